This design comes from an exercise in tuning for small area on the open sky130 flow, not from production work.
RTL that was checked went through simulation tests only; none was proved equivalent to the original.
The runs stand in the order in which they began. Some may have run side by side, so a run need not build on the results above it, and the first need not be the original design.
The series may have gaps, and a smaller design here may also do less where the tests do not look.
The RTL of runs 1 to 3 and 16 was laid out without a check of its function.
In runs 8 to 19 the design's own scripts or RTL, not TritonCTS, make the clock network.
No driver is modelled on the clock port, so clock power and skew are understated where the tree is cut down; a real chip needs a root buffer or a tree.
Power figures rest on the tool's default switching activity, not on a simulated workload.

==> design/flow/design.v <==
module m_prescale(input clock, input reset, input en, input [32:0] length, output prescaled_clock);
	reg [32:0] count;
	assign prescaled_clock = (count == 32'b0) ? 1'b1 : 1'b0;
	always @(posedge clock)
	begin
		if(reset) count <= 0;
		else if(en) begin
			if(count >= length) count <= 0;
			else count <= count + 1;
		end
	end
endmodule
module m_chattering_filter(input clk, input reset, input sample, input signal_in, output signal_out);
	reg signal_reg;
	assign signal_out = signal_reg;
	always @(posedge clk) begin
		if(reset) signal_reg <= 1'b0;
		else if(sample) signal_reg <= signal_in;
	end
endmodule
module m_counter( clk, reset, increment_clock, res, law, q, countup );
    input   clk, reset, increment_clock, res;
		input [5:0] law;
    output  [5:0] q;
    reg     [5:0] q;
		output countup;
		reg countup;
		reg last_clock;
		always @( posedge clk )
    begin
        if( reset ) begin
            q <= 6'h0;
            countup <= 1'b0;
            last_clock <= 1'b1;
        end
        else begin
            last_clock <= increment_clock;
            if( res == 1'b1 )
                q <= 6'h0;
            else if (increment_clock == 1'b1 && last_clock == 1'b0) begin
                q <= q + 6'h1;
                if(q + 6'h1 >= law) begin
                    q <= 6'h0;
                    countup <= 1'b1;
                end
                else begin
                    countup <= 1'b0;
                end
            end
        end
    end
endmodule
module m_seven_segment(input [3:0] idat, input should_show_point, output [7:0] odat);
    function [7:0] LedDec;
      input [3:0] num;
      input _should_show_point;
      begin
        if (num == 4'h0) LedDec = {~_should_show_point, 7'b1000000};   
        else if (num == 4'h1) LedDec = {~_should_show_point, 7'b1111001};   
        else if (num == 4'h2) LedDec = {~_should_show_point, 7'b0100100};   
        else if (num == 4'h3) LedDec = {~_should_show_point, 7'b0110000};   
        else if (num == 4'h4) LedDec = {~_should_show_point, 7'b0011001};   
        else if (num == 4'h5) LedDec = {~_should_show_point, 7'b0010010};   
        else if (num == 4'h6) LedDec = {~_should_show_point, 7'b0000010};   
        else if (num == 4'h7) LedDec = {~_should_show_point, 7'b1111000};   
        else if (num == 4'h8) LedDec = {~_should_show_point, 7'b0000000};   
        else if (num == 4'h9) LedDec = {~_should_show_point, 7'b0011000};   
        else if (num == 4'ha) LedDec = {~_should_show_point, 7'b0001000};   
        else if (num == 4'hb) LedDec = {~_should_show_point, 7'b0000011};   
        else if (num == 4'hc) LedDec = {~_should_show_point, 7'b0100111};   
        else if (num == 4'hd) LedDec = {~_should_show_point, 7'b0100001};   
        else if (num == 4'he) LedDec = {~_should_show_point, 7'b0000110};   
        else if (num == 4'hf) LedDec = {~_should_show_point, 7'b0001110};   
        else LedDec = 8'b11111111;   
      end
    endfunction
    assign odat = LedDec(idat, should_show_point);
endmodule
module TopModule(
	input 		          		CLK1,
	input 		          		RST,
	output		     [7:0]		HEX0,
	output		     [7:0]		HEX1,
	output		     [7:0]		HEX2,
	output		     [7:0]		HEX3,
	output		     [7:0]		HEX4,
	output		     [7:0]		HEX5,
	input 		     [1:0]		BTN,
	output		     [9:0]		LED,
	input 		     [9:0]		SW
	);
	wire clock_chattering;
	m_prescale p_chat(CLK1, RST, 1'b1, 32'd31, clock_chattering);
	reg last_chattering;
	always @(posedge CLK1) begin
		if(RST) last_chattering <= 1'b1;
		else last_chattering <= clock_chattering;
	end
	wire sample = clock_chattering & ~last_chattering;
	wire increment_button;
	m_chattering_filter f_inc(CLK1, RST, sample, ~BTN[0], increment_button);
	wire reset_button;
	m_chattering_filter f_res(CLK1, RST, sample, ~BTN[1], reset_button);
	wire is_second_editing;
	m_chattering_filter f_sec(CLK1, RST, sample, SW[0], is_second_editing);
	wire is_minute_editing;
	m_chattering_filter f_min(CLK1, RST, sample, SW[1], is_minute_editing);
	wire is_hour_editing;
	m_chattering_filter f_hour(CLK1, RST, sample, SW[2], is_hour_editing);
	wire is_editing = is_second_editing || is_minute_editing || is_hour_editing;
	wire clock_1hz;
	m_prescale p_1hz(CLK1, RST, ~is_editing, 32'd32767, clock_1hz);
	wire [5:0] hour;
	wire [6:0] minute;
	wire [6:0] second;
	wire second_countup, minute_countup, hour_countup;
	m_counter c_sec(CLK1, RST, clock_1hz || (is_second_editing && increment_button), is_second_editing && reset_button, 6'd60, second, second_countup);
	m_counter c_min(CLK1, RST, second_countup || (is_minute_editing && increment_button), is_minute_editing && reset_button, 6'd60, minute, minute_countup);
	m_counter c_hour(CLK1, RST, minute_countup || (is_hour_editing && increment_button), is_hour_editing && reset_button, 6'd24, hour, hour_countup);
	assign LED={is_editing, 4'b0, reset_button, increment_button, is_hour_editing, is_minute_editing, is_second_editing};
	m_seven_segment s0(second % 10, 1'b1, HEX0);
	m_seven_segment s1(second / 10, 1'b0, HEX1);
	m_seven_segment s2(minute % 10, 1'b1, HEX2);
	m_seven_segment s3(minute / 10, 1'b0, HEX3);
	m_seven_segment s4(hour % 10, 1'b1, HEX4);
	m_seven_segment s5(hour / 10, 1'b0, HEX5);
endmodule
==> design/flow/run.sh <==
#!/bin/bash
# synth_recipe.tcl (not shown) runs the flow's synth.tcl, then flattens the netlist and writes it again
# the make line also repeats each setting of config.mk as NAME=value (left out here)
make -C /OpenROAD-flow-scripts/flow DESIGN_CONFIG=/design/flow/config.mk WORK_HOME=/design/flow/orfs CLKGATE_MAP_FILE= SYNTH_SCRIPT=/design/flow/synth_recipe.tcl finish
==> design/flow/config.mk <==
export PLATFORM = sky130hd
export DESIGN_NAME = TopModule
export DESIGN_NICKNAME = TopModule
export VERILOG_FILES = /design/flow/design.v
export SDC_FILE = /design/flow/constraint.sdc
export NUM_CORES = 4
export LEC_CHECK = 0
export CAP_MARGIN = 20
export CORE_MARGIN = 2
export CORE_UTILIZATION = 40
export SLEW_MARGIN = 20
==> design/flow/constraint.sdc <==
create_clock -name core_clock -period 20.0 [get_ports {CLK1}]
set_input_delay 4.0000 -clock core_clock [delete_from_list [all_inputs] [get_ports {CLK1}]]
set_output_delay 4.0000 -clock core_clock [all_outputs]
set_load 0.01 [all_outputs]
==> out/qor.yml, run 1 <==
cells_and_area:
  layout.nets: 832
  area_growth_pct: 14.4
  drive_gt1_share_pct: 5.47
  reg_top3: "p_1hz.count: 33 flops, p_chat.count: 33 flops"
  antenna-diode-count: 0
synth:
  share_of_synthesized_area_occupied_by_flip_flops_and_latches_pct: 31.8
  synth.largest_area_cell: "sky130_fd_sc_hd__dfxtp_1"
  synth.most_common_cell: "sky130_fd_sc_hd__nor2_1"
  yosys.area_share.adder_pct: 4.14
  mappedNetlistArea_mm2: 0.00598
  yosys_register_bits: 95
  synth.area.top_cells: "sky130_fd_sc_hd__dfxtp_1 32%, sky130_fd_sc_hd__nor2_1 6.0%, sky130_fd_sc_hd__a21oi_1 4.8%, sky130_fd_sc_hd__ha_1 4.0%, sky130_fd_sc_hd__nand2_1 3.9%"
  synth_edf_count: 0
  ys_warn_count: 13
  main_combinational_cell_family_by_area_after_synthesis: "simple AND/OR/NAND/NOR gates"
  synth_cells: 762
  synth_xor_area_share_pct: 5.81
  yosys.area.top_type_share_pct: 31.8
  synth.avg_cell_area_um2: 7.85
  synth_compound_gate_area_share_pct: 22.5
  post_synth_num_cell_types: 81
  ys.flop_type: "sky130_fd_sc_hd__dfxtp_1"
  proportion_of_synthesized_flip_flops_having_asynchronous_set_or_reset_pct: 0
  synthMuxAreaShare_pct: 2.38
  ys_top_cells_by_count: "96 x sky130_fd_sc_hd__nor2_1, 95 x sky130_fd_sc_hd__dfxtp_1, 62 x sky130_fd_sc_hd__nand2_1"
  synth_simple_gate_area_share_pct: 26.3
critical_path:
  worst-endpoint-arrival_ns: 4.61
  setup.worst_path.end_class: "output pin"
  worstSetupEndpoint: "HEX0[1]"
  worst_path_largest_cell_delay_ns: 0.78
  highest_delay_cell_along_the_critical_path: "sky130_fd_sc_hd__a311oi_1"
  worstRegToRegCells: 7
  worstReg2RegEnd: "c_sec.q[4]"
  worst_r2r_startpoint: "c_sec.q[1]"
  worstPathMaxFanout: 22
  r2r_setup_slack_ns: 17.59
  crit_path_cell_trace: "or2_2 -> ha_1 -> nor2b_4 -> a211oi_1 -> a311oi_1 -> ha_1 -> xor2_2 -> nand2b_1 -> a32o_1 -> or3_1 -> clkdlybuf4s50_1"
  worst_setup_path_start_kind: "register"
  crit_required_ns: 16.00
  worst-setup-path-type: "register to output pin"
  setup.worst_path.start: "c_sec.q[3]"
  critical-path-top-cell-by-count: "sky130_fd_sc_hd__ha_1"
power:
  power.total_w: 0.000380
  pwr-share-comb_pct: 4.0
  power.share.switching_pct: 24.1
  power.clock.fraction_pct: 44.5
  switching_power_summed_over_all_nets_w: 0.0000916
  power.internal_w: 0.000288
  power.ir.vdd_worst_mv: 0.0578
  cellLeakagePower_nw: 2.54
  power-per-cell-area_mw_per_mm2: 55.5
  seqPwrFrac_pct: 51.6
clock_network:
  worst_setup_hold_path_clk_slew_ns: 0.07
  insertion_delay_ns: 0.34
  numCtsBuffers: 9
  cts_setup_buffers: 0
  cts.sink_count: 95
  htree_num_levels: 3
  post_cts_resize_count: 0
  cts_hold_fix_bufs: 0
  cts_tree: "done"
  clock_tree.buffer_depth: 2
  cts_root_buf: "sky130_fd_sc_hd__clkbuf_16"
routing:
  drt_first_pass_iters: 4
  post_drt_via_cell_ratio: 5.44
  detail_route.wirelength_um: 12900
  first_iter_violations: 342
  route.detailed.drc: 0
  met2_length_um: 6090
  met3_wirelength_um: 386
  route.top_layer_used: "met4"
  detail-route-antenna-nets: 0
  routed_wl_per_cell_um: 13.0
  detailroute.via_count: 5376
  wirelength_met1_um: 6180
sta:
  final_max_slew_viol_count: 0
  setup_violations: 0
  clock-skew-final_ns: 0.00810
  tns_ns: 0
  max_freq_mhz: 116
  post-route-period-util_pct: 43.1
  final_hold_viol_count: 0
  finalCriticalPeriod_ns: 8.61
  grt_setup_unrepaired: "no"
  worst_margin_slew_ns: 0.985
  max-slew-margin-rel_pct: 33.9
place:
  numPortBuffers: 54
  detailed_place_hpwl_um: 9330
  gpl.final_weighted_congestion: 0.862
global_routing:
  number_of_antenna_violations_at_the_first_check_in_global_routing: 0
  gr-total-overflow: 0
  gr-usage-all-layers_pct: 15.9
  vias_in_the_first_global_route: 4981
  grt_pass1_wl_um: 21900
  grt_start_max_net_pins: 34
min_path:
  worst_hold_startpoint: "c_min.countup"
  holdCritPathClass: "register to register"
die:
  die_x_um: 126
  io_pins: 72
  core-area_mm2: 0.0146
  die-height_um: 126
  num_rows: 44
  start_util_pct: 41.0
  full_die_area_mm2: 0.0160
outcome:
  status: "timing/DRC/antenna clean"
flow_run:
  cap_violations: 0
[layout by cell type (no fill, tap or decap), drive strengths merged, types with 16 or more instances in the layout]
cell type	count
a21oi	58
clkdlybuf4s50	54
conb	38
dfxtp	95
ha	19
inv	21
nand2	63
nand2b	19
nand3	24
nor2	96
nor3	22
nor4	16
o21ai	40
xnor2	21
xor2	17
[critical path, delay by kind of cell, from the launching register on]
family | cells | cell delay, ns
fa+ha+maj | 2 | 0.76
flops | 1 | 0.77
buf+inv | 1 | 0.48
xor+xnor | 1 | 0.14
compound gates | 3 | 1.17
simple gates | 4 | 0.94
[layout make-up]
class,count,area [um2]
Tap cell,184,230
Clock buffer,9,225
Inverter,16,60.1
Fill cell,1418,7750
Sequential cell,95,1900
Timing Repair Buffer,55,548
Multi-Input combinational cell,622,3800
Clock inverter,7,73.8
[cells by family after synthesis]
kind of cell               count (synthesis)
xor gates and xnor gates                  38
other                                      2
AOI/OAI and AO/OA                        199
DFF                                       95
adders and majority gates                 20
and+or+nand+nor                          313
muxes                                     14
buffers and inverters                     81
[routing by layer]
layer  track usage [%]  vias to the layer above
li1                  -                     2745
met1              21.0                     2518
met2              27.1                      101
met3              1.56                       12
met4              5.56                        0
met5                 0                        -
[worst min-delay path by stage]
stage / endpoint / slack (ns) / depth (start not counted)
floorplan: c_hour.last_clock / 0.43 / 2
global route: c_min.countup / 0.48 / 2
global placement: c_hour.last_clock / 0.45 / 2
detailed placement: c_hour.last_clock / 0.45 / 2
CTS: c_min.countup / 0.47 / 2
finish: c_min.countup / 0.47 / 2
[power groups by stage]
stage / Combinational (W) / Sequential, W / Clock (W)
finish: 0.0000151 / 0.000196 / 0.000169
floorplan: 0.0000129 / 0.000199 / 0
global placement: 0.0000147 / 0.000200 / 0
detailed placement: 0.0000150 / 0.000200 / 0
CTS: 0.0000151 / 0.000196 / 0.000174
global route: 0.0000170 / 0.000196 / 0.000182
[metrics by stage]
| stage | utilization [%] | hold WS, ns | instances | cell area, um2 | setup WS (ns) |
|---|---|---|---|---|---|
| 2_1_floorplan | - | 0.428 | 798 | 6120 | 12.99 |
| 3_3_place_gp | 44.9 | 0.447 | 972 | 6540 | 11.89 |
| 3_5_place_dp | 44.9 | 0.453 | 972 | 6540 | 11.81 |
| 4_1_cts | 46.9 | 0.470 | 988 | 6840 | 11.41 |
| 5_1_grt | 46.9 | 0.484 | 988 | 6840 | 11.16 |
| 6_report | 46.9 | 0.467 | 988 | 6840 | 11.39 |
==> run 2: changes to the inputs <==
==> design/flow/design.v (replaced) <==
module m_prescale(input clock, input reset, output sample, output ca0, output ca31);
	reg [4:0] ca;
	reg la;
	assign ca0 = (ca == 5'd0);
	assign sample = ca0 & ~la;
	assign ca31 = &ca;
	always @(posedge clock) begin
		if(reset) ca <= 5'd0;
		else ca <= ca + 5'd1;
		la <= reset;
	end
endmodule
module m_chattering_filter(input clk, input reset, input sample, input signal_in, output signal_out);
	reg signal_reg;
	assign signal_out = signal_reg;
	always @(posedge clk) begin
		if(reset) signal_reg <= 1'b0;
		else if(sample) signal_reg <= signal_in;
	end
endmodule
module m_counter #(parameter HOURS = 0) (clk, reset, increment_clock, res, ones, tens, countup);
	input clk, reset, increment_clock, res;
	output reg [3:0] ones;
	output reg [2:0] tens;
	output reg countup;
	reg last_clock;
	wire ones9 = ones[3] & ones[0];
	wire [2:0] tens_inc = HOURS ? {1'b0, tens[0], ~tens[0]} : tens + 3'd1;
	wire wrap = HOURS ? (tens[1] & ones[1] & ones[0]) : (tens[2] & tens[0] & ones9);
	always @(posedge clk) begin
		if(reset) begin
			ones <= 4'd0;
			tens <= 3'd0;
			countup <= 1'b0;
			last_clock <= 1'b1;
		end
		else begin
			last_clock <= increment_clock;
			if(res) begin
				ones <= 4'd0;
				tens <= 3'd0;
			end
			else if(increment_clock & ~last_clock) begin
				if(wrap) begin
					ones <= 4'd0;
					tens <= 3'd0;
					countup <= 1'b1;
				end
				else begin
					countup <= 1'b0;
					if(ones9) begin
						ones <= 4'd0;
						tens <= tens_inc;
					end
					else ones <= ones + 4'd1;
				end
			end
		end
	end
endmodule
module m_seven_segment(input [3:0] idat, output [6:0] odat);
	reg [6:0] r;
	always @(*) begin
		case(idat)
			4'h0: r = 7'b1000000;
			4'h1: r = 7'b1111001;
			4'h2: r = 7'b0100100;
			4'h3: r = 7'b0110000;
			4'h4: r = 7'b0011001;
			4'h5: r = 7'b0010010;
			4'h6: r = 7'b0000010;
			4'h7: r = 7'b1111000;
			4'h8: r = 7'b0000000;
			default: r = 7'b0011000;
		endcase
	end
	assign odat = r;
endmodule
module TopModule(
	input CLK1,
	input RST,
	output [7:0] HEX0,
	output [7:0] HEX1,
	output [7:0] HEX2,
	output [7:0] HEX3,
	output [7:0] HEX4,
	output [7:0] HEX5,
	input [1:0] BTN,
	output [9:0] LED,
	input [9:0] SW
	);
	wire sample, ca0, ca31;
	m_prescale p_chat(CLK1, RST, sample, ca0, ca31);
	wire increment_button, reset_button;
	wire is_second_editing, is_minute_editing, is_hour_editing;
	m_chattering_filter f_inc(CLK1, RST, sample, ~BTN[0], increment_button);
	m_chattering_filter f_res(CLK1, RST, sample, ~BTN[1], reset_button);
	m_chattering_filter f_sec(CLK1, RST, sample, SW[0], is_second_editing);
	m_chattering_filter f_min(CLK1, RST, sample, SW[1], is_minute_editing);
	m_chattering_filter f_hour(CLK1, RST, sample, SW[2], is_hour_editing);
	wire is_editing = is_second_editing | is_minute_editing | is_hour_editing;
	reg [9:0] cb;
	always @(posedge CLK1) begin
		if(RST) cb <= 10'd0;
		else if(ca31 & ~is_editing) cb <= cb + 10'd1;
	end
	wire clock_1hz = ca0 & (cb == 10'd0);
	wire [3:0] s1, m1, h1;
	wire [2:0] s10, m10, h10;
	wire second_countup, minute_countup, hour_countup;
	m_counter #(0) c_sec(CLK1, RST, clock_1hz | (is_second_editing & increment_button), is_second_editing & reset_button, s1, s10, second_countup);
	m_counter #(0) c_min(CLK1, RST, second_countup | (is_minute_editing & increment_button), is_minute_editing & reset_button, m1, m10, minute_countup);
	m_counter #(1) c_hour(CLK1, RST, minute_countup | (is_hour_editing & increment_button), is_hour_editing & reset_button, h1, h10, hour_countup);
	assign LED = {is_editing, 4'b0, reset_button, increment_button, is_hour_editing, is_minute_editing, is_second_editing};
	m_seven_segment s0(s1, HEX0[6:0]);
	m_seven_segment s1d({1'b0, s10}, HEX1[6:0]);
	m_seven_segment s2(m1, HEX2[6:0]);
	m_seven_segment s3({1'b0, m10}, HEX3[6:0]);
	m_seven_segment s4(h1, HEX4[6:0]);
	m_seven_segment s5({1'b0, h10}, HEX5[6:0]);
	assign HEX0[7] = 1'b0;
	assign HEX1[7] = 1'b1;
	assign HEX2[7] = 1'b0;
	assign HEX3[7] = 1'b1;
	assign HEX4[7] = 1'b0;
	assign HEX5[7] = 1'b1;
endmodule
==> out/qor.yml, run 2 <==
die:
  start_util_pct: 41.0  # about the same
  die-height_um: 104  # -18%
  full_die_area_mm2: 0.0107  # -33%
  io_pins: 72  # unchanged
  core-area_mm2: 0.00968  # -34%
  die_x_um: 104  # -18%
  num_rows: 36  # -18%
power:
  cellLeakagePower_nw: 1.95  # -23%
  power-per-cell-area_mw_per_mm2: 72.6  # +31%
  power.total_w: 0.000347  # -8.7%
  power.ir.vdd_worst_mv: 0.0336  # -42%
critical_path:
  worst_r2r_startpoint: "p_chat.ca[0]"
  r2r_setup_slack_ns: 17.15  # -0.44 ns
  worstRegToRegCells: 11  # +4
  setup.worst_path.end_class: "register"
  worstReg2RegEnd: "s0.odat[3]"
  crit_required_ns: 20.23  # +4.23 ns
  worst-endpoint-arrival_ns: 6.33  # +1.72 ns
  worstPathMaxFanout: 32  # +45%
  worst_setup_path_start_kind: "primary input"
  worst-setup-path-type: "primary input to register"
synth:
  synth.most_common_cell: "sky130_fd_sc_hd__dfxtp_1"
  ys_top_cells_by_count: "86 x sky130_fd_sc_hd__dfxtp_1, 45 x sky130_fd_sc_hd__nor2_1, 33 x sky130_fd_sc_hd__ha_1"
  synth_cells: 407  # -47%
  post_synth_num_cell_types: 53  # -35%
  ys_warn_count: 6  # -7
  synth.avg_cell_area_um2: 9.75  # +24%
  synth.area.top_cells: "sky130_fd_sc_hd__dfxtp_1 43%, sky130_fd_sc_hd__ha_1 10%, sky130_fd_sc_hd__nor2_1 4.3%, sky130_fd_sc_hd__mux2i_1 3.5%, sky130_fd_sc_hd__a21oi_1 3.4%"
  proportion_of_synthesized_flip_flops_having_asynchronous_set_or_reset_pct: 0  # unchanged
  share_of_synthesized_area_occupied_by_flip_flops_and_latches_pct: 43.4  # +12 points
  yosys_register_bits: 86  # -9.5%
  ys.flop_type: "sky130_fd_sc_hd__dfxtp_1"
  synth_edf_count: 0  # unchanged
  yosys.area.top_type_share_pct: 43.4  # +12 points
  mappedNetlistArea_mm2: 0.00397  # -34%
  synth.largest_area_cell: "sky130_fd_sc_hd__dfxtp_1"
sta:
  clock-skew-final_ns: 0.00727  # -0.000824 ns
  setup_violations: 0  # unchanged
  worst_margin_slew_ns: 0.626  # -0.359 ns
  finalCriticalPeriod_ns: 6.10  # -2.51 ns
  post-route-period-util_pct: 30.5  # -13 points
  final_hold_viol_count: 0  # unchanged
  hold_ws_ns: 0.462  # -0.00495 ns
  max-slew-margin-rel_pct: 58.2  # +24 points
  tns_ns: 0  # unchanged
  grt_setup_unrepaired: "no"
  max_freq_mhz: 164  # +41%
  final_max_slew_viol_count: 0  # unchanged
global_routing:
  gr-total-overflow: 0  # unchanged
  gr-usage-all-layers_pct: 13.1  # -2.8 points
  number_of_antenna_violations_at_the_first_check_in_global_routing: 0  # unchanged
  vias_in_the_first_global_route: 2732  # -45%
  grt_start_max_net_pins: 33  # -2.9%
  grt_pass1_wl_um: 11800  # -46%
routing:
  drt_first_pass_iters: 4  # unchanged
  first_iter_violations: 74  # -78%
  route.detailed.drc: 0  # unchanged
  post_drt_via_cell_ratio: 4.68  # -14%
  detail_route.wirelength_um: 6940  # -46%
  routed_wl_per_cell_um: 11.7  # -10%
  detail-route-antenna-nets: 0  # unchanged
  detailroute.via_count: 2782  # -48%
clock_network:
  htree_num_levels: 3  # unchanged
  cts_tree: "done"
  insertion_delay_ns: 0.35  # about the same
  cts_setup_buffers: 0  # unchanged
  clock_tree.buffer_depth: 2  # unchanged
  cts.sink_count: 86  # -9.5%
  worst_setup_hold_path_clk_slew_ns: 0.08  # about the same
  post_cts_resize_count: 0  # unchanged
  cts_root_buf: "sky130_fd_sc_hd__clkbuf_8"
  numCtsBuffers: 9  # unchanged
  cts_hold_fix_bufs: 0  # unchanged
flow_run:
  cap_violations: 0  # unchanged
place:
  gpl.final_weighted_congestion: 0.824  # -4.4%
  detailed_place_hpwl_um: 4940  # -47%
  numPortBuffers: 53  # -1.9%
cells_and_area:
  largest_register: "cb"
  antenna-diode-count: 0  # unchanged
  final.fill_count: 901  # -36%
  layout.nets: 503  # -40%
  area_growth_pct: 20.5
  commonest_non_fill_non_tap_cells_in_the_layout: "86 x sky130_fd_sc_hd__dfxtp_1, 53 x sky130_fd_sc_hd__clkdlybuf4s50_1, 45 x sky130_fd_sc_hd__nor2_1"
  leading_cell_type_in_the_layout_fill_and_taps_excluded: "sky130_fd_sc_hd__dfxtp_1"
  drive_gt1_share_pct: 8.46  # +3.0 points
  max_reg_flops: 10
min_path:
  worst_hold_startpoint: "p_chat.ca[0]"
  holdCritPathClass: "register to register"
  hold-path-cell-count: 1  # -1
  hold_end: "p_chat.ca[0]"
outcome:
  status: "timing/DRC/antenna clean"
[run 2: worst max-delay path by stage]
stage	start	to	slack (ns)	cells after the start
floorplan	RST	s0.odat[4]	14.46	8
global placement	RST	s2.odat[3]	13.55	10
detailed placement	RST	s2.odat[3]	13.53	10
CTS	RST	s2.odat[3]	13.90	10
global route	RST	s2.odat[4]	13.67	10
finish	RST	s2.odat[3]	13.90	10
[run 2: cells by family (layout without fill, tap and decap cells)]
kind of cell | count (synthesis) | count (layout) | synth area share (%)
AO/OA/AOI/OAI | 65 | 65 | 11.3
XOR/XNOR | 19 | 19 | 4.19
adder cells (fa/ha/maj) | 33 | 33 | 10.4
buffers and inverters | 52 | 97 | 6.62
flip-flops | 86 | 86 | 43.4
multiplexers | 21 | 21 | 5.70
other | 2 | 11 | 0.189
AND/OR/NAND/NOR | 129 | 129 | 18.2
[run 2: cell type report]
| type | count | area [um2] | share of cell area, % |
|---|---|---|---|
| Tap cell | 133 | 166 | 3.48 |
| Inverter | 27 | 101 | 2.12 |
| Multi-Input combinational cell | 278 | 2020 | 42.2 |
| Timing Repair Buffer | 54 | 538 | 11.2 |
| Clock inverter | 7 | 113 | 2.35 |
| Sequential cell | 86 | 1720 | 36.0 |
| Clock buffer | 9 | 124 | 2.59 |
[run 2: power by group]
group | leakage, nW | total [W] | internal [W] | switching, W
combinational | 1.14 | 0.0000242 | 0.0000116 | 0.0000127
sequential | 0.696 | 0.000179 | 0.000175 | 0.00000406
clock | 0.119 | 0.000144 | 0.0000823 | 0.0000617
total | 1.95 | 0.000347 | 0.000269 | 0.0000784
[run 2: worst max-delay path, cell delays in order]
cell and delay (ns):
sky130_fd_sc_hd__clkdlybuf4s50_1 0.39, sky130_fd_sc_hd__buf_4 0.23, sky130_fd_sc_hd__a21oi_1 0.36, sky130_fd_sc_hd__nand2b_1 0.23, sky130_fd_sc_hd__a21oi_1 0.35, sky130_fd_sc_hd__inv_1 0.15
sky130_fd_sc_hd__ha_1 0.29, sky130_fd_sc_hd__nand2_1 0.05, sky130_fd_sc_hd__o21ai_0 0.16, sky130_fd_sc_hd__a21oi_1 0.09
[run 2: stage by stage]
step / instance area [um2] / instances / util (%) / setup slack, ns
after detailed placement: 4550 / 578 / 47.0 / 13.53
final: 4780 / 594 / 49.4 / 13.90
after global routing: 4780 / 594 / 49.4 / 13.67
after CTS: 4780 / 594 / 49.4 / 13.90
after global placement: 4550 / 578 / 47.0 / 13.55
after floorplan: 4000 / 416 / - / 14.46
[run 2: layer usage]
layer / vias to the layer above / part of all wire (%) / routed length, um / GRT usage (%)
met4: 0 / 0.99 / 69 / 5.79
met2: 52 / 46 / 3220 / 22.0
li1: 1453 / - / - / -
met1: 1269 / 49 / 3390 / 16.0
met3: 8 / 3.7 / 257 / 2.89
met5: - / 0 / 0 / 0
==> run 3: changes to the inputs <==
--- a/design/flow/design.v
+++ b/design/flow/design.v
@@ -59,22 +59,16 @@
 	end
 endmodule
 module m_seven_segment(input [3:0] idat, output [6:0] odat);
-	reg [6:0] r;
-	always @(*) begin
-		case(idat)
-			4'h0: r = 7'b1000000;
-			4'h1: r = 7'b1111001;
-			4'h2: r = 7'b0100100;
-			4'h3: r = 7'b0110000;
-			4'h4: r = 7'b0011001;
-			4'h5: r = 7'b0010010;
-			4'h6: r = 7'b0000010;
-			4'h7: r = 7'b1111000;
-			4'h8: r = 7'b0000000;
-			default: r = 7'b0011000;
-		endcase
-	end
-	assign odat = r;
+	assign odat =
+		(idat == 4'h0) ? 7'b1000000 :
+		(idat == 4'h1) ? 7'b1111001 :
+		(idat == 4'h2) ? 7'b0100100 :
+		(idat == 4'h3) ? 7'b0110000 :
+		(idat == 4'h4) ? 7'b0011001 :
+		(idat == 4'h5) ? 7'b0010010 :
+		(idat == 4'h6) ? 7'b0000010 :
+		(idat == 4'h7) ? 7'b1111000 :
+		(idat == 4'h8) ? 7'b0000000 : 7'b0011000;
 endmodule
 module TopModule(
 	input CLK1,
@@ -104,7 +98,7 @@
 		if(RST) cb <= 10'd0;
 		else if(ca31 & ~is_editing) cb <= cb + 10'd1;
 	end
-	wire clock_1hz = ca0 & (cb == 10'd0);
+	wire clock_1hz = ca0 & ~is_editing & (cb == 10'd0);
 	wire [3:0] s1, m1, h1;
 	wire [2:0] s10, m10, h10;
 	wire second_countup, minute_countup, hour_countup;
==> design/flow/flow/run.sh (new file) <==
#!/bin/bash
# Own layout flow: the standard synthesis unchanged, then the standard ORFS
# steps with area-oriented settings (smallest port buffers, no large cells
# after synthesis, a small clock tree without dummy loads, power recovery).
set -euo pipefail
bash standard.sh synth > synth.log 2>&1

# the platform's don't-use cells and every cell above the smallest drive
DONT_USE=$(tr '\n' ' ' < flow/dont_use.txt)

bash standard.sh \
  "DONT_USE_CELLS=$DONT_USE" \
  "BUFFER_PORTS_ARGS=-buffer_cell sky130_fd_sc_hd__buf_1" \
  "CTS_ARGS=$(cat flow/cts_args.txt)" \
  "RECOVER_POWER=100" \
  finish > finish.log 2>&1
==> design/flow/flow/cts_args.txt (new file) <==
-sink_clustering_enable -sink_clustering_size 30 -sink_clustering_max_diameter 200 -buf_list {sky130_fd_sc_hd__clkbuf_4 sky130_fd_sc_hd__clkbuf_8} -dont_use_dummy_load -repair_clock_nets
==> design/flow/flow/dont_use.txt (new file) <==
sky130_fd_sc_hd__a2111o_2
sky130_fd_sc_hd__a2111o_4
sky130_fd_sc_hd__a2111oi_2
sky130_fd_sc_hd__a2111oi_4
sky130_fd_sc_hd__a211o_2
sky130_fd_sc_hd__a211o_4
sky130_fd_sc_hd__a211oi_2
sky130_fd_sc_hd__a211oi_4
sky130_fd_sc_hd__a21bo_2
sky130_fd_sc_hd__a21bo_4
sky130_fd_sc_hd__a21boi_2
sky130_fd_sc_hd__a21boi_4
sky130_fd_sc_hd__a21o_2
sky130_fd_sc_hd__a21o_4
sky130_fd_sc_hd__a21oi_2
sky130_fd_sc_hd__a21oi_4
sky130_fd_sc_hd__a221o_2
sky130_fd_sc_hd__a221o_4
sky130_fd_sc_hd__a221oi_2
sky130_fd_sc_hd__a221oi_4
sky130_fd_sc_hd__a22o_2
sky130_fd_sc_hd__a22o_4
sky130_fd_sc_hd__a22oi_2
sky130_fd_sc_hd__a22oi_4
sky130_fd_sc_hd__a2bb2o_2
sky130_fd_sc_hd__a2bb2o_4
sky130_fd_sc_hd__a2bb2oi_2
sky130_fd_sc_hd__a2bb2oi_4
sky130_fd_sc_hd__a311o_2
sky130_fd_sc_hd__a311o_4
sky130_fd_sc_hd__a311oi_2
sky130_fd_sc_hd__a311oi_4
sky130_fd_sc_hd__a31o_2
sky130_fd_sc_hd__a31o_4
sky130_fd_sc_hd__a31oi_2
sky130_fd_sc_hd__a31oi_4
sky130_fd_sc_hd__a32o_2
sky130_fd_sc_hd__a32o_4
sky130_fd_sc_hd__a32oi_2
sky130_fd_sc_hd__a32oi_4
sky130_fd_sc_hd__a41o_2
sky130_fd_sc_hd__a41o_4
sky130_fd_sc_hd__a41oi_2
sky130_fd_sc_hd__a41oi_4
sky130_fd_sc_hd__and2_2
sky130_fd_sc_hd__and2_4
sky130_fd_sc_hd__and2b_2
sky130_fd_sc_hd__and2b_4
sky130_fd_sc_hd__and3_2
sky130_fd_sc_hd__and3_4
sky130_fd_sc_hd__and3b_2
sky130_fd_sc_hd__and3b_4
sky130_fd_sc_hd__and4_2
sky130_fd_sc_hd__and4_4
sky130_fd_sc_hd__and4b_2
sky130_fd_sc_hd__and4b_4
sky130_fd_sc_hd__and4bb_2
sky130_fd_sc_hd__and4bb_4
sky130_fd_sc_hd__buf_12
sky130_fd_sc_hd__buf_16
sky130_fd_sc_hd__buf_2
sky130_fd_sc_hd__buf_4
sky130_fd_sc_hd__buf_6
sky130_fd_sc_hd__buf_8
sky130_fd_sc_hd__bufbuf_16
sky130_fd_sc_hd__bufbuf_8
sky130_fd_sc_hd__bufinv_16
sky130_fd_sc_hd__bufinv_8
sky130_fd_sc_hd__clkdlybuf4s15_1
sky130_fd_sc_hd__clkdlybuf4s15_2
sky130_fd_sc_hd__clkdlybuf4s18_1
sky130_fd_sc_hd__clkdlybuf4s18_2
sky130_fd_sc_hd__clkdlybuf4s25_1
sky130_fd_sc_hd__clkdlybuf4s25_2
sky130_fd_sc_hd__clkdlybuf4s50_1
sky130_fd_sc_hd__clkdlybuf4s50_2
sky130_fd_sc_hd__clkinv_16
sky130_fd_sc_hd__clkinv_2
sky130_fd_sc_hd__clkinv_4
sky130_fd_sc_hd__clkinv_8
sky130_fd_sc_hd__clkinvlp_2
sky130_fd_sc_hd__clkinvlp_4
sky130_fd_sc_hd__decap_12
sky130_fd_sc_hd__decap_3
sky130_fd_sc_hd__decap_4
sky130_fd_sc_hd__decap_6
sky130_fd_sc_hd__decap_8
sky130_fd_sc_hd__dfbbn_2
sky130_fd_sc_hd__dfrbp_2
sky130_fd_sc_hd__dfrtp_2
sky130_fd_sc_hd__dfrtp_4
sky130_fd_sc_hd__dfsbp_2
sky130_fd_sc_hd__dfstp_2
sky130_fd_sc_hd__dfstp_4
sky130_fd_sc_hd__dfxbp_2
sky130_fd_sc_hd__dfxtp_2
sky130_fd_sc_hd__dfxtp_4
sky130_fd_sc_hd__diode_2
sky130_fd_sc_hd__dlclkp_2
sky130_fd_sc_hd__dlclkp_4
sky130_fd_sc_hd__dlrbn_2
sky130_fd_sc_hd__dlrbp_2
sky130_fd_sc_hd__dlrtn_2
sky130_fd_sc_hd__dlrtn_4
sky130_fd_sc_hd__dlrtp_2
sky130_fd_sc_hd__dlrtp_4
sky130_fd_sc_hd__dlxbn_2
sky130_fd_sc_hd__dlxtn_2
sky130_fd_sc_hd__dlxtn_4
sky130_fd_sc_hd__dlygate4sd1_1
sky130_fd_sc_hd__dlygate4sd2_1
sky130_fd_sc_hd__dlygate4sd3_1
sky130_fd_sc_hd__dlymetal6s2s_1
sky130_fd_sc_hd__dlymetal6s4s_1
sky130_fd_sc_hd__dlymetal6s6s_1
sky130_fd_sc_hd__ebufn_2
sky130_fd_sc_hd__ebufn_4
sky130_fd_sc_hd__ebufn_8
sky130_fd_sc_hd__einvn_2
sky130_fd_sc_hd__einvn_4
sky130_fd_sc_hd__einvn_8
sky130_fd_sc_hd__einvp_2
sky130_fd_sc_hd__einvp_4
sky130_fd_sc_hd__einvp_8
sky130_fd_sc_hd__fa_2
sky130_fd_sc_hd__fa_4
sky130_fd_sc_hd__ha_2
sky130_fd_sc_hd__ha_4
sky130_fd_sc_hd__inv_12
sky130_fd_sc_hd__inv_16
sky130_fd_sc_hd__inv_2
sky130_fd_sc_hd__inv_4
sky130_fd_sc_hd__inv_6
sky130_fd_sc_hd__inv_8
sky130_fd_sc_hd__lpflow_bleeder_1
sky130_fd_sc_hd__lpflow_clkbufkapwr_1
sky130_fd_sc_hd__lpflow_clkbufkapwr_16
sky130_fd_sc_hd__lpflow_clkbufkapwr_2
sky130_fd_sc_hd__lpflow_clkbufkapwr_4
sky130_fd_sc_hd__lpflow_clkbufkapwr_8
sky130_fd_sc_hd__lpflow_clkinvkapwr_1
sky130_fd_sc_hd__lpflow_clkinvkapwr_16
sky130_fd_sc_hd__lpflow_clkinvkapwr_2
sky130_fd_sc_hd__lpflow_clkinvkapwr_4
sky130_fd_sc_hd__lpflow_clkinvkapwr_8
sky130_fd_sc_hd__lpflow_decapkapwr_12
sky130_fd_sc_hd__lpflow_decapkapwr_3
sky130_fd_sc_hd__lpflow_decapkapwr_4
sky130_fd_sc_hd__lpflow_decapkapwr_6
sky130_fd_sc_hd__lpflow_decapkapwr_8
sky130_fd_sc_hd__lpflow_inputiso0n_1
sky130_fd_sc_hd__lpflow_inputiso0p_1
sky130_fd_sc_hd__lpflow_inputiso1n_1
sky130_fd_sc_hd__lpflow_inputiso1p_1
sky130_fd_sc_hd__lpflow_inputisolatch_1
sky130_fd_sc_hd__lpflow_isobufsrc_1
sky130_fd_sc_hd__lpflow_isobufsrc_16
sky130_fd_sc_hd__lpflow_isobufsrc_2
sky130_fd_sc_hd__lpflow_isobufsrc_4
sky130_fd_sc_hd__lpflow_isobufsrc_8
sky130_fd_sc_hd__lpflow_isobufsrckapwr_16
sky130_fd_sc_hd__lpflow_lsbuf_lh_hl_isowell_tap_1
sky130_fd_sc_hd__lpflow_lsbuf_lh_hl_isowell_tap_2
sky130_fd_sc_hd__lpflow_lsbuf_lh_hl_isowell_tap_4
sky130_fd_sc_hd__lpflow_lsbuf_lh_isowell_4
sky130_fd_sc_hd__lpflow_lsbuf_lh_isowell_tap_1
sky130_fd_sc_hd__lpflow_lsbuf_lh_isowell_tap_2
sky130_fd_sc_hd__lpflow_lsbuf_lh_isowell_tap_4
sky130_fd_sc_hd__maj3_2
sky130_fd_sc_hd__maj3_4
sky130_fd_sc_hd__mux2_2
sky130_fd_sc_hd__mux2_4
sky130_fd_sc_hd__mux2_8
sky130_fd_sc_hd__mux2i_2
sky130_fd_sc_hd__mux2i_4
sky130_fd_sc_hd__mux4_2
sky130_fd_sc_hd__mux4_4
sky130_fd_sc_hd__nand2_2
sky130_fd_sc_hd__nand2_4
sky130_fd_sc_hd__nand2_8
sky130_fd_sc_hd__nand2b_2
sky130_fd_sc_hd__nand2b_4
sky130_fd_sc_hd__nand3_2
sky130_fd_sc_hd__nand3_4
sky130_fd_sc_hd__nand3b_2
sky130_fd_sc_hd__nand3b_4
sky130_fd_sc_hd__nand4_2
sky130_fd_sc_hd__nand4_4
sky130_fd_sc_hd__nand4b_2
sky130_fd_sc_hd__nand4b_4
sky130_fd_sc_hd__nand4bb_2
sky130_fd_sc_hd__nand4bb_4
sky130_fd_sc_hd__nor2_2
sky130_fd_sc_hd__nor2_4
sky130_fd_sc_hd__nor2_8
sky130_fd_sc_hd__nor2b_2
sky130_fd_sc_hd__nor2b_4
sky130_fd_sc_hd__nor3_2
sky130_fd_sc_hd__nor3_4
sky130_fd_sc_hd__nor3b_2
sky130_fd_sc_hd__nor3b_4
sky130_fd_sc_hd__nor4_2
sky130_fd_sc_hd__nor4_4
sky130_fd_sc_hd__nor4b_2
sky130_fd_sc_hd__nor4b_4
sky130_fd_sc_hd__nor4bb_2
sky130_fd_sc_hd__nor4bb_4
sky130_fd_sc_hd__o2111a_2
sky130_fd_sc_hd__o2111a_4
sky130_fd_sc_hd__o2111ai_2
sky130_fd_sc_hd__o2111ai_4
sky130_fd_sc_hd__o211a_2
sky130_fd_sc_hd__o211a_4
sky130_fd_sc_hd__o211ai_2
sky130_fd_sc_hd__o211ai_4
sky130_fd_sc_hd__o21a_2
sky130_fd_sc_hd__o21a_4
sky130_fd_sc_hd__o21ai_2
sky130_fd_sc_hd__o21ai_4
sky130_fd_sc_hd__o21ba_2
sky130_fd_sc_hd__o21ba_4
sky130_fd_sc_hd__o21bai_2
sky130_fd_sc_hd__o21bai_4
sky130_fd_sc_hd__o221a_2
sky130_fd_sc_hd__o221a_4
sky130_fd_sc_hd__o221ai_2
sky130_fd_sc_hd__o221ai_4
sky130_fd_sc_hd__o22a_2
sky130_fd_sc_hd__o22a_4
sky130_fd_sc_hd__o22ai_2
sky130_fd_sc_hd__o22ai_4
sky130_fd_sc_hd__o2bb2a_2
sky130_fd_sc_hd__o2bb2a_4
sky130_fd_sc_hd__o2bb2ai_2
sky130_fd_sc_hd__o2bb2ai_4
sky130_fd_sc_hd__o311a_2
sky130_fd_sc_hd__o311a_4
sky130_fd_sc_hd__o311ai_2
sky130_fd_sc_hd__o311ai_4
sky130_fd_sc_hd__o31a_2
sky130_fd_sc_hd__o31a_4
sky130_fd_sc_hd__o31ai_2
sky130_fd_sc_hd__o31ai_4
sky130_fd_sc_hd__o32a_2
sky130_fd_sc_hd__o32a_4
sky130_fd_sc_hd__o32ai_2
sky130_fd_sc_hd__o32ai_4
sky130_fd_sc_hd__o41a_2
sky130_fd_sc_hd__o41a_4
sky130_fd_sc_hd__o41ai_2
sky130_fd_sc_hd__o41ai_4
sky130_fd_sc_hd__or2_2
sky130_fd_sc_hd__or2_4
sky130_fd_sc_hd__or2b_2
sky130_fd_sc_hd__or2b_4
sky130_fd_sc_hd__or3_2
sky130_fd_sc_hd__or3_4
sky130_fd_sc_hd__or3b_2
sky130_fd_sc_hd__or3b_4
sky130_fd_sc_hd__or4_2
sky130_fd_sc_hd__or4_4
sky130_fd_sc_hd__or4b_2
sky130_fd_sc_hd__or4b_4
sky130_fd_sc_hd__or4bb_2
sky130_fd_sc_hd__or4bb_4
sky130_fd_sc_hd__probe_p_8
sky130_fd_sc_hd__probec_p_8
sky130_fd_sc_hd__sdfbbn_2
sky130_fd_sc_hd__sdfrbp_2
sky130_fd_sc_hd__sdfrtp_2
sky130_fd_sc_hd__sdfrtp_4
sky130_fd_sc_hd__sdfsbp_2
sky130_fd_sc_hd__sdfstp_2
sky130_fd_sc_hd__sdfstp_4
sky130_fd_sc_hd__sdfxbp_2
sky130_fd_sc_hd__sdfxtp_2
sky130_fd_sc_hd__sdfxtp_4
sky130_fd_sc_hd__sdlclkp_2
sky130_fd_sc_hd__sdlclkp_4
sky130_fd_sc_hd__sedfxbp_2
sky130_fd_sc_hd__sedfxtp_2
sky130_fd_sc_hd__sedfxtp_4
sky130_fd_sc_hd__xnor2_2
sky130_fd_sc_hd__xnor2_4
sky130_fd_sc_hd__xnor3_2
sky130_fd_sc_hd__xnor3_4
sky130_fd_sc_hd__xor2_2
sky130_fd_sc_hd__xor2_4
sky130_fd_sc_hd__xor3_2
sky130_fd_sc_hd__xor3_4
==> design/flow/standard.sh (new file) <==
#!/bin/bash
# synth_recipe.tcl (not shown) runs the flow's synth.tcl, then flattens the netlist and writes it again
# the make line also repeats each setting of config.mk as NAME=value (left out here)
make -C /OpenROAD-flow-scripts/flow DESIGN_CONFIG=/design/flow/config.mk WORK_HOME=/design/flow/orfs CLKGATE_MAP_FILE= SYNTH_SCRIPT=/design/flow/synth_recipe.tcl "${@:-finish}"
removed: design/flow/run.sh
==> out/qor.yml, run 3 <==
outcome:
  status: "timing/DRC/antenna clean"
critical_path:
  worstRegToRegCells: 7  # -4
  worst_setup_path_start_kind: "register"
  r2r_setup_slack_ns: 17.94  # +0.79 ns
  worst-setup-path-type: "register to output pin"
  setup.worst_path.end_class: "output pin"
  crit_required_ns: 16.00  # -4.23 ns
  worstReg2RegEnd: "c_sec.countup"
  worst_r2r_startpoint: "p_chat.ca[0]"
  worst-endpoint-arrival_ns: 1.88  # -4.45 ns
  worstPathMaxFanout: 10  # -69%
routing:
  route.detailed.drc: 0  # unchanged
  drt_first_pass_iters: 4  # unchanged
  post_drt_via_cell_ratio: 5.02  # +7.2%
  detail_route.wirelength_um: 5800  # -16%
  first_iter_violations: 93  # +26%
  routed_wl_per_cell_um: 11.1  # -5.3%
  detailroute.via_count: 2635  # -5.3%
  detail-route-antenna-nets: 0  # unchanged
clock_network:
  cts_setup_buffers: 0  # unchanged
  cts.sink_count: 46  # -47%
  worst_setup_hold_path_clk_slew_ns: 0.08  # about the same
  numCtsBuffers: 5  # -4
  post_cts_resize_count: 0  # unchanged
  htree_num_levels: 2  # -1
  insertion_delay_ns: 0.29  # -0.06 ns
  cts_tree: "done"
  cts_root_buf: "sky130_fd_sc_hd__clkbuf_8"
  clock_tree.buffer_depth: 2  # unchanged
  cts_hold_fix_bufs: 0  # unchanged
synth:
  proportion_of_synthesized_flip_flops_having_asynchronous_set_or_reset_pct: 0  # unchanged
  yosys.area_share.adder_pct: 11.8  # +1.4 points
  main_combinational_cell_family_by_area_after_synthesis: "simple AND/OR/NAND/NOR gates"
  synth_simple_gate_area_share_pct: 26.7  # +8.5 points
  post_synth_num_cell_types: 44  # -17%
  ys.flop_type: "sky130_fd_sc_hd__dfxtp_1"
  mappedNetlistArea_mm2: 0.00307  # -23%
  yosys.area.top_type_share_pct: 30.0  # -13 points
  ys_warn_count: 5  # -1
  synthMuxAreaShare_pct: 2.97  # -2.7 points
  ys_top_cells_by_count: "55 x sky130_fd_sc_hd__nor2_1, 46 x sky130_fd_sc_hd__dfxtp_1, 30 x sky130_fd_sc_hd__a21oi_1"
  yosys_register_bits: 46  # -47%
  synth.most_common_cell: "sky130_fd_sc_hd__nor2_1"
  share_of_synthesized_area_occupied_by_flip_flops_and_latches_pct: 30.0  # -13 points
  synth.largest_area_cell: "sky130_fd_sc_hd__dfxtp_1"
  synth.area.top_cells: "sky130_fd_sc_hd__dfxtp_1 30%, sky130_fd_sc_hd__ha_1 12%, sky130_fd_sc_hd__nor2_1 6.7%, sky130_fd_sc_hd__a21oi_1 4.9%, sky130_fd_sc_hd__buf_4 4.4%"
  synth_xor_area_share_pct: 3.70  # -0.49 points
  synth.avg_cell_area_um2: 7.78  # -20%
  synth_edf_count: 0  # unchanged
  synth_compound_gate_area_share_pct: 15.2  # +3.9 points
  synth_cells: 395  # -2.9%
cells_and_area:
  leading_cell_type_in_the_layout_fill_and_taps_excluded: "sky130_fd_sc_hd__nor2_1"
  multi_input_area_mm2: 0.00190  # -5.9%
  largest_register: "cb"
  area_growth_pct: 7.16
  antenna-diode-count: 0  # unchanged
  commonest_non_fill_non_tap_cells_in_the_layout: "55 x sky130_fd_sc_hd__nor2_1, 54 x sky130_fd_sc_hd__buf_1, 46 x sky130_fd_sc_hd__dfxtp_1"
  final.fill_count: 755  # -16%
  finish.cell_count_without_fillers: 525  # -12%
  layout.area.seq_um2: 921  # -47%
  drive_gt1_share_pct: 2.58  # -5.9 points
  max_reg_flops: 10  # unchanged
  reg_top3: "cb: 10 flops, p_chat.ca: 5 flops"
  final_area_mm2: 0.00329  # -31%
  layout.nets: 471  # -6.4%
sta:
  clock-skew-final_ns: 0.0123  # +0.00507 ns
  max-slew-margin-rel_pct: 45.7  # -12 points
  worst_margin_slew_ns: 0.808  # +0.182 ns
  post-route-period-util_pct: 29.4  # -1.1 points
  tns_ns: 0  # unchanged
  hold_ws_ns: 0.470  # +0.00823 ns
  grt_setup_unrepaired: "no"
  final_hold_viol_count: 0  # unchanged
  final_max_slew_viol_count: 0  # unchanged
  finalCriticalPeriod_ns: 5.88  # -0.216 ns
  max_freq_mhz: 170  # +3.7%
  setup_violations: 0  # unchanged
flow_run:
  cap_violations: 0  # unchanged
die:
  core-area_mm2: 0.00733  # -24%
  full_die_area_mm2: 0.00840  # -22%
  die-height_um: 91.7  # -12%
  io_pins: 72  # unchanged
  num_rows: 31  # -14%
  die_x_um: 91.7  # -12%
  start_util_pct: 41.9  # +0.94 points
power:
  switching_power_summed_over_all_nets_w: 0.0000438  # -44%
  power.internal_w: 0.000125  # -53%
  power.clock.fraction_pct: 29.3  # -12 points
  power-per-cell-area_mw_per_mm2: 51.3  # -29%
  power.total_w: 0.000169  # -51%
  cellLeakagePower_nw: 1.23  # -37%
  seqPwrFrac_pct: 57.6  # +6.1 points
  power.share.switching_pct: 25.9  # +3.3 points
  power.ir.vdd_worst_mv: 0.0330  # -2.0%
  pwr-share-comb_pct: 13.0  # +6.0 points
min_path:
  hold_end: "p_chat.ca[0]"
  hold-path-cell-count: 1  # unchanged
  holdCritPathClass: "register to register"
  worst_hold_startpoint: "p_chat.ca[0]"
global_routing:
  grt_pass1_wl_um: 10100  # -14%
  gr-total-overflow: 0  # unchanged
  globalRoute.busiestLayer: "met2"
  gr-usage-met3_pct: 2.22  # -0.68 points
  grt_start_max_net_pins: 18  # -45%
  vias_in_the_first_global_route: 2339  # -14%
  met2_usage_pct: 24.1  # +2.1 points
  gr-usage-all-layers_pct: 14.0  # +0.96 points
  number_of_antenna_violations_at_the_first_check_in_global_routing: 0  # unchanged
  global_route_track_usage_on_met1_pct: 18.7  # +2.7 points
place:
  dpl.cell_count: 520  # -10%
  detailed_place_hpwl_um: 4390  # -11%
  placed_area_mm2: 0.00323  # -29%
  gpl.final_weighted_congestion: 0.756  # -8.2%
  numPortBuffers: 53  # unchanged
[run 3: changes by cell type after synthesis, sizes merged, moves of 6 or more]
cell	before	now
dfxtp	86	46
o21ai	7	21
a211oi	12	5
mux2	7	1
nor2	46	56
mux2i	14	8
inv	27	21
clkbuf	6	15
nor3	6	14
nor4	1	9
[run 3: layout make-up]
cell class                      instances  share of cell area [%]
Sequential cell                        46                    28.0
Clock buffer                            5                    2.09
Multi-Input combinational cell        300                    57.7
Tap cell                               99                    3.76
Timing Repair Buffer                   54                    6.15
Inverter                               21                    2.39
[run 3: cell families after synthesis]
logic type | count (synthesis)
AOI/OAI and AO/OA | 78
adders and majority gates | 29
DFF | 46
xor gates and xnor gates | 13
other | 2
muxes | 9
and+or+nand+nor | 160
buffers and inverters | 58
[run 3: per-layer routing]
metal / vias up / wire length, um
met1: 1213 / 2880
met2: 35 / 2710
met5: - / 0
met4: 0 / 34
li1: 1383 / -
met3: 4 / 171
[run 3: power by group through the flow]
stage,combinational (W),clock [W],sequential (W)
final,0.0000220,0.0000496,0.0000974
after global routing,0.0000251,0.0000553,0.0000980
after CTS,0.0000223,0.0000521,0.0000974
after detailed placement,0.0000222,0,0.0000996
after global placement,0.0000218,0,0.0000994
after floorplan,0.0000204,0,0.0000985
[run 3: how the worst max path moves through the flow]
stage	startpoint	endpoint	slack, ns	cells after the start
2_1_floorplan	c_sec.ones[0]	HEX0[6]	14.56	7
3_3_place_gp	c_sec.ones[0]	HEX0[6]	14.44	7
3_5_place_dp	c_sec.ones[0]	HEX0[6]	14.43	7
4_1_cts	c_sec.ones[0]	HEX0[6]	14.10	7
5_1_grt	c_sec.ones[0]	HEX0[6]	13.86	7
6_report	c_sec.ones[0]	HEX0[6]	14.12	7
[run 3: worst max-delay path, stage by stage, from the launching register on]
cell	delay, ns
sky130_fd_sc_hd__dfxtp_1	0.43
sky130_fd_sc_hd__inv_1	0.15
sky130_fd_sc_hd__ha_1	0.33
sky130_fd_sc_hd__nor2_1	0.17
sky130_fd_sc_hd__nand3_1	0.09
sky130_fd_sc_hd__o22a_1	0.19
sky130_fd_sc_hd__nor2_1	0.08
sky130_fd_sc_hd__buf_1	0.15
[run 3: through the flow]
stage	utilization [%]	setup WS (ns)
2_1_floorplan	-	14.56
3_3_place_gp	44.0	14.44
3_5_place_dp	44.0	14.43
4_1_cts	44.9	14.10
5_1_grt	44.9	13.86
6_report	44.9	14.12
==> run 4: changes to the inputs <==
==> design/flow/design.v (replaced) <==
module m_prescale(input clock, input reset, output [4:0] count);
	reg [4:0] ca;
	assign count = ca;
	always @(posedge clock) begin
		if(reset) ca <= 5'd0;
		else ca <= {ca[4] ^ (&ca[3:0]), ca[3] ^ (&ca[2:0]), ca[2] ^ (&ca[1:0]), ca[1] ^ ca[0], ~ca[0]};
	end
endmodule
module m_chattering_filter(input clk, input reset, input sample, input signal_in, output signal_out);
	reg signal_reg;
	assign signal_out = signal_reg;
	always @(posedge clk) begin
		if(reset) signal_reg <= 1'b0;
		else if(sample) signal_reg <= signal_in;
	end
endmodule
module m_counter #(parameter HOURS = 0) (clk, reset, increment_clock, res, ones, tens, last_clock, countup);
	input clk, reset, increment_clock, res;
	output reg [3:0] ones;
	output reg [2:0] tens;
	output reg last_clock;
	output reg countup;
	wire ones9 = ones[3] & ones[0];
	wire [3:0] ones_inc = {ones[3] ^ (&ones[2:0]), ones[2] ^ (&ones[1:0]), ones[1] ^ ones[0], ~ones[0]};
	wire tens_max = HOURS ? tens[1] : (~tens[0] & tens[1] & ~tens[2]);
	wire wrap = HOURS ? (tens[1] & ones[1] & ones[0]) : (tens_max & ones9);
	wire [2:0] tens_inc = HOURS ? {1'b0, tens[0], ~tens[0]} :
		{~tens[1] | (tens[2] & tens[0]), ~(tens[2] & tens[0]), ~tens[0] & (tens[2] ~^ tens[1])};
	wire step = increment_clock & ~last_clock;
	always @(posedge clk) begin
		if(reset) begin
			ones <= 4'd0;
			tens <= 3'd0;
			countup <= 1'b0;
			last_clock <= 1'b1;
		end
		else begin
			last_clock <= increment_clock;
			if(res) begin
				ones <= 4'd0;
				tens <= 3'd0;
			end
			else if(step) begin
				countup <= wrap;
				if(wrap) begin
					ones <= 4'd0;
					tens <= 3'd0;
				end
				else if(ones9) begin
					ones <= 4'd0;
					tens <= tens_inc;
				end
				else ones <= ones_inc;
			end
		end
	end
endmodule
module m_seven_segment(input [3:0] idat, output [6:0] odat);
	assign odat =
		(idat == 4'h0) ? 7'b1000000 :
		(idat == 4'h1) ? 7'b1111001 :
		(idat == 4'h2) ? 7'b0100100 :
		(idat == 4'h3) ? 7'b0110000 :
		(idat == 4'h4) ? 7'b0011001 :
		(idat == 4'h5) ? 7'b0010010 :
		(idat == 4'h6) ? 7'b0000010 :
		(idat == 4'h7) ? 7'b1111000 :
		(idat == 4'h8) ? 7'b0000000 : 7'b0011000;
endmodule
module m_seven_segment_tens(input [2:0] t, output [6:0] odat);
	wire a = t[0], e = t[1], f = t[2];
	assign odat = {(e ~^ f) & (a | ~e), f, e, a, ~e & f, ~a & e & ~f, a};
endmodule
module TopModule(
	input CLK1,
	input RST,
	output [7:0] HEX0,
	output [7:0] HEX1,
	output [7:0] HEX2,
	output [7:0] HEX3,
	output [7:0] HEX4,
	output [7:0] HEX5,
	input [1:0] BTN,
	output [9:0] LED,
	input [9:0] SW
	);
	wire [4:0] ca;
	m_prescale p_chat(CLK1, RST, ca);
	wire ca0 = ~|ca;
	wire increment_button, reset_button;
	wire is_second_editing, is_minute_editing, is_hour_editing;
	wire sample;
	m_chattering_filter f_inc(CLK1, RST, sample, ~BTN[0], increment_button);
	m_chattering_filter f_res(CLK1, RST, sample, ~BTN[1], reset_button);
	m_chattering_filter f_sec(CLK1, RST, sample, SW[0], is_second_editing);
	m_chattering_filter f_min(CLK1, RST, sample, SW[1], is_minute_editing);
	m_chattering_filter f_hour(CLK1, RST, sample, SW[2], is_hour_editing);
	wire is_editing = is_second_editing | is_minute_editing | is_hour_editing;
	reg [9:0] cb;
	wire cb_en = (&ca) & ~is_editing;
	always @(posedge CLK1) begin
		if(RST) cb <= 10'd0;
		else if(cb_en) cb <= {cb[9] ^ (&cb[8:0]), cb[8] ^ (&cb[7:0]), cb[7] ^ (&cb[6:0]), cb[6] ^ (&cb[5:0]),
			cb[5] ^ (&cb[4:0]), cb[4] ^ (&cb[3:0]), cb[3] ^ (&cb[2:0]), cb[2] ^ (&cb[1:0]), cb[1] ^ cb[0], ~cb[0]};
	end
	wire clock_1hz = ca0 & ~is_editing & ~|cb;
	wire [3:0] s1, m1, h1;
	wire [2:0] s10, m10, h10;
	wire second_last, minute_last, hour_last;
	wire second_countup, minute_countup, hour_countup;
	m_counter #(0) c_sec(CLK1, RST, clock_1hz | (is_second_editing & increment_button), is_second_editing & reset_button, s1, s10, second_last, second_countup);
	m_counter #(0) c_min(CLK1, RST, second_countup | (is_minute_editing & increment_button), is_minute_editing & reset_button, m1, m10, minute_last, minute_countup);
	m_counter #(1) c_hour(CLK1, RST, minute_countup | (is_hour_editing & increment_button), is_hour_editing & reset_button, h1, h10, hour_last, hour_countup);
	assign sample = ca0 & ~(clock_1hz & second_last);
	assign LED = {is_editing, 4'b0, reset_button, increment_button, is_hour_editing, is_minute_editing, is_second_editing};
	m_seven_segment d0(s1, HEX0[6:0]);
	m_seven_segment_tens d1(s10, HEX1[6:0]);
	m_seven_segment d2(m1, HEX2[6:0]);
	m_seven_segment_tens d3(m10, HEX3[6:0]);
	m_seven_segment d4(h1, HEX4[6:0]);
	assign HEX5[6:0] = {~h10[1], h10[1] | h10[0], h10[0], h10[0], h10[1], 1'b0, h10[0]};
	assign HEX0[7] = 1'b0;
	assign HEX1[7] = 1'b1;
	assign HEX2[7] = 1'b0;
	assign HEX3[7] = 1'b1;
	assign HEX4[7] = 1'b0;
	assign HEX5[7] = 1'b1;
endmodule
--- a/design/flow/flow/run.sh
+++ b/design/flow/flow/run.sh
@@ -13,4 +13,5 @@
   "BUFFER_PORTS_ARGS=-buffer_cell sky130_fd_sc_hd__buf_1" \
   "CTS_ARGS=$(cat flow/cts_args.txt)" \
   "RECOVER_POWER=100" \
+  "POST_FLOORPLAN_TCL=$PWD/flow/downsize.tcl" \
   finish > finish.log 2>&1
==> design/flow/flow/downsize.tcl (new file) <==
# Replace every combinational cell by the smallest-area cell of the same
# function (same name stem, other drive strength) that is not don't-use.
set db [ord::get_db]
set dont_use [split $::env(DONT_USE_CELLS)]
set masters {}
foreach lib [$db getLibs] {
  foreach m [$lib getMasters] { dict set masters [$m getName] $m }
}
set n 0
foreach inst [[ord::get_db_block] getInsts] {
  set m [$inst getMaster]
  if {[$m getType] ne "CORE"} continue
  set name [$m getName]
  if {![regexp {^(sky130_fd_sc_hd__[a-z0-9]+)_([0-9]+)$} $name -> stem drive]} continue
  if {[string match "*__df*" $stem] || [string match "*__conb" $stem]} continue
  set best $name
  set best_area [expr {[$m getWidth] * [$m getHeight]}]
  dict for {cand cm} $masters {
    if {![regexp "^${stem}_\[0-9\]+\$" $cand]} continue
    if {$cand in $dont_use} continue
    set a [expr {[$cm getWidth] * [$cm getHeight]}]
    if {$a < $best_area} { set best $cand; set best_area $a }
  }
  if {$best ne $name} {
    replace_cell [$inst getName] $best
    incr n
  }
}
puts "downsize: replaced $n cells"
==> out/qor.yml, run 4 <==
outcome:
  status: "timing/DRC/antenna clean"
synth:
  ys_warn_count: 5  # unchanged
  share_of_synthesized_area_occupied_by_flip_flops_and_latches_pct: 30.9  # +0.93 points
  synth.area.top_cells: "sky130_fd_sc_hd__dfxtp_1 31%, sky130_fd_sc_hd__ha_1 11%, sky130_fd_sc_hd__buf_4 6.2%, sky130_fd_sc_hd__nor2_1 5.0%, sky130_fd_sc_hd__a21oi_1 4.8%"
  yosys.area.top_type_share_pct: 30.9  # +0.93 points
  yosys_register_bits: 45  # -2.2%
  post_synth_num_cell_types: 50  # +14%
  synth.most_common_cell: "sky130_fd_sc_hd__dfxtp_1"
  synth_cells: 360  # -8.9%
  ys_top_cells_by_count: "45 x sky130_fd_sc_hd__dfxtp_1, 39 x sky130_fd_sc_hd__nor2_1, 28 x sky130_fd_sc_hd__a21oi_1"
  synth.largest_area_cell: "sky130_fd_sc_hd__dfxtp_1"
  ys.flop_type: "sky130_fd_sc_hd__dfxtp_1"
  mappedNetlistArea_mm2: 0.00292  # -5.1%
  synth_edf_count: 0  # unchanged
  proportion_of_synthesized_flip_flops_having_asynchronous_set_or_reset_pct: 0  # unchanged
  synth.avg_cell_area_um2: 8.10  # +4.1%
clock_network:
  numCtsBuffers: 5  # unchanged
  cts_hold_fix_bufs: 0  # unchanged
  htree_num_levels: 2  # unchanged
  cts_setup_buffers: 0  # unchanged
  worst_setup_hold_path_clk_slew_ns: 0.07  # about the same
  clock_tree.buffer_depth: 2  # unchanged
  cts_root_buf: "sky130_fd_sc_hd__clkbuf_8"
  cts.sink_count: 45  # -2.2%
  post_cts_resize_count: 0  # unchanged
  cts_tree: "done"
  insertion_delay_ns: 0.29  # about the same
critical_path:
  crit_required_ns: 16.00  # about the same
  crit_path_cell_trace: "inv_1 -> ha_1 -> nor2_1 -> nand3b_1 -> a211oi_1 -> buf_1"
  worst-setup-path-type: "register to output pin"
  setup.worst_path.start: "c_hour.ones[0]"
  worst_setup_path_start_kind: "register"
  r2r_setup_slack_ns: 17.81  # -0.13 ns
  highest_delay_cell_along_the_critical_path: "sky130_fd_sc_hd__dfxtp_1"
  setup.worst_path.end_class: "output pin"
  worst_path_largest_cell_delay_ns: 0.44  # about the same
  worstSetupEndpoint: "HEX4[6]"
  worst_r2r_startpoint: "p_chat.ca[0]"
  worstRegToRegCells: 5  # -2
  worst-endpoint-arrival_ns: 1.88  # about the same
  worstPathMaxFanout: 6  # -4
  worstReg2RegEnd: "f_inc.signal_reg"
routing:
  detail-route-antenna-nets: 0  # unchanged
  first_iter_violations: 68  # -27%
  route.detailed.drc: 0  # unchanged
  detailroute.via_count: 2392  # -9.2%
  detail_route.wirelength_um: 5380  # -7.3%
  drt_first_pass_iters: 4  # unchanged
  post_drt_via_cell_ratio: 4.90  # -2.3%
  routed_wl_per_cell_um: 11.0  # -0.28%
sta:
  final_max_slew_viol_count: 0  # unchanged
  finalCriticalPeriod_ns: 5.88  # +0.000300 ns
  clock-skew-final_ns: 0.00802  # -0.00432 ns
  tns_ns: 0  # unchanged
  grt_setup_unrepaired: "no"
  post-route-period-util_pct: 29.4  # about the same
  worst_margin_slew_ns: 0.931  # +0.123 ns
  max-slew-margin-rel_pct: 37.9  # -7.8 points
  final_hold_viol_count: 0  # unchanged
  setup_violations: 0  # unchanged
  max_freq_mhz: 170  # about the same
cells_and_area:
  drive_gt1_share_pct: 2.83  # +0.25 points
  commonest_non_fill_non_tap_cells_in_the_layout: "55 x sky130_fd_sc_hd__buf_1, 45 x sky130_fd_sc_hd__dfxtp_1, 39 x sky130_fd_sc_hd__nor2_1"
  finish.utilization_pct: 43.1  # -1.8 points
  leading_cell_type_in_the_layout_fill_and_taps_excluded: "sky130_fd_sc_hd__buf_1"
  area_growth_pct: 5.49
  layout.nets: 431  # -8.5%
  largest_register: "cb"
  antenna-diode-count: 0  # unchanged
  max_reg_flops: 10  # unchanged
  reg_top3: "cb: 10 flops, p_chat.ca: 5 flops"
place:
  numPortBuffers: 53  # unchanged
  gpl.final_weighted_congestion: 0.776  # +2.6%
  detailed_place_hpwl_um: 4080  # -7.0%
die:
  die_x_um: 89.4  # -2.5%
  full_die_area_mm2: 0.00799  # -4.9%
  num_rows: 31  # unchanged
  start_util_pct: 40.9  # -1.1 points
  io_pins: 72  # unchanged
  die-height_um: 89.4  # -2.5%
  core-area_mm2: 0.00714  # -2.6%
power:
  switching_power_summed_over_all_nets_w: 0.0000498  # +14%
  power-per-cell-area_mw_per_mm2: 57.2  # +11%
  power.internal_w: 0.000126  # +0.72%
  cellLeakagePower_nw: 1.15  # -5.9%
  power.ir.vdd_worst_mv: 0.0378  # +15%
  pwr-share-comb_pct: 15.9  # +2.9 points
  power.share.switching_pct: 28.3  # +2.4 points
  seqPwrFrac_pct: 56.0  # -1.6 points
  power.clock.fraction_pct: 28.0  # -1.3 points
global_routing:
  grt_start_max_net_pins: 19  # +1
  gr-total-overflow: 0  # unchanged
  gr-usage-all-layers_pct: 13.5  # -0.50 points
  number_of_antenna_violations_at_the_first_check_in_global_routing: 0  # unchanged
  grt_pass1_wl_um: 8740  # -13%
  vias_in_the_first_global_route: 2051  # -12%
flow_run:
  cap_violations: 0  # unchanged
min_path:
  holdCritPathClass: "register to register"
[run 4: power by group through the flow]
stage / registers (W) / clock network (W) / logic [W]
finish: 0.0000986 / 0.0000493 / 0.0000280
global route: 0.0000993 / 0.0000556 / 0.0000320
CTS: 0.0000987 / 0.0000521 / 0.0000284
detailed placement: 0.000101 / 0 / 0.0000282
global placement: 0.000101 / 0 / 0.0000278
floorplan: 0.0000980 / 0 / 0.0000283
[run 4: final cells by class]
cell class                 count  area (um2)
sequential                    45         901
multi-input combinational    262        1690
tap                           99         124
timing repair buffer          55         206
fill                         761        4060
inverter                      22        82.6
clock buffer                   5        68.8
[run 4: worst min-delay path by stage]
| stage | from | endpoint | slack, ns | cells past startpoint |
|---|---|---|---|---|
| after floorplan | p_chat.ca[0] | p_chat.ca[0] | 0.40 | 1 |
| after global placement | p_chat.ca[0] | p_chat.ca[0] | 0.42 | 1 |
| after detailed placement | p_chat.ca[0] | p_chat.ca[0] | 0.42 | 1 |
| after CTS | p_chat.ca[0] | p_chat.ca[0] | 0.44 | 1 |
| after global routing | p_chat.ca[0] | p_chat.ca[0] | 0.48 | 1 |
| final | p_chat.ca[0] | p_chat.ca[0] | 0.43 | 1 |
[run 4: metal layers]
| layer | wire (um) | global-route usage [%] | vias to the layer above |
|---|---|---|---|
| met3 | 204 | 2.68 | 5 |
| met5 | 0 | 0 | - |
| met2 | 2490 | 23.3 | 40 |
| li1 | - | - | 1258 |
| met1 | 2650 | 17.4 | 1089 |
| met4 | 37 | 3.26 | 0 |
[run 4: critical path: cells and delay by family (launching register included)]
family	cells	cell delay, ns
AND/OR/NAND/NOR	2	0.36
adder cells (fa/ha/maj)	1	0.24
buffers and inverters	2	0.31
AO/OA/AOI/OAI	1	0.25
flip-flops	1	0.44
[run 4: cell families (layout without fill, tap and decap cells)]
family          after synthesis  in the layout  share of synthesized area (%)
compound gates               67             67                           15.1
fa+ha+maj                    26             26                           11.2
xor+xnor                      9              9                           2.70
flops                        45             45                           30.9
other cells                   2             11                          0.257
simple gates                133            133                           23.1
buf+inv                      62             82                           11.1
mux                          16             16                           5.66
[run 4: per-stage QoR]
stage | hold slack [ns] | std cells | total power (W) | area (um2) | setup WS [ns]
after detailed placement | 0.421 | 483 | 0.000129 | 3010 | 13.99
after global routing | 0.477 | 488 | 0.000187 | 3080 | 13.94
after global placement | 0.417 | 483 | 0.000128 | 3010 | 14.00
after floorplan | 0.402 | 369 | 0.000126 | 2950 | 14.58
after CTS | 0.439 | 488 | 0.000179 | 3080 | 14.09
final | 0.432 | 488 | 0.000176 | 3080 | 14.12
==> run 5: changes to the inputs <==
==> design/flow/flow/run.sh (replaced) <==
#!/bin/bash
# Own layout flow: the standard synthesis script, with no half/full adder
# cells and no cell above the smallest drive, then the standard ORFS steps with
# area-oriented settings (smallest port buffers, cells downsized after
# floorplan, a small clock tree without dummy loads).
set -euo pipefail

# the platform's don't-use cells and every cell above the smallest drive
DONT_USE=$(tr '\n' ' ' < flow/dont_use.txt)

bash standard.sh \
  "DONT_USE_CELLS=$DONT_USE sky130_fd_sc_hd__ha_1 sky130_fd_sc_hd__fa_1" \
  "MIN_BUF_CELL_AND_PORTS=sky130_fd_sc_hd__buf_1 A X" \
  synth > synth.log 2>&1

bash standard.sh \
  "DONT_USE_CELLS=$DONT_USE" \
  "REMOVE_ABC_BUFFERS=1" \
  "BUFFER_PORTS_ARGS=-buffer_cell sky130_fd_sc_hd__buf_1" \
  "CTS_ARGS=$(cat flow/cts_args.txt)" \
  "RECOVER_POWER=100" \
  "POST_FLOORPLAN_TCL=$PWD/flow/downsize.tcl" \
  finish > finish.log 2>&1
==> out/qor.yml, run 5 <==
outcome:
  status: "timing/DRC/antenna clean"
global_routing:
  global_route_track_usage_on_met1_pct: 20.5  # +3.2 points
  globalRoute.busiestLayer: "met2"
  number_of_antenna_violations_at_the_first_check_in_global_routing: 0  # unchanged
  gr-usage-all-layers_pct: 15.0  # +1.5 points
  grt_start_max_net_pins: 24  # +5
  gr-usage-met3_pct: 2.82  # +0.14 points
  vias_in_the_first_global_route: 2014  # -1.8%
  met2_usage_pct: 24.2  # +0.92 points
  gr-total-overflow: 0  # unchanged
  grt_pass1_wl_um: 9090  # +4.0%
synth:
  yosys_register_bits: 45  # unchanged
  ys_warn_count: 5  # unchanged
  mappedNetlistArea_mm2: 0.00263  # -9.8%
  yosys.area.top_type_share_pct: 34.2  # +3.3 points
  synth.largest_area_cell: "sky130_fd_sc_hd__dfxtp_1"
  ys_top_cells_by_count: "45 x sky130_fd_sc_hd__dfxtp_1, 30 x sky130_fd_sc_hd__nor2_1, 26 x sky130_fd_sc_hd__a21oi_1"
  synth.most_common_cell: "sky130_fd_sc_hd__dfxtp_1"
  synth_edf_count: 0  # unchanged
  synth.avg_cell_area_um2: 7.63  # -5.9%
  proportion_of_synthesized_flip_flops_having_asynchronous_set_or_reset_pct: 0  # unchanged
  synth.area.top_cells: "sky130_fd_sc_hd__dfxtp_1 34%, sky130_fd_sc_hd__a21oi_1 4.9%, sky130_fd_sc_hd__nor2_1 4.3%, sky130_fd_sc_hd__mux2i_1 4.2%, sky130_fd_sc_hd__xnor2_1 3.7%"
  ys.flop_type: "sky130_fd_sc_hd__dfxtp_1"
  post_synth_num_cell_types: 46  # -8.0%
  share_of_synthesized_area_occupied_by_flip_flops_and_latches_pct: 34.2  # +3.3 points
  synth_cells: 345  # -4.2%
die:
  die-height_um: 85.1  # -4.8%
  full_die_area_mm2: 0.00724  # -9.4%
  io_pins: 72  # unchanged
  start_util_pct: 41.4  # +0.57 points
  num_rows: 29  # -6.5%
  die_x_um: 85.1  # -4.8%
  core-area_mm2: 0.00635  # -11%
sta:
  max-slew-margin-rel_pct: 38.3  # +0.33 points
  post-route-period-util_pct: 28.4  # -0.98 points
  grt_setup_unrepaired: "no"
  final_hold_viol_count: 0  # unchanged
  clock-skew-final_ns: 0.00797  # -0.0000523 ns
  final_max_slew_viol_count: 0  # unchanged
  finalCriticalPeriod_ns: 5.69  # -0.196 ns
  final.setup.worst_slack_ns: 14.31  # +0.196 ns
  worst_margin_slew_ns: 0.926  # -0.00498 ns
  tns_ns: 0  # unchanged
  setup_violations: 0  # unchanged
  max_freq_mhz: 176  # +3.4%
clock_network:
  cts_tree: "done"
  numCtsBuffers: 5  # unchanged
  clock_tree.buffer_depth: 2  # unchanged
  cts_hold_fix_bufs: 0  # unchanged
  post_cts_resize_count: 0  # unchanged
  htree_num_levels: 2  # unchanged
  worst_setup_hold_path_clk_slew_ns: 0.08  # about the same
  cts_root_buf: "sky130_fd_sc_hd__clkbuf_8"
  cts.sink_count: 45  # unchanged
  cts_setup_buffers: 0  # unchanged
  insertion_delay_ns: 0.29  # about the same
flow_run:
  cap_violations: 0  # unchanged
cells_and_area:
  area_growth_pct: 8.42
  leading_cell_type_in_the_layout_fill_and_taps_excluded: "sky130_fd_sc_hd__buf_1"
  layout.nets: 382  # -11%
  commonest_non_fill_non_tap_cells_in_the_layout: "53 x sky130_fd_sc_hd__buf_1, 45 x sky130_fd_sc_hd__dfxtp_1, 30 x sky130_fd_sc_hd__nor2_1"
  antenna-diode-count: 0  # unchanged
  drive_gt1_share_pct: 1.37  # -1.5 points
  largest_register: "cb"
  max_reg_flops: 10  # unchanged
  reg_top3: "cb: 10 flops, p_chat.ca: 5 flops"
  final_area_mm2: 0.00285  # -7.3%
critical_path:
  setup.worst_path.end_class: "register"
  path_delay_family: "buffers and inverters"
  worst_path_largest_cell_delay_ns: 0.76  # +0.32 ns
  count_of_buffer_and_inverter_cells_on_the_critical_path: 2  # unchanged
  crit_required_ns: 20.19  # +4.19 ns
  r2r_setup_slack_ns: 17.59  # -0.22 ns
  worst-setup-path-type: "primary input to register"
  worstPathMaxFanout: 23  # +17
  worst_setup_path_start_kind: "primary input"
  worst-endpoint-arrival_ns: 5.88  # +4.00 ns
  crit_path_cell_trace: "buf_1 -> clkbuf_1 -> a21oi_1 -> a32o_1"
  highest_delay_cell_along_the_critical_path: "sky130_fd_sc_hd__clkbuf_1"
min_path:
  holdCritPathClass: "register to register"
place:
  numPortBuffers: 53  # unchanged
  detailed_place_hpwl_um: 3760  # -7.8%
  gpl.final_weighted_congestion: 0.744  # -4.2%
  pre_cts_slack_ns: 13.94  # -0.0491 ns
  placed_area_mm2: 0.00278  # -7.4%
routing:
  detail_route.wirelength_um: 5310  # -1.2%
  first_iter_violations: 93  # +37%
  detail-route-antenna-nets: 0  # unchanged
  drt_first_pass_iters: 4  # unchanged
  post_drt_via_cell_ratio: 5.31  # +8.4%
  detailroute.via_count: 2353  # -1.6%
  route.detailed.drc: 0  # unchanged
  routed_wl_per_cell_um: 12.0  # +8.8%
power:
  power-per-cell-area_mw_per_mm2: 63.6  # +11%
  power.ir.vdd_worst_mv: 0.0315  # -17%
  cellLeakagePower_nw: 1.03  # -11%
==> run 5: changes by cell type in the layout (fill, tap and decap cells not counted), sizes merged, moves of 5 or more <==
cell and change:
inv -15, nor2b +6, ha -26, xnor2 +7, nor2 -9, nor4 -5
==> run 5: routing by layer <==
layer / wire length, um / share of wire (%)
met2: 2430 / 46
met1: 2630 / 49
met5: 0 / 0
met4: 46 / 0.87
met3: 209 / 3.9
==> run 5: worst register-to-register path: cells and delay by family (launching register included) <==
family / cells / cell delay, ns
multiplexers: 1 / 0.39
flip-flops: 1 / 0.37
AO/OA/AOI/OAI: 1 / 0.67
AND/OR/NAND/NOR: 2 / 0.87
==> run 5: layout make-up <==
class / instances / area (um2)
timing repair buffer: 54 / 203
tap: 77 / 96.3
inverter: 7 / 26.3
sequential: 45 / 901
clock buffer: 5 / 68.8
fill: 643 / 3500
multi-input combinational: 255 / 1560
==> run 5: worst paths after layout <==
path / start / endpoint / cells after the start
worst max-delay path: RST / c_sec.tens[0] / 4
worst min-delay path: c_sec.countup / c_sec.countup / 2
worst max register to register: p_chat.ca[0] / f_res.signal_reg / 4
worst min register to register: c_sec.countup / c_sec.countup / 2
==> run 5: where the power goes <==
part / internal [W] / switching (W) / total (W)
Combinational: 0.0000125 / 0.0000168 / 0.0000293
Clock: 0.0000226 / 0.0000278 / 0.0000503
Sequential: 0.0000930 / 0.00000871 / 0.000102
Total: 0.000128 / 0.0000533 / 0.000181
==> run 5: cells by family (layout without fill, tap and decap cells) <==
family                 count (synthesis)  in the layout  share of synthesized area [%]
XOR/XNOR                              16             16                           5.33
multiplexers                          15             15                           5.90
AO/OA/AOI/OAI                         67             67                           16.0
buffers and inverters                 54             66                           7.85
flip-flops                            45             45                           34.2
other                                  2             11                          0.285
AND/OR/NAND/NOR                      146            146                           30.4
==> run 5: stage by stage <==
step	util, %	total power (W)	std cells	hold slack (ns)
6_report	44.9	0.000181	443	0.489
5_1_grt	44.9	0.000192	443	0.523
4_1_cts	44.9	0.000184	443	0.496
3_5_place_dp	43.8	0.000133	438	0.484
3_3_place_gp	43.8	0.000133	438	0.468
2_1_floorplan	-	0.000122	307	0.448
==> run 6: changes to the inputs <==
--- a/design/flow/flow/run.sh
+++ b/design/flow/flow/run.sh
@@ -8,7 +8,10 @@
 # the platform's don't-use cells and every cell above the smallest drive
 DONT_USE=$(tr '\n' ' ' < flow/dont_use.txt)
 
-bash standard.sh \
+# The standard flow's synthesis script, with ABC mapping for area (flow/abc_override.tcl)
+cat flow/abc_override.tcl synth_recipe.tcl > area_synth.tcl
+AREA_ABC_SCRIPT=$PWD/flow/area.script bash standard.sh \
+  "SYNTH_SCRIPT=$PWD/area_synth.tcl" \
   "DONT_USE_CELLS=$DONT_USE sky130_fd_sc_hd__ha_1 sky130_fd_sc_hd__fa_1" \
   "MIN_BUF_CELL_AND_PORTS=sky130_fd_sc_hd__buf_1 A X" \
   synth > synth.log 2>&1
==> design/flow/flow/abc_override.tcl (new file) <==
# Map with an area-oriented ABC script instead of the flow's speed script.
proc abc {args} {
  set i [lsearch -exact $args -script]
  if {$i >= 0} { lset args [expr {$i + 1}] $::env(AREA_ABC_SCRIPT) }
  yosys abc {*}$args
}
==> design/flow/flow/area.script (new file) <==
strash
&get -n
&deepsyn -T 20
&dch -f
&nf -R 1000
&put
topo
==> design/flow/flow/cts_args.txt (replaced) <==
-sink_clustering_enable -sink_clustering_size 60 -sink_clustering_max_diameter 500 -buf_list {sky130_fd_sc_hd__clkbuf_16} -dont_use_dummy_load -repair_clock_nets
==> out/qor.yml, run 6 <==
cells_and_area:
  commonest_non_fill_non_tap_cells_in_the_layout: "54 x sky130_fd_sc_hd__buf_1, 45 x sky130_fd_sc_hd__dfxtp_1, 38 x sky130_fd_sc_hd__nor2_1"
  layout.nets: 334  # -13%
  leading_cell_type_in_the_layout_fill_and_taps_excluded: "sky130_fd_sc_hd__buf_1"
  area_growth_pct: 17.5
  final.fill_count: 539  # -16%
  reg_top3: "cb: 10 flops, p_chat.ca: 5 flops"
  drive_gt1_share_pct: 1.57  # +0.21 points
  max_reg_flops: 10  # unchanged
  largest_register: "cb"
  antenna-diode-count: 0  # unchanged
critical_path:
  setup.worst_path.end_class: "output pin"
  count_of_buffer_and_inverter_cells_on_the_critical_path: 1  # -1
  path_delay_family: "simple AND/OR/NAND/NOR gates"
  worst-setup-path-type: "register to output pin"
  worst_path_largest_cell_delay_ns: 0.41  # -0.35 ns
  worst-endpoint-arrival_ns: 1.75  # -4.13 ns
  crit_path_cell_trace: "nand2b_1 -> o21ai_0 -> nand2b_1 -> nand2_1 -> nor2_1 -> nor2_1 -> nor3b_1 -> buf_1"
  worstPathMaxFanout: 6  # -74%
  highest_delay_cell_along_the_critical_path: "sky130_fd_sc_hd__dfxtp_1"
  worst_setup_path_start_kind: "register"
  crit_required_ns: 16.00  # -4.19 ns
die:
  die_x_um: 75.5  # -11%
  start_util_pct: 40.9  # -0.58 points
  core-area_mm2: 0.00501  # -21%
  num_rows: 26  # -10%
  io_pins: 72  # unchanged
  die-height_um: 75.5  # -11%
  full_die_area_mm2: 0.00571  # -21%
global_routing:
  global_route_track_usage_on_met1_pct: 18.4  # -2.1 points
  gr-usage-all-layers_pct: 14.3  # -0.69 points
  gr-total-overflow: 0  # unchanged
  vias_in_the_first_global_route: 1485  # -26%
  grt_pass1_wl_um: 6390  # -30%
  gr-usage-met3_pct: 4.37  # +1.5 points
  met2_usage_pct: 23.1  # -1.1 points
  number_of_antenna_violations_at_the_first_check_in_global_routing: 0  # unchanged
  globalRoute.busiestLayer: "met2"
  grt_start_max_net_pins: 18  # -25%
sta:
  grt_setup_unrepaired: "no"
  clock-skew-final_ns: 0.0133  # +0.00535 ns
  final.setup.worst_slack_ns: 14.25  # -0.0576 ns
  max_freq_mhz: 174  # -1.0%
  tns_ns: 0  # unchanged
  setup_violations: 0  # unchanged
  post-route-period-util_pct: 28.7  # +0.29 points
  worst_margin_slew_ns: 0.689  # -0.237 ns
  final_max_slew_viol_count: 0  # unchanged
  finalCriticalPeriod_ns: 5.75  # +0.0576 ns
  max-slew-margin-rel_pct: 54.1  # +16 points
  final_hold_viol_count: 0  # unchanged
clock_network:
  cts.sink_count: 45  # unchanged
  cts_hold_fix_bufs: 0  # unchanged
  numCtsBuffers: 5  # unchanged
  cts_tree: "done"
  worst_setup_hold_path_clk_slew_ns: 0.06  # -0.02 ns
  cts_setup_buffers: 0  # unchanged
  clock_tree.buffer_depth: 2  # unchanged
  htree_num_levels: 2  # unchanged
  insertion_delay_ns: 0.28  # about the same
  cts_root_buf: "sky130_fd_sc_hd__clkbuf_16"
  post_cts_resize_count: 0  # unchanged
flow_run:
  cap_violations: 0  # unchanged
synth:
  synth.most_common_cell: "sky130_fd_sc_hd__dfxtp_1"
  ys.flop_type: "sky130_fd_sc_hd__dfxtp_1"
  ys_top_cells_by_count: "45 x sky130_fd_sc_hd__dfxtp_1, 38 x sky130_fd_sc_hd__nor2_1, 36 x sky130_fd_sc_hd__a21oi_1"
  post_synth_num_cell_types: 26  # -43%
  proportion_of_synthesized_flip_flops_having_asynchronous_set_or_reset_pct: 0  # unchanged
  synth.avg_cell_area_um2: 7.47  # -2.0%
  synth_edf_count: 0  # unchanged
  synth_cells: 274  # -21%
  synth.largest_area_cell: "sky130_fd_sc_hd__dfxtp_1"
  yosys_register_bits: 45  # unchanged
  yosys.area.top_type_share_pct: 44.0  # +9.8 points
  synth.area.top_cells: "sky130_fd_sc_hd__dfxtp_1 44%, sky130_fd_sc_hd__a21oi_1 8.8%, sky130_fd_sc_hd__nor2_1 7.0%, sky130_fd_sc_hd__nor3_1 5.1%, sky130_fd_sc_hd__buf_1 4.4%"
  mappedNetlistArea_mm2: 0.00205  # -22%
  ys_warn_count: 5  # unchanged
  share_of_synthesized_area_occupied_by_flip_flops_and_latches_pct: 44.0  # +9.8 points
routing:
  routed_wl_per_cell_um: 10.4  # -13%
  first_iter_violations: 49  # -47%
  route.detailed.drc: 0  # unchanged
  detail-route-antenna-nets: 0  # unchanged
  drt_first_pass_iters: 4  # unchanged
  detailroute.via_count: 1858  # -21%
  detail_route.wirelength_um: 4050  # -24%
  post_drt_via_cell_ratio: 4.79  # -9.8%
place:
  detailed_place_hpwl_um: 3070  # -18%
  gpl.final_weighted_congestion: 0.768  # +3.3%
  pre_cts_slack_ns: 14.46  # +0.516 ns
  numPortBuffers: 53  # unchanged
power:
  power.ir.vdd_worst_mv: 0.0523  # +66%
  cellLeakagePower_nw: 0.948  # -7.6%
  power-per-cell-area_mw_per_mm2: 80.6  # +27%
outcome:
  status: "timing/DRC/antenna clean"
min_path:
  holdCritPathClass: "register to register"
run 6: worst paths after layout:
path	slack, ns	to	start	cells past startpoint
worst min register to register	0.48	p_chat.ca[0]	p_chat.ca[0]	1
worst min-delay path	0.48	p_chat.ca[0]	p_chat.ca[0]	1
worst max register to register	17.54	cb[9]	f_hour.signal_reg	8
worst max-delay path	14.25	HEX2[6]	c_min.ones[3]	8
run 6: power by group:
group	switching (W)	internal [W]
sequential	0.00000478	0.0000937
clock	0.0000281	0.0000440
combinational	0.0000152	0.00000823
total	0.0000481	0.000146
run 6: layer usage:
| metal | part of all wire (%) | up-vias | routed length (um) |
|---|---|---|---|
| met4 | 0.89 | 0 | 36 |
| met2 | 44 | 37 | 1790 |
| met1 | 49 | 813 | 2000 |
| met5 | 0 | - | 0 |
| met3 | 5.5 | 5 | 221 |
| li1 | - | 1003 | - |
run 6: stage by stage:
step / util, % / power [W] / cells / cell area [um2] / hold slack [ns]
finish: 48.0 / 0.000194 / 388 / 2410 / 0.476
global route: 48.0 / 0.000205 / 388 / 2410 / 0.517
CTS: 48.0 / 0.000197 / 388 / 2410 / 0.483
detailed placement: 45.5 / 0.000124 / 383 / 2280 / 0.468
global placement: 45.5 / 0.000124 / 383 / 2280 / 0.452
floorplan: - / 0.000115 / 259 / 1990 / 0.433
run 6: cell type report:
class,instances,area (um2),share of cell area (%)
Multi-Input combinational cell,205,1060,43.9
Sequential cell,45,901,37.4
Inverter,9,33.8,1.40
Timing Repair Buffer,54,203,8.42
Clock buffer,5,125,5.20
Tap cell,70,87.6,3.64
run 6: logic make-up after synthesis:
group	after synthesis	synth area share [%]
simple gates	128	30.6
compound gates	66	19.0
flops	45	44.0
buf+inv	33	6.05
other cells	2	0.367
run 6: worst reg2reg max path, cell delays in order (launching register included):
cell	delay, ns
sky130_fd_sc_hd__dfxtp_1	0.36
sky130_fd_sc_hd__nor3_1	0.43
sky130_fd_sc_hd__and3_1	0.30
sky130_fd_sc_hd__and3_1	0.25
sky130_fd_sc_hd__and3_1	0.22
sky130_fd_sc_hd__and2_0	0.24
sky130_fd_sc_hd__and3_1	0.27
sky130_fd_sc_hd__and3_1	0.18
sky130_fd_sc_hd__nor3_1	0.05
==> run 7: changes to the inputs <==
==> design/flow/flow/area.script (replaced) <==
strash
&get -n
&deepsyn -T 20
&put
dch -f
amap
topo
==> out/qor.yml, run 7 <==
die:
  full_die_area_mm2: 0.00567  # -0.69%
  num_rows: 25  # -3.8%
  io_pins: 72  # unchanged
  die-height_um: 75.3  # -0.34%
  start_util_pct: 42.2  # +1.3 points
  die_x_um: 75.3  # -0.34%
  core-area_mm2: 0.00482  # -3.8%
critical_path:
  path_delay_family: "simple AND/OR/NAND/NOR gates"
  count_of_buffer_and_inverter_cells_on_the_critical_path: 3  # +2
  worst_path_largest_cell_delay_ns: 0.37  # -0.04 ns
  crit_required_ns: 16.00  # about the same
  worst_setup_path_start_kind: "register"
  worstRegToRegCells: 13  # +5
  worst_r2r_startpoint: "cb[7]"
  highest_delay_cell_along_the_critical_path: "sky130_fd_sc_hd__dfxtp_1"
  r2r_setup_slack_ns: 17.47  # -0.07 ns
  worstReg2RegEnd: "c_sec.tens[2]"
  worst-endpoint-arrival_ns: 1.88  # +0.13 ns
  setup.worst_path.end_class: "output pin"
  crit_path_cell_trace: "clkinv_1 -> a22oi_1 -> or2_0 -> o311ai_0 -> clkinv_1 -> nor2_1 -> nor3_1 -> buf_1"
  worst-setup-path-type: "register to output pin"
  critical-path-top-cell-by-count: "sky130_fd_sc_hd__clkinv_1"
  worstPathMaxFanout: 4  # -2
clock_network:
  cts.sink_count: 45  # unchanged
  cts_setup_buffers: 0  # unchanged
  numCtsBuffers: 5  # unchanged
  post_cts_resize_count: 0  # unchanged
  worst_setup_hold_path_clk_slew_ns: 0.06  # about the same
  insertion_delay_ns: 0.28  # about the same
  cts_tree: "done"
  clock_tree.buffer_depth: 2  # unchanged
  cts_root_buf: "sky130_fd_sc_hd__clkbuf_16"
  htree_num_levels: 2  # unchanged
  cts_hold_fix_bufs: 0  # unchanged
routing:
  drt_first_pass_iters: 4  # unchanged
  detail_route.wirelength_um: 4050  # about the same
  post_drt_via_cell_ratio: 4.74  # -0.95%
  routed_wl_per_cell_um: 10.1  # -3.3%
  route.detailed.drc: 0  # unchanged
  first_iter_violations: 47  # -4.1%
  detailroute.via_count: 1902  # +2.4%
  detail-route-antenna-nets: 0  # unchanged
power:
  power.total_w: 0.000190  # -2.1%
  pwr-share-comb_pct: 11.2  # -0.9 points
  power.share.switching_pct: 24.3  # -0.48 points
  cellLeakagePower_nw: 0.879  # -7.3%
  switching_power_summed_over_all_nets_w: 0.0000462  # -4.0%
  power.ir.vdd_worst_mv: 0.0429  # -18%
  power.clock.fraction_pct: 38.5  # +1.4 points
  seqPwrFrac_pct: 50.3  # -0.5 points
  power-per-cell-area_mw_per_mm2: 79.6  # -1.3%
  power.internal_w: 0.000144  # -1.4%
synth:
  yosys_register_bits: 45  # unchanged
  synth.most_common_cell: "sky130_fd_sc_hd__nor2_1"
  share_of_synthesized_area_occupied_by_flip_flops_and_latches_pct: 44.3  # +0.33 points
  yosys.area.top_type_share_pct: 44.3  # +0.33 points
  ys.flop_type: "sky130_fd_sc_hd__dfxtp_1"
  synth.area.top_cells: "sky130_fd_sc_hd__dfxtp_1 44%, sky130_fd_sc_hd__nor2_1 11%, sky130_fd_sc_hd__clkinv_1 7.6%, sky130_fd_sc_hd__nor3_1 4.4%, sky130_fd_sc_hd__buf_1 4.4%"
  mappedNetlistArea_mm2: 0.00203  # -0.73%
  proportion_of_synthesized_flip_flops_having_asynchronous_set_or_reset_pct: 0  # unchanged
  post_synth_num_cell_types: 28  # +7.7%
  ys_warn_count: 5  # unchanged
  synth_cells: 290  # +5.8%
  ys_top_cells_by_count: "58 x sky130_fd_sc_hd__nor2_1, 45 x sky130_fd_sc_hd__dfxtp_1, 41 x sky130_fd_sc_hd__clkinv_1"
  synth_edf_count: 0  # unchanged
  synth.avg_cell_area_um2: 7.01  # -6.2%
  synth.largest_area_cell: "sky130_fd_sc_hd__dfxtp_1"
sta:
  post-route-period-util_pct: 29.4  # +0.68 points
  worst_margin_slew_ns: 0.833  # +0.144 ns
  max_freq_mhz: 170  # -2.3%
  grt_setup_unrepaired: "no"
  tns_ns: 0  # unchanged
  final_max_slew_viol_count: 0  # unchanged
  final_hold_viol_count: 0  # unchanged
  max-slew-margin-rel_pct: 44.5  # -9.6 points
  setup_violations: 0  # unchanged
  final.setup.worst_slack_ns: 14.12  # -0.135 ns
  clock-skew-final_ns: 0.0104  # -0.00296 ns
  finalCriticalPeriod_ns: 5.88  # +0.135 ns
min_path:
  holdCritPathClass: "register to register"
  worst_hold_startpoint: "p_chat.ca[0]"
  hold_end: "p_chat.ca[0]"
  hold-path-cell-count: 1  # unchanged
place:
  placed_area_mm2: 0.00226  # -0.82%
  pre_cts_slack_ns: 14.41  # -0.0448 ns
  numPortBuffers: 53  # unchanged
  detailed_place_hpwl_um: 3090  # +0.86%
  gpl.final_weighted_congestion: 0.801  # +4.2%
global_routing:
  gr-usage-all-layers_pct: 15.2  # +0.84 points
  number_of_antenna_violations_at_the_first_check_in_global_routing: 0  # unchanged
  grt_pass1_wl_um: 6530  # +2.3%
  vias_in_the_first_global_route: 1549  # +4.3%
  gr-total-overflow: 0  # unchanged
  grt_start_max_net_pins: 18  # unchanged
cells_and_area:
  commonest_non_fill_non_tap_cells_in_the_layout: "58 x sky130_fd_sc_hd__nor2_1, 54 x sky130_fd_sc_hd__buf_1, 45 x sky130_fd_sc_hd__dfxtp_1"
  area_growth_pct: 17.5  # about the same
  leading_cell_type_in_the_layout_fill_and_taps_excluded: "sky130_fd_sc_hd__nor2_1"
  layout.nets: 350  # +4.8%
  final.fill_count: 530  # -1.7%
  largest_register: "cb"
  final_area_mm2: 0.00239  # -0.78%
  reg_top3: "cb: 10 flops, p_chat.ca: 5 flops"
  antenna-diode-count: 0  # unchanged
  drive_gt1_share_pct: 1.50  # -0.075 points
  max_reg_flops: 10  # unchanged
outcome:
  status: "timing/DRC/antenna clean"
flow_run:
  cap_violations: 0  # unchanged
run 7: metal layers:
| layer | vias to the layer above | track usage, % | wire length, um | share of wire (%) |
|---|---|---|---|---|
| met5 | - | 0 | 0 | 0 |
| met4 | 0 | 5.26 | 22 | 0.54 |
| met3 | 2 | 4.95 | 223 | 5.5 |
| met2 | 48 | 23.7 | 1780 | 44 |
| met1 | 823 | 19.8 | 2020 | 50 |
| li1 | 1029 | - | - | - |
run 7: kinds of logic (layout without fill, tap and decap cells):
kind of cell | count (synthesis) | in the layout | share of synthesized area, %
buffers and inverters | 65 | 100 | 12.0
and+or+nand+nor | 122 | 122 | 26.8
DFF | 45 | 45 | 44.3
AOI/OAI and AO/OA | 56 | 56 | 16.4
other | 2 | 11 | 0.370
run 7: worst max-delay path by stage:
stage / from / endpoint / slack [ns] / cells past startpoint
floorplan: c_min.ones[3] / HEX2[6] / 14.39 / 7
global placement: c_min.ones[3] / HEX2[6] / 14.43 / 8
detailed placement: c_min.ones[3] / HEX2[6] / 14.41 / 8
CTS: c_min.ones[3] / HEX2[6] / 14.10 / 8
global route: c_min.ones[3] / HEX2[6] / 13.90 / 8
finish: c_min.ones[3] / HEX2[6] / 14.12 / 8
run 7: through the flow:
step	hold slack [ns]	utilization, %	std cells
final	0.444	49.6	401
after detailed placement	0.433	47.0	396
after global placement	0.425	47.0	396
after global routing	0.462	49.6	401
after CTS	0.444	49.6	401
after floorplan	0.404	-	275
run 7: power groups by stage:
stage          registers (W)  clock network (W)  logic [W]
2_1_floorplan      0.0000983                  0  0.0000127
3_5_place_dp       0.0000974                  0  0.0000214
5_1_grt            0.0000960          0.0000792  0.0000244
4_1_cts            0.0000955          0.0000757  0.0000216
6_report           0.0000955          0.0000732  0.0000213
3_3_place_gp       0.0000973                  0  0.0000212
run 7: layout make-up:
type | instances | area (um2) | share of cell area (%)
Timing Repair Buffer | 54 | 203 | 8.49
Sequential cell | 45 | 901 | 37.7
Inverter | 41 | 154 | 6.45
Tap cell | 67 | 83.8 | 3.51
Multi-Input combinational cell | 189 | 921 | 38.6
Clock buffer | 5 | 125 | 5.24
==> run 8: changes to the inputs <==
--- a/design/flow/flow/run.sh
+++ b/design/flow/flow/run.sh
@@ -19,8 +19,10 @@
 bash standard.sh \
   "DONT_USE_CELLS=$DONT_USE" \
   "REMOVE_ABC_BUFFERS=1" \
+  "SKIP_REPAIR_TIE_FANOUT=1" \
   "BUFFER_PORTS_ARGS=-buffer_cell sky130_fd_sc_hd__buf_1" \
   "CTS_ARGS=$(cat flow/cts_args.txt)" \
   "RECOVER_POWER=100" \
+  "POST_CTS_TCL=$PWD/flow/clock_split.tcl" "CLOCK_SPLIT_COUNT=2" "CLOCK_SPLIT_CELL=sky130_fd_sc_hd__clkbuf_16" \
   "POST_FLOORPLAN_TCL=$PWD/flow/downsize.tcl" \
   finish > finish.log 2>&1
==> design/flow/flow/clock_split.tcl (new file) <==
# After CTS: rebuild the clock tree as CLOCK_SPLIT_COUNT buffers of type
# CLOCK_SPLIT_CELL, each driven by the clock port and driving the flip-flops of
# one vertical strip of the core (sinks sorted by x), placed at the middle of
# its sinks. The buffers CTS made are removed.
set block [ord::get_db_block]
set db [ord::get_db]
set clk [$block findNet CLK1]
set k $::env(CLOCK_SPLIT_COUNT)
set master [$db findMaster $::env(CLOCK_SPLIT_CELL)]

# collect the flip-flop clock pins below the port through the CTS buffers
set sinks {}
set bufs {}
set todo [list $clk]
while {[llength $todo]} {
  set n [lindex $todo 0]
  set todo [lrange $todo 1 end]
  foreach it [$n getITerms] {
    set inst [$it getInst]
    if {[string match "*clkbuf*" [[$inst getMaster] getName]] && [$it getIoType] eq "INPUT"} {
      lappend bufs $inst
      lappend todo [[$inst findITerm X] getNet]
    } elseif {[$it getIoType] eq "INPUT"} {
      lappend sinks $it
    }
  }
}
foreach b $bufs {
  set n [[$b findITerm X] getNet]
  foreach it [$n getITerms] { $it disconnect }
  foreach it [$b getITerms] { if {[$it getNet] ne "NULL"} { $it disconnect } }
  odb::dbInst_destroy $b
  if {$n ne $clk} { odb::dbNet_destroy $n }
}
foreach it $sinks { if {[$it getNet] ne "NULL"} { $it disconnect } }

# strips by x
set keyed {}
foreach it $sinks { lappend keyed [list [lindex [[$it getInst] getLocation] 0] $it] }
set keyed [lsort -integer -index 0 $keyed]
set n [llength $keyed]
for {set g 0} {$g < $k} {incr g} {
  set lo [expr {$g * $n / $k}]
  set hi [expr {($g + 1) * $n / $k}]
  set buf [odb::dbInst_create $block $master "clkbuf_split_$g"]
  set net [odb::dbNet_create $block "clknet_split_$g"]
  $net setSigType CLOCK
  [$buf findITerm A] connect $clk
  [$buf findITerm X] connect $net
  set sx 0; set sy 0
  for {set i $lo} {$i < $hi} {incr i} {
    set it [lindex [lindex $keyed $i] 1]
    $it connect $net
    set loc [[$it getInst] getLocation]
    incr sx [lindex $loc 0]; incr sy [lindex $loc 1]
  }
  set m [expr {$hi - $lo}]
  $buf setLocation [expr {$sx / $m}] [expr {$sy / $m}]
  $buf setPlacementStatus PLACED
  puts "clock_split: $::env(CLOCK_SPLIT_CELL) clkbuf_split_$g drives $m sinks"
}
detailed_placement
estimate_parasitics -placement
==> out/qor.yml, run 8 <==
synth:
  synthMuxAreaShare_pct: 0  # unchanged
  share_of_synthesized_area_occupied_by_flip_flops_and_latches_pct: 44.3  # unchanged
  main_combinational_cell_family_by_area_after_synthesis: "simple AND/OR/NAND/NOR gates"
  synth_compound_gate_area_share_pct: 16.4  # unchanged
  yosys.area.top_type_share_pct: 44.3  # unchanged
  ys_top_cells_by_count: "58 x sky130_fd_sc_hd__nor2_1, 45 x sky130_fd_sc_hd__dfxtp_1, 41 x sky130_fd_sc_hd__clkinv_1"
  synth_cells: 290  # unchanged
  synth.largest_area_cell: "sky130_fd_sc_hd__dfxtp_1"
  synth.area.top_cells: "sky130_fd_sc_hd__dfxtp_1 44%, sky130_fd_sc_hd__nor2_1 11%, sky130_fd_sc_hd__clkinv_1 7.6%, sky130_fd_sc_hd__nor3_1 4.4%, sky130_fd_sc_hd__buf_1 4.4%"
  proportion_of_synthesized_flip_flops_having_asynchronous_set_or_reset_pct: 0  # unchanged
  ys_warn_count: 5  # unchanged
  synth.most_common_cell: "sky130_fd_sc_hd__nor2_1"
  ys.flop_type: "sky130_fd_sc_hd__dfxtp_1"
  synth_xor_area_share_pct: 0  # unchanged
  synth_simple_gate_area_share_pct: 26.8  # unchanged
  synth_edf_count: 0  # unchanged
  mappedNetlistArea_mm2: 0.00203  # unchanged
  yosys.area_share.adder_pct: 0  # unchanged
  yosys_register_bits: 45  # unchanged
  post_synth_num_cell_types: 28  # unchanged
  synth.avg_cell_area_um2: 7.01  # unchanged
power:
  switching_power_summed_over_all_nets_w: 0.0000386  # -16%
  cellLeakagePower_nw: 0.811  # -7.7%
  pwr-share-comb_pct: 13.5  # +2.3 points
  seqPwrFrac_pct: 60.9  # +11 points
  power.ir.vdd_worst_mv: 0.0645  # +50%
  power.total_w: 0.000156  # -18%
  power.share.switching_pct: 24.7  # +0.38 points
  power-per-cell-area_mw_per_mm2: 68.7  # -14%
  power.internal_w: 0.000118  # -18%
  power.clock.fraction_pct: 25.6  # -13 points
sta:
  max_freq_mhz: 168  # -1.0%
  grt_setup_unrepaired: "no"
  worst_margin_slew_ns: 0.843  # +0.0104 ns
  final_max_slew_viol_count: 0  # unchanged
  finalCriticalPeriod_ns: 5.94  # +0.0609 ns
  clock-skew-final_ns: 0.00572  # -0.00464 ns
  final.setup.worst_slack_ns: 14.06  # -0.0609 ns
  post-route-period-util_pct: 29.7  # +0.30 points
  max-slew-margin-rel_pct: 43.8  # -0.69 points
  tns_ns: 0  # unchanged
  setup_violations: 0  # unchanged
  final_hold_viol_count: 0  # unchanged
critical_path:
  worst-endpoint-arrival_ns: 6.03  # +4.15 ns
  worst-setup-path-type: "primary input to register"
  setup.worst_path.end_class: "register"
  worstPathMaxFanout: 18  # +14
  worst_setup_path_start_kind: "primary input"
  crit_required_ns: 20.08  # +4.08 ns
routing:
  post_drt_via_cell_ratio: 4.79  # +0.96%
  detailroute.via_count: 1858  # -2.3%
  route.detailed.drc: 0  # unchanged
  routed_wl_per_cell_um: 9.93  # -1.6%
  detail-route-antenna-nets: 0  # unchanged
  drt_first_pass_iters: 4  # unchanged
  detail_route.wirelength_um: 3850  # -4.8%
  first_iter_violations: 29  # -38%
cells_and_area:
  drive_gt1_share_pct: 0.623  # -0.87 points
  commonest_non_fill_non_tap_cells_in_the_layout: "58 x sky130_fd_sc_hd__nor2_1, 52 x sky130_fd_sc_hd__buf_1, 45 x sky130_fd_sc_hd__dfxtp_1"
  max_reg_flops: 10  # unchanged
  multi_input_area_um2: 887  # -3.7%
  final_area_mm2: 0.00227  # -4.7%
  antenna-diode-count: 0  # unchanged
  layout.area.seq_um2: 901  # unchanged
  finish.utilization_pct: 47.2  # -2.3 points
  final.fill_count: 539  # +1.7%
  area_growth_pct: 11.9
  reg_top3: "cb: 10 flops, p_chat.ca: 5 flops"
  layout.nets: 337  # -3.7%
  leading_cell_type_in_the_layout_fill_and_taps_excluded: "sky130_fd_sc_hd__nor2_1"
  largest_register: "cb"
clock_network:
  cts.sink_count: 45  # unchanged
  worst_setup_hold_path_clk_slew_ns: 0.09  # +0.03 ns
  insertion_delay_ns: 0.15  # -0.13 ns
global_routing:
  gr-usage-met3_pct: 3.08  # -1.9 points
  number_of_antenna_violations_at_the_first_check_in_global_routing: 0  # unchanged
  gr-usage-all-layers_pct: 13.2  # -2.0 points
  vias_in_the_first_global_route: 1464  # -5.5%
  grt_start_max_net_pins: 24  # +6
  met2_usage_pct: 22.4  # -1.3 points
  grt_pass1_wl_um: 5960  # -8.8%
  gr-total-overflow: 0  # unchanged
  global_route_track_usage_on_met1_pct: 17.2  # -2.6 points
  globalRoute.busiestLayer: "met2"
place:
  detailed_place_hpwl_um: 3100  # about the same
  placed_area_mm2: 0.00222  # -1.7%
  numPortBuffers: 53  # unchanged
  gpl.final_weighted_congestion: 0.768  # -4.1%
  pre_cts_slack_ns: 13.90  # -0.509 ns
min_path:
  holdCritPathClass: "register to register"
die:
  start_util_pct: 42.2  # unchanged
  die-height_um: 75.3  # unchanged
  core-area_mm2: 0.00482  # unchanged
  io_pins: 72  # unchanged
  full_die_area_mm2: 0.00567  # unchanged
  die_x_um: 75.3  # unchanged
  num_rows: 25  # unchanged
outcome:
  status: "timing/DRC/antenna clean"
flow_run:
  cap_violations: 0  # unchanged
==> run 8: cell counts after synthesis <==
Identical to the previous run, type by type.
==> run 8: path summary, 6_finish.rpt <==
path / end / slack [ns] / cells after the start / start
max reg2reg: c_sec.tens[2] / 17.41 / 13 / cb[7]
max: c_hour.tens[1] / 14.06 / 8 / RST
min reg2reg: p_chat.ca[0] / 0.43 / 1 / p_chat.ca[0]
min: p_chat.ca[0] / 0.43 / 1 / p_chat.ca[0]
==> run 8: metal layers <==
layer | part of all wire, % | vias up
met5 | 0 | -
met4 | 0.60 | 0
met3 | 4.4 | 2
met2 | 45 | 29
met1 | 50 | 821
li1 | - | 1006
==> run 8: worst max-delay path: stages <==
cell and delay (ns):
sky130_fd_sc_hd__clkbuf_1 0.62, sky130_fd_sc_hd__clkinv_1 0.42, sky130_fd_sc_hd__o21ai_0 0.30, sky130_fd_sc_hd__o21bai_1 0.19, sky130_fd_sc_hd__nor2_1 0.07, sky130_fd_sc_hd__nor2_1 0.20
sky130_fd_sc_hd__nand2b_1 0.11, sky130_fd_sc_hd__o22ai_1 0.12
==> run 8: through the flow <==
| step | hold slack [ns] | std cells |
|---|---|---|
| 3_3_place_gp | 0.421 | 386 |
| 6_report | 0.435 | 388 |
| 2_1_floorplan | 0.404 | 266 |
| 5_1_grt | 0.463 | 388 |
| 3_5_place_dp | 0.427 | 386 |
==> run 8: cells by family after synthesis <==
logic type             after synthesis
AND/OR/NAND/NOR                    122
other                                2
flip-flops                          45
AO/OA/AOI/OAI                       56
buffers and inverters               65
==> run 8: power groups by stage <==
stage	Combinational (W)	Clock [W]	Sequential, W
after global routing	0.0000238	0.0000447	0.0000958
after detailed placement	0.0000213	0	0.0000974
final	0.0000211	0.0000401	0.0000952
after floorplan	0.0000127	0	0.0000983
after global placement	0.0000212	0	0.0000972
==> run 8: final cells by class <==
| cell class | count | share of cell area [%] |
|---|---|---|
| plain buffers | 2 | 2.20 |
| inverters | 41 | 6.77 |
| multi-input cells | 180 | 39.0 |
| flip-flops and latches | 45 | 39.6 |
| well taps | 67 | 3.69 |
| repair buffers | 53 | 8.75 |
==> run 9: changes to the inputs <==
--- a/design/flow/flow/run.sh
+++ b/design/flow/flow/run.sh
@@ -23,6 +23,6 @@
   "BUFFER_PORTS_ARGS=-buffer_cell sky130_fd_sc_hd__buf_1" \
   "CTS_ARGS=$(cat flow/cts_args.txt)" \
   "RECOVER_POWER=100" \
-  "POST_CTS_TCL=$PWD/flow/clock_split.tcl" "CLOCK_SPLIT_COUNT=2" "CLOCK_SPLIT_CELL=sky130_fd_sc_hd__clkbuf_16" \
+  "POST_CTS_TCL=$PWD/flow/clock_split.tcl" "CLOCK_SPLIT_COUNT=3" "CLOCK_SPLIT_CELL=sky130_fd_sc_hd__clkbuf_8" \
   "POST_FLOORPLAN_TCL=$PWD/flow/downsize.tcl" \
   finish > finish.log 2>&1
==> out/qor.yml, run 9 <==
outcome:
  status: "timing/DRC/antenna clean"
cells_and_area:
  reg_top3: "cb: 10 flops, p_chat.ca: 5 flops"
  drive_gt1_share_pct: 0.932  # +0.31 points
  leading_cell_type_in_the_layout_fill_and_taps_excluded: "sky130_fd_sc_hd__nor2_1"
  commonest_non_fill_non_tap_cells_in_the_layout: "58 x sky130_fd_sc_hd__nor2_1, 52 x sky130_fd_sc_hd__buf_1, 45 x sky130_fd_sc_hd__dfxtp_1"
  area_growth_pct: 11.5
  largest_register: "cb"
  final_area_mm2: 0.00227  # -0.39%
  layout.nets: 338  # +0.30%
  max_reg_flops: 10  # unchanged
  antenna-diode-count: 0  # unchanged
synth:
  mappedNetlistArea_mm2: 0.00203  # unchanged
  synth.most_common_cell: "sky130_fd_sc_hd__nor2_1"
  ys_warn_count: 5  # unchanged
  share_of_synthesized_area_occupied_by_flip_flops_and_latches_pct: 44.3  # unchanged
  synth_edf_count: 0  # unchanged
  synth_cells: 290  # unchanged
  synth.avg_cell_area_um2: 7.01  # unchanged
  synth.largest_area_cell: "sky130_fd_sc_hd__dfxtp_1"
  ys_top_cells_by_count: "58 x sky130_fd_sc_hd__nor2_1, 45 x sky130_fd_sc_hd__dfxtp_1, 41 x sky130_fd_sc_hd__clkinv_1"
  ys.flop_type: "sky130_fd_sc_hd__dfxtp_1"
  post_synth_num_cell_types: 28  # unchanged
  yosys.area.top_type_share_pct: 44.3  # unchanged
  yosys_register_bits: 45  # unchanged
  synth.area.top_cells: "sky130_fd_sc_hd__dfxtp_1 44%, sky130_fd_sc_hd__nor2_1 11%, sky130_fd_sc_hd__clkinv_1 7.6%, sky130_fd_sc_hd__nor3_1 4.4%, sky130_fd_sc_hd__buf_1 4.4%"
  proportion_of_synthesized_flip_flops_having_asynchronous_set_or_reset_pct: 0  # unchanged
sta:
  post-route-period-util_pct: 29.6  # -0.16 points
  finalCriticalPeriod_ns: 5.91  # -0.0323 ns
  final_max_slew_viol_count: 0  # unchanged
  setup_violations: 0  # unchanged
  tns_ns: 0  # unchanged
  max-slew-margin-rel_pct: 46.1  # +2.3 points
  worst_margin_slew_ns: 0.808  # -0.0349 ns
  max_freq_mhz: 169  # +0.55%
  grt_setup_unrepaired: "no"
  clock-skew-final_ns: 0.00451  # -0.00121 ns
  final_hold_viol_count: 0  # unchanged
  final.setup.worst_slack_ns: 14.09  # +0.0323 ns
routing:
  routed_wl_per_cell_um: 9.99  # +0.68%
  route.detailed.drc: 0  # unchanged
  detailroute.via_count: 1861  # +0.16%
  post_drt_via_cell_ratio: 4.78  # about the same
  detail-route-antenna-nets: 0  # unchanged
  detail_route.wirelength_um: 3890  # +0.93%
  first_iter_violations: 41  # +41%
  drt_first_pass_iters: 4  # unchanged
place:
  gpl.final_weighted_congestion: 0.768  # unchanged
  detailed_place_hpwl_um: 3100  # unchanged
  placed_area_mm2: 0.00222  # unchanged
  pre_cts_slack_ns: 13.90  # unchanged
  numPortBuffers: 53  # unchanged
power:
  power.total_w: 0.000153  # -2.4%
  cellLeakagePower_nw: 0.808  # -0.38%
  power.ir.vdd_worst_mv: 0.0714  # +11%
  power-per-cell-area_mw_per_mm2: 67.3  # -2.0%
critical_path:
  crit_path_cell_trace: "clkbuf_1 -> clkinv_1 -> o21ai_0 -> o21bai_1 -> nor2_1 -> nor2_1 -> nand2b_1 -> o22ai_1"
  crit_required_ns: 20.09  # about the same
  worst-endpoint-arrival_ns: 6.00  # -0.03 ns
  setup.worst_path.end_class: "register"
  r2r_setup_slack_ns: 17.41  # about the same
  worst_r2r_startpoint: "cb[7]"
  worstPathMaxFanout: 18  # unchanged
  worst-setup-path-type: "primary input to register"
  path_delay_family: "buffers and inverters"
  highest_delay_cell_along_the_critical_path: "sky130_fd_sc_hd__clkbuf_1"
  critical-path-top-cell-by-count: "sky130_fd_sc_hd__nor2_1"
  timing.critical_path.depth: 8  # unchanged
  setup.worst_path.start: "RST"
  worst_setup_path_start_kind: "primary input"
  worstSetupEndpoint: "c_hour.tens[1]"
  count_of_buffer_and_inverter_cells_on_the_critical_path: 2  # unchanged
  worstRegToRegCells: 13  # unchanged
  worstReg2RegEnd: "c_sec.tens[2]"
  worst_path_largest_cell_delay_ns: 0.59  # -0.03 ns
die:
  die-height_um: 75.3  # unchanged
  die_x_um: 75.3  # unchanged
  core-area_mm2: 0.00482  # unchanged
  start_util_pct: 42.2  # unchanged
  full_die_area_mm2: 0.00567  # unchanged
  num_rows: 25  # unchanged
  io_pins: 72  # unchanged
global_routing:
  number_of_antenna_violations_at_the_first_check_in_global_routing: 0  # unchanged
  gr-total-overflow: 0  # unchanged
  gr-usage-all-layers_pct: 13.4  # +0.19 points
  grt_pass1_wl_um: 5990  # +0.47%
  grt_start_max_net_pins: 19  # -21%
  vias_in_the_first_global_route: 1462  # -0.14%
min_path:
  holdCritPathClass: "register to register"
clock_network:
  insertion_delay_ns: 0.15  # about the same
  worst_setup_hold_path_clk_slew_ns: 0.09  # about the same
  cts.sink_count: 45  # unchanged
flow_run:
  cap_violations: 0  # unchanged
run 9: cell counts after synthesis:
Identical to the previous run, type by type.
run 9: cell type report:
class | instances | area, um2
multi-input cells | 180 | 887
repair buffers | 53 | 199
fillers | 532 | 2550
inverters | 41 | 154
well taps | 67 | 83.8
plain buffers | 3 | 41.3
flip-flops and latches | 45 | 901
run 9: worst min-delay path by stage:
stage                            start            to  slack, ns  cells past startpoint
after global placement    p_chat.ca[0]  p_chat.ca[0]       0.42                      1
after detailed placement  p_chat.ca[0]  p_chat.ca[0]       0.43                      1
final                     p_chat.ca[0]  p_chat.ca[0]       0.44                      1
after floorplan           p_chat.ca[0]  p_chat.ca[0]       0.40                      1
after global routing      p_chat.ca[0]  p_chat.ca[0]       0.46                      1
run 9: routing by layer:
| metal | up-vias | global-route usage [%] | part of all wire [%] | wire length (um) |
|---|---|---|---|---|
| met5 | - | 0 | 0 | 0 |
| met4 | 0 | 2.53 | 0.36 | 14 |
| met3 | 2 | 3.48 | 4.0 | 156 |
| met2 | 27 | 23.0 | 46 | 1790 |
| met1 | 824 | 17.0 | 50 | 1930 |
| li1 | 1008 | - | - | - |
run 9: logic make-up after synthesis:
family | Yosys count | share of synthesized area (%)
AND/OR/NAND/NOR | 122 | 26.8
buffers and inverters | 65 | 12.0
AO/OA/AOI/OAI | 56 | 16.4
flip-flops | 45 | 44.3
other | 2 | 0.370
run 9: through the flow:
| step | hold slack [ns] | utilization (%) | cells |
|---|---|---|---|
| detailed placement | 0.427 | 46.2 | 386 |
| global placement | 0.421 | 46.2 | 386 |
| global route | 0.464 | 47.0 | 389 |
| finish | 0.436 | 47.0 | 389 |
| floorplan | 0.404 | - | 266 |
run 9: power breakdown:
group	leakage [nW]	total [W]	internal (W)	switching [W]
logic	0.421	0.0000211	0.00000662	0.0000145
clock network	0.0216	0.0000363	0.0000139	0.0000224
registers	0.366	0.0000953	0.0000929	0.00000238
run 9: worst reg2reg max path, delay by kind of cell, from the launching register on:
kind,cells,cell delay [ns]
and+or+nand+nor,9,1.64
AOI/OAI and AO/OA,2,0.25
buffers and inverters,2,0.30
DFF,1,0.33
==> run 10: changes to the inputs <==
--- a/design/flow/flow/run.sh
+++ b/design/flow/flow/run.sh
@@ -23,6 +23,6 @@
   "BUFFER_PORTS_ARGS=-buffer_cell sky130_fd_sc_hd__buf_1" \
   "CTS_ARGS=$(cat flow/cts_args.txt)" \
   "RECOVER_POWER=100" \
-  "POST_CTS_TCL=$PWD/flow/clock_split.tcl" "CLOCK_SPLIT_COUNT=3" "CLOCK_SPLIT_CELL=sky130_fd_sc_hd__clkbuf_8" \
+  "POST_CTS_TCL=$PWD/flow/clock_split.tcl" "CLOCK_SPLIT_COUNT=3" "CLOCK_SPLIT_CELL=sky130_fd_sc_hd__buf_6" \
   "POST_FLOORPLAN_TCL=$PWD/flow/downsize.tcl" \
   finish > finish.log 2>&1
==> out/qor.yml, run 10 <==
critical_path:
  r2r_setup_slack_ns: 17.41  # about the same
  worst-setup-path-type: "primary input to register"
  worst-endpoint-arrival_ns: 5.99  # about the same
  worst_setup_path_start_kind: "primary input"
  crit_required_ns: 20.06  # -0.03 ns
  worstRegToRegCells: 13  # unchanged
  worst_r2r_startpoint: "cb[7]"
  setup.worst_path.end_class: "register"
  setup.worst_path.start: "RST"
  worstReg2RegEnd: "c_sec.tens[2]"
  worstPathMaxFanout: 18  # unchanged
routing:
  detail-route-antenna-nets: 0  # unchanged
  route.detailed.drc: 0  # unchanged
  detailroute.via_count: 1858  # -0.16%
  drt_first_pass_iters: 4  # unchanged
  detail_route.wirelength_um: 3890  # +0.10%
  routed_wl_per_cell_um: 10.0  # +0.10%
  post_drt_via_cell_ratio: 4.78  # -0.16%
  first_iter_violations: 40  # -2.4%
global_routing:
  vias_in_the_first_global_route: 1462  # unchanged
  grt_start_max_net_pins: 19  # unchanged
  globalRoute.busiestLayer: "met2"
  grt_pass1_wl_um: 5990  # unchanged
  global_route_track_usage_on_met1_pct: 17.0  # unchanged
  gr-usage-met3_pct: 3.48  # unchanged
  gr-total-overflow: 0  # unchanged
  met2_usage_pct: 23.0  # unchanged
  number_of_antenna_violations_at_the_first_check_in_global_routing: 0  # unchanged
  gr-usage-all-layers_pct: 13.4  # unchanged
sta:
  final_max_slew_viol_count: 0  # unchanged
  max-slew-margin-rel_pct: 46.5  # +0.42 points
  max_freq_mhz: 169  # -0.27%
  worst_margin_slew_ns: 0.802  # -0.00625 ns
  setup_violations: 0  # unchanged
  finalCriticalPeriod_ns: 5.93  # +0.0162 ns
  clock-skew-final_ns: 0.00402  # -0.000483 ns
  grt_setup_unrepaired: "no"
  tns_ns: 0  # unchanged
  post-route-period-util_pct: 29.6  # +0.081 points
  final_hold_viol_count: 0  # unchanged
  hold_ws_ns: 0.437  # +0.00105 ns
die:
  full_die_area_mm2: 0.00567  # unchanged
  die-height_um: 75.3  # unchanged
  core-area_mm2: 0.00482  # unchanged
  die_x_um: 75.3  # unchanged
  num_rows: 25  # unchanged
  start_util_pct: 42.2  # unchanged
  io_pins: 72  # unchanged
synth:
  synth.largest_area_cell: "sky130_fd_sc_hd__dfxtp_1"
  ys_warn_count: 5  # unchanged
  ys_top_cells_by_count: "58 x sky130_fd_sc_hd__nor2_1, 45 x sky130_fd_sc_hd__dfxtp_1, 41 x sky130_fd_sc_hd__clkinv_1"
  synth.area.top_cells: "sky130_fd_sc_hd__dfxtp_1 44%, sky130_fd_sc_hd__nor2_1 11%, sky130_fd_sc_hd__clkinv_1 7.6%, sky130_fd_sc_hd__nor3_1 4.4%, sky130_fd_sc_hd__buf_1 4.4%"
  yosys_register_bits: 45  # unchanged
  mappedNetlistArea_mm2: 0.00203  # unchanged
  share_of_synthesized_area_occupied_by_flip_flops_and_latches_pct: 44.3  # unchanged
  post_synth_num_cell_types: 28  # unchanged
  synth.most_common_cell: "sky130_fd_sc_hd__nor2_1"
  yosys.area.top_type_share_pct: 44.3  # unchanged
  synth_edf_count: 0  # unchanged
  proportion_of_synthesized_flip_flops_having_asynchronous_set_or_reset_pct: 0  # unchanged
  synth.avg_cell_area_um2: 7.01  # unchanged
  synth_cells: 290  # unchanged
  ys.flop_type: "sky130_fd_sc_hd__dfxtp_1"
clock_network:
  worst_setup_hold_path_clk_slew_ns: 0.10  # about the same
  cts.sink_count: 45  # unchanged
  insertion_delay_ns: 0.13  # -0.02 ns
cells_and_area:
  reg_top3: "cb: 10 flops, p_chat.ca: 5 flops"
  layout.area.seq_um2: 901  # unchanged
  antenna-diode-count: 0  # unchanged
  multi_input_area_um2: 887  # unchanged
  largest_register: "cb"
  max_reg_flops: 10  # unchanged
  leading_cell_type_in_the_layout_fill_and_taps_excluded: "sky130_fd_sc_hd__nor2_1"
  drive_gt1_share_pct: 0.932  # unchanged
  layout.nets: 338  # unchanged
  area_growth_pct: 11.1
  commonest_non_fill_non_tap_cells_in_the_layout: "58 x sky130_fd_sc_hd__nor2_1, 52 x sky130_fd_sc_hd__buf_1, 45 x sky130_fd_sc_hd__dfxtp_1"
  final.fill_count: 533  # +0.19%
power:
  power.ir.vdd_worst_mv: 0.0696  # -2.5%
  power-per-cell-area_mw_per_mm2: 66.8  # -0.86%
  cellLeakagePower_nw: 0.805  # -0.42%
min_path:
  hold-path-cell-count: 1  # unchanged
  hold_end: "p_chat.ca[0]"
  holdCritPathClass: "register to register"
  worst_hold_startpoint: "p_chat.ca[0]"
outcome:
  status: "timing/DRC/antenna clean"
place:
  detailed_place_hpwl_um: 3100  # unchanged
  numPortBuffers: 53  # unchanged
  gpl.final_weighted_congestion: 0.768  # unchanged
flow_run:
  cap_violations: 0  # unchanged
-- run 10: cell types whose count changed in the layout (fill, tap and decap cells not counted) --
cell,delta
sky130_fd_sc_hd__buf_6,+3
sky130_fd_sc_hd__clkbuf_8,-3
-- run 10: cell type report --
type                    instances  area share, %
inverters                      41           6.81
well taps                      67           3.71
multi-input cells             180           39.3
plain buffers                   3           1.50
repair buffers                 53           8.81
flip-flops and latches         45           39.9
-- run 10: metal layers --
metal	up-vias	routed length (um)	share of wire, %
met5	-	0	0
met4	0	23	0.59
met3	2	176	4.5
met2	26	1780	46
met1	822	1910	49
li1	1008	-	-
-- run 10: logic make-up (layout without fill, tap and decap cells) --
logic type | Yosys count | count (layout) | synth area share (%)
DFF | 45 | 45 | 44.3
and+or+nand+nor | 122 | 122 | 26.8
buffers and inverters | 65 | 97 | 12.0
other | 2 | 2 | 0.370
AOI/OAI and AO/OA | 56 | 56 | 16.4
-- run 10: where the power goes --
group          internal (W)  switching (W)   total, W
logic            0.00000662      0.0000144  0.0000210
clock network     0.0000121      0.0000224  0.0000345
registers         0.0000929     0.00000238  0.0000953
total              0.000112      0.0000392   0.000151
-- run 10: metrics by stage --
| stage | utilization [%] | cell area, um2 | instances | setup slack [ns] | total power (W) |
|---|---|---|---|---|---|
| 5_1_grt | 46.9 | 2260 | 389 | 13.70 | 0.000158 |
| 2_1_floorplan | - | 1940 | 266 | 14.39 | 0.000111 |
| 3_3_place_gp | 46.2 | 2220 | 386 | 13.91 | 0.000118 |
| 6_report | 46.9 | 2260 | 389 | 14.07 | 0.000151 |
| 3_5_place_dp | 46.2 | 2220 | 386 | 13.90 | 0.000119 |
-- run 10: worst max path at each step --
stage,to,slack (ns),cells past startpoint
after floorplan,HEX2[6],14.39,7
after global placement,c_hour.tens[1],13.91,8
after detailed placement,c_hour.tens[1],13.90,8
after global routing,c_hour.tens[0],13.70,8
final,c_hour.tens[1],14.07,8
-- run 10: critical path, cell delays in order --
cell	delay, ns
sky130_fd_sc_hd__clkbuf_1	0.59
sky130_fd_sc_hd__clkinv_1	0.41
sky130_fd_sc_hd__o21ai_0	0.29
sky130_fd_sc_hd__o21bai_1	0.19
sky130_fd_sc_hd__nor2_1	0.07
sky130_fd_sc_hd__nor2_1	0.20
sky130_fd_sc_hd__nand2b_1	0.11
sky130_fd_sc_hd__o22ai_1	0.12
==> run 11: changes to the inputs <==
--- a/design/flow/flow/run.sh
+++ b/design/flow/flow/run.sh
@@ -23,6 +23,6 @@
   "BUFFER_PORTS_ARGS=-buffer_cell sky130_fd_sc_hd__buf_1" \
   "CTS_ARGS=$(cat flow/cts_args.txt)" \
   "RECOVER_POWER=100" \
-  "POST_CTS_TCL=$PWD/flow/clock_split.tcl" "CLOCK_SPLIT_COUNT=3" "CLOCK_SPLIT_CELL=sky130_fd_sc_hd__buf_6" \
+  "POST_CTS_TCL=$PWD/flow/clock_split.tcl" "CLOCK_SPLIT_COUNT=4" "CLOCK_SPLIT_CELL=sky130_fd_sc_hd__buf_4" \
   "POST_FLOORPLAN_TCL=$PWD/flow/downsize.tcl" \
   finish > finish.log 2>&1
==> out/qor.yml, run 11 <==
synth:
  synth.area.top_cells: "sky130_fd_sc_hd__dfxtp_1 44%, sky130_fd_sc_hd__nor2_1 11%, sky130_fd_sc_hd__clkinv_1 7.6%, sky130_fd_sc_hd__nor3_1 4.4%, sky130_fd_sc_hd__buf_1 4.4%"
  synth_simple_gate_area_share_pct: 26.8  # unchanged
  mappedNetlistArea_mm2: 0.00203  # unchanged
  yosys.area_share.adder_pct: 0  # unchanged
  synth_cells: 290  # unchanged
  share_of_synthesized_area_occupied_by_flip_flops_and_latches_pct: 44.3  # unchanged
  post_synth_num_cell_types: 28  # unchanged
  synth.avg_cell_area_um2: 7.01  # unchanged
  yosys.area.top_type_share_pct: 44.3  # unchanged
  synthMuxAreaShare_pct: 0  # unchanged
  ys_warn_count: 5  # unchanged
  synth_edf_count: 0  # unchanged
  main_combinational_cell_family_by_area_after_synthesis: "simple AND/OR/NAND/NOR gates"
  synth.most_common_cell: "sky130_fd_sc_hd__nor2_1"
  ys.flop_type: "sky130_fd_sc_hd__dfxtp_1"
  synth_xor_area_share_pct: 0  # unchanged
  synth.largest_area_cell: "sky130_fd_sc_hd__dfxtp_1"
  ys_top_cells_by_count: "58 x sky130_fd_sc_hd__nor2_1, 45 x sky130_fd_sc_hd__dfxtp_1, 41 x sky130_fd_sc_hd__clkinv_1"
  yosys_register_bits: 45  # unchanged
  proportion_of_synthesized_flip_flops_having_asynchronous_set_or_reset_pct: 0  # unchanged
  synth_compound_gate_area_share_pct: 16.4  # unchanged
routing:
  post_drt_via_cell_ratio: 4.82  # +0.87%
  first_iter_violations: 29  # -28%
  detailroute.via_count: 1879  # +1.1%
  routed_wl_per_cell_um: 10.0  # about the same
  route.detailed.drc: 0  # unchanged
  drt_first_pass_iters: 4  # unchanged
  detail_route.wirelength_um: 3900  # +0.23%
  detail-route-antenna-nets: 0  # unchanged
critical_path:
  worstReg2RegEnd: "c_sec.tens[2]"
  worstPathMaxFanout: 18  # unchanged
  critical-path-top-cell-by-count: "sky130_fd_sc_hd__nor2_1"
  count_of_buffer_and_inverter_cells_on_the_critical_path: 2  # unchanged
  r2r_setup_slack_ns: 17.38  # -0.03 ns
  crit_required_ns: 20.07  # about the same
  worst-setup-path-type: "primary input to register"
  setup.worst_path.end_class: "register"
  crit_path_cell_trace: "clkbuf_1 -> clkinv_1 -> o21ai_0 -> o21bai_1 -> nor2_1 -> nor2_1 -> nand2b_1 -> o22ai_1"
  worst_r2r_startpoint: "cb[7]"
  worstRegToRegCells: 13  # unchanged
  path_delay_family: "buffers and inverters"
  worst-endpoint-arrival_ns: 6.03  # +0.04 ns
  worst_setup_path_start_kind: "primary input"
  worst_path_largest_cell_delay_ns: 0.62  # +0.03 ns
  highest_delay_cell_along_the_critical_path: "sky130_fd_sc_hd__clkbuf_1"
cells_and_area:
  area_growth_pct: 11.0
  final.fill_count: 530  # -0.56%
  drive_gt1_share_pct: 1.24  # +0.31 points
  finish.utilization_pct: 46.8  # -0.078 points
  multi_input_area_um2: 887  # unchanged
  layout.nets: 339  # +0.30%
  reg_top3: "cb: 10 flops, p_chat.ca: 5 flops"
  antenna-diode-count: 0  # unchanged
  commonest_non_fill_non_tap_cells_in_the_layout: "58 x sky130_fd_sc_hd__nor2_1, 52 x sky130_fd_sc_hd__buf_1, 45 x sky130_fd_sc_hd__dfxtp_1"
  largest_register: "cb"
  leading_cell_type_in_the_layout_fill_and_taps_excluded: "sky130_fd_sc_hd__nor2_1"
  max_reg_flops: 10  # unchanged
  final_area_mm2: 0.00225  # -0.17%
  layout.area.seq_um2: 901  # unchanged
global_routing:
  grt_pass1_wl_um: 5990  # unchanged
  grt_start_max_net_pins: 19  # unchanged
  number_of_antenna_violations_at_the_first_check_in_global_routing: 0  # unchanged
  vias_in_the_first_global_route: 1475  # +0.89%
  gr-total-overflow: 0  # unchanged
  gr-usage-all-layers_pct: 13.4  # unchanged
sta:
  setup_violations: 0  # unchanged
  grt_setup_unrepaired: "no"
  max_freq_mhz: 168  # -0.60%
  worst_margin_slew_ns: 0.849  # +0.0467 ns
  max-slew-margin-rel_pct: 43.4  # -3.1 points
  final_max_slew_viol_count: 0  # unchanged
  final_hold_viol_count: 0  # unchanged
  post-route-period-util_pct: 29.8  # +0.18 points
  clock-skew-final_ns: 0.0118  # +0.00773 ns
  finalCriticalPeriod_ns: 5.96  # +0.0358 ns
  tns_ns: 0  # unchanged
power:
  cellLeakagePower_nw: 0.806  # +0.13%
  switching_power_summed_over_all_nets_w: 0.0000398  # +1.6%
  seqPwrFrac_pct: 63.6  # +0.4 points
  power.internal_w: 0.000110  # -1.4%
  power.ir.vdd_worst_mv: 0.0768  # +10%
  power.clock.fraction_pct: 22.4  # -0.5 points
  pwr-share-comb_pct: 14.1  # about the same
  power.share.switching_pct: 26.5  # +0.57 points
  power-per-cell-area_mw_per_mm2: 66.5  # -0.45%
die:
  die-height_um: 75.3  # unchanged
  core-area_mm2: 0.00482  # unchanged
  full_die_area_mm2: 0.00567  # unchanged
  num_rows: 25  # unchanged
  start_util_pct: 42.2  # unchanged
  io_pins: 72  # unchanged
  die_x_um: 75.3  # unchanged
place:
  gpl.final_weighted_congestion: 0.768  # unchanged
  placed_area_mm2: 0.00222  # unchanged
  numPortBuffers: 53  # unchanged
  detailed_place_hpwl_um: 3100  # unchanged
clock_network:
  insertion_delay_ns: 0.15  # +0.02 ns
  worst_setup_hold_path_clk_slew_ns: 0.10  # about the same
  cts.sink_count: 45  # unchanged
min_path:
  worst_hold_startpoint: "p_chat.ca[0]"
  hold-path-cell-count: 1  # unchanged
  hold_end: "p_chat.ca[0]"
  holdCritPathClass: "register to register"
outcome:
  status: "timing/DRC/antenna clean"
flow_run:
  cap_violations: 0  # unchanged
==> run 11: changes by cell type in the layout (fill, tap and decap cells not counted), sizes merged <==
| cell | previous run | this run |
|---|---|---|
| buf | 55 | 56 |
==> run 11: power by group through the flow <==
stage | sequential [W] | clock, W | combinational (W)
after global routing | 0.0000958 | 0.0000379 | 0.0000238
after global placement | 0.0000972 | 0 | 0.0000212
after floorplan | 0.0000983 | 0 | 0.0000127
final | 0.0000953 | 0.0000335 | 0.0000211
after detailed placement | 0.0000974 | 0 | 0.0000213
==> run 11: per-stage QoR <==
stage	hold slack, ns	std cells	worst slack [ns]	power [W]
after floorplan	0.404	266	14.39	0.000111
after global placement	0.421	386	13.91	0.000118
after detailed placement	0.427	386	13.90	0.000119
after global routing	0.467	390	13.71	0.000158
final	0.437	390	14.04	0.000150
==> run 11: worst max path at each step <==
stage                  startpoint        endpoint  slack [ns]  cells after the start
floorplan           c_min.ones[3]         HEX2[6]       14.39                      7
global placement              RST  c_hour.tens[1]       13.91                      8
detailed placement            RST  c_hour.tens[1]       13.90                      8
global route                  RST  c_hour.tens[0]       13.71                      8
finish                        RST  c_hour.tens[1]       14.04                      8
==> run 11: per-layer routing <==
metal | vias to the layer above | global-route usage [%] | routed length [um]
met5 | - | 0 | 0
met4 | 0 | 2.53 | 20
met3 | 2 | 3.48 | 176
met2 | 27 | 23.1 | 1800
met1 | 841 | 16.9 | 1900
li1 | 1009 | - | -
==> run 11: final cells by class <==
| type | count | share of cell area [%] |
|---|---|---|
| Sequential cell | 45 | 40.0 |
| Multi-Input combinational cell | 180 | 39.3 |
| Timing Repair Buffer | 53 | 8.82 |
| Buffer | 4 | 1.33 |
| Inverter | 41 | 6.83 |
| Tap cell | 67 | 3.72 |
==> run 11: logic make-up after synthesis <==
family	count (synthesis)
compound gates	56
other cells	2
buf+inv	65
simple gates	122
flops	45
==> run 12: changes to the inputs <==
--- a/design/flow/design.v
+++ b/design/flow/design.v
@@ -14,22 +14,31 @@
 		else if(sample) signal_reg <= signal_in;
 	end
 endmodule
-module m_counter #(parameter HOURS = 0) (clk, reset, increment_clock, res, ones, tens, last_clock, countup);
+module m_counter #(parameter HOURS = 0) (clk, reset, increment_clock, res, seg, tens, last_clock, countup);
 	input clk, reset, increment_clock, res;
-	output reg [3:0] ones;
+	output [6:0] seg;
 	output reg [2:0] tens;
 	output reg last_clock;
 	output reg countup;
-	wire ones9 = ones[3] & ones[0];
-	wire [3:0] ones_inc = {ones[3] ^ (&ones[2:0]), ones[2] ^ (&ones[1:0]), ones[1] ^ ones[0], ~ones[0]};
+	reg [3:0] ones;
+	localparam [3:0] ZERO = HOURS ? 4'd13 : 4'd15;
+	wire [3:0] ones_inc;
+	wire ones9, ones3;
+	generate
+		if (HOURS) begin : g24
+			m_ones24 d(ones, ones_inc, ones9, ones3, seg);
+		end else begin : g60
+			m_ones60 d(ones, ones_inc, ones9, ones3, seg);
+		end
+	endgenerate
 	wire tens_max = HOURS ? tens[1] : (~tens[0] & tens[1] & ~tens[2]);
-	wire wrap = HOURS ? (tens[1] & ones[1] & ones[0]) : (tens_max & ones9);
+	wire wrap = HOURS ? (tens[1] & ones3) : (tens_max & ones9);
 	wire [2:0] tens_inc = HOURS ? {1'b0, tens[0], ~tens[0]} :
 		{~tens[1] | (tens[2] & tens[0]), ~(tens[2] & tens[0]), ~tens[0] & (tens[2] ~^ tens[1])};
 	wire step = increment_clock & ~last_clock;
 	always @(posedge clk) begin
 		if(reset) begin
-			ones <= 4'd0;
+			ones <= ZERO;
 			tens <= 3'd0;
 			countup <= 1'b0;
 			last_clock <= 1'b1;
@@ -37,17 +46,17 @@
 		else begin
 			last_clock <= increment_clock;
 			if(res) begin
-				ones <= 4'd0;
+				ones <= ZERO;
 				tens <= 3'd0;
 			end
 			else if(step) begin
 				countup <= wrap;
 				if(wrap) begin
-					ones <= 4'd0;
+					ones <= ZERO;
 					tens <= 3'd0;
 				end
 				else if(ones9) begin
-					ones <= 4'd0;
+					ones <= ZERO;
 					tens <= tens_inc;
 				end
 				else ones <= ones_inc;
@@ -55,17 +64,35 @@
 		end
 	end
 endmodule
-module m_seven_segment(input [3:0] idat, output [6:0] odat);
-	assign odat =
-		(idat == 4'h0) ? 7'b1000000 :
-		(idat == 4'h1) ? 7'b1111001 :
-		(idat == 4'h2) ? 7'b0100100 :
-		(idat == 4'h3) ? 7'b0110000 :
-		(idat == 4'h4) ? 7'b0011001 :
-		(idat == 4'h5) ? 7'b0010010 :
-		(idat == 4'h6) ? 7'b0000010 :
-		(idat == 4'h7) ? 7'b1111000 :
-		(idat == 4'h8) ? 7'b0000000 : 7'b0011000;
+module m_ones60(input [3:0] q, output [3:0] next, output is9, output is3, output [6:0] seg);
+	assign next[0] = (~q[1] & q[3]) | (~q[2] & q[3]);
+	assign next[1] = (~q[1] & ~q[2]) | (~q[0] & q[1] & q[2] & q[3]);
+	assign next[2] = (~q[0]);
+	assign next[3] = (~q[1] & ~q[3]) | (~q[0] & ~q[1]);
+	assign is9 = (q[0] & q[2] & ~q[3]);
+	assign is3 = 1'b0;
+	assign seg[0] = (~q[0] & ~q[1] & ~q[3]);
+	assign seg[1] = (~q[1] & q[3]);
+	assign seg[2] = (~q[0] & q[1] & q[2] & q[3]);
+	assign seg[3] = (~q[1] & ~q[3]);
+	assign seg[4] = (~q[3]) | (~q[0] & ~q[1]);
+	assign seg[5] = (~q[1] & ~q[2]) | (~q[0] & q[1] & q[2]);
+	assign seg[6] = (~q[1] & ~q[2]) | (q[0] & q[1]);
+endmodule
+module m_ones24(input [3:0] q, output [3:0] next, output is9, output is3, output [6:0] seg);
+	assign next[0] = (q[1]) | (~q[0]);
+	assign next[1] = (~q[2]) | (~q[1] & ~q[3]) | (~q[0] & ~q[3]);
+	assign next[2] = (~q[2]) | (q[0] & ~q[3]);
+	assign next[3] = (q[0] & q[3]) | (~q[0] & ~q[3]);
+	assign is9 = (~q[2] & ~q[3]);
+	assign is3 = (~q[1] & q[2] & ~q[3]);
+	assign seg[0] = (~q[0] & ~q[1]) | (~q[0] & ~q[3]);
+	assign seg[1] = (q[0] & q[1] & q[3]);
+	assign seg[2] = (q[0] & q[1] & ~q[3]);
+	assign seg[3] = (~q[1] & ~q[2]) | (~q[0] & ~q[3]);
+	assign seg[4] = (~q[2]) | (~q[1] & ~q[3]) | (~q[0] & ~q[3]);
+	assign seg[5] = (q[0] & q[2] & ~q[3]) | (~q[1] & ~q[2] & q[3]);
+	assign seg[6] = (~q[1] & q[3]);
 endmodule
 module m_seven_segment_tens(input [2:0] t, output [6:0] odat);
 	wire a = t[0], e = t[1], f = t[2];
@@ -104,7 +131,7 @@
 			cb[5] ^ (&cb[4:0]), cb[4] ^ (&cb[3:0]), cb[3] ^ (&cb[2:0]), cb[2] ^ (&cb[1:0]), cb[1] ^ cb[0], ~cb[0]};
 	end
 	wire clock_1hz = ca0 & ~is_editing & ~|cb;
-	wire [3:0] s1, m1, h1;
+	wire [6:0] s1, m1, h1;
 	wire [2:0] s10, m10, h10;
 	wire second_last, minute_last, hour_last;
 	wire second_countup, minute_countup, hour_countup;
@@ -113,11 +140,11 @@
 	m_counter #(1) c_hour(CLK1, RST, minute_countup | (is_hour_editing & increment_button), is_hour_editing & reset_button, h1, h10, hour_last, hour_countup);
 	assign sample = ca0 & ~(clock_1hz & second_last);
 	assign LED = {is_editing, 4'b0, reset_button, increment_button, is_hour_editing, is_minute_editing, is_second_editing};
-	m_seven_segment d0(s1, HEX0[6:0]);
+	assign HEX0[6:0] = s1;
 	m_seven_segment_tens d1(s10, HEX1[6:0]);
-	m_seven_segment d2(m1, HEX2[6:0]);
+	assign HEX2[6:0] = m1;
 	m_seven_segment_tens d3(m10, HEX3[6:0]);
-	m_seven_segment d4(h1, HEX4[6:0]);
+	assign HEX4[6:0] = h1;
 	assign HEX5[6:0] = {~h10[1], h10[1] | h10[0], h10[0], h10[0], h10[1], 1'b0, h10[0]};
 	assign HEX0[7] = 1'b0;
 	assign HEX1[7] = 1'b1;
==> out/qor.yml, run 12 <==
sta:
  hold_ws_ns: 0.457  # +0.0201 ns
  post-route-period-util_pct: 29.0  # -0.82 points
  max-slew-margin-rel_pct: 41.8  # -1.6 points
  setup_violations: 0  # unchanged
  worst_margin_slew_ns: 0.872  # +0.0239 ns
  final_max_slew_viol_count: 0  # unchanged
  final_hold_viol_count: 0  # unchanged
  max_freq_mhz: 172  # +2.8%
  grt_setup_unrepaired: "no"
  clock-skew-final_ns: 0.0135  # +0.00174 ns
  tns_ns: 0  # unchanged
  finalCriticalPeriod_ns: 5.80  # -0.164 ns
synth:
  synth_edf_count: 0  # unchanged
  ys.flop_type: "sky130_fd_sc_hd__dfxtp_1"
  ys_top_cells_by_count: "45 x sky130_fd_sc_hd__dfxtp_1, 42 x sky130_fd_sc_hd__nor2_1, 38 x sky130_fd_sc_hd__clkinv_1"
  synth.largest_area_cell: "sky130_fd_sc_hd__dfxtp_1"
  ys_warn_count: 5  # unchanged
  yosys_register_bits: 45  # unchanged
  synth.area.top_cells: "sky130_fd_sc_hd__dfxtp_1 45%, sky130_fd_sc_hd__nor2_1 7.8%, sky130_fd_sc_hd__clkinv_1 7.1%, sky130_fd_sc_hd__nor3_1 5.2%, sky130_fd_sc_hd__buf_1 4.5%"
  share_of_synthesized_area_occupied_by_flip_flops_and_latches_pct: 44.7  # +0.39 points
  synth.avg_cell_area_um2: 7.41  # +5.7%
  synth.most_common_cell: "sky130_fd_sc_hd__dfxtp_1"
  post_synth_num_cell_types: 30  # +7.1%
  proportion_of_synthesized_flip_flops_having_asynchronous_set_or_reset_pct: 0  # unchanged
  yosys.area.top_type_share_pct: 44.7  # +0.39 points
  synth_cells: 272  # -6.2%
  mappedNetlistArea_mm2: 0.00201  # -0.86%
global_routing:
  gr-usage-all-layers_pct: 14.5  # +1.2 points
  number_of_antenna_violations_at_the_first_check_in_global_routing: 0  # unchanged
  gr-total-overflow: 0  # unchanged
  grt_pass1_wl_um: 6490  # +8.3%
  grt_start_max_net_pins: 21  # +2
  vias_in_the_first_global_route: 1536  # +4.1%
die:
  die_x_um: 75.0  # -0.41%
  io_pins: 72  # unchanged
  start_util_pct: 42.1  # -0.090 points
  full_die_area_mm2: 0.00562  # -0.82%
  core-area_mm2: 0.00479  # -0.65%
  die-height_um: 75.0  # -0.41%
  num_rows: 25  # unchanged
place:
  dpl.cell_count: 368  # -4.7%
  gpl.final_weighted_congestion: 0.793  # +3.3%
  detailed_place_hpwl_um: 3070  # -0.89%
  numPortBuffers: 53  # unchanged
routing:
  wirelength_met1_um: 1980  # +4.3%
  detail-route-antenna-nets: 0  # unchanged
  routed_wl_per_cell_um: 11.0  # +9.8%
  post_drt_via_cell_ratio: 4.93  # +2.3%
  route.top_layer_used: "met4"
  route.detailed.drc: 0  # unchanged
  drt_first_pass_iters: 4  # unchanged
  met2_length_um: 1880  # +4.5%
  met3_wirelength_um: 195  # +11%
  first_iter_violations: 56  # +93%
  detail_route.wirelength_um: 4090  # +4.8%
  detailroute.via_count: 1833  # -2.4%
cells_and_area:
  layout.nets: 321  # -5.3%
  drive_gt1_share_pct: 1.31  # +0.073 points
  commonest_non_fill_non_tap_cells_in_the_layout: "52 x sky130_fd_sc_hd__buf_1, 45 x sky130_fd_sc_hd__dfxtp_1, 42 x sky130_fd_sc_hd__nor2_1"
  leading_cell_type_in_the_layout_fill_and_taps_excluded: "sky130_fd_sc_hd__buf_1"
  antenna-diode-count: 0  # unchanged
  area_growth_pct: 11.1  # about the same
  finish.cell_count_without_fillers: 372  # -4.6%
  reg_top3: "cb: 10 flops, p_chat.ca: 5 flops"
  largest_register: "cb"
  max_reg_flops: 10  # unchanged
critical_path:
  worst-endpoint-arrival_ns: 5.89  # -0.14 ns
  crit_required_ns: 20.09  # +0.02 ns
  setup.worst_path.end_class: "register"
  worst-setup-path-type: "primary input to register"
  worst_setup_path_start_kind: "primary input"
  worstPathMaxFanout: 20  # +2
clock_network:
  worst_setup_hold_path_clk_slew_ns: 0.10  # about the same
  cts.sink_count: 45  # unchanged
  insertion_delay_ns: 0.15  # about the same
flow_run:
  cap_violations: 0  # unchanged
min_path:
  holdCritPathClass: "register to register"
outcome:
  status: "timing/DRC/antenna clean"
power:
  cellLeakagePower_nw: 0.776  # -3.7%
  power-per-cell-area_mw_per_mm2: 70.1  # +5.5%
  power.ir.vdd_worst_mv: 0.0732  # -4.8%
-- run 12: changes by cell type in the layout (fill, tap and decap cells not counted), sizes merged, moves of 3 or more --
cell    delta
o32a       +6
nor2      -16
o22a       +5
nand2      -6
nor3       +3
o22ai      -3
clkinv     -3
-- run 12: final timing paths --
check / slack [ns] / to / cells past startpoint / startpoint
worst max register to register: 17.61 / cb[9] / 10 / p_chat.ca[0]
worst max-delay path: 14.20 / c_sec.ones[0] / 6 / RST
worst min register to register: 0.46 / p_chat.ca[0] / 1 / p_chat.ca[0]
worst min-delay path: 0.46 / p_chat.ca[0] / 1 / p_chat.ca[0]
-- run 12: critical path, stage by stage --
cell	delay, ns
sky130_fd_sc_hd__clkbuf_1	0.64
sky130_fd_sc_hd__clkinv_1	0.40
sky130_fd_sc_hd__o21ai_0	0.28
sky130_fd_sc_hd__clkinv_1	0.19
sky130_fd_sc_hd__nand4_1	0.20
sky130_fd_sc_hd__o22a_1	0.17
-- run 12: cell type report --
type,instances,area [um2]
inverter,38,143
sequential,45,901
timing repair buffer,53,199
tap,67,83.8
multi-input combinational,165,881
fill,493,2550
buffer,4,30.0
-- run 12: cells by family (layout without fill, tap and decap cells) --
group	count (synthesis)	count (layout)	synth area share, %
buf+inv	62	95	11.6
simple gates	101	101	23.1
compound gates	62	62	20.2
other cells	2	2	0.373
flops	45	45	44.7
-- run 12: power by group --
group | total (W) | internal [W] | switching (W) | leakage, nW
clock | 0.0000329 | 0.0000106 | 0.0000223 | 0.0192
combinational | 0.0000248 | 0.00000876 | 0.0000161 | 0.391
sequential | 0.0000991 | 0.0000941 | 0.00000497 | 0.366
total | 0.000157 | 0.000113 | 0.0000434 | 0.776
-- run 12: routing by layer --
metal / vias to the layer above / GRT usage, %
met3: 2 / 3.21
met4: 0 / 2.38
met5: - / 0
met2: 41 / 25.4
li1: 984 / -
met1: 806 / 18.6
-- run 12: metrics by stage --
stage	util, %	setup slack (ns)	total power (W)	cell area [um2]
final	46.7	14.20	0.000157	2240
after global routing	46.7	13.98	0.000166	2240
after detailed placement	46.1	14.08	0.000126	2210
after global placement	46.1	14.05	0.000126	2210
after floorplan	-	14.93	0.000118	1920
==> run 13: changes to the inputs <==
--- a/design/flow/design.v
+++ b/design/flow/design.v
@@ -85,7 +85,7 @@
 	assign next[2] = (~q[2]) | (q[0] & ~q[3]);
 	assign next[3] = (q[0] & q[3]) | (~q[0] & ~q[3]);
 	assign is9 = (~q[2] & ~q[3]);
-	assign is3 = (~q[1] & q[2] & ~q[3]);
+	assign is3 = (~q[1] & ~q[3]);
 	assign seg[0] = (~q[0] & ~q[1]) | (~q[0] & ~q[3]);
 	assign seg[1] = (q[0] & q[1] & q[3]);
 	assign seg[2] = (q[0] & q[1] & ~q[3]);
==> out/qor.yml, run 13 <==
outcome:
  status: "timing/DRC/antenna clean"
power:
  power.ir.vdd_worst_mv: 0.0399  # -45%
  power.clock.fraction_pct: 20.7  # -0.3 points
  power.internal_w: 0.000113  # about the same
  seqPwrFrac_pct: 62.1  # -1.1 points
  power.share.switching_pct: 28.4  # +0.72 points
  cellLeakagePower_nw: 0.800  # +3.0%
  pwr-share-comb_pct: 17.1  # +1.3 points
  power-per-cell-area_mw_per_mm2: 71.1  # +1.4%
  switching_power_summed_over_all_nets_w: 0.0000450  # +3.7%
flow_run:
  cap_violations: 0  # unchanged
global_routing:
  grt_pass1_wl_um: 6910  # +6.6%
  globalRoute.busiestLayer: "met2"
  met2_usage_pct: 26.6  # +1.2 points
  gr-usage-all-layers_pct: 15.7  # +1.2 points
  gr-usage-met3_pct: 3.08  # -0.13 points
  grt_start_max_net_pins: 13  # -38%
  global_route_track_usage_on_met1_pct: 21.0  # +2.4 points
  number_of_antenna_violations_at_the_first_check_in_global_routing: 0  # unchanged
  vias_in_the_first_global_route: 1613  # +5.0%
  gr-total-overflow: 0  # unchanged
die:
  core-area_mm2: 0.00479  # unchanged
  num_rows: 25  # unchanged
  die_x_um: 74.8  # -0.27%
  io_pins: 72  # unchanged
  die-height_um: 74.8  # -0.27%
  full_die_area_mm2: 0.00559  # -0.53%
  start_util_pct: 41.9  # -0.24 points
cells_and_area:
  final.fill_count: 526  # +6.7%
  leading_cell_type_in_the_layout_fill_and_taps_excluded: "sky130_fd_sc_hd__buf_1"
  commonest_non_fill_non_tap_cells_in_the_layout: "54 x sky130_fd_sc_hd__buf_1, 45 x sky130_fd_sc_hd__dfxtp_1, 44 x sky130_fd_sc_hd__nor2_1"
  area_growth_pct: 11.3
  drive_gt1_share_pct: 1.29  # -0.017 points
  layout.nets: 325  # +1.2%
  reg_top3: "cb: 10 flops, p_chat.ca: 5 flops"
  antenna-diode-count: 0  # unchanged
  max_reg_flops: 10  # unchanged
  final_area_mm2: 0.00223  # -0.34%
  largest_register: "cb"
place:
  numPortBuffers: 53  # unchanged
  gpl.final_weighted_congestion: 0.852  # +7.5%
  placed_area_mm2: 0.00220  # -0.34%
  detailed_place_hpwl_um: 3190  # +4.0%
synth:
  post_synth_num_cell_types: 33  # +10%
  synth_edf_count: 0  # unchanged
  proportion_of_synthesized_flip_flops_having_asynchronous_set_or_reset_pct: 0  # unchanged
  yosys.area.top_type_share_pct: 45.0  # +0.25 points
  ys.flop_type: "sky130_fd_sc_hd__dfxtp_1"
  ys_warn_count: 5  # unchanged
  synth.largest_area_cell: "sky130_fd_sc_hd__dfxtp_1"
  synth.avg_cell_area_um2: 7.28  # -1.6%
  synth.area.top_cells: "sky130_fd_sc_hd__dfxtp_1 45%, sky130_fd_sc_hd__nor2_1 8.2%, sky130_fd_sc_hd__clkinv_1 7.1%, sky130_fd_sc_hd__o21ai_0 4.7%, sky130_fd_sc_hd__a21oi_1 4.5%"
  mappedNetlistArea_mm2: 0.00200  # -0.56%
  share_of_synthesized_area_occupied_by_flip_flops_and_latches_pct: 45.0  # +0.25 points
  yosys_register_bits: 45  # unchanged
  synth.most_common_cell: "sky130_fd_sc_hd__dfxtp_1"
  synth_cells: 275  # +1.1%
  ys_top_cells_by_count: "45 x sky130_fd_sc_hd__dfxtp_1, 44 x sky130_fd_sc_hd__nor2_1, 38 x sky130_fd_sc_hd__clkinv_1"
clock_network:
  insertion_delay_ns: 0.15  # about the same
  cts.sink_count: 45  # unchanged
  worst_setup_hold_path_clk_slew_ns: 0.10  # about the same
routing:
  drt_first_pass_iters: 4  # unchanged
  routed_wl_per_cell_um: 10.9  # -0.63%
  post_drt_via_cell_ratio: 4.87  # -1.1%
  detail-route-antenna-nets: 0  # unchanged
  detailroute.via_count: 1832  # -0.055%
  detail_route.wirelength_um: 4100  # +0.44%
  first_iter_violations: 60  # +7.1%
  route.detailed.drc: 0  # unchanged
min_path:
  holdCritPathClass: "register to register"
sta:
  worst_margin_slew_ns: 0.556  # -0.317 ns
  finalCriticalPeriod_ns: 5.34  # -0.454 ns
  max-slew-margin-rel_pct: 62.6  # +21 points
  grt_setup_unrepaired: "no"
  clock-skew-final_ns: 0.0182  # +0.00475 ns
  max_freq_mhz: 187  # +8.5%
  setup_violations: 0  # unchanged
  post-route-period-util_pct: 26.7  # -2.3 points
  final_max_slew_viol_count: 0  # unchanged
  tns_ns: 0  # unchanged
  final_hold_viol_count: 0  # unchanged
critical_path:
  worst_setup_path_start_kind: "register"
  worstPathMaxFanout: 7  # -65%
  worst-setup-path-type: "register to output pin"
  setup.worst_path.end_class: "output pin"
  crit_required_ns: 16.00  # -4.09 ns
  worst-endpoint-arrival_ns: 1.34  # -4.55 ns
[run 13: path summary, 6_finish.rpt]
path / slack, ns / from / end / cells past startpoint
worst max-delay path: 14.66 / c_sec.ones[1] / HEX0[2] / 3
worst min-delay path: 0.45 / p_chat.ca[0] / p_chat.ca[0] / 1
worst max register to register: 17.53 / cb[7] / c_sec.tens[1] / 10
worst min register to register: 0.45 / p_chat.ca[0] / p_chat.ca[0] / 1
[run 13: critical path: stages (launching register included)]
cell and delay [ns]:
sky130_fd_sc_hd__dfxtp_1 0.43, sky130_fd_sc_hd__clkinv_1 0.20, sky130_fd_sc_hd__nor4_1 0.38, sky130_fd_sc_hd__buf_1 0.19
[run 13: cells by family (layout without fill, tap and decap cells)]
logic type / count (synthesis) / count (layout) / share of synthesized area, %
AOI/OAI and AO/OA: 66 / 66 / 20.2
buffers and inverters: 62 / 96 / 11.6
DFF: 45 / 45 / 45.0
other: 2 / 2 / 0.375
and+or+nand+nor: 100 / 100 / 22.9
[run 13: layout make-up]
type	instances	area (um2)	share of cell area [%]
sequential	45	901	40.4
multi-input combinational	168	870	39.0
timing repair buffer	54	203	9.09
inverter	38	143	6.40
tap	67	83.8	3.76
buffer	4	30.0	1.35
[run 13: power groups by stage]
stage,clock [W],sequential (W),combinational (W)
after global placement,0,0.000100,0.0000272
final,0.0000328,0.0000985,0.0000272
after detailed placement,0,0.000101,0.0000274
after floorplan,0,0.000100,0.0000178
after global routing,0.0000378,0.0000996,0.0000312
[run 13: per-layer routing]
metal  up-vias  part of all wire (%)
met5         -                     0
met4         0                  0.61
met3         3                   3.9
met2        32                    46
met1       811                    49
li1        986                     -
[run 13: metrics by stage]
step	total power, W	setup WS [ns]	hold slack (ns)	cells	util, %
after floorplan	0.000118	14.92	0.404	251	-
after global placement	0.000128	14.46	0.427	372	46.0
after detailed placement	0.000128	14.52	0.437	372	46.0
after global routing	0.000169	14.43	0.488	376	46.6
final	0.000158	14.66	0.450	376	46.6
==> run 14: changes to the inputs <==
--- a/design/flow/flow/clock_split.tcl
+++ b/design/flow/flow/clock_split.tcl
@@ -1,6 +1,6 @@
 # After CTS: rebuild the clock tree as CLOCK_SPLIT_COUNT buffers of type
 # CLOCK_SPLIT_CELL, each driven by the clock port and driving the flip-flops of
-# one vertical strip of the core (sinks sorted by x), placed at the middle of
+# one part of the core (sinks halved alternately by x and y), placed at the middle of
 # its sinks. The buffers CTS made are removed.
 set block [ord::get_db_block]
 set db [ord::get_db]
@@ -34,30 +34,39 @@
 }
 foreach it $sinks { if {[$it getNet] ne "NULL"} { $it disconnect } }
 
-# strips by x
-set keyed {}
-foreach it $sinks { lappend keyed [list [lindex [[$it getInst] getLocation] 0] $it] }
-set keyed [lsort -integer -index 0 $keyed]
-set n [llength $keyed]
-for {set g 0} {$g < $k} {incr g} {
-  set lo [expr {$g * $n / $k}]
-  set hi [expr {($g + 1) * $n / $k}]
+# groups by recursive halving, alternately by x and by y
+proc split_groups {items k axis} {
+  if {$k <= 1} { return [list $items] }
+  set keyed {}
+  foreach it $items { lappend keyed [list [lindex [[$it getInst] getLocation] $axis] $it] }
+  set keyed [lsort -integer -index 0 $keyed]
+  set n [llength $keyed]
+  set k1 [expr {$k / 2}]
+  set cut [expr {$n * $k1 / $k}]
+  set a {}; set b {}
+  for {set i 0} {$i < $n} {incr i} {
+    if {$i < $cut} { lappend a [lindex [lindex $keyed $i] 1] } else { lappend b [lindex [lindex $keyed $i] 1] }
+  }
+  return [concat [split_groups $a $k1 [expr {1 - $axis}]] [split_groups $b [expr {$k - $k1}] [expr {1 - $axis}]]]
+}
+set g 0
+foreach group [split_groups $sinks $k 0] {
   set buf [odb::dbInst_create $block $master "clkbuf_split_$g"]
   set net [odb::dbNet_create $block "clknet_split_$g"]
   $net setSigType CLOCK
   [$buf findITerm A] connect $clk
   [$buf findITerm X] connect $net
   set sx 0; set sy 0
-  for {set i $lo} {$i < $hi} {incr i} {
-    set it [lindex [lindex $keyed $i] 1]
+  foreach it $group {
     $it connect $net
     set loc [[$it getInst] getLocation]
     incr sx [lindex $loc 0]; incr sy [lindex $loc 1]
   }
-  set m [expr {$hi - $lo}]
+  set m [llength $group]
   $buf setLocation [expr {$sx / $m}] [expr {$sy / $m}]
   $buf setPlacementStatus PLACED
   puts "clock_split: $::env(CLOCK_SPLIT_CELL) clkbuf_split_$g drives $m sinks"
+  incr g
 }
 detailed_placement
 estimate_parasitics -placement
==> out/qor.yml, run 14 <==
global_routing:
  grt_pass1_wl_um: 6870  # -0.59%
  globalRoute.busiestLayer: "met2"
  global_route_track_usage_on_met1_pct: 22.2  # +1.2 points
  met2_usage_pct: 24.3  # -2.4 points
  vias_in_the_first_global_route: 1587  # -1.6%
  number_of_antenna_violations_at_the_first_check_in_global_routing: 0  # unchanged
  gr-usage-met3_pct: 4.69  # +1.6 points
  gr-usage-all-layers_pct: 15.8  # +0.14 points
  grt_start_max_net_pins: 13  # unchanged
  gr-total-overflow: 0  # unchanged
place:
  numPortBuffers: 53  # unchanged
  gpl.final_weighted_congestion: 0.852  # unchanged
  detailed_place_hpwl_um: 3190  # unchanged
clock_network:
  insertion_delay_ns: 0.15  # about the same
  cts.sink_count: 45  # unchanged
  worst_setup_hold_path_clk_slew_ns: 0.10  # about the same
cells_and_area:
  area_growth_pct: 11.3  # unchanged
  max_reg_flops: 10  # unchanged
  leading_cell_type_in_the_layout_fill_and_taps_excluded: "sky130_fd_sc_hd__buf_1"
  finish.utilization_pct: 46.6  # unchanged
  antenna-diode-count: 0  # unchanged
  drive_gt1_share_pct: 1.29  # unchanged
  largest_register: "cb"
  layout.nets: 325  # unchanged
  commonest_non_fill_non_tap_cells_in_the_layout: "54 x sky130_fd_sc_hd__buf_1, 45 x sky130_fd_sc_hd__dfxtp_1, 44 x sky130_fd_sc_hd__nor2_1"
  final.fill_count: 528  # +0.38%
  reg_top3: "cb: 10 flops, p_chat.ca: 5 flops"
critical_path:
  timing.critical_path.depth: 3  # unchanged
  crit_path_cell_trace: "clkinv_1 -> nor4_1 -> buf_1"
  crit_required_ns: 16.00  # about the same
  worst_setup_path_start_kind: "register"
  highest_delay_cell_along_the_critical_path: "sky130_fd_sc_hd__dfxtp_1"
  path_delay_family: "flip-flops"
  worst-endpoint-arrival_ns: 1.36  # +0.02 ns
  setup.worst_path.end_class: "output pin"
  worstPathMaxFanout: 7  # unchanged
  count_of_buffer_and_inverter_cells_on_the_critical_path: 2  # unchanged
  worst_path_largest_cell_delay_ns: 0.43  # about the same
  worst-setup-path-type: "register to output pin"
  worstRegToRegCells: 10  # unchanged
synth:
  ys.flop_type: "sky130_fd_sc_hd__dfxtp_1"
  mappedNetlistArea_mm2: 0.00200  # unchanged
  post_synth_num_cell_types: 33  # unchanged
  share_of_synthesized_area_occupied_by_flip_flops_and_latches_pct: 45.0  # unchanged
  proportion_of_synthesized_flip_flops_having_asynchronous_set_or_reset_pct: 0  # unchanged
  synth_edf_count: 0  # unchanged
  ys_warn_count: 5  # unchanged
  synth_cells: 275  # unchanged
  synth.largest_area_cell: "sky130_fd_sc_hd__dfxtp_1"
  synth.avg_cell_area_um2: 7.28  # unchanged
  yosys_register_bits: 45  # unchanged
  yosys.area.top_type_share_pct: 45.0  # unchanged
  synth.most_common_cell: "sky130_fd_sc_hd__dfxtp_1"
  ys_top_cells_by_count: "45 x sky130_fd_sc_hd__dfxtp_1, 44 x sky130_fd_sc_hd__nor2_1, 38 x sky130_fd_sc_hd__clkinv_1"
  synth.area.top_cells: "sky130_fd_sc_hd__dfxtp_1 45%, sky130_fd_sc_hd__nor2_1 8.2%, sky130_fd_sc_hd__clkinv_1 7.1%, sky130_fd_sc_hd__o21ai_0 4.7%, sky130_fd_sc_hd__a21oi_1 4.5%"
die:
  die-height_um: 74.8  # unchanged
  start_util_pct: 41.9  # unchanged
  die_x_um: 74.8  # unchanged
  full_die_area_mm2: 0.00559  # unchanged
  num_rows: 25  # unchanged
  io_pins: 72  # unchanged
  core-area_mm2: 0.00479  # unchanged
flow_run:
  cap_violations: 0  # unchanged
min_path:
  holdCritPathClass: "register to register"
  hold-path-cell-count: 1  # unchanged
sta:
  final_max_slew_viol_count: 0  # unchanged
  final_hold_viol_count: 0  # unchanged
  max-slew-margin-rel_pct: 64.9  # +2.3 points
  finalCriticalPeriod_ns: 5.36  # +0.0124 ns
  max_freq_mhz: 187  # -0.23%
  setup_violations: 0  # unchanged
  tns_ns: 0  # unchanged
  grt_setup_unrepaired: "no"
  worst_margin_slew_ns: 0.522  # -0.0341 ns
  post-route-period-util_pct: 26.8  # +0.062 points
  clock-skew-final_ns: 0.0109  # -0.00734 ns
routing:
  post_drt_via_cell_ratio: 4.89  # +0.44%
  detail-route-antenna-nets: 0  # unchanged
  routed_wl_per_cell_um: 10.9  # -0.22%
  detail_route.wirelength_um: 4100  # -0.22%
  first_iter_violations: 55  # -8.3%
  drt_first_pass_iters: 6  # +2
  detailroute.via_count: 1840  # +0.44%
  route.detailed.drc: 0  # unchanged
power:
  power.ir.vdd_worst_mv: 0.0483  # +21%
  cellLeakagePower_nw: 0.800  # unchanged
  power-per-cell-area_mw_per_mm2: 71.1  # about the same
  power.total_w: 0.000159  # about the same
outcome:
  status: "timing/DRC/antenna clean"
==> run 14: cell counts after synthesis <==
Identical to the previous run, type by type.
==> run 14: cells by family after synthesis <==
| group | synth area share [%] |
|---|---|
| buf+inv | 11.6 |
| simple gates | 22.9 |
| other cells | 0.375 |
| flops | 45.0 |
| compound gates | 20.2 |
==> run 14: final timing paths <==
check                 from            end  slack (ns)
min reg2reg   p_chat.ca[0]   p_chat.ca[0]        0.45
min           p_chat.ca[0]   p_chat.ca[0]        0.45
max          c_sec.ones[1]        HEX0[2]       14.64
max reg2reg          cb[7]  c_sec.tens[1]       17.52
==> run 14: power breakdown <==
| group | total (W) | switching, W | leakage [nW] | internal, W |
|---|---|---|---|---|
| Combinational | 0.0000271 | 0.0000183 | 0.415 | 0.00000884 |
| Clock | 0.0000330 | 0.0000224 | 0.0192 | 0.0000106 |
| Sequential | 0.0000985 | 0.00000436 | 0.366 | 0.0000941 |
| Total | 0.000159 | 0.0000450 | 0.800 | 0.000113 |
==> run 14: metal layers <==
layer,vias up,routed length [um]
met5,-,0
met4,0,29
met3,3,193
met2,35,1810
met1,816,2060
li1,986,-
==> run 14: metrics by stage <==
| stage | cell area (um2) | cells | hold WS (ns) | worst slack, ns |
|---|---|---|---|---|
| finish | 2230 | 376 | 0.450 | 14.64 |
| floorplan | 1910 | 251 | 0.404 | 14.92 |
| detailed placement | 2200 | 372 | 0.437 | 14.52 |
| global route | 2230 | 376 | 0.488 | 14.42 |
| global placement | 2200 | 372 | 0.427 | 14.46 |
==> run 14: worst register-to-register path, cell delays in order, from the launching register on <==
cell	delay [ns]
sky130_fd_sc_hd__dfxtp_1	0.33
sky130_fd_sc_hd__or4_1	0.52
sky130_fd_sc_hd__nor3_1	0.19
sky130_fd_sc_hd__nand4_1	0.14
sky130_fd_sc_hd__o21ai_0	0.12
sky130_fd_sc_hd__nand2_1	0.16
sky130_fd_sc_hd__nor4_1	0.39
sky130_fd_sc_hd__nand2b_1	0.19
sky130_fd_sc_hd__a21oi_1	0.20
sky130_fd_sc_hd__nor2_1	0.07
sky130_fd_sc_hd__a21oi_1	0.10
==> run 14: cell type report <==
type,instances,area (um2),share of cell area (%)
timing repair buffer,54,203,9.09
multi-input combinational,168,870,39.0
sequential,45,901,40.4
buffer,4,30.0,1.35
tap,67,83.8,3.76
inverter,38,143,6.40
==> run 15: changes to the inputs <==
==> design/flow/flow/area.script (replaced) <==
strash
&get -n
&deepsyn -T 20
&dch -f
&nf -R 1000 -p
&put
topo
==> out/qor.yml, run 15 <==
routing:
  detail_route.wirelength_um: 3930  # -4.2%
  detailroute.via_count: 1779  # -3.3%
  routed_wl_per_cell_um: 10.9  # +0.39%
  post_drt_via_cell_ratio: 4.96  # +1.3%
  route.detailed.drc: 0  # unchanged
  drt_first_pass_iters: 4  # -2
  detail-route-antenna-nets: 0  # unchanged
  first_iter_violations: 79  # +44%
clock_network:
  insertion_delay_ns: 0.14  # about the same
  worst_setup_hold_path_clk_slew_ns: 0.11  # about the same
  cts.sink_count: 45  # unchanged
sta:
  max-slew-margin-rel_pct: 53.9  # -11 points
  post-route-period-util_pct: 28.9  # +2.1 points
  final_max_slew_viol_count: 0  # unchanged
  grt_setup_unrepaired: "no"
  finalCriticalPeriod_ns: 5.78  # +0.425 ns
  tns_ns: 0  # unchanged
  worst_margin_slew_ns: 0.692  # +0.171 ns
  setup_violations: 0  # unchanged
  clock-skew-final_ns: 0.00941  # -0.00149 ns
  final.setup.worst_slack_ns: 14.22  # -0.425 ns
  final_hold_viol_count: 0  # unchanged
  max_freq_mhz: 173  # -7.3%
cells_and_area:
  drive_gt1_share_pct: 1.37  # +0.075 points
  reg_top3: "cb: 10 flops, p_chat.ca: 5 flops"
  largest_register: "cb"
  max_reg_flops: 10  # unchanged
  leading_cell_type_in_the_layout_fill_and_taps_excluded: "sky130_fd_sc_hd__buf_1"
  commonest_non_fill_non_tap_cells_in_the_layout: "53 x sky130_fd_sc_hd__buf_1, 45 x sky130_fd_sc_hd__dfxtp_1, 28 x sky130_fd_sc_hd__a21oi_1"
  area_growth_pct: 11.2  # about the same
  layout.nets: 308  # -5.2%
  finish.cell_count_without_fillers: 359  # -4.5%
  finish.utilization_pct: 46.8  # +0.26 points
  antenna-diode-count: 0  # unchanged
critical_path:
  worstReg2RegEnd: "cb[9]"
  setup.worst_path.end_class: "register"
  worstPathMaxFanout: 18  # +11
  worstRegToRegCells: 9  # -1
  worst_path_largest_cell_delay_ns: 0.58  # +0.15 ns
  worst-endpoint-arrival_ns: 5.83  # +4.47 ns
  r2r_setup_slack_ns: 17.58  # +0.06 ns
  worst-setup-path-type: "primary input to register"
  crit_path_cell_trace: "buf_1 -> clkbuf_1 -> a21oi_1 -> o311ai_0 -> o21bai_1 -> nand2_1 -> a22o_1"
  count_of_buffer_and_inverter_cells_on_the_critical_path: 2  # unchanged
  path_delay_family: "buffers and inverters"
  worst_r2r_startpoint: "p_chat.ca[0]"
  crit_required_ns: 20.05  # +4.05 ns
  worst_setup_path_start_kind: "primary input"
  highest_delay_cell_along_the_critical_path: "sky130_fd_sc_hd__clkbuf_1"
power:
  power.ir.vdd_worst_mv: 0.0423  # -12%
  power-per-cell-area_mw_per_mm2: 74.2  # +4.3%
  cellLeakagePower_nw: 0.848  # +6.0%
synth:
  ys_top_cells_by_count: "45 x sky130_fd_sc_hd__dfxtp_1, 28 x sky130_fd_sc_hd__a21oi_1, 24 x sky130_fd_sc_hd__buf_1"
  mappedNetlistArea_mm2: 0.00202  # +0.62%
  yosys.area.top_type_share_pct: 44.7  # -0.28 points
  synth.avg_cell_area_um2: 7.81  # +7.3%
  synth.area.top_cells: "sky130_fd_sc_hd__dfxtp_1 45%, sky130_fd_sc_hd__a21oi_1 7.0%, sky130_fd_sc_hd__buf_1 4.5%, sky130_fd_sc_hd__nor2b_1 4.3%, sky130_fd_sc_hd__nand2_1 4.3%"
  proportion_of_synthesized_flip_flops_having_asynchronous_set_or_reset_pct: 0  # unchanged
  share_of_synthesized_area_occupied_by_flip_flops_and_latches_pct: 44.7  # -0.28 points
  synth_cells: 258  # -6.2%
  yosys_register_bits: 45  # unchanged
  ys.flop_type: "sky130_fd_sc_hd__dfxtp_1"
  synth.most_common_cell: "sky130_fd_sc_hd__dfxtp_1"
  ys_warn_count: 5  # unchanged
  post_synth_num_cell_types: 34  # +3.0%
  synth_edf_count: 0  # unchanged
  synth.largest_area_cell: "sky130_fd_sc_hd__dfxtp_1"
die:
  die_x_um: 75.0  # +0.29%
  num_rows: 25  # unchanged
  start_util_pct: 42.1  # +0.26 points
  full_die_area_mm2: 0.00562  # +0.59%
  io_pins: 72  # unchanged
  core-area_mm2: 0.00479  # unchanged
  die-height_um: 75.0  # +0.29%
flow_run:
  cap_violations: 0  # unchanged
place:
  pre_cts_slack_ns: 14.14  # -0.384 ns
  detailed_place_hpwl_um: 2880  # -9.8%
  dpl.cell_count: 354  # -4.8%
  numPortBuffers: 53  # unchanged
  gpl.final_weighted_congestion: 0.770  # -9.7%
min_path:
  worst_hold_startpoint: "c_min.countup"
  holdCritPathClass: "register to register"
  hold_end: "c_min.countup"
  hold-path-cell-count: 2  # +1
global_routing:
  gr-total-overflow: 0  # unchanged
  grt_start_max_net_pins: 27  # +14
  number_of_antenna_violations_at_the_first_check_in_global_routing: 0  # unchanged
  grt_pass1_wl_um: 6300  # -8.3%
  vias_in_the_first_global_route: 1456  # -8.3%
  gr-usage-all-layers_pct: 14.3  # -1.5 points
outcome:
  status: "timing/DRC/antenna clean"
run 15: cell types whose count changed after synthesis, sizes merged, moves of 3 or more:
cell / previous run / this run
nand2b: 1 / 5
nor2: 44 / 22
a21oi: 18 / 28
o21ai: 19 / 16
o21a: 1 / 5
clkinv: 38 / 6
a22o: 1 / 4
nand2: 13 / 23
o22ai: 8 / 5
o32ai: 4 / 1
nor3: 18 / 15
and3: 5 / 8
a21o: 0 / 3
nor2b: 1 / 14
run 15: worst min-delay path, cell delays in order (launching register included):
cell                       delay (ns)
sky130_fd_sc_hd__dfxtp_1         0.32
sky130_fd_sc_hd__clkinv_1        0.04
sky130_fd_sc_hd__o32ai_1         0.07
run 15: worst max path at each step:
stage	slack, ns	cells past startpoint	startpoint	to
2_1_floorplan	15.04	4	RST	c_hour.ones[3]
3_3_place_gp	14.10	6	RST	c_hour.tens[1]
3_5_place_dp	14.14	6	RST	c_hour.tens[1]
5_1_grt	14.01	7	RST	c_hour.tens[1]
6_report	14.22	7	RST	c_hour.tens[1]
run 15: cells by family after synthesis:
group | count (synthesis) | synth area share [%]
XOR/XNOR | 1 | 0.435
buffers and inverters | 30 | 5.59
flip-flops | 45 | 44.7
AND/OR/NAND/NOR | 109 | 27.6
AO/OA/AOI/OAI | 71 | 21.4
other | 2 | 0.373
run 15: cell type report:
type	instances	area [um2]
buffer	4	30.0
fill	525	2540
inverter	6	22.5
multi-input combinational	183	1000
sequential	45	901
tap	67	83.8
timing repair buffer	54	203
run 15: per-layer routing:
metal	up-vias	wire length [um]	GRT usage, %
met3	5	214	2.68
met2	43	1570	21.0
met5	-	0	0
li1	957	-	-
met1	774	2070	20.3
met4	0	70	6.94
run 15: where the power goes:
| group | leakage [nW] | total [W] | switching (W) | internal, W |
|---|---|---|---|---|
| sequential | 0.366 | 0.000104 | 0.00000843 | 0.0000951 |
| clock | 0.0192 | 0.0000322 | 0.0000217 | 0.0000105 |
| combinational | 0.462 | 0.0000306 | 0.0000181 | 0.0000125 |
| total | 0.848 | 0.000166 | 0.0000482 | 0.000118 |
run 15: through the flow:
stage               instance area, um2  total power, W  hold slack [ns]
finish                            2240        0.000166            0.475
global route                      2240        0.000177            0.490
detailed placement                2210        0.000136            0.459
global placement                  2210        0.000136            0.451
floorplan                         1930        0.000125            0.433
==> run 16: changes to the inputs <==
--- a/design/flow/design.v
+++ b/design/flow/design.v
@@ -123,14 +123,14 @@
 	m_chattering_filter f_min(CLK1, RST, sample, SW[1], is_minute_editing);
 	m_chattering_filter f_hour(CLK1, RST, sample, SW[2], is_hour_editing);
 	wire is_editing = is_second_editing | is_minute_editing | is_hour_editing;
-	reg [9:0] cb;
-	wire cb_en = (&ca) & ~is_editing;
+	reg [9:0] cbx;
+	wire ca0_run = ca0 & ~is_editing;
 	always @(posedge CLK1) begin
-		if(RST) cb <= 10'd0;
-		else if(cb_en) cb <= {cb[9] ^ (&cb[8:0]), cb[8] ^ (&cb[7:0]), cb[7] ^ (&cb[6:0]), cb[6] ^ (&cb[5:0]),
-			cb[5] ^ (&cb[4:0]), cb[4] ^ (&cb[3:0]), cb[3] ^ (&cb[2:0]), cb[2] ^ (&cb[1:0]), cb[1] ^ cb[0], ~cb[0]};
+		if(RST) cbx <= 10'h3ff;
+		else if(ca0_run) cbx <= {cbx[9] ^ (&cbx[8:0]), cbx[8] ^ (&cbx[7:0]), cbx[7] ^ (&cbx[6:0]), cbx[6] ^ (&cbx[5:0]),
+			cbx[5] ^ (&cbx[4:0]), cbx[4] ^ (&cbx[3:0]), cbx[3] ^ (&cbx[2:0]), cbx[2] ^ (&cbx[1:0]), cbx[1] ^ cbx[0], ~cbx[0]};
 	end
-	wire clock_1hz = ca0 & ~is_editing & ~|cb;
+	wire clock_1hz = ca0_run & (&cbx);
 	wire [6:0] s1, m1, h1;
 	wire [2:0] s10, m10, h10;
 	wire second_last, minute_last, hour_last;
==> design/flow/flow/area.script (replaced) <==
strash
&get -n
&deepsyn -T 20
&put
dch -f
amap
topo
==> out/qor.yml, run 16 <==
cells_and_area:
  layout.area.seq_um2: 901  # unchanged
  largest_register: "cbx"
  layout.nets: 318  # +3.2%
  area_growth_pct: 11.2  # about the same
  drive_gt1_share_pct: 1.32  # -0.045 points
  multi_input_area_um2: 863  # -14%
  finish.utilization_pct: 46.4  # -0.48 points
  commonest_non_fill_non_tap_cells_in_the_layout: "53 x sky130_fd_sc_hd__buf_1, 45 x sky130_fd_sc_hd__nor2_1, 45 x sky130_fd_sc_hd__dfxtp_1"
  leading_cell_type_in_the_layout_fill_and_taps_excluded: "sky130_fd_sc_hd__buf_1"
  final.fill_count: 512  # -2.5%
  max_reg_flops: 10  # unchanged
  antenna-diode-count: 0  # unchanged
  reg_top3: "cbx: 10 flops, p_chat.ca: 5 flops"
synth:
  ys.flop_type: "sky130_fd_sc_hd__dfxtp_1"
  synth_edf_count: 0  # unchanged
  mappedNetlistArea_mm2: 0.00198  # -1.7%
  synth.largest_area_cell: "sky130_fd_sc_hd__dfxtp_1"
  ys_top_cells_by_count: "45 x sky130_fd_sc_hd__dfxtp_1, 45 x sky130_fd_sc_hd__nor2_1, 34 x sky130_fd_sc_hd__clkinv_1"
  synth_cells: 269  # +4.3%
  post_synth_num_cell_types: 26  # -24%
  proportion_of_synthesized_flip_flops_having_asynchronous_set_or_reset_pct: 0  # unchanged
  yosys.area.top_type_share_pct: 45.5  # +0.76 points
  ys_warn_count: 5  # unchanged
  synth.area.top_cells: "sky130_fd_sc_hd__dfxtp_1 45%, sky130_fd_sc_hd__nor2_1 8.5%, sky130_fd_sc_hd__o21ai_0 6.6%, sky130_fd_sc_hd__clkinv_1 6.4%, sky130_fd_sc_hd__a21oi_1 4.5%"
  synth.avg_cell_area_um2: 7.37  # -5.7%
  share_of_synthesized_area_occupied_by_flip_flops_and_latches_pct: 45.5  # +0.76 points
  yosys_register_bits: 45  # unchanged
die:
  die-height_um: 74.4  # -0.79%
  full_die_area_mm2: 0.00553  # -1.6%
  die_x_um: 74.4  # -0.79%
  num_rows: 25  # unchanged
  start_util_pct: 41.7  # -0.43 points
  io_pins: 72  # unchanged
  core-area_mm2: 0.00475  # -0.65%
flow_run:
  cap_violations: 0  # unchanged
global_routing:
  number_of_antenna_violations_at_the_first_check_in_global_routing: 0  # unchanged
  vias_in_the_first_global_route: 1550  # +6.5%
  grt_pass1_wl_um: 6690  # +6.1%
  gr-usage-all-layers_pct: 15.3  # +0.95 points
  grt_start_max_net_pins: 18  # -33%
  gr-total-overflow: 0  # unchanged
critical_path:
  setup.worst_path.start: "RST"
  crit_required_ns: 20.06  # about the same
  worst_r2r_startpoint: "p_chat.ca[0]"
  worstSetupEndpoint: "c_min.tens[2]"
  worstPathMaxFanout: 17  # -1
  worstReg2RegEnd: "c_sec.tens[1]"
  worst-setup-path-type: "primary input to register"
  r2r_setup_slack_ns: 16.35  # -1.23 ns
  setup.worst_path.end_class: "register"
  worst-endpoint-arrival_ns: 5.74  # -0.09 ns
  worst_setup_path_start_kind: "primary input"
  worstRegToRegCells: 16  # +7
sta:
  hold_ws_ns: 0.457  # -0.0178 ns
  final_max_slew_viol_count: 0  # unchanged
  finalCriticalPeriod_ns: 5.67  # -0.108 ns
  tns_ns: 0  # unchanged
  setup_violations: 0  # unchanged
  post-route-period-util_pct: 28.4  # -0.54 points
  final_hold_viol_count: 0  # unchanged
  max_freq_mhz: 176  # +1.9%
  clock-skew-final_ns: 0.0131  # +0.00372 ns
  grt_setup_unrepaired: "no"
outcome:
  status: "timing/DRC/antenna clean"
routing:
  detail_route.wirelength_um: 4100  # +4.4%
  detail-route-antenna-nets: 0  # unchanged
  first_iter_violations: 38  # -52%
  route.detailed.drc: 0  # unchanged
  post_drt_via_cell_ratio: 5.00  # +0.95%
  drt_first_pass_iters: 4  # unchanged
  routed_wl_per_cell_um: 11.1  # +1.5%
  detailroute.via_count: 1846  # +3.8%
min_path:
  hold-path-cell-count: 1  # -1
  holdCritPathClass: "register to register"
power:
  power-per-cell-area_mw_per_mm2: 79.7  # +7.5%
  cellLeakagePower_nw: 0.805  # -5.0%
  power.ir.vdd_worst_mv: 0.0394  # -6.9%
clock_network:
  worst_setup_hold_path_clk_slew_ns: 0.11  # about the same
  cts.sink_count: 45  # unchanged
  insertion_delay_ns: 0.15  # about the same
place:
  gpl.final_weighted_congestion: 0.785  # +1.9%
  numPortBuffers: 53  # unchanged
  detailed_place_hpwl_um: 3080  # +7.0%
[run 16: critical path: stages]
cell	delay (ns)
sky130_fd_sc_hd__buf_1	0.32
sky130_fd_sc_hd__clkinv_1	0.47
sky130_fd_sc_hd__o21ai_0	0.32
sky130_fd_sc_hd__or2_0	0.30
sky130_fd_sc_hd__nor2_1	0.09
sky130_fd_sc_hd__o32ai_1	0.22
[run 16: per-stage QoR]
step / worst slack (ns) / instances / cell area, um2 / power [W]
3_5_place_dp: 14.10 / 365 / 2170 / 0.000145
5_1_grt: 13.97 / 369 / 2200 / 0.000187
2_1_floorplan: 14.92 / 245 / 1890 / 0.000133
3_3_place_gp: 14.15 / 365 / 2170 / 0.000145
6_report: 14.33 / 369 / 2200 / 0.000176
[run 16: cells by family after synthesis]
| logic type | share of synthesized area (%) |
|---|---|
| AO/OA/AOI/OAI | 22.0 |
| buffers and inverters | 11.0 |
| flip-flops | 45.5 |
| other | 0.379 |
| AND/OR/NAND/NOR | 21.1 |
[run 16: worst min-delay path by stage]
stage                   from       endpoint  slack [ns]
2_1_floorplan   p_chat.ca[0]   p_chat.ca[0]        0.41
3_3_place_gp    p_chat.ca[0]   p_chat.ca[0]        0.43
3_5_place_dp    p_chat.ca[0]   p_chat.ca[0]        0.44
5_1_grt        c_min.countup  c_min.countup        0.48
6_report        p_chat.ca[0]   p_chat.ca[0]        0.46
[run 16: layer usage]
metal / up-vias / global-route usage (%) / part of all wire, %
li1: 962 / - / -
met1: 843 / 20.5 / 49
met2: 34 / 24.6 / 45
met3: 7 / 2.98 / 5.0
met4: 0 / 5.36 / 1.3
met5: - / 0 / 0
[run 16: cell type report]
| cell class | count | area share, % |
|---|---|---|
| tap | 67 | 3.80 |
| inverter | 34 | 5.79 |
| buffer | 4 | 1.36 |
| timing repair buffer | 53 | 9.02 |
| multi-input combinational | 166 | 39.2 |
| sequential | 45 | 40.9 |
[run 16: report_power, final]
group / internal, W / switching (W) / leakage (nW)
combinational: 0.0000134 / 0.0000234 / 0.418
sequential: 0.0000988 / 0.00000769 / 0.368
clock: 0.0000105 / 0.0000220 / 0.0192
total: 0.000123 / 0.0000530 / 0.805
==> run 17: changes to the inputs <==
--- a/design/flow/design.v
+++ b/design/flow/design.v
@@ -1,9 +1,9 @@
-module m_prescale(input clock, input reset, output [4:0] count);
-	reg [4:0] ca;
-	assign count = ca;
+module m_prescale(input clock, input reset, output ca0);
+	reg [4:0] cam1;
+	assign ca0 = &cam1;
 	always @(posedge clock) begin
-		if(reset) ca <= 5'd0;
-		else ca <= {ca[4] ^ (&ca[3:0]), ca[3] ^ (&ca[2:0]), ca[2] ^ (&ca[1:0]), ca[1] ^ ca[0], ~ca[0]};
+		if(reset) cam1 <= 5'h1f;
+		else cam1 <= {cam1[4] ^ (&cam1[3:0]), cam1[3] ^ (&cam1[2:0]), cam1[2] ^ (&cam1[1:0]), cam1[1] ^ cam1[0], ~cam1[0]};
 	end
 endmodule
 module m_chattering_filter(input clk, input reset, input sample, input signal_in, output signal_out);
@@ -111,9 +111,8 @@
 	output [9:0] LED,
 	input [9:0] SW
 	);
-	wire [4:0] ca;
-	m_prescale p_chat(CLK1, RST, ca);
-	wire ca0 = ~|ca;
+	wire ca0;
+	m_prescale p_chat(CLK1, RST, ca0);
 	wire increment_button, reset_button;
 	wire is_second_editing, is_minute_editing, is_hour_editing;
 	wire sample;
==> out/qor.yml, run 17 <==
sta:
  finalCriticalPeriod_ns: 5.67  # +0.00170 ns
  grt_setup_unrepaired: "no"
  max_freq_mhz: 176  # about the same
  setup_violations: 0  # unchanged
  final_max_slew_viol_count: 0  # unchanged
  clock-skew-final_ns: 0.00608  # -0.00705 ns
  final_hold_viol_count: 0  # unchanged
  tns_ns: 0  # unchanged
  post-route-period-util_pct: 28.4  # about the same
synth:
  synth.area.top_cells: "sky130_fd_sc_hd__dfxtp_1 46%, sky130_fd_sc_hd__o21ai_0 8.4%, sky130_fd_sc_hd__nor2_1 7.3%, sky130_fd_sc_hd__clkinv_1 6.9%, sky130_fd_sc_hd__buf_1 4.6%"
  yosys_register_bits: 45  # unchanged
  proportion_of_synthesized_flip_flops_having_asynchronous_set_or_reset_pct: 0  # unchanged
  synth.avg_cell_area_um2: 7.33  # -0.45%
  ys_warn_count: 5  # unchanged
  synth_cells: 268  # -0.37%
  mappedNetlistArea_mm2: 0.00197  # -0.82%
  post_synth_num_cell_types: 25  # -3.8%
  synth.largest_area_cell: "sky130_fd_sc_hd__dfxtp_1"
  share_of_synthesized_area_occupied_by_flip_flops_and_latches_pct: 45.8  # +0.38 points
  yosys.area.top_type_share_pct: 45.8  # +0.38 points
  synth_edf_count: 0  # unchanged
  ys_top_cells_by_count: "45 x sky130_fd_sc_hd__dfxtp_1, 38 x sky130_fd_sc_hd__nor2_1, 36 x sky130_fd_sc_hd__clkinv_1"
  synth.most_common_cell: "sky130_fd_sc_hd__dfxtp_1"
  ys.flop_type: "sky130_fd_sc_hd__dfxtp_1"
outcome:
  status: "timing/DRC/antenna clean"
routing:
  first_iter_violations: 117  # +210%
  detail_route.wirelength_um: 4050  # -1.1%
  post_drt_via_cell_ratio: 4.89  # -2.3%
  drt_first_pass_iters: 4  # unchanged
  detailroute.via_count: 1798  # -2.6%
  route.detailed.drc: 0  # unchanged
  detail-route-antenna-nets: 0  # unchanged
  routed_wl_per_cell_um: 11.0  # -0.88%
die:
  num_rows: 25  # unchanged
  core-area_mm2: 0.00472  # -0.66%
  die-height_um: 74.1  # -0.39%
  die_x_um: 74.1  # -0.39%
  start_util_pct: 41.6  # -0.068 points
  full_die_area_mm2: 0.00549  # -0.78%
  io_pins: 72  # unchanged
global_routing:
  gr-total-overflow: 0  # unchanged
  grt_pass1_wl_um: 6680  # -0.10%
  vias_in_the_first_global_route: 1518  # -2.1%
  grt_start_max_net_pins: 21  # +3
  gr-usage-all-layers_pct: 15.5  # +0.20 points
  number_of_antenna_violations_at_the_first_check_in_global_routing: 0  # unchanged
cells_and_area:
  max_reg_flops: 10  # unchanged
  final_area_mm2: 0.00219  # -0.74%
  finish.utilization_pct: 46.3  # about the same
  drive_gt1_share_pct: 1.33  # +0.0044 points
  largest_register: "cbx"
  layout.nets: 317  # -0.31%
  commonest_non_fill_non_tap_cells_in_the_layout: "53 x sky130_fd_sc_hd__buf_1, 45 x sky130_fd_sc_hd__dfxtp_1, 38 x sky130_fd_sc_hd__nor2_1"
  leading_cell_type_in_the_layout_fill_and_taps_excluded: "sky130_fd_sc_hd__buf_1"
  reg_top3: "cbx: 10 flops, p_chat.cam1: 5 flops"
  area_growth_pct: 11.3  # about the same
  antenna-diode-count: 0  # unchanged
flow_run:
  cap_violations: 0  # unchanged
critical_path:
  setup.worst_path.start: "RST"
  worstPathMaxFanout: 20  # +3
  worst-endpoint-arrival_ns: 5.75  # about the same
  crit_required_ns: 20.08  # +0.02 ns
  setup.worst_path.end_class: "register"
  worst-setup-path-type: "primary input to register"
  worst_r2r_startpoint: "p_chat.cam1[0]"
  r2r_setup_slack_ns: 16.43  # +0.08 ns
  worst_setup_path_start_kind: "primary input"
place:
  numPortBuffers: 53  # unchanged
  gpl.final_weighted_congestion: 0.868  # +11%
  placed_area_mm2: 0.00216  # -0.75%
  detailed_place_hpwl_um: 3020  # -1.7%
power:
  power.clock.fraction_pct: 18.6  # about the same
  power-per-cell-area_mw_per_mm2: 81.5  # +2.3%
  power.ir.vdd_worst_mv: 0.0510  # +29%
  power.internal_w: 0.000124  # +0.67%
  cellLeakagePower_nw: 0.812  # +0.89%
  power.share.switching_pct: 30.8  # +0.57 points
  seqPwrFrac_pct: 59.8  # -0.8 points
  switching_power_summed_over_all_nets_w: 0.0000549  # +3.4%
  pwr-share-comb_pct: 21.6  # +0.7 points
clock_network:
  worst_setup_hold_path_clk_slew_ns: 0.11  # about the same
  cts.sink_count: 45  # unchanged
  insertion_delay_ns: 0.14  # about the same
min_path:
  holdCritPathClass: "register to register"
  worst_hold_startpoint: "p_chat.cam1[0]"
-- run 17: changes by cell type after synthesis, sizes merged, moves of 3 or more --
cell	delta
o21ai	+7
nor2	-7
nand3	-3
or3	+3
o32ai	-5
a21oi	-6
a31oi	+4
nand2	+5
-- run 17: cell type report --
class	instances	area [um2]
well taps	67	83.8
inverters	36	135
repair buffers	53	199
plain buffers	4	30.0
flip-flops and latches	45	901
multi-input cells	163	840
fillers	487	2530
-- run 17: per-stage QoR --
step	setup WS (ns)	total power (W)	std cells	hold slack (ns)
detailed placement	14.12	0.000147	364	0.385
global placement	14.09	0.000147	364	0.377
global route	14.11	0.000190	368	0.437
finish	14.33	0.000178	368	0.407
floorplan	14.87	0.000135	244	0.367
-- run 17: kinds of logic (layout without fill, tap and decap cells) --
| group | count (synthesis) | in the layout | share of synthesized area, % |
|---|---|---|---|
| buf+inv | 60 | 93 | 11.5 |
| compound gates | 72 | 72 | 21.3 |
| flops | 45 | 45 | 45.8 |
| other cells | 2 | 2 | 0.382 |
| simple gates | 89 | 89 | 21.1 |
-- run 17: layer usage --
metal,global-route usage (%),share of wire (%)
met4,6.26,1.7
met3,2.98,4.3
met2,22.2,43
met1,22.7,51
met5,0,0
-- run 17: critical path, cell delays in order --
cell	delay, ns
sky130_fd_sc_hd__buf_1	0.26
sky130_fd_sc_hd__clkinv_1	0.47
sky130_fd_sc_hd__o21ai_0	0.36
sky130_fd_sc_hd__nand4b_1	0.23
sky130_fd_sc_hd__nor2_1	0.08
sky130_fd_sc_hd__nor3_1	0.21
sky130_fd_sc_hd__o21bai_1	0.13
-- run 17: power groups by stage --
stage               clock network [W]  registers (W)  logic [W]
floorplan                           0       0.000108  0.0000271
global placement                    0       0.000108  0.0000384
detailed placement                  0       0.000109  0.0000387
global route                0.0000374       0.000108  0.0000442
finish                      0.0000332       0.000107  0.0000385
-- run 17: final timing paths --
| path | end | cells after the start |
|---|---|---|
| worst min register to register | p_chat.cam1[0] | 1 |
| worst max register to register | c_sec.ones[1] | 19 |
| worst min-delay path | p_chat.cam1[0] | 1 |
| worst max-delay path | c_min.tens[2] | 7 |
==> run 18: changes to the inputs <==
--- a/design/flow/design.v
+++ b/design/flow/design.v
@@ -65,19 +65,19 @@
 	end
 endmodule
 module m_ones60(input [3:0] q, output [3:0] next, output is9, output is3, output [6:0] seg);
-	assign next[0] = (~q[1] & q[3]) | (~q[2] & q[3]);
-	assign next[1] = (~q[1] & ~q[2]) | (~q[0] & q[1] & q[2] & q[3]);
-	assign next[2] = (~q[0]);
+	assign next[0] = (~q[1] & q[3]) | (q[0] & q[1]);
+	assign next[1] = (q[0] & ~q[3]) | (~q[0] & q[1] & q[2] & q[3]);
+	assign next[2] = (q[2] & ~q[3]) | (q[1] & q[2]);
 	assign next[3] = (~q[1] & ~q[3]) | (~q[0] & ~q[1]);
-	assign is9 = (q[0] & q[2] & ~q[3]);
+	assign is9 = (~q[0] & ~q[2] & ~q[3]);
 	assign is3 = 1'b0;
-	assign seg[0] = (~q[0] & ~q[1] & ~q[3]);
+	assign seg[0] = (~q[1] & q[2] & ~q[3]);
 	assign seg[1] = (~q[1] & q[3]);
 	assign seg[2] = (~q[0] & q[1] & q[2] & q[3]);
 	assign seg[3] = (~q[1] & ~q[3]);
 	assign seg[4] = (~q[3]) | (~q[0] & ~q[1]);
-	assign seg[5] = (~q[1] & ~q[2]) | (~q[0] & q[1] & q[2]);
-	assign seg[6] = (~q[1] & ~q[2]) | (q[0] & q[1]);
+	assign seg[5] = (q[0] & ~q[3]) | (~q[0] & q[1] & q[2]);
+	assign seg[6] = (q[0] & q[2]) | (q[0] & ~q[3]);
 endmodule
 module m_ones24(input [3:0] q, output [3:0] next, output is9, output is3, output [6:0] seg);
 	assign next[0] = (q[1]) | (~q[0]);
==> out/qor.yml, run 18 <==
sta:
  final_hold_viol_count: 0  # unchanged
  final_max_slew_viol_count: 0  # unchanged
  hold_ws_ns: 0.411  # +0.00409 ns
  post-route-period-util_pct: 27.6  # -0.76 points
  clock-skew-final_ns: 0.00874  # +0.00266 ns
  grt_setup_unrepaired: "no"
  finalCriticalPeriod_ns: 5.52  # -0.153 ns
  max-slew-margin-rel_pct: 65.6
  tns_ns: 0  # unchanged
  max_freq_mhz: 181  # +2.8%
  setup_violations: 0  # unchanged
  worst_margin_slew_ns: 0.513
routing:
  detail-route-antenna-nets: 0  # unchanged
  drt_first_pass_iters: 4  # unchanged
  detail_route.wirelength_um: 3900  # -3.8%
  detailroute.via_count: 1749  # -2.7%
  post_drt_via_cell_ratio: 4.95  # +1.4%
  route.detailed.drc: 0  # unchanged
  first_iter_violations: 60  # -49%
  routed_wl_per_cell_um: 11.0  # +0.34%
global_routing:
  number_of_antenna_violations_at_the_first_check_in_global_routing: 0  # unchanged
  grt_start_max_net_pins: 23  # +9.5%
  vias_in_the_first_global_route: 1440  # -5.1%
  gr-usage-all-layers_pct: 14.3  # -1.2 points
  gr-total-overflow: 0  # unchanged
  grt_pass1_wl_um: 6000  # -10%
synth:
  synth.area.top_cells: "sky130_fd_sc_hd__dfxtp_1 47%, sky130_fd_sc_hd__nor2_1 9.5%, sky130_fd_sc_hd__o21ai_0 9.3%, sky130_fd_sc_hd__clkinv_1 6.8%, sky130_fd_sc_hd__buf_1 4.7%"
  synth_edf_count: 0  # unchanged
  ys_warn_count: 5  # unchanged
  synth_cells: 266  # -0.75%
  yosys_register_bits: 45  # unchanged
  post_synth_num_cell_types: 25  # unchanged
  mappedNetlistArea_mm2: 0.00193  # -1.6%
  ys.flop_type: "sky130_fd_sc_hd__dfxtp_1"
  synth.most_common_cell: "sky130_fd_sc_hd__nor2_1"
  ys_top_cells_by_count: "49 x sky130_fd_sc_hd__nor2_1, 45 x sky130_fd_sc_hd__dfxtp_1, 36 x sky130_fd_sc_hd__o21ai_0"
  proportion_of_synthesized_flip_flops_having_asynchronous_set_or_reset_pct: 0  # unchanged
  yosys.area.top_type_share_pct: 46.6  # +0.74 points
  share_of_synthesized_area_occupied_by_flip_flops_and_latches_pct: 46.6  # +0.74 points
  synth.avg_cell_area_um2: 7.27  # -0.85%
  synth.largest_area_cell: "sky130_fd_sc_hd__dfxtp_1"
outcome:
  status: "timing/DRC/antenna clean"
die:
  full_die_area_mm2: 0.00541  # -1.5%
  core-area_mm2: 0.00469  # -0.66%
  die_x_um: 73.5  # -0.76%
  start_util_pct: 41.2  # -0.39 points
  die-height_um: 73.5  # -0.76%
  num_rows: 25  # unchanged
  io_pins: 72  # unchanged
power:
  power.ir.vdd_worst_mv: 0.0439  # -14%
  cellLeakagePower_nw: 0.785  # -3.4%
  power-per-cell-area_mw_per_mm2: 75.7  # -7.1%
cells_and_area:
  leading_cell_type_in_the_layout_fill_and_taps_excluded: "sky130_fd_sc_hd__buf_1"
  reg_top3: "cbx: 10 flops, p_chat.cam1: 5 flops"
  area_growth_pct: 10.7
  layout.nets: 315  # -0.63%
  max_reg_flops: 10  # unchanged
  finish.utilization_pct: 45.6  # -0.70 points
  commonest_non_fill_non_tap_cells_in_the_layout: "53 x sky130_fd_sc_hd__buf_1, 49 x sky130_fd_sc_hd__nor2_1, 45 x sky130_fd_sc_hd__dfxtp_1"
  drive_gt1_share_pct: 1.34  # +0.0089 points
  largest_register: "cbx"
  final_area_mm2: 0.00214  # -2.2%
  antenna-diode-count: 0  # unchanged
critical_path:
  worst-setup-path-type: "primary input to register"
  worstPathMaxFanout: 22  # +10%
  worst-endpoint-arrival_ns: 5.61  # -0.14 ns
  crit_required_ns: 20.09  # about the same
  worst_setup_path_start_kind: "primary input"
  setup.worst_path.end_class: "register"
flow_run:
  cap_violations: 0  # unchanged
clock_network:
  insertion_delay_ns: 0.15  # about the same
  worst_setup_hold_path_clk_slew_ns: 0.11  # about the same
  cts.sink_count: 45  # unchanged
place:
  placed_area_mm2: 0.00211  # -2.2%
  gpl.final_weighted_congestion: 0.851  # -2.0%
  numPortBuffers: 53  # unchanged
  detailed_place_hpwl_um: 2870  # -5.1%
min_path:
  holdCritPathClass: "register to register"
## run 18: layout make-up
cell class / instances / area, um2
Tap cell: 54 / 67.6
Multi-Input combinational cell: 162 / 812
Timing Repair Buffer: 53 / 199
Sequential cell: 45 / 901
Inverter: 35 / 131
Fill cell: 501 / 2550
Buffer: 4 / 30.0
## run 18: critical path: stages
cell and delay [ns]:
sky130_fd_sc_hd__buf_1 0.15, sky130_fd_sc_hd__clkinv_1 0.45, sky130_fd_sc_hd__o21ai_0 0.36, sky130_fd_sc_hd__nand3b_1 0.21
sky130_fd_sc_hd__nor2_1 0.07, sky130_fd_sc_hd__nor3_1 0.22, sky130_fd_sc_hd__o21bai_1 0.13
## run 18: final timing paths
path                                      from              to  slack, ns  depth (start not counted)
worst max-delay path                       RST   c_min.tens[2]      14.48                          7
worst min-delay path            p_chat.cam1[0]  p_chat.cam1[0]       0.41                          1
worst max register to register  p_chat.cam1[0]   c_sec.tens[0]      16.49                         16
worst min register to register  p_chat.cam1[0]  p_chat.cam1[0]       0.41                          1
## run 18: kinds of logic (layout without fill, tap and decap cells)
group           after synthesis  in the layout  synth area share [%]
other cells                   2              2                 0.388
buf+inv                      59             92                  11.4
simple gates                 93             93                  21.4
flops                        45             45                  46.6
compound gates               67             67                  20.2
## run 18: routing by layer
metal  share of wire, %  track usage [%]
met1                 49             17.4
met2                 43             22.3
met3                8.0             6.86
met4                  0             4.44
met5                  0                0
## run 18: stage by stage
stage	instances	worst slack (ns)	power (W)
after floorplan	242	14.85	0.000123
after global placement	349	14.28	0.000131
after detailed placement	349	14.28	0.000131
after global routing	353	14.23	0.000171
final	353	14.48	0.000162
## run 18: power breakdown
group	internal [W]	switching, W
Clock	0.0000105	0.0000222
Combinational	0.00000950	0.0000167
Sequential	0.0000975	0.00000567
Total	0.000118	0.0000446
==> run 19: changes to the inputs <==
--- a/design/flow/design.v
+++ b/design/flow/design.v
@@ -22,6 +22,7 @@
 	output reg countup;
 	reg [3:0] ones;
 	localparam [3:0] ZERO = HOURS ? 4'd13 : 4'd15;
+	localparam [2:0] TZERO = HOURS ? 3'd0 : 3'd0;
 	wire [3:0] ones_inc;
 	wire ones9, ones3;
 	generate
@@ -31,15 +32,18 @@
 			m_ones60 d(ones, ones_inc, ones9, ones3, seg);
 		end
 	endgenerate
-	wire tens_max = HOURS ? tens[1] : (~tens[0] & tens[1] & ~tens[2]);
+	wire [2:0] tens_next60;
+	wire tens_is5;
+	wire [6:0] tens_seg_unused;
+	m_tens60 dt(tens, tens_next60, tens_is5, tens_seg_unused);
+	wire tens_max = HOURS ? tens[1] : tens_is5;
 	wire wrap = HOURS ? (tens[1] & ones3) : (tens_max & ones9);
-	wire [2:0] tens_inc = HOURS ? {1'b0, tens[0], ~tens[0]} :
-		{~tens[1] | (tens[2] & tens[0]), ~(tens[2] & tens[0]), ~tens[0] & (tens[2] ~^ tens[1])};
+	wire [2:0] tens_inc = HOURS ? {1'b0, tens[0], ~tens[0]} : tens_next60;
 	wire step = increment_clock & ~last_clock;
 	always @(posedge clk) begin
 		if(reset) begin
 			ones <= ZERO;
-			tens <= 3'd0;
+			tens <= TZERO;
 			countup <= 1'b0;
 			last_clock <= 1'b1;
 		end
@@ -47,13 +51,13 @@
 			last_clock <= increment_clock;
 			if(res) begin
 				ones <= ZERO;
-				tens <= 3'd0;
+				tens <= TZERO;
 			end
 			else if(step) begin
 				countup <= wrap;
 				if(wrap) begin
 					ones <= ZERO;
-					tens <= 3'd0;
+					tens <= TZERO;
 				end
 				else if(ones9) begin
 					ones <= ZERO;
@@ -94,9 +98,23 @@
 	assign seg[5] = (q[0] & q[2] & ~q[3]) | (~q[1] & ~q[2] & q[3]);
 	assign seg[6] = (~q[1] & q[3]);
 endmodule
+module m_tens60(input [2:0] t, output [2:0] next, output is5, output [6:0] odat);
+	assign next[0] = (t[0]) | (t[1] & t[2]);
+	assign next[1] = (~t[1]);
+	assign next[2] = (t[2]) | (t[1]);
+	assign is5 = (t[0] & t[1]);
+	assign odat[0] = (t[1] & ~t[2]) | (t[0] & ~t[1]);
+	assign odat[1] = (t[0] & t[1]);
+	assign odat[2] = (~t[0] & ~t[1] & t[2]);
+	assign odat[3] = (t[1] & ~t[2]) | (t[0] & ~t[1]);
+	assign odat[4] = (t[1]) | (t[0]);
+	assign odat[5] = (~t[0] & t[2]) | (t[1] & ~t[2]);
+	assign odat[6] = (~t[2]);
+endmodule
 module m_seven_segment_tens(input [2:0] t, output [6:0] odat);
-	wire a = t[0], e = t[1], f = t[2];
-	assign odat = {(e ~^ f) & (a | ~e), f, e, a, ~e & f, ~a & e & ~f, a};
+	wire [2:0] next;
+	wire is5;
+	m_tens60 d(t, next, is5, odat);
 endmodule
 module TopModule(
 	input CLK1,
==> out/qor.yml, run 19 <==
routing:
  routed_wl_per_cell_um: 11.2  # +1.2%
  route.top_layer_used: "met3"
  wirelength_met1_um: 2020  # +6.6%
  route.detailed.drc: 0  # unchanged
  detail_route.wirelength_um: 3890  # -0.23%
  met2_length_um: 1670  # -1.4%
  post_drt_via_cell_ratio: 5.04  # +1.7%
  met3_wirelength_um: 200  # -36%
  drt_first_pass_iters: 4  # unchanged
  detailroute.via_count: 1753  # +0.23%
  first_iter_violations: 63  # +5.0%
  detail-route-antenna-nets: 0  # unchanged
sta:
  worst_margin_slew_ns: 0.717  # +0.204 ns
  hold_ws_ns: 0.404  # -0.00660 ns
  setup_violations: 0  # unchanged
  max-slew-margin-rel_pct: 51.7  # -14 points
  finalCriticalPeriod_ns: 5.49  # -0.0317 ns
  post-route-period-util_pct: 27.4  # -0.16 points
  clock-skew-final_ns: 0.0116  # +0.00282 ns
  grt_setup_unrepaired: "no"
  max_freq_mhz: 182  # +0.58%
  tns_ns: 0  # unchanged
  final_hold_viol_count: 0  # unchanged
  final_max_slew_viol_count: 0  # unchanged
global_routing:
  grt_pass1_wl_um: 6060  # +0.92%
  vias_in_the_first_global_route: 1385  # -3.8%
  grt_start_max_net_pins: 20  # -13%
  number_of_antenna_violations_at_the_first_check_in_global_routing: 0  # unchanged
  gr-total-overflow: 0  # unchanged
  gr-usage-all-layers_pct: 14.4  # +0.086 points
min_path:
  holdCritPathClass: "register to register"
  hold-path-cell-count: 1  # unchanged
  hold_end: "p_chat.cam1[0]"
  worst_hold_startpoint: "p_chat.cam1[0]"
synth:
  yosys_register_bits: 45  # unchanged
  synth.avg_cell_area_um2: 7.38  # +1.5%
  yosys.area.top_type_share_pct: 46.8  # +0.21 points
  ys.flop_type: "sky130_fd_sc_hd__dfxtp_1"
  synth.largest_area_cell: "sky130_fd_sc_hd__dfxtp_1"
  synth_edf_count: 0  # unchanged
  synth.area.top_cells: "sky130_fd_sc_hd__dfxtp_1 47%, sky130_fd_sc_hd__o21ai_0 9.1%, sky130_fd_sc_hd__nor2_1 8.6%, sky130_fd_sc_hd__clkinv_1 6.2%, sky130_fd_sc_hd__buf_1 4.7%"
  synth_cells: 261  # -1.9%
  synth.most_common_cell: "sky130_fd_sc_hd__dfxtp_1"
  post_synth_num_cell_types: 28  # +12%
  ys_warn_count: 5  # unchanged
  share_of_synthesized_area_occupied_by_flip_flops_and_latches_pct: 46.8  # +0.21 points
  ys_top_cells_by_count: "45 x sky130_fd_sc_hd__dfxtp_1, 44 x sky130_fd_sc_hd__nor2_1, 35 x sky130_fd_sc_hd__o21ai_0"
  proportion_of_synthesized_flip_flops_having_asynchronous_set_or_reset_pct: 0  # unchanged
  mappedNetlistArea_mm2: 0.00193  # -0.45%
cells_and_area:
  finish.utilization_pct: 45.4  # -0.19 points
  area_growth_pct: 10.7  # about the same
  antenna-diode-count: 0  # unchanged
  layout.nets: 310  # -1.6%
  max_reg_flops: 10  # unchanged
  drive_gt1_share_pct: 1.36  # +0.023 points
  largest_register: "cbx"
  reg_top3: "cbx: 10 flops, p_chat.cam1: 5 flops"
  commonest_non_fill_non_tap_cells_in_the_layout: "53 x sky130_fd_sc_hd__buf_1, 45 x sky130_fd_sc_hd__dfxtp_1, 44 x sky130_fd_sc_hd__nor2_1"
  leading_cell_type_in_the_layout_fill_and_taps_excluded: "sky130_fd_sc_hd__buf_1"
place:
  numPortBuffers: 53  # unchanged
  gpl.final_weighted_congestion: 0.794  # -6.8%
  detailed_place_hpwl_um: 2900  # +1.0%
critical_path:
  r2r_setup_slack_ns: 16.44  # -0.05 ns
  highest_delay_cell_along_the_critical_path: "sky130_fd_sc_hd__clkinv_1"
  crit_required_ns: 20.05  # -0.04 ns
  worst_path_largest_cell_delay_ns: 0.45  # about the same
  worst-endpoint-arrival_ns: 5.54  # -0.07 ns
  worstRegToRegCells: 15  # -1
  worst-setup-path-type: "primary input to register"
  worst_setup_path_start_kind: "primary input"
  critical-path-top-cell-by-count: "sky130_fd_sc_hd__nor2_1"
  worstReg2RegEnd: "c_sec.countup"
  path_delay_family: "buffers and inverters"
  setup.worst_path.end_class: "register"
  worstPathMaxFanout: 19  # -14%
  crit_path_cell_trace: "buf_1 -> clkinv_1 -> o21ai_0 -> a31oi_1 -> nand2_1 -> nor2_1 -> nor2_1 -> o22ai_1"
  count_of_buffer_and_inverter_cells_on_the_critical_path: 2  # unchanged
  worst_r2r_startpoint: "p_chat.cam1[0]"
outcome:
  status: "timing/DRC/antenna clean"
power:
  cellLeakagePower_nw: 0.803  # +2.2%
  power.ir.vdd_worst_mv: 0.0486  # +11%
  power-per-cell-area_mw_per_mm2: 77.2  # +2.0%
clock_network:
  worst_setup_hold_path_clk_slew_ns: 0.11  # about the same
  cts.sink_count: 45  # unchanged
  insertion_delay_ns: 0.15  # about the same
die:
  die-height_um: 73.4  # -0.22%
  start_util_pct: 41.0  # -0.19 points
  core-area_mm2: 0.00469  # unchanged
  full_die_area_mm2: 0.00538  # -0.43%
  die_x_um: 73.4  # -0.22%
  io_pins: 72  # unchanged
  num_rows: 25  # unchanged
flow_run:
  cap_violations: 0  # unchanged
==> run 19: cell types whose count changed in the layout (fill, tap and decap cells not counted), sizes merged, moves of 2 or more <==
| cell | previous run | this run |
|---|---|---|
| a21oi | 10 | 7 |
| o22ai | 9 | 14 |
| clkinv | 35 | 32 |
| nor2 | 49 | 44 |
| a22oi | 0 | 2 |
==> run 19: worst max-delay path by stage <==
stage	startpoint	end	slack, ns	depth (start not counted)
final	RST	c_hour.tens[0]	14.51	8
after global routing	RST	c_hour.tens[1]	14.26	8
after detailed placement	RST	c_hour.tens[0]	14.34	8
after global placement	RST	c_hour.tens[0]	14.34	8
after floorplan	c_hour.ones[0]	HEX4[4]	14.91	3
==> run 19: area by class of cell <==
cell class | instances | area, um2
Buffer | 4 | 30.0
Fill cell | 492 | 2560
Timing Repair Buffer | 53 | 199
Multi-Input combinational cell | 160 | 815
Sequential cell | 45 | 901
Tap cell | 54 | 67.6
Inverter | 32 | 120
==> run 19: kinds of logic (layout without fill, tap and decap cells) <==
logic type             Yosys count  count (layout)  share of synthesized area, %
buffers and inverters           56              89                          10.9
other                            2               2                         0.390
and+or+nand+nor                 90              90                          21.1
DFF                             45              45                          46.8
AOI/OAI and AO/OA               68              68                          20.9
==> run 19: worst reg2reg max path: stages (launching register included) <==
cell and delay (ns):
sky130_fd_sc_hd__dfxtp_1 0.36, sky130_fd_sc_hd__and2_0 0.19, sky130_fd_sc_hd__and3_1 0.22, sky130_fd_sc_hd__nand2_1 0.09
sky130_fd_sc_hd__nor2_1 0.14, sky130_fd_sc_hd__and2_0 0.20, sky130_fd_sc_hd__and3_1 0.20, sky130_fd_sc_hd__and3_1 0.20
sky130_fd_sc_hd__and3_1 0.21, sky130_fd_sc_hd__and3_1 0.21, sky130_fd_sc_hd__nand2_1 0.11, sky130_fd_sc_hd__o21ai_0 0.11
sky130_fd_sc_hd__nand2_1 0.20, sky130_fd_sc_hd__nor4_1 0.65, sky130_fd_sc_hd__nand3b_1 0.24, sky130_fd_sc_hd__o32ai_1 0.15
==> run 19: report_power, final <==
| group | total [W] | switching [W] | internal [W] | leakage (nW) |
|---|---|---|---|---|
| clock | 0.0000325 | 0.0000220 | 0.0000105 | 0.0192 |
| sequential | 0.000103 | 0.00000570 | 0.0000976 | 0.368 |
| combinational | 0.0000288 | 0.0000183 | 0.0000105 | 0.416 |
| total | 0.000165 | 0.0000459 | 0.000119 | 0.803 |
==> run 19: per-layer routing <==
metal,GRT usage (%),vias to the layer above
met5,0,-
met1,20.2,755
met2,21.7,57
met4,3.64,0
met3,4.25,0
li1,-,941
==> run 19: per-stage QoR <==
| stage | setup WS (ns) | cells | power [W] | area, um2 |
|---|---|---|---|---|
| 2_1_floorplan | 14.91 | 237 | 0.000125 | 1840 |
| 3_3_place_gp | 14.34 | 344 | 0.000134 | 2100 |
| 3_5_place_dp | 14.34 | 344 | 0.000134 | 2100 |
| 5_1_grt | 14.26 | 348 | 0.000175 | 2130 |
| 6_report | 14.51 | 348 | 0.000165 | 2130 |

separate check: timing with driven ports:
The flow's constraints put no driver on any port. The routed layouts listed below were extracted and timed again, unchanged, in two steps.
Step 1, drivers: a clkbuf_16 drives CLK1 and a buf_2 each remaining input, both assumed.
Step 2 adds t to the input delays and takes it off the output delays; t is the mean of the earliest and latest rising clock arrival at the registers after step 1. Input paths then give back, and output paths get back, about the clock's delay inside the block.
Three values: no drivers, after step 1, after step 2; two values: the first two.
run | shift t [ns] | setup slack, ns | worst hold slack (ns) | worst setup path at the end
run 1 | 0.372 | 11.387 / 11.354 / 11.726 | 0.467 / 0.467 / 0.467 | register to output
run 2 | 0.372 | 13.900 / 13.904 / 13.532 | 0.462 / 0.462 / 0.462 | input to register
run 3 | 0.309 | 14.116 / 14.087 / 14.397 | 0.470 / 0.470 / 0.470 | register to output
run 4 | 0.310 | 14.116 / 14.088 / 13.995 | 0.432 / 0.432 / 0.432 | input to register
run 5 | 0.315 | 14.311 / 14.315 / 14.000 | 0.489 / 0.489 / 0.489 | input to register
run 6 | 0.299 | 14.253 / 14.224 / 14.480 | 0.476 / 0.476 / 0.476 | input to register
run 7 | 0.304 | 14.118 / 14.087 / 14.391 | 0.444 / 0.444 / 0.444 | register to output
run 8 | 0.192 | 14.058 / 14.074 / 13.882 | 0.435 / 0.435 / 0.435 | input to register
run 9 | 0.191 | 14.090 / 14.103 / 13.913 | 0.436 / 0.436 / 0.436 | input to register
run 10 | 0.171 | 14.074 / 14.091 / 13.920 | 0.437 / 0.437 / 0.437 | input to register
run 11 | 0.181 | 14.038 / 14.049 / 13.868 | 0.437 / 0.437 / 0.437 | input to register
run 12 | 0.183 | 14.202 / 14.215 / 14.032 | 0.457 / 0.457 / 0.457 | input to register
run 13 | 0.185 | 14.656 / 14.614 / 14.542 | 0.450 / 0.450 / 0.450 | input to register
run 14 | 0.190 | 14.644 / 14.597 / 14.542 | 0.450 / 0.451 / 0.451 | input to register
run 15 | 0.185 | 14.219 / 14.242 / 14.056 | 0.475 / 0.475 / 0.475 | input to register
run 16 | 0.185 | 14.328 / 14.350 / 14.165 | 0.457 / 0.457 / 0.457 | input to register
run 17 | 0.190 | 14.326 / 14.350 / 14.160 | 0.407 / 0.407 / 0.407 | input to register
run 18 | 0.189 | 14.479 / 14.488 / 14.299 | 0.411 / 0.411 / 0.411 | input to register
run 19 | 0.184 | 14.510 / 14.529 / 14.344 | 0.404 / 0.404 / 0.404 | input to register
After both steps setup and hold are still met in every run listed. For run 2, which loses most, drivers alone change the setup slack by +0.004 ns; drivers and shift together by -0.368 ns.
